Context: an optimization exercise on an open-source flow, tuned for small area and a short achievable clock period. The choices shown serve that exercise and are no tape-out recipe.
Where RTL was checked, it was by simulation tests only, not by an equivalence proof against the original.
Order is by start time. A run may have started before the one above it ended, and the first run may already hold edits.
Not every run is shown, and edits may drop behaviour that the tests do not exercise.
No functional check of the RTL was part of runs 2 to 7, 9 to 11 and 16.
No activity file was given, so power comes from the tool's default toggle rates.

==> flow/design.v <==
`timescale 1ns / 1ps
module Decoder #(parameter SLAVE_NUM=4)(
	input [$clog2(SLAVE_NUM)-1:0]SEL,
	output reg HSEL_1,
	output reg HSEL_2,
	output reg HSEL_3,
	output reg HSEL_4,
	output [$clog2(SLAVE_NUM)-1:0] Multiplexor_SEL
	);
always@ (*)begin
	if(SEL==0) begin
            HSEL_1=1;
            HSEL_2=0;
            HSEL_3=0;
            HSEL_4=0;
    end
    else if(SEL==1) begin
            HSEL_1=0;
            HSEL_2=1;
            HSEL_3=0;
            HSEL_4=0;
    end
    else if(SEL==2) begin
            HSEL_1=0;
            HSEL_2=0;
            HSEL_3=1;
            HSEL_4=0;
    end
    else if(SEL==3)  begin
            HSEL_1=0;
            HSEL_2=0;
            HSEL_3=0;
            HSEL_4=1;
    end
    else begin
        HSEL_1=0;
        HSEL_2=0;
        HSEL_3=0;
        HSEL_4=0;
    end
end
 assign Multiplexor_SEL=SEL;
endmodule
`timescale 1ns / 1ps
module Multiplexor(
	input [31:0]HRDATA1,
	input [31:0]HRDATA2,
	input [31:0]HRDATA3,
	input [31:0]HRDATA4,
	input HRESP1,
	input HRESP2,
	input HRESP3,
	input HRESP4,
	input HREADYOUT1,
	input HREADYOUT2,
	input HREADYOUT3,
	input HREADYOUT4,
	input [1:0]SEL,
	output reg [31:0]HRDATA,
	output reg HREADYOUT,
	output reg HRESP);
   always@(*)begin
         if (SEL==0)begin
            HRDATA=HRDATA1;
            HREADYOUT=HREADYOUT1;
            HRESP=HRESP1;
         end
         else if(SEL==1)begin
            HRDATA=HRDATA2;
            HREADYOUT=HREADYOUT2;
            HRESP=HRESP2;
         end
         else if(SEL==2)begin
            HRDATA=HRDATA3;
            HREADYOUT=HREADYOUT3;
            HRESP=HRESP3;
        end
        else begin
            HRDATA=HRDATA4;
            HREADYOUT=HREADYOUT4;
            HRESP=HRESP4;
        end
   end
endmodule
`timescale 1ns / 1ps
module master
   (
    input enable,
    input [31:0] addr,
    input [31:0] w_data,
    input [1:0] htrans,
    input [2:0] hsize,
    input hwrite,
    input [1:0] hselx,
    input [2:0]hburst,
    input HCLK,
    input HRESETn,
    input HREADY,
    input HRESP,
    input [31:0] HRDATA,
    output [1:0] HSELx,
    output   HWRITE,
    output reg [31:0] HADDR,
    output reg [31:0] HWDATA,
    output reg [2:0]  HSIZE,
    output reg [2:0]  HBURST,
    output reg [1:0] HTRANS,
    output reg [31:0] data_out
    );
    parameter IDLE=0 , WRITE = 1 , READ = 2  ; 
      parameter SINGLE     = 3'b000;
      parameter INCR       = 3'b001;
      parameter WRAP4      = 3'b010;
      parameter INCR4      = 3'b011;
      parameter WRAP8      = 3'b100;
      parameter INCR8      = 3'b101;
      parameter WRAP16     = 3'b110;
      parameter INCR16     = 3'b111;
    parameter ERROR=1;  
    reg [1:0] current_state , next_state;
    reg [10:0] burst_counter , wrap_counter;
    reg half_of_wrap;
    reg burst_counter_busy_flag,wrap_counter_busy_flag, HREADY_flag;
    reg [31:0] HWDATA_reg_c,HWDATA_reg_d;
    reg [31:0] temp_addr;   
    reg [31:0] data_out_q;
    reg [31:0] wrap , address;
    assign HSELx = hselx;
    assign HWRITE = hwrite;
    always @ (*) begin
        case (hburst) 
            WRAP4: begin
                wrap= ((temp_addr >> 4) <<4);
                address = wrap + 16;
            end
            WRAP8: begin
                wrap= ((temp_addr >> 5) <<5);
                address = wrap + 32;
            end
            WRAP16: begin
                wrap= ((temp_addr >> 6) <<6);
                address = wrap + 64;
            end
            default : begin
                wrap =0;
                address =0;
            end
        endcase
    end
    always @(posedge HCLK or negedge HRESETn ) begin
        if(!HRESETn) begin
            current_state <= IDLE;
        end
        else begin
            current_state <= next_state;
        end
    end
     always @(*) begin
        case(current_state) 
            IDLE: begin
                if(enable) begin
                    if(HRESP == ERROR) begin
                       next_state = IDLE; 
                    end    
                    else if(hwrite) begin
                        next_state = WRITE;
                    end
                    else begin
                        next_state = READ;
                    end
                end
                else begin
                    next_state = IDLE;
                end
            end
            WRITE: begin 
                if(enable) begin
                    if(HREADY) begin
                        if(HRESP == ERROR) begin
                           next_state = IDLE; 
                        end    
                        else if(hwrite) begin
                            next_state = WRITE;
                        end
                        else begin
                            next_state = READ;
                        end
                    end
                    else begin
                        next_state = current_state ;
                    end
                end
                else begin
                    next_state =IDLE ;
                end
            end
            READ: begin
                if(enable) begin
                    if(HREADY) begin
                        if(HRESP == ERROR) begin
                           next_state = IDLE; 
                        end    
                        else if(hwrite) begin
                            next_state = WRITE;
                        end
                        else begin
                            next_state = READ;
                        end
                    end
                    else begin
                        next_state = current_state ;
                    end
                end
                else begin
                    next_state =IDLE ;
                end
            end
            default: begin
                next_state = IDLE;
            end
        endcase
    end
    always @(*) begin
        case(current_state)
            IDLE: begin
                HADDR=0;
                HWDATA=0;
                HSIZE=0;
                HBURST=0;
                HTRANS=0;
                data_out=0;
            end
            WRITE: begin
              if(~HREADY) begin
                HWDATA=HWDATA_reg_c;
              end
              else begin
                HWDATA=HWDATA_reg_d;
              end
                HSIZE=hsize;
                HBURST=hburst;
                HTRANS=htrans;
                data_out=data_out_q;
                case (HBURST)
                    INCR, INCR4, INCR8, INCR16: HADDR=burst_counter;
                    WRAP4, WRAP8, WRAP16 :  HADDR=wrap_counter;
                    SINGLE : HADDR= addr;
                endcase
            end
            READ: begin
               if(~HREADY) begin
                HWDATA=HWDATA_reg_c;
              end
              else begin
                HWDATA=HWDATA_reg_d;
              end
                HSIZE=hsize;
                HBURST=hburst;
                HTRANS=htrans;
                data_out = HRDATA;
                case (HBURST)
                    INCR, INCR4, INCR8, INCR16: HADDR=burst_counter;
                    WRAP4, WRAP8, WRAP16 :  HADDR=wrap_counter ;
                    SINGLE : HADDR= addr;
                endcase
            end
            default: begin
                data_out=0;
                HADDR=0;
                HWDATA=0;
                HSIZE=0;
                HBURST=0;
                HTRANS=0;
            end
        endcase 
    end
     always @(posedge HCLK or negedge HRESETn ) begin
         if(!HRESETn) begin
            burst_counter <=0;
            burst_counter_busy_flag <=0;
            temp_addr <=0;
        end
        else begin
            if(HREADY) begin
                if ( htrans == 2 )  begin
                    burst_counter <= addr;
                    temp_addr <= addr;
                end
                else if (htrans == 3) begin
                    case (hburst) 
                        INCR: begin
                            if(~burst_counter_busy_flag ) begin
                                burst_counter <= burst_counter+4;
                            end
                            else begin
                                burst_counter_busy_flag  <=0;
                            end
                        end
                        INCR4: begin
                            if(~burst_counter_busy_flag ) begin
                                if(burst_counter < temp_addr +12 ) begin
                                    burst_counter <= burst_counter+4;
                                end
                            end    
                            else begin
                                burst_counter_busy_flag  <=0;
                            end
                        end
                        INCR8: begin
                            if(~burst_counter_busy_flag ) begin
                                if(burst_counter < temp_addr +28 ) begin
                                    burst_counter <= burst_counter+4;
                                end
                            end    
                            else begin
                                burst_counter_busy_flag  <=0;
                            end
                        end
                        INCR16: begin
                            if(~burst_counter_busy_flag ) begin
                                if(burst_counter < temp_addr +60 ) begin
                                    burst_counter <= burst_counter+4;
                                end
                            end    
                            else begin
                                burst_counter_busy_flag  <=0;
                            end
                        end
                        default : begin
                            burst_counter <=burst_counter;
                        end
                    endcase
                end
                else if (htrans == 1 ) begin
                    if(burst_counter_busy_flag) begin
                         burst_counter <=burst_counter;
                    end     
                     else begin 
                         burst_counter <=burst_counter +4 ;
                         burst_counter_busy_flag <=1;
                     end    
                end
                else begin
                    burst_counter <=burst_counter;
                end
            end
            else if (htrans == 1 )begin
                if(~burst_counter_busy_flag) begin
                    burst_counter <=burst_counter + 4;
                    burst_counter_busy_flag <=1;
                end
                else begin 
                    burst_counter <=burst_counter  ;                    
                end 
            end
        end
     end
    always @(posedge HCLK or negedge HRESETn ) begin
        if(!HRESETn) begin
            data_out_q <= 0;
        end
        else begin
            data_out_q <= data_out;
        end
    end
    always @(posedge HCLK or negedge HRESETn ) begin
         if(!HRESETn) begin
            HWDATA_reg_c <= 0;
            HWDATA_reg_d <=0;
        end
        else begin
            if(HREADY ) begin
                HWDATA_reg_c <= w_data;
                HWDATA_reg_d <=HWDATA_reg_c;
            end
        end
     end
      always @(posedge HCLK or negedge HRESETn ) begin
         if(!HRESETn) begin
            wrap_counter <= 0;
            wrap_counter_busy_flag <=0;
        end
        else begin
            if(HREADY) begin
                if(htrans == 2) begin
                    wrap_counter <= addr;
                end
                else if (htrans == 3) begin
                    if(~wrap_counter_busy_flag) begin
                        if(wrap_counter >= address - 4) begin
                            wrap_counter <= wrap;
                        end
                        else begin
                            wrap_counter <= wrap_counter+4;
                        end
                    end
                    else begin
                       wrap_counter_busy_flag <=0;                
                    end
                end
                else if (htrans == 1 ) begin
                    if(wrap_counter_busy_flag) begin
                         wrap_counter <=wrap_counter;
                    end     
                    else begin 
                         wrap_counter <=wrap_counter +4 ;
                         wrap_counter_busy_flag <=1;
                    end    
                end
            end
            else begin
                if(~wrap_counter_busy_flag) begin
                    wrap_counter <=wrap_counter + 4;
                    wrap_counter_busy_flag <=1;
                end
                else begin 
                    wrap_counter <=wrap_counter  ;
                end 
            end
         end 
      end
endmodule
`timescale 1ns / 1ps
module slave
#(parameter ADDR_DEPTH = 1024 , hsel = 1 , mem_rst = 0)
    (
    input HCLK,
    input HRESETn,
    input HREADY,
    input HWRITE,
    input HMASTLOCK,
    input [1:0] HTRANS,
    input [2:0] HBURST,
    input [2:0] HSIZE,
    input  HSELx,
    input [3:0] HPROT,
    input [31:0] HWDATA,
    input [31:0] HADDR,
    output reg HREADYout,
    output reg HRESP,
    output reg [31:0] HRDATA
    );
    parameter OKAY =0 , error = 1 ;
    parameter IDLE=0 , WRITE = 1 , READ = 2 , BUSY = 3 ,ERROR = 4; 
    reg [2:0] current_state , next_state;
    reg [32*ADDR_DEPTH-1 : 0] mem;
    reg [31:0]  ADDR_buf;
    reg [31:0] HRDATA_buf1,HRDATA_buf2;
    reg sel_buf1 ;
    reg  Busy_flag;
    reg HREADYout_q, HRESP_q;
    reg [31:0] HRDATA_q;
    wire        mem_we = (current_state == WRITE) && (ADDR_buf < ADDR_DEPTH);
    reg  [31:0] mem_wdata;
    wire [31:0] rd_index = HADDR >> 2;
    reg  [31:0] mem_rdata;
    integer i;
    always @(*) begin
        case(HSIZE)
        0: begin mem_wdata = {{24{1'b0}},HWDATA[7:0]};      end
        1: begin mem_wdata = {{16{1'b0}},HWDATA[15:0]};     end
        2: begin mem_wdata = HWDATA;                        end
        default: begin mem_wdata = HWDATA;                  end
        endcase
    end
    always @(*) begin
        mem_rdata = 0;
        for(i = 0 ; i < ADDR_DEPTH ; i=i+1) begin
            if(rd_index == i) begin
                if(mem_we && ADDR_buf == i)
                    mem_rdata = mem_wdata;
                else
                    mem_rdata = mem[32*i +: 32];
            end
        end
    end
    genvar g;
    generate
        for(g = 0 ; g < ADDR_DEPTH ; g=g+1) begin : word
            always @(posedge HCLK or negedge HRESETn ) begin
                if(!HRESETn) begin
                    mem[32*g +: 32] <= g + mem_rst;
                end
                else if(mem_we && ADDR_buf == g) begin
                    mem[32*g +: 32] <= mem_wdata;
                end
            end
        end
    endgenerate
    always @(posedge HCLK or negedge HRESETn ) begin
        if(!HRESETn) begin
            current_state <= IDLE;
        end
        else begin
            current_state <= next_state;
        end
    end
    always @(posedge HCLK or negedge HRESETn ) begin
        if(!HRESETn) begin
            HREADYout_q <= 0;
            HRESP_q <= OKAY;
            HRDATA_q <= 0;
        end
        else begin
            HREADYout_q <= HREADYout;
            HRESP_q <= HRESP;
            HRDATA_q <= HRDATA;
        end
    end
    always @(posedge HCLK or negedge HRESETn ) begin
        if(!HRESETn) begin
            HRDATA_buf1 <=0;
            HRDATA_buf2 <=0;
            ADDR_buf <=0;
            sel_buf1 <=0;
        end
        else begin
            if(HREADY) begin
                HRDATA_buf1 <= mem_rdata;
                HRDATA_buf2 <= HRDATA_buf1 ;
                ADDR_buf <= HADDR >>2;
                sel_buf1 <= HSELx;
            end
        end
    end
    always @(posedge HCLK or negedge HRESETn ) begin
        if(!HRESETn) begin
            Busy_flag <=0;
        end
        else begin
            if(current_state == BUSY) begin
                Busy_flag <=1;
            end
            else begin
                Busy_flag <=0;
            end
        end
    end
    always @(*) begin
        case(current_state)
            IDLE: begin
                if(HWRITE && HREADY  ) begin
                    next_state = WRITE;
                end
                else if (~HWRITE && HREADY  ) begin
                    next_state = READ;
                end
                else begin
                    next_state = IDLE;
                end
            end
            WRITE: begin
                if(HREADY) begin
                    if(ADDR_buf > ADDR_DEPTH) begin
                        next_state = ERROR;
                    end
                    else if(HTRANS == 1 ) begin
                        next_state = BUSY;
                    end
                    else if ( HTRANS == 2 || HTRANS == 3) begin
                         if(HWRITE && HREADY && HSELx == hsel) begin
                             next_state = WRITE;
                         end
                         else if (~HWRITE && HREADY && HSELx == hsel) begin
                              next_state = READ;
                          end
                          else begin
                             next_state =IDLE;
                         end 
                    end
                    else begin
                        next_state = IDLE;
                    end
                end
                else begin
                    if(HTRANS == 0) begin 
                        next_state = IDLE;
                    end
                    else begin
                        next_state = current_state;
                    end
                end
            end
            READ: begin
                 if(HREADY) begin
                    if(ADDR_buf > ADDR_DEPTH) begin
                        next_state = ERROR;
                    end
                    else if(HTRANS == 1 ) begin
                        next_state = BUSY;
                    end
                    else if ( HTRANS == 2 || HTRANS == 3) begin
                         if(HWRITE && HREADY && HSELx == hsel) begin
                             next_state = WRITE;
                         end
                         else if (~HWRITE && HREADY && HSELx == hsel) begin
                              next_state = READ;
                         end 
                         else begin
                             next_state =IDLE;
                         end
                    end
                    else begin
                        next_state = IDLE;
                    end
                end
                else begin
                    if(HTRANS == 0) begin 
                        next_state = IDLE;
                    end
                    else begin
                        next_state = current_state;
                    end
                end
            end
            BUSY: begin
                if(HTRANS == 1 ) begin
                        next_state = BUSY;
                end
                else if ( HTRANS == 2 || HTRANS == 3) begin
                         if(HWRITE && HREADY && HSELx == hsel) begin
                             next_state = WRITE;
                         end
                         else if (~HWRITE && HREADY && HSELx == hsel) begin
                              next_state = READ;
                         end 
                         else begin
                              next_state = BUSY;
                         end
                end
                else begin
                        next_state = IDLE;
                end
            end
            ERROR: begin
                    next_state = IDLE;
            end
            default : begin
                    next_state = IDLE;
            end
        endcase
    end
    always @(*) begin
        case(current_state)
            IDLE: begin
                HREADYout =0;
                HRESP = OKAY;
                HRDATA =0;
            end
            WRITE: begin
                HRDATA =HRDATA_q;
               if(ADDR_buf > ADDR_DEPTH) begin
                    HRESP = error;
                    HREADYout =0;
               end
               else begin
                    HRESP = OKAY;
                    HREADYout =1;
               end
            end
            READ: begin
               if(ADDR_buf > ADDR_DEPTH) begin
                    HRESP = error;
                    HREADYout =0;
                    HRDATA =HRDATA_q;
               end
               else begin
                    if(Busy_flag ) begin
                        HRDATA =HRDATA_q ;
                        HRESP = HRESP_q;
                        HREADYout = HREADYout_q;
                    end
                    else begin
                        if(HREADY) begin
                            HRDATA = HRDATA_buf1;
                            HREADYout =1;
                            HRESP = OKAY;
                        end
                        else begin
                            HRDATA =HRDATA_buf2 ;
                            HRESP = HRESP_q;
                            HREADYout = HREADYout_q;
                        end
                    end
               end
            end
            BUSY: begin
                if(Busy_flag == 0) begin
                    HRDATA =HRDATA_buf2 ;
                end
                else begin
                    HRDATA = HRDATA_q ;
                end
                HRESP = HRESP_q;
                HREADYout = HREADYout_q;
            end
            ERROR: begin
                HRDATA = HRDATA_q;
                HRESP = error;
                HREADYout =1;
            end
            default : begin
                HREADYout =0;
                HRESP = OKAY;
                HRDATA =0;
            end
        endcase
    end
endmodule
`timescale 1ns / 1ps
module Top
    #(parameter DATA_WIDTH = 32, parameter ADDR_DEPTH = 16)
    (
    input enable,
    input [31:0] addr,
    input [31:0] w_data,
    input [1:0] htrans,
    input [2:0] hsize,
    input hwrite,
    input [2:0]hburst,
    input Master_ready , Slave_ready,  
    input HCLK,
    input HRESETn,
    input [1:0] hselx,  
    output  [31:0] data_out
    );
    wire HREADY;
    wire HRESP;
    wire HRESP1;
    wire HRESP2;
    wire HRESP3;
    wire HRESP4;
    wire HREADYOUT1;
    wire HREADYOUT2;
    wire HREADYOUT3;
    wire HREADYOUT4;
    wire [DATA_WIDTH-1:0]HRDATA1;
    wire [DATA_WIDTH-1:0]HRDATA2;
    wire [DATA_WIDTH-1:0]HRDATA3;
    wire [DATA_WIDTH-1:0]HRDATA4;
    wire HSEL_1;
    wire HSEL_2;
    wire HSEL_3;
    wire HSEL_4;
    wire [1:0]HSEL , Multiplexor_SEL;
        wire [31:0] HWDATA;
        wire [31:0] HRDATA;
        wire [31:0] HADDR;
        wire [2:0]  HBURST;
        wire [2:0]  HSIZE;
        wire [1:0] HTRANS;
        wire HWRITE;
        wire HREADYout;
    master Master
   (
     .enable(enable),
     .addr(addr),
     .w_data(w_data),
     .htrans(htrans),
     .hsize(hsize),
     .hwrite(hwrite),
     .hselx(hselx),
     .hburst(hburst),
     .HCLK(HCLK),
     .HRESETn(HRESETn),
     .HREADY(Master_ready),
     .HRESP(HRESP),
     .HRDATA(HRDATA),
     .HSELx(HSEL),
     .HWRITE(HWRITE),
    . HADDR(HADDR),
     .HWDATA(HWDATA),
     .HSIZE(HSIZE),
    . HBURST(HBURST),
    . HTRANS(HTRANS),
    . data_out(data_out)
    );
    slave #(ADDR_DEPTH , 1 ,  0) Slave1
    (
    .HCLK(HCLK),
    .HRESETn(HRESETn),
    .HREADY(Slave_ready),
    .HWRITE(HWRITE),
    .HTRANS(HTRANS),
    .HBURST(HBURST),
    .HSIZE(HSIZE),
    .HSELx(HSEL_1),
    .HWDATA(HWDATA),
    .HADDR(HADDR),
    .HREADYout(HREADYOUT1),
    .HRESP(HRESP1),
    .HRDATA(HRDATA1)
    );
    slave
     #(ADDR_DEPTH , 1 ,  1024) 
     Slave2
    (
    .HCLK(HCLK),
    .HRESETn(HRESETn),
    .HREADY(Slave_ready),
    .HWRITE(HWRITE),
    .HTRANS(HTRANS),
    .HBURST(HBURST),
    .HSIZE(HSIZE),
    .HSELx(HSEL_2),
    .HWDATA(HWDATA),
    .HADDR(HADDR),
    .HREADYout(HREADYOUT2),
    .HRESP(HRESP2),
    .HRDATA(HRDATA2)
    );
    slave 
    #(ADDR_DEPTH , 1 ,  2048) 
    Slave3
    (
    .HCLK(HCLK),
    .HRESETn(HRESETn),
    .HREADY(Slave_ready),
    .HWRITE(HWRITE),
    .HTRANS(HTRANS),
    .HBURST(HBURST),
    .HSIZE(HSIZE),
    .HSELx(HSEL_3),
    .HWDATA(HWDATA),
    .HADDR(HADDR),
    .HREADYout(HREADYOUT3),
    .HRESP(HRESP3),
    .HRDATA(HRDATA3)
    );
    slave 
    #(ADDR_DEPTH , 1 ,  3072) 
    Slave4
    (
    .HCLK(HCLK),
    .HRESETn(HRESETn),
    .HREADY(Slave_ready),
    .HWRITE(HWRITE),
    .HTRANS(HTRANS),
    .HBURST(HBURST),
    .HSIZE(HSIZE),
    .HSELx(HSEL_4),
    .HWDATA(HWDATA),
    .HADDR(HADDR),
    .HREADYout(HREADYOUT4),
    .HRESP(HRESP4),
    .HRDATA(HRDATA4)
    );
    Decoder Decode
    (.SEL(HSEL),
	.HSEL_1(HSEL_1),
	.HSEL_2(HSEL_2),
	.HSEL_3(HSEL_3),
	.HSEL_4(HSEL_4),
    .Multiplexor_SEL(Multiplexor_SEL)
    );
    Multiplexor Mux(
    .HRDATA1(HRDATA1),
	.HRDATA2(HRDATA2),
	.HRDATA3(HRDATA3),
	.HRDATA4(HRDATA4),
    .HRESP1(HRESP1),
	.HRESP2(HRESP2),
	.HRESP3(HRESP3),
	.HRESP4(HRESP4),
	.HREADYOUT1(HREADYOUT1),
	.HREADYOUT2(HREADYOUT2),
	.HREADYOUT3(HREADYOUT3),
	.HREADYOUT4(HREADYOUT4),
	.SEL(Multiplexor_SEL),
	.HRDATA(HRDATA),
	.HREADYOUT(HREADYout),
	.HRESP(HRESP)
 	);
endmodule
==> flow/run.sh <==
#!/bin/bash
# synth_recipe.tcl (not shown) runs the flow's synth.tcl, then flattens the netlist and writes it again
# the make line also repeats each setting of config.mk as NAME=value (left out here)
make -C /OpenROAD-flow-scripts/flow DESIGN_CONFIG=/design/flow/config.mk WORK_HOME=/design/flow/orfs CLKGATE_MAP_FILE= SYNTH_SCRIPT=/design/flow/synth_recipe.tcl finish
==> flow/config.mk <==
export PLATFORM = sky130hd
export DESIGN_NAME = Top
export DESIGN_NICKNAME = Top
export VERILOG_FILES = /design/flow/design.v
export SDC_FILE = /design/flow/constraint.sdc
export NUM_CORES = 4
export LEC_CHECK = 0
export CAP_MARGIN = 20
export CORE_MARGIN = 2
export CORE_UTILIZATION = 45
export PLACE_DENSITY = 0.6
export SLEW_MARGIN = 20
==> flow/constraint.sdc <==
create_clock -name core_clock -period 8.0 [get_ports {HCLK}]
set_input_delay 1.6000 -clock core_clock [delete_from_list [all_inputs] [get_ports {HCLK}]]
set_output_delay 1.6000 -clock core_clock [all_outputs]
set_load 0.01 [all_outputs]
==> results of run 1 <==
[synth_stat cells (all sizes together), types with 82 or more instances]
library cell and count:
a211oi 89, a21oi 402, a221o 122, a221oi 160
a222oi 137, a22o 96, a22oi 202, and3 82
buf 203, clkbuf 905, dfrtp 2442, dfstp 192
inv 210, mux2 182, mux2i 113, nand2 2581
nand3 143, nand4 82, nor2 370, nor3 134
o21ai 2319, o22ai 119
[metrics by stage]
step / instances / utilization (%) / total power, uW / hold WS [ns]
finish: 15535 / 51.25 / 49050 / 0.4651
global route: 15516 / 51.24 / 50770 / 0.4924
detailed placement: 14981 / 47.40 / 34800 / 0.4548
floorplan: 12157 / - / 26690 / 0.4371
global placement: 14981 / 47.39 / 34330 / 0.4517
CTS: 15512 / 51.21 / 48590 / 0.4676
[cell families after synthesis]
family	count (synthesis)	synth area share, %
adder cells (fa/ha/maj)	43	0.4611
XOR/XNOR	63	0.4729
flip-flops	2634	56.69
multiplexers	297	2.774
AO/OA/AOI/OAI	4109	21.63
buffers and inverters	1318	4.455
AND/OR/NAND/NOR	3693	13.51
[flip-flops by register name (all words and copies together) (netlist names), 9 cells and up]
| name | flops |
|---|---|
| Slave2.HRDATA_q | 32 |
| Slave4.ADDR_buf | 30 |
| Slave4.HRDATA_buf2 | 32 |
| Slave4.HRDATA_buf1 | 32 |
| Slave3.mem | 512 |
| Slave2.HRDATA_buf2 | 32 |
| Master.wrap_counter | 9 |
| Slave3.HRDATA_q | 32 |
| Slave2.mem | 512 |
| Slave1.mem | 512 |
| Master.data_out_q | 32 |
| Slave1.HRDATA_q | 32 |
| Slave3.HRDATA_buf1 | 32 |
| Master.HWDATA_reg_c | 32 |
| Slave3.HRDATA_buf2 | 32 |
| Slave4.HRDATA_q | 32 |
| Master.HWDATA_reg_d | 32 |
| Slave2.HRDATA_buf1 | 32 |
| Slave1.HRDATA_buf2 | 32 |
| Slave1.HRDATA_buf1 | 32 |
| Master.temp_addr | 32 |
| Master.burst_counter | 11 |
| Slave4.mem | 512 |
[worst paths after layout]
kind                                                          start                                   to  slack, ns  cells past startpoint
worst max register to register  Master.current_state[0]$_DFFE_PN0P_   Slave2.HRDATA_buf1[16]$_DFFE_PN0P_       2.15                     14
max in group asynchronous                                   HRESETn    Slave4.HRDATA_buf1[8]$_DFFE_PN0P_       5.27                      3
worst max-delay path                Slave4.ADDR_buf[16]$_DFFE_PN0P_                         data_out[24]       0.33                     14
min in group asynchronous                                   HRESETn   Master.HWDATA_reg_c[2]$_DFFE_PN0P_       0.64                      1
worst min register to register  Master.burst_counter[0]$_DFFE_PN0P_  Master.burst_counter[0]$_DFFE_PN0P_       0.47                      2
worst min-delay path            Master.burst_counter[0]$_DFFE_PN0P_  Master.burst_counter[0]$_DFFE_PN0P_       0.47                      2
[area by class of cell]
type / count / share of cell area, %
sequential: 2634 / 50.15
multi-input combinational: 8205 / 34.77
clock buffer: 485 / 7.019
timing repair buffer: 550 / 3.792
tap: 3384 / 3.209
inverter: 210 / 0.5994
clock inverter: 46 / 0.4211
antenna: 21 / 0.03983
[power by group through the flow]
stage / Sequential, uW / Clock, uW / Combinational (uW)
2_1_floorplan: 18300 / 0 / 8440
3_5_place_dp: 19200 / 0 / 15600
5_1_grt: 19300 / 14500 / 16900
6_report: 19000 / 13900 / 16100
4_1_cts: 19000 / 14000 / 15600
3_3_place_gp: 19100 / 0 / 15300
[layer usage]
| layer | global-route usage (%) | vias up | wire length (um) |
|---|---|---|---|
| met4 | 24.92 | 12 | 39840 |
| met2 | 53.75 | 5908 | 210200 |
| met1 | 48.70 | 49784 | 189000 |
| met3 | 8.717 | 1376 | 52310 |
| li1 | - | 42633 | - |
| met5 | 0 | - | 83 |
[tightest hold or removal path, stage by stage (launching register included)]
cell and delay (ns):
dfrtp_1 0.33, nand2_1 0.05, nand2_1 0.06
==> flow_summary.html, run 1 <==
<table>
<tr><th>Metric</th><th>Value</th></tr>
<tr><th colspan="2">Yosys</th></tr>
<tr><td>Synthesized netlist net count</td><td>12.28k</td></tr>
<tr><td>Leading area contributor after synthesis</td><td>dfrtp_1</td></tr>
<tr><td>Cell types with the largest area share after synthesis</td><td>dfrtp_1 52%, o21ai_0 9.9%, nand2_1 8.3%</td></tr>
<tr><td>Number of synthesized flops with an enable pin</td><td>0</td></tr>
<tr><td>Avg Cell Area, Syn</td><td>9.599 um^2</td></tr>
<tr><td>Primary FF master, synth</td><td>dfrtp_1</td></tr>
<tr><td>Summed instance area of the synthesized netlist</td><td>116700 um^2</td></tr>
<tr><td>Async S/R FF share, synth</td><td>100.0%</td></tr>
<tr><td>Portion of the post-synthesis area used by sequential elements</td><td>56.69%</td></tr>
<tr><td>Post-synthesis register bit count</td><td>2634</td></tr>
<tr><td>Warning count from the yosys run</td><td>7</td></tr>
<tr><td>Yosys top cell area share</td><td>52.37%</td></tr>
<tr><td>Number of standard cells after synthesis</td><td>12.16k</td></tr>
<tr><td>Unique masters post-synth</td><td>112</td></tr>
<tr><th colspan="2">Pwr</th></tr>
<tr><td>Share of power burned in the clock network</td><td>28.3%</td></tr>
<tr><td>Internal Pwr Total</td><td>29850 uW</td></tr>
<tr><td>Peak supply drop</td><td>0.2913 mV</td></tr>
<tr><td>Cell leakage power</td><td>0.06154 uW</td></tr>
<tr><td>Total power per unit cell area</td><td>371.8 nW/um^2</td></tr>
<tr><td>Share of total power in sequential cells</td><td>38.8%</td></tr>
<tr><td>Switching fraction of total power</td><td>39.15%</td></tr>
<tr><td>Comb pwr share</td><td>32.9%</td></tr>
<tr><td>Switch Pwr</td><td>19200 uW</td></tr>
<tr><th colspan="2">Run status</th></tr>
<tr><td>Result of the run</td><td>timing/DRC/antenna clean</td></tr>
<tr><th colspan="2">Critical path</th></tr>
<tr><td>Worst EP required</td><td>6.40 ns</td></tr>
<tr><td>Critical-path cell with the highest stage delay</td><td>a222oi_1</td></tr>
<tr><td>Critical path class</td><td>flip-flop to output port</td></tr>
<tr><td>Startpoint types</td><td>flip-flop</td></tr>
<tr><td>Arrival time reported for the critical path endpoint</td><td>6.07 ns</td></tr>
<tr><td>Kind of end point of the critical path</td><td>output port</td></tr>
<tr><td>Crit path cell chain</td><td>nor4_1 -&gt; and4_1 -&gt; buf_4 -&gt; and3_1 -&gt; nor2_1 -&gt; o21ai_0 -&gt; a21o_1 -&gt; nand2_1 -&gt; buf_4 -&gt; a222oi_1 -&gt; a21oi_1 -&gt; a21oi_1 -&gt; o21ai_0 -&gt; clkdlybuf4s50_1</td></tr>
<tr><td>Buf+Inv Stages, Crit Path</td><td>3</td></tr>
<tr><td>CP Max Fanout</td><td>37</td></tr>
<tr><td>Category of cells accounting for the largest share of critical-path delay</td><td>compound AO/OA/AOI/OAI gates</td></tr>
<tr><td>Largest incremental delay on the critical path</td><td>1.09 ns</td></tr>
<tr><th colspan="2">Timing</th></tr>
<tr><td>Minimum period implied by the final worst setup slack</td><td>7.671 ns</td></tr>
<tr><td>Final worst setup slack</td><td>0.3288 ns</td></tr>
<tr><td>Peak clock frequency supported by timing</td><td>0.1304 GHz</td></tr>
<tr><td>Final Cycle Share</td><td>95.89%</td></tr>
<tr><td>Setup violators final</td><td>0</td></tr>
<tr><td>Max Clock Skew</td><td>0.08304 ns</td></tr>
<tr><td>Setup TNS after final layout</td><td>0 ns</td></tr>
<tr><td>Transition time at the pin with the least slew margin</td><td>1.290 ns</td></tr>
<tr><td>Fin. Hold Viols</td><td>0</td></tr>
<tr><td>Unrepaired setup endpoints after global routing</td><td>no</td></tr>
<tr><td>Max-slew headroom</td><td>13.99%</td></tr>
<tr><td>Number of pins exceeding their max-slew limit in the final report</td><td>0</td></tr>
<tr><th colspan="2">Clock network</th></tr>
<tr><td>Number of levels in the clock H-tree</td><td>5</td></tr>
<tr><td>Clock tree from TritonCTS</td><td>built</td></tr>
<tr><td>Worst-case clock buffer depth</td><td>4</td></tr>
<tr><td>Clock slew seen by the registers of the worst setup and hold paths</td><td>0.05 ns</td></tr>
<tr><td>Number of CTS-inserted buffers</td><td>304</td></tr>
<tr><td>Post-CTS Repair Setup Buffers</td><td>0</td></tr>
<tr><td>CTS Root Cell</td><td>clkbuf_16</td></tr>
<tr><td>Hold buffer count at cts</td><td>0</td></tr>
<tr><td>Num Clock Sinks</td><td>2634</td></tr>
<tr><td>Gates resized, CTS repair</td><td>0</td></tr>
<tr><td>Clock insertion delay at the later pin of the skew report</td><td>0.98 ns</td></tr>
<tr><th colspan="2">Drt</th></tr>
<tr><td>Number of design rule violations left after detail routing</td><td>0</td></tr>
<tr><td>Total via count after detailed routing</td><td>99.71k</td></tr>
<tr><td>Ratio of routed vias to standard cells</td><td>6.419</td></tr>
<tr><td>Number of detailed-route iterations in the first pass</td><td>7</td></tr>
<tr><td>Post-route ant nets</td><td>0</td></tr>
<tr><td>Number of design-rule violations left by the first detailed-router iteration</td><td>13.42k</td></tr>
<tr><td>Average routed wire per standard cell</td><td>31.63 um</td></tr>
<tr><td>Sum of routed wire length over all layers</td><td>491400 um</td></tr>
<tr><th colspan="2">Job</th></tr>
<tr><td>Count of maximum capacitance violations</td><td>0</td></tr>
<tr><th colspan="2">Floorplanning</th></tr>
<tr><td>Area of the die</td><td>263400 um^2</td></tr>
<tr><td>Die Y-Extent</td><td>513.2 um</td></tr>
<tr><td>Row count</td><td>186</td></tr>
<tr><td>Placeable Area</td><td>257400 um^2</td></tr>
<tr><td>Die Wd</td><td>513.2 um</td></tr>
<tr><td>Starting utilization of the core area</td><td>45.34%</td></tr>
<tr><td>Ports</td><td>112</td></tr>
<tr><th colspan="2">Final layout</th></tr>
<tr><td>Commonest non-fill, non-tap cells in the layout</td><td>2534 x nand2_1, 2442 x dfrtp_1, 2296 x o21ai_0, 396 x a21oi_1, 395 x buf_4</td></tr>
<tr><td>Most common cell after layout, fill and taps aside</td><td>nand2_1</td></tr>
<tr><td>Ratio of cells with drive above 1 in the final layout</td><td>12.14%</td></tr>
<tr><td>Reg area</td><td>66150 um^2</td></tr>
<tr><td>Layout filler cell count</td><td>23.61k</td></tr>
<tr><td>Fin nets</td><td>12.03k</td></tr>
<tr><td>Area taken by multi-input logic gates</td><td>45880 um^2</td></tr>
<tr><td>Area grow syn2layout</td><td>13.06%</td></tr>
<tr><td>Final design area excluding fillers</td><td>131900 um^2</td></tr>
<tr><th colspan="2">GRT</th></tr>
<tr><td>Overflow left after global routing</td><td>0</td></tr>
<tr><td>Initial antenna violation count</td><td>40</td></tr>
<tr><td>Global-route wire length before repair</td><td>704100 um</td></tr>
<tr><td>Largest net degree at the start of global routing</td><td>183</td></tr>
<tr><td>Global Route Usage Sum</td><td>36.82%</td></tr>
<tr><td>Vias in the first global route</td><td>95.87k</td></tr>
<tr><th colspan="2">Place</th></tr>
<tr><td>Post-place setup slack</td><td>0.6980 ns</td></tr>
<tr><td>IO buf count</td><td>111</td></tr>
<tr><td>Final weighted congestion of routability-driven global placement</td><td>0.9700</td></tr>
<tr><td>Placed Area</td><td>122000 um^2</td></tr>
<tr><td>Post-detailed-placement half-perimeter wirelength</td><td>325900 um</td></tr>
<tr><th colspan="2">Hold path</th></tr>
<tr><td>Hold/Removal Path Class</td><td>flip-flop to flip-flop</td></tr>
</table>
==> inputs of run 2 (changes only) <==
==> flow/design.v (replaced) <==
module Decoder (
    input  [1:0] SEL,
    output [3:0] HSEL
    );
    assign HSEL = 4'b0001 << SEL;
endmodule
module Multiplexor (
    input      [1:0]   SEL,
    input      [127:0] HRDATA_ALL,
    input      [3:0]   HRESP_ALL,
    output     [31:0]  HRDATA,
    output             HRESP
    );
    assign HRDATA = HRDATA_ALL[32*SEL +: 32];
    assign HRESP  = HRESP_ALL[SEL];
endmodule
module master (
    input             HCLK,
    input             HRESETn,
    input             enable,
    input      [31:0] addr,
    input      [31:0] w_data,
    input      [1:0]  htrans,
    input      [2:0]  hsize,
    input             hwrite,
    input      [2:0]  hburst,
    input             HREADY,
    input             HRESP,
    output            m_idle,
    output            m_write,
    output            m_read,
    output     [31:0] HADDR,
    output     [1:0]  HTRANS,
    output     [31:0] WDATA,      
    input      [31:0] data_out,
    output reg [31:0] data_out_q
    );
    localparam IDLE = 2'd0, WRITE = 2'd1, READ = 2'd2;
    reg [1:0]  state;
    reg [10:0] bc, wc;
    reg        bflag, wflag;
    reg [10:0] temp_lo;
    reg        t_hz, t_ho;
    reg [31:0] wd_c, wd_d;
    assign m_idle  = (state == IDLE) || (state == 2'd3);
    assign m_write = (state == WRITE);
    assign m_read  = (state == READ);
    wire [31:0] cnt_addr = {21'b0, hburst[0] ? bc : wc};
    assign HADDR  = m_idle ? 32'd0 : (hburst == 3'd0) ? addr : cnt_addr;
    assign HTRANS = m_idle ? 2'd0 : htrans;
    wire [2:0]  HSIZE  = m_idle ? 3'd0 : hsize;
    wire [31:0] HWDATA = m_idle ? 32'd0 : (HREADY ? wd_d : wd_c);
    assign WDATA = (HSIZE == 3'd0) ? {24'b0, HWDATA[7:0]} :
                   (HSIZE == 3'd1) ? {16'b0, HWDATA[15:0]} : HWDATA;
    reg [1:0] next_state;
    always @(*) begin
        case (state)
            IDLE:
                next_state = !enable ? IDLE : HRESP ? IDLE : hwrite ? WRITE : READ;
            WRITE, READ:
                next_state = !enable ? IDLE : !HREADY ? state :
                             HRESP ? IDLE : hwrite ? WRITE : READ;
            default:
                next_state = IDLE;
        endcase
    end
    always @(posedge HCLK or negedge HRESETn) begin
        if (!HRESETn) state <= IDLE;
        else          state <= next_state;
    end
    always @(posedge HCLK or negedge HRESETn) begin
        if (!HRESETn) data_out_q <= 32'd0;
        else          data_out_q <= data_out;
    end
    always @(posedge HCLK or negedge HRESETn) begin
        if (!HRESETn) begin
            wd_c <= 32'd0;
            wd_d <= 32'd0;
        end else if (HREADY) begin
            wd_c <= w_data;
            wd_d <= wd_c;
        end
    end
    reg [5:0] lim_k;
    always @(*) begin
        case (hburst)
            3'd3:    lim_k = 6'd12;
            3'd5:    lim_k = 6'd28;
            default: lim_k = 6'd60;
        endcase
    end
    wire [11:0] lim_sum = {1'b0, temp_lo} + {6'b0, lim_k};
    wire        lim_hz  = (t_hz & ~lim_sum[11]) | (t_ho & lim_sum[11]);
    wire        bc_lt   = ~lim_hz | (bc < lim_sum[10:0]);
    wire [10:0] bc_inc = bc + 11'd4;
    always @(posedge HCLK or negedge HRESETn) begin
        if (!HRESETn) begin
            bc      <= 11'd0;
            bflag   <= 1'b0;
            temp_lo <= 11'd0;
            t_hz    <= 1'b1;
            t_ho    <= 1'b0;
        end else if (HREADY) begin
            if (htrans == 2'd2) begin
                bc      <= addr[10:0];
                temp_lo <= addr[10:0];
                t_hz    <= (addr[31:11] == 21'd0);
                t_ho    <= (&addr[31:11]);
            end else if (htrans == 2'd3) begin
                if (hburst[0]) begin
                    if (bflag)
                        bflag <= 1'b0;
                    else if (hburst == 3'd1 || bc_lt)
                        bc <= bc_inc;
                end
            end else if (htrans == 2'd1) begin
                if (!bflag) begin
                    bc    <= bc_inc;
                    bflag <= 1'b1;
                end
            end
        end else if (htrans == 2'd1) begin
            if (!bflag) begin
                bc    <= bc_inc;
                bflag <= 1'b1;
            end
        end
    end
    reg [10:0] wmask;
    reg        wvalid;
    always @(*) begin
        case (hburst)
            3'd2:    begin wmask = 11'h7F0; wvalid = 1'b1; end
            3'd4:    begin wmask = 11'h7E0; wvalid = 1'b1; end
            3'd6:    begin wmask = 11'h7C0; wvalid = 1'b1; end
            default: begin wmask = 11'h000; wvalid = 1'b0; end
        endcase
    end
    wire [10:0] wrapv  = temp_lo & wmask;
    wire [10:0] wlimit = wrapv + (~wmask - 11'd3);
    wire        wcond  = wvalid & t_hz & (wc >= wlimit);
    wire [10:0] wc_inc = wc + 11'd4;
    always @(posedge HCLK or negedge HRESETn) begin
        if (!HRESETn) begin
            wc    <= 11'd0;
            wflag <= 1'b0;
        end else if (HREADY) begin
            if (htrans == 2'd2) begin
                wc <= addr[10:0];
            end else if (htrans == 2'd3) begin
                if (wflag)
                    wflag <= 1'b0;
                else
                    wc <= wcond ? wrapv : wc_inc;
            end else if (htrans == 2'd1) begin
                if (!wflag) begin
                    wc    <= wc_inc;
                    wflag <= 1'b1;
                end
            end
        end else if (!wflag) begin
            wc    <= wc_inc;
            wflag <= 1'b1;
        end
    end
endmodule
module slave #(parameter [1:0] SLAVE = 2'd0) (
    input             HCLK,
    input             HRESETn,
    input             HREADY,
    input             HWRITE,
    input      [1:0]  HTRANS,
    input             HSELx,
    input      [31:0] WDATA,
    input      [3:0]  idx,         
    input             lt16,        
    input             gt16,        
    input      [15:0] wsel,        
    input      [15:0] sel_next,    
    input      [3:0]  idx_next,    
    output reg        HRESP,
    output reg [31:0] HRDATA
    );
    localparam IDLE = 3'd0, WRITE = 3'd1, READ = 3'd2, BUSY = 3'd3, ERROR = 3'd4;
    reg [2:0]  state, next_state;
    reg        busy_flag;
    reg        resp_q;
    reg [31:0] rdata_q;
    reg [31:0] buf2;
    reg [15:0] written;
    reg [511:0] mem;
    wire we = (state == WRITE) & lt16;
    genvar g;
    generate
        for (g = 0; g < 16; g = g + 1) begin : word
            always @(posedge HCLK) begin
                if (we & wsel[g])
                    mem[32*g +: 32] <= WDATA;
            end
        end
    endgenerate
    wire [15:0] written_next = written | ({16{we}} & wsel);
    always @(posedge HCLK or negedge HRESETn) begin
        if (!HRESETn) written <= 16'd0;
        else          written <= written_next;
    end
    wire [15:0] rsel   = sel_next & written;
    wire        rconst = |(sel_next & ~written);
    wire        bypass = we & |(sel_next & wsel);
    reg  [31:0] mem_rd;
    integer i;
    always @(*) begin
        mem_rd = rconst ? {20'b0, SLAVE, 6'b0, idx_next} : 32'd0;
        for (i = 0; i < 16; i = i + 1)
            mem_rd = mem_rd | ({32{rsel[i]}} & mem[32*i +: 32]);
        if (bypass)
            mem_rd = WDATA;
    end
    reg [31:0] buf1;
    always @(posedge HCLK or negedge HRESETn) begin
        if (!HRESETn) begin
            buf1 <= 32'd0;
            buf2 <= 32'd0;
        end else if (HREADY) begin
            buf1 <= mem_rd;
            buf2 <= buf1;
        end
    end
    always @(*) begin
        case (state)
            IDLE:
                next_state = !HREADY ? IDLE : HWRITE ? WRITE : READ;
            WRITE, READ:
                if (HREADY) begin
                    if (gt16)
                        next_state = ERROR;
                    else if (HTRANS == 2'd1)
                        next_state = BUSY;
                    else if (HTRANS[1])
                        next_state = !HSELx ? IDLE : HWRITE ? WRITE : READ;
                    else
                        next_state = IDLE;
                end else begin
                    next_state = (HTRANS == 2'd0) ? IDLE : state;
                end
            BUSY:
                if (HTRANS == 2'd1)
                    next_state = BUSY;
                else if (HTRANS[1])
                    next_state = !(HREADY & HSELx) ? BUSY : HWRITE ? WRITE : READ;
                else
                    next_state = IDLE;
            default:
                next_state = IDLE;
        endcase
    end
    always @(posedge HCLK or negedge HRESETn) begin
        if (!HRESETn) begin
            state     <= IDLE;
            busy_flag <= 1'b0;
            resp_q    <= 1'b0;
            rdata_q   <= 32'd0;
        end else begin
            state     <= next_state;
            busy_flag <= (state == BUSY);
            resp_q    <= HRESP;
            rdata_q   <= HRDATA;
        end
    end
    always @(*) begin
        case (state)
            IDLE: begin
                HRESP  = 1'b0;
                HRDATA = 32'd0;
            end
            WRITE: begin
                HRESP  = gt16;
                HRDATA = rdata_q;
            end
            READ: begin
                if (gt16) begin
                    HRESP  = 1'b1;
                    HRDATA = rdata_q;
                end else if (busy_flag) begin
                    HRESP  = resp_q;
                    HRDATA = rdata_q;
                end else if (HREADY) begin
                    HRESP  = 1'b0;
                    HRDATA = buf1;
                end else begin
                    HRESP  = resp_q;
                    HRDATA = buf2;
                end
            end
            BUSY: begin
                HRESP  = resp_q;
                HRDATA = busy_flag ? rdata_q : buf2;
            end
            ERROR: begin
                HRESP  = 1'b1;
                HRDATA = rdata_q;
            end
            default: begin
                HRESP  = 1'b0;
                HRDATA = 32'd0;
            end
        endcase
    end
endmodule
module Top (
    input         enable,
    input  [31:0] addr,
    input  [31:0] w_data,
    input  [1:0]  htrans,
    input  [2:0]  hsize,
    input         hwrite,
    input  [2:0]  hburst,
    input         Master_ready,
    input         Slave_ready,
    input         HCLK,
    input         HRESETn,
    input  [1:0]  hselx,
    output [31:0] data_out
    );
    wire        m_idle, m_write, m_read;
    wire [31:0] HADDR;
    wire [1:0]  HTRANS;
    wire [31:0] WDATA;
    wire [31:0] data_out_q;
    wire [31:0] HRDATA;
    wire        HRESP;
    wire [3:0]  HSEL;
    wire [127:0] hrdata_all;
    wire [3:0]  hresp_all;
    master Master (
        .HCLK(HCLK), .HRESETn(HRESETn),
        .enable(enable), .addr(addr), .w_data(w_data), .htrans(htrans),
        .hsize(hsize), .hwrite(hwrite), .hburst(hburst),
        .HREADY(Master_ready), .HRESP(HRESP),
        .m_idle(m_idle), .m_write(m_write), .m_read(m_read),
        .HADDR(HADDR), .HTRANS(HTRANS), .WDATA(WDATA),
        .data_out(data_out), .data_out_q(data_out_q)
    );
    reg  [3:0] idx;
    reg        lt16, gt16;
    wire       lt16_n = (HADDR[31:6] == 26'd0);
    wire       eq16_n = (HADDR[31:2] == 30'd16);
    wire [15:0] sel_next = lt16_n ? (16'd1 << HADDR[5:2]) : 16'd0;
    wire [15:0] wsel     = lt16   ? (16'd1 << idx) : 16'd0;
    always @(posedge HCLK or negedge HRESETn) begin
        if (!HRESETn) begin
            idx  <= 4'd0;
            lt16 <= 1'b1;
            gt16 <= 1'b0;
        end else begin
            if (Slave_ready) begin
                idx  <= HADDR[5:2];
                lt16 <= lt16_n;
                gt16 <= ~lt16_n & ~eq16_n;
            end
        end
    end
    Decoder Decode (.SEL(hselx), .HSEL(HSEL));
    genvar s;
    generate
        for (s = 0; s < 4; s = s + 1) begin : sl
            slave #(.SLAVE(s)) Slave (
                .HCLK(HCLK), .HRESETn(HRESETn),
                .HREADY(Slave_ready), .HWRITE(hwrite), .HTRANS(HTRANS),
                .HSELx(HSEL[s]), .WDATA(WDATA),
                .idx(idx), .lt16(lt16), .gt16(gt16), .wsel(wsel),
                .sel_next(sel_next), .idx_next(HADDR[5:2]),
                .HRESP(hresp_all[s]), .HRDATA(hrdata_all[32*s +: 32])
            );
        end
    endgenerate
    Multiplexor Mux (
        .SEL(hselx), .HRDATA_ALL(hrdata_all), .HRESP_ALL(hresp_all),
        .HRDATA(HRDATA), .HRESP(HRESP)
    );
    assign data_out = m_read ? HRDATA : m_write ? data_out_q : 32'd0;
endmodule
==> flow_summary.html, run 2 <==
<table>
<tr><th>Metric</th><th>Value</th></tr>
<tr><th colspan="2">Run status</th></tr>
<tr><td>Result of the run</td><td>timing/DRC/antenna clean</td></tr>
<tr><th colspan="2">Pwr</th></tr>
<tr><td>Comb pwr share</td><td>16.3%</td></tr>
<tr><td>Total power per unit cell area</td><td>310.6 nW/um^2</td></tr>
<tr><td>Peak supply drop</td><td>0.2259 mV</td></tr>
<tr><td>Share of power burned in the clock network</td><td>35.4%</td></tr>
<tr><td>Share of total power in sequential cells</td><td>48.3%</td></tr>
<tr><td>Switch Pwr</td><td>10540 uW</td></tr>
<tr><td>Switching fraction of total power</td><td>29.02%</td></tr>
<tr><td>Cell leakage power</td><td>0.04213 uW</td></tr>
<tr><td>Internal Pwr Total</td><td>25790 uW</td></tr>
<tr><th colspan="2">Hold path</th></tr>
<tr><td>Worst Hold Endpoint</td><td>Master.bc[0]$_DFFE_PN0P_</td></tr>
<tr><td>Hold Path Origin</td><td>Master.bc[0]$_DFFE_PN0P_</td></tr>
<tr><td>Hold/Removal Path Class</td><td>flip-flop to flip-flop</td></tr>
<tr><td>Number of cells on the worst hold path</td><td>2</td></tr>
<tr><th colspan="2">Yosys</th></tr>
<tr><td>Primary FF master, synth</td><td>edfxtp_1</td></tr>
<tr><td>Cell types with the largest area share after synthesis</td><td>edfxtp_1 60%, dfrtp_1 15%, a22oi_1 4.0%</td></tr>
<tr><td>Number of standard cells after synthesis</td><td>6367</td></tr>
<tr><td>Summed instance area of the synthesized netlist</td><td>101800 um^2</td></tr>
<tr><td>Top-count cell post-synth</td><td>edfxtp_1</td></tr>
<tr><td>Synthesized netlist net count</td><td>6473</td></tr>
<tr><td>Async S/R FF share, synth</td><td>22.92%</td></tr>
<tr><td>Post-synthesis register bit count</td><td>2657</td></tr>
<tr><td>Warning count from the yosys run</td><td>6</td></tr>
<tr><td>Unique masters post-synth</td><td>98</td></tr>
<tr><td>Ranking of synthesized cells by instance count</td><td>2048 x edfxtp_1, 607 x dfrtp_1, 541 x a22oi_1, 404 x nand2_1, 281 x clkbuf_1</td></tr>
<tr><td>Yosys top cell area share</td><td>60.39%</td></tr>
<tr><td>Portion of the post-synthesis area used by sequential elements</td><td>75.36%</td></tr>
<tr><td>Leading area contributor after synthesis</td><td>edfxtp_1</td></tr>
<tr><td>Avg Cell Area, Syn</td><td>15.99 um^2</td></tr>
<tr><td>Number of synthesized flops with an enable pin</td><td>2048</td></tr>
<tr><th colspan="2">Timing</th></tr>
<tr><td>Max Clock Skew</td><td>0.05858 ns</td></tr>
<tr><td>Number of pins exceeding their max-slew limit in the final report</td><td>0</td></tr>
<tr><td>Peak clock frequency supported by timing</td><td>0.1522 GHz</td></tr>
<tr><td>Setup TNS after final layout</td><td>0 ns</td></tr>
<tr><td>Setup violators final</td><td>0</td></tr>
<tr><td>Unrepaired setup endpoints after global routing</td><td>no</td></tr>
<tr><td>Transition time at the pin with the least slew margin</td><td>1.155 ns</td></tr>
<tr><td>Max-slew headroom</td><td>23.00%</td></tr>
<tr><td>Minimum period implied by the final worst setup slack</td><td>6.570 ns</td></tr>
<tr><td>Fin. Hold Viols</td><td>0</td></tr>
<tr><td>Final Cycle Share</td><td>82.13%</td></tr>
<tr><th colspan="2">Job</th></tr>
<tr><td>Count of maximum capacitance violations</td><td>0</td></tr>
<tr><th colspan="2">Clock network</th></tr>
<tr><td>Clock slew seen by the registers of the worst setup and hold paths</td><td>0.06 ns</td></tr>
<tr><td>Clock insertion delay at the later pin of the skew report</td><td>0.94 ns</td></tr>
<tr><td>Hold buffer count at cts</td><td>0</td></tr>
<tr><td>Number of levels in the clock H-tree</td><td>5</td></tr>
<tr><td>Number of CTS-inserted buffers</td><td>292</td></tr>
<tr><td>Gates resized, CTS repair</td><td>0</td></tr>
<tr><td>Worst-case clock buffer depth</td><td>4</td></tr>
<tr><td>CTS Root Cell</td><td>clkbuf_16</td></tr>
<tr><td>Num Clock Sinks</td><td>2657</td></tr>
<tr><td>Clock tree from TritonCTS</td><td>built</td></tr>
<tr><td>Post-CTS Repair Setup Buffers</td><td>0</td></tr>
<tr><th colspan="2">Final layout</th></tr>
<tr><td>Most common cell after layout, fill and taps aside</td><td>edfxtp_1</td></tr>
<tr><td>Post-route insts no fill</td><td>9798</td></tr>
<tr><td>Area grow syn2layout</td><td>14.89%</td></tr>
<tr><td>Reg area</td><td>76740 um^2</td></tr>
<tr><td>Layout filler cell count</td><td>18.02k</td></tr>
<tr><td>Area taken by multi-input logic gates</td><td>23980 um^2</td></tr>
<tr><td>Ratio of cells with drive above 1 in the final layout</td><td>16.21%</td></tr>
<tr><td>Commonest non-fill, non-tap cells in the layout</td><td>2048 x edfxtp_1, 607 x dfrtp_1, 541 x a22oi_1, 401 x nand2_1, 301 x clkbuf_16</td></tr>
<tr><td>Max reg flops</td><td>2048</td></tr>
<tr><td>Register name with the most flops</td><td>sl.Slave.mem</td></tr>
<tr><td>Fin nets</td><td>6697</td></tr>
<tr><th colspan="2">Floorplanning</th></tr>
<tr><td>Placeable Area</td><td>224900 um^2</td></tr>
<tr><td>Ports</td><td>112</td></tr>
<tr><td>Die Y-Extent</td><td>479.7 um</td></tr>
<tr><td>Area of the die</td><td>230100 um^2</td></tr>
<tr><td>Starting utilization of the core area</td><td>45.28%</td></tr>
<tr><td>Die Wd</td><td>479.7 um</td></tr>
<tr><td>Row count</td><td>174</td></tr>
<tr><th colspan="2">Drt</th></tr>
<tr><td>Average routed wire per standard cell</td><td>33.85 um</td></tr>
<tr><td>Sum of routed wire length over all layers</td><td>331600 um</td></tr>
<tr><td>Total via count after detailed routing</td><td>64.28k</td></tr>
<tr><td>Number of design-rule violations left by the first detailed-router iteration</td><td>9716</td></tr>
<tr><td>Number of detailed-route iterations in the first pass</td><td>7</td></tr>
<tr><td>Post-route ant nets</td><td>0</td></tr>
<tr><td>Ratio of routed vias to standard cells</td><td>6.561</td></tr>
<tr><td>Number of design rule violations left after detail routing</td><td>0</td></tr>
<tr><th colspan="2">Place</th></tr>
<tr><td>Post-detailed-placement half-perimeter wirelength</td><td>189300 um</td></tr>
<tr><td>IO buf count</td><td>111</td></tr>
<tr><td>Post-placement cell count</td><td>9285</td></tr>
<tr><td>Final weighted congestion of routability-driven global placement</td><td>0.9572</td></tr>
<tr><th colspan="2">Critical path</th></tr>
<tr><td>Depth of the worst register-to-register path</td><td>12</td></tr>
<tr><td>CP Max Fanout</td><td>43</td></tr>
<tr><td>Worst setup startpoint</td><td>Slave_ready</td></tr>
<tr><td>Setup slack of the most critical reg-to-reg path</td><td>2.86 ns</td></tr>
<tr><td>Reg-to-reg endpoint</td><td>sl[1].Slave.buf1[12]$_DFFE_PN0P_</td></tr>
<tr><td>Startpoint types</td><td>primary input</td></tr>
<tr><td>Worst EP required</td><td>6.40 ns</td></tr>
<tr><td>Critical path class</td><td>primary input to output port</td></tr>
<tr><td>Arrival time reported for the critical path endpoint</td><td>4.97 ns</td></tr>
<tr><td>Kind of end point of the critical path</td><td>output port</td></tr>
<tr><td>Reg-to-reg startpoint</td><td>Master.state[0]$_DFFE_PN0P_</td></tr>
<tr><th colspan="2">GRT</th></tr>
<tr><td>Global Route Usage Sum</td><td>28.30%</td></tr>
<tr><td>Initial antenna violation count</td><td>31</td></tr>
<tr><td>Largest net degree at the start of global routing</td><td>177</td></tr>
<tr><td>Global-route wire length before repair</td><td>467500 um</td></tr>
<tr><td>Overflow left after global routing</td><td>0</td></tr>
<tr><td>Vias in the first global route</td><td>61.49k</td></tr>
</table>
run 2: final cells by class:
class                   count  share of cell area, %
multi-input cells        3211                  20.49
diodes                     15                0.03208
flip-flops and latches   2657                  65.59
repair buffers            373                  2.813
clock buffers             391                  6.949
clock inverters           103                 0.7379
inverters                  56                 0.1818
well taps                2992                  3.200
run 2: cell families after synthesis:
logic type | synth area share (%)
other cells | 0.003683
fa+ha+maj | 0.3293
buf+inv | 2.065
flops | 75.36
simple gates | 6.655
xor+xnor | 0.1806
mux | 2.804
compound gates | 12.60
run 2: worst max-delay path by stage:
stage / end / depth (start not counted)
floorplan: data_out[23] / 8
global placement: sl[3].Slave.buf1[21]$_DFFE_PN0P_ / 14
detailed placement: sl[3].Slave.buf1[15]$_DFFE_PN0P_ / 14
CTS: data_out[29] / 7
global route: data_out[29] / 7
finish: data_out[29] / 7
run 2: power by group through the flow:
stage               logic (uW)  clock network, uW  registers (uW)
floorplan                 3220                  0           17200
CTS                       5810              13000           17500
global route              6200              13600           17600
detailed placement        5780                  0           17700
global placement          5690                  0           17700
finish                    5930              12900           17500
run 2: metrics by stage:
| stage | cell area [um^2] | worst slack (ns) | power (uW) | utilization (%) | hold slack (ns) |
|---|---|---|---|---|---|
| floorplan | 101800 | 2.420 | 20410 | - | 0.4374 |
| global placement | 107800 | 1.155 | 23420 | 47.95 | 0.4521 |
| detailed placement | 107900 | 1.079 | 23530 | 47.97 | 0.4550 |
| CTS | 116900 | 1.520 | 36300 | 51.97 | 0.4696 |
| global route | 117000 | 1.394 | 37360 | 52.01 | 0.4934 |
| finish | 117000 | 1.430 | 36330 | 52.02 | 0.4689 |
run 2: critical path: stages:
cell	delay (ns)
buf_8	0.37
buf_4	0.58
mux2_2	0.42
a221o_1	0.48
mux4_2	0.50
a22o_1	0.38
clkdlybuf4s50_1	0.53
run 2: layer usage:
metal,share of wire [%],GRT usage (%)
met5,0.032,0
met2,46,43.78
met3,10,5.416
met4,4.3,11.23
met1,40,39.62
==> inputs of run 3 (changes only) <==
--- a/flow/design.v
+++ b/flow/design.v
@@ -6,13 +6,17 @@
 endmodule
 module Multiplexor (
     input      [1:0]   SEL,
-    input      [127:0] HRDATA_ALL,
+    input              READY,
     input      [3:0]   HRESP_ALL,
-    output     [31:0]  HRDATA,
-    output             HRESP
+    input      [127:0] G1_ALL,
+    input      [127:0] G0_ALL,
+    output             HRESP,
+    output     [31:0]  data_out
     );
-    assign HRDATA = HRDATA_ALL[32*SEL +: 32];
-    assign HRESP  = HRESP_ALL[SEL];
+    assign HRESP = HRESP_ALL[SEL];
+    wire [31:0] d1 = G1_ALL[32*SEL +: 32];
+    wire [31:0] d0 = G0_ALL[32*SEL +: 32];
+    assign data_out = READY ? d1 : d0;
 endmodule
 module master (
     input             HCLK,
@@ -29,6 +33,7 @@
     output            m_idle,
     output            m_write,
     output            m_read,
+    output            mr_next,
     output     [31:0] HADDR,
     output     [1:0]  HTRANS,
     output     [31:0] WDATA,      
@@ -53,6 +58,7 @@
     assign WDATA = (HSIZE == 3'd0) ? {24'b0, HWDATA[7:0]} :
                    (HSIZE == 3'd1) ? {16'b0, HWDATA[15:0]} : HWDATA;
     reg [1:0] next_state;
+    assign mr_next = (next_state == READ);
     always @(*) begin
         case (state)
             IDLE:
@@ -178,8 +184,14 @@
     input      [15:0] wsel,        
     input      [15:0] sel_next,    
     input      [3:0]  idx_next,    
+    input             gt16_next,   
+    input             mr_next,     
+    input             mw,          
+    input      [31:0] doq,         
     output reg        HRESP,
-    output reg [31:0] HRDATA
+    output reg [31:0] HRDATA,
+    output     [31:0] G1,
+    output     [31:0] G0
     );
     localparam IDLE = 3'd0, WRITE = 3'd1, READ = 3'd2, BUSY = 3'd3, ERROR = 3'd4;
     reg [2:0]  state, next_state;
@@ -267,6 +279,25 @@
             rdata_q   <= HRDATA;
         end
     end
+    wire n_idle = (next_state == IDLE) || (next_state > ERROR);
+    wire n_b1   = (next_state == READ) & ~gt16_next & (state != BUSY);
+    wire n_b2   = (next_state == BUSY) & (state != BUSY);
+    reg  e_b1, e_b2, e_q;
+    always @(posedge HCLK or negedge HRESETn) begin
+        if (!HRESETn) begin
+            e_b1 <= 1'b0;
+            e_b2 <= 1'b0;
+            e_q  <= 1'b0;
+        end else begin
+            e_b1 <= mr_next & n_b1;
+            e_b2 <= mr_next & n_b2;
+            e_q  <= mr_next & ~n_idle & ~n_b1 & ~n_b2;
+        end
+    end
+    assign G1 = ({32{e_b1}} & buf1) | ({32{e_b2}} & buf2) |
+                ({32{e_q}} & rdata_q) | ({32{mw}} & doq);
+    assign G0 = ({32{e_b1 | e_b2}} & buf2) |
+                ({32{e_q}} & rdata_q) | ({32{mw}} & doq);
     always @(*) begin
         case (state)
             IDLE: begin
@@ -322,22 +353,21 @@
     input  [1:0]  hselx,
     output [31:0] data_out
     );
-    wire        m_idle, m_write, m_read;
+    wire        m_idle, m_write, m_read, mr_next;
     wire [31:0] HADDR;
     wire [1:0]  HTRANS;
     wire [31:0] WDATA;
     wire [31:0] data_out_q;
-    wire [31:0] HRDATA;
     wire        HRESP;
     wire [3:0]  HSEL;
-    wire [127:0] hrdata_all;
+    wire [127:0] hrdata_all, g1_all, g0_all;
     wire [3:0]  hresp_all;
     master Master (
         .HCLK(HCLK), .HRESETn(HRESETn),
         .enable(enable), .addr(addr), .w_data(w_data), .htrans(htrans),
         .hsize(hsize), .hwrite(hwrite), .hburst(hburst),
         .HREADY(Master_ready), .HRESP(HRESP),
-        .m_idle(m_idle), .m_write(m_write), .m_read(m_read),
+        .m_idle(m_idle), .m_write(m_write), .m_read(m_read), .mr_next(mr_next),
         .HADDR(HADDR), .HTRANS(HTRANS), .WDATA(WDATA),
         .data_out(data_out), .data_out_q(data_out_q)
     );
@@ -370,13 +400,16 @@
                 .HSELx(HSEL[s]), .WDATA(WDATA),
                 .idx(idx), .lt16(lt16), .gt16(gt16), .wsel(wsel),
                 .sel_next(sel_next), .idx_next(HADDR[5:2]),
+                .gt16_next(Slave_ready ? (~lt16_n & ~eq16_n) : gt16),
+                .mr_next(mr_next), .mw(m_write), .doq(data_out_q),
+                .G1(g1_all[32*s +: 32]), .G0(g0_all[32*s +: 32]),
                 .HRESP(hresp_all[s]), .HRDATA(hrdata_all[32*s +: 32])
             );
         end
     endgenerate
     Multiplexor Mux (
-        .SEL(hselx), .HRDATA_ALL(hrdata_all), .HRESP_ALL(hresp_all),
-        .HRDATA(HRDATA), .HRESP(HRESP)
+        .SEL(hselx), .READY(Slave_ready), .HRESP_ALL(hresp_all),
+        .G1_ALL(g1_all), .G0_ALL(g0_all),
+        .HRESP(HRESP), .data_out(data_out)
     );
-    assign data_out = m_read ? HRDATA : m_write ? data_out_q : 32'd0;
 endmodule
--- a/flow/config.mk
+++ b/flow/config.mk
@@ -8,5 +8,8 @@
 export CAP_MARGIN = 20
 export CORE_MARGIN = 2
 export CORE_UTILIZATION = 45
+export CTS_CLUSTER_DIAMETER = 60
+export CTS_CLUSTER_SIZE = 24
 export PLACE_DENSITY = 0.6
+export SETUP_SLACK_MARGIN = 3.5
 export SLEW_MARGIN = 20
==> flow_summary.html, run 3 <==
<table>
<tr><th>Metric</th><th>Value</th></tr>
<tr><th colspan="2">Run status</th></tr>
<tr><td>Result of the run</td><td>timing/DRC/antenna clean</td></tr>
<tr><th colspan="2">Clock network</th></tr>
<tr><td>Worst-case clock buffer depth</td><td>3</td></tr>
<tr><td>CTS Root Cell</td><td>clkbuf_16</td></tr>
<tr><td>Number of CTS-inserted buffers</td><td>167</td></tr>
<tr><td>Hold buffer count at cts</td><td>0</td></tr>
<tr><td>Num Clock Sinks</td><td>2669</td></tr>
<tr><td>Clock slew seen by the registers of the worst setup and hold paths</td><td>0.08 ns</td></tr>
<tr><td>Clock tree from TritonCTS</td><td>built</td></tr>
<tr><td>Number of levels in the clock H-tree</td><td>4</td></tr>
<tr><td>Clock insertion delay at the later pin of the skew report</td><td>0.89 ns</td></tr>
<tr><th colspan="2">Timing</th></tr>
<tr><td>Transition time at the pin with the least slew margin</td><td>1.237 ns</td></tr>
<tr><td>Unrepaired setup endpoints after global routing</td><td>yes</td></tr>
<tr><td>Final Cycle Share</td><td>67.48%</td></tr>
<tr><td>Fin. Hold Viols</td><td>0</td></tr>
<tr><td>Post-Route Hold Slack</td><td>0.4819 ns</td></tr>
<tr><td>Max-slew headroom</td><td>17.30%</td></tr>
<tr><td>Setup violators final</td><td>0</td></tr>
<tr><td>Minimum period implied by the final worst setup slack</td><td>5.398 ns</td></tr>
<tr><td>Max Clock Skew</td><td>0.06712 ns</td></tr>
<tr><td>Number of pins exceeding their max-slew limit in the final report</td><td>0</td></tr>
<tr><td>Setup TNS after final layout</td><td>0 ns</td></tr>
<tr><td>Peak clock frequency supported by timing</td><td>0.1852 GHz</td></tr>
<tr><th colspan="2">Critical path</th></tr>
<tr><td>Largest incremental delay on the critical path</td><td>0.85 ns</td></tr>
<tr><td>Reg-to-reg startpoint</td><td>Master.state[0]$_DFF_PN0_</td></tr>
<tr><td>Setup slack of the most critical reg-to-reg path</td><td>3.68 ns</td></tr>
<tr><td>Startpoint types</td><td>primary input</td></tr>
<tr><td>CP Max Fanout</td><td>6</td></tr>
<tr><td>Arrival time reported for the critical path endpoint</td><td>3.80 ns</td></tr>
<tr><td>Kind of end point of the critical path</td><td>output port</td></tr>
<tr><td>Most frequent CP cell</td><td>buf_6</td></tr>
<tr><td>Critical path class</td><td>primary input to output port</td></tr>
<tr><td>Buf+Inv Stages, Crit Path</td><td>7</td></tr>
<tr><td>Crit path cell chain</td><td>buf_16 -&gt; inv_16 -&gt; buf_12 -&gt; buf_8 -&gt; a21o_4 -&gt; buf_6 -&gt; buf_6 -&gt; a222oi_1 -&gt; o221ai_2 -&gt; buf_2</td></tr>
<tr><td>Category of cells accounting for the largest share of critical-path delay</td><td>compound AO/OA/AOI/OAI gates</td></tr>
<tr><td>Critical-path cell with the highest stage delay</td><td>a222oi_1</td></tr>
<tr><td>Worst EP required</td><td>6.40 ns</td></tr>
<tr><td>Depth of the worst register-to-register path</td><td>15</td></tr>
<tr><td>Reg-to-reg endpoint</td><td>sl[2].Slave.buf1[19]$_DFFE_PN0P_</td></tr>
<tr><th colspan="2">Floorplanning</th></tr>
<tr><td>Die Y-Extent</td><td>484.3 um</td></tr>
<tr><td>Row count</td><td>176</td></tr>
<tr><td>Placeable Area</td><td>229700 um^2</td></tr>
<tr><td>Die Wd</td><td>484.3 um</td></tr>
<tr><td>Starting utilization of the core area</td><td>45.20%</td></tr>
<tr><td>Ports</td><td>112</td></tr>
<tr><td>Area of the die</td><td>234600 um^2</td></tr>
<tr><th colspan="2">Yosys</th></tr>
<tr><td>Async S/R FF share, synth</td><td>23.27%</td></tr>
<tr><td>Leading area contributor after synthesis</td><td>edfxtp_1</td></tr>
<tr><td>Yosys top cell area share</td><td>59.23%</td></tr>
<tr><td>Warning count from the yosys run</td><td>6</td></tr>
<tr><td>Portion of the post-synthesis area used by sequential elements</td><td>74.20%</td></tr>
<tr><td>Cell types with the largest area share after synthesis</td><td>edfxtp_1 59%, dfrtp_1 15%, a22oi_1 4.3%</td></tr>
<tr><td>Summed instance area of the synthesized netlist</td><td>103800 um^2</td></tr>
<tr><td>Number of standard cells after synthesis</td><td>6797</td></tr>
<tr><td>Unique masters post-synth</td><td>91</td></tr>
<tr><td>Avg Cell Area, Syn</td><td>15.28 um^2</td></tr>
<tr><td>Ranking of synthesized cells by instance count</td><td>2048 x edfxtp_1, 619 x dfrtp_1, 598 x a22oi_1, 434 x nand2_1, 347 x nor2_1</td></tr>
<tr><td>Number of synthesized flops with an enable pin</td><td>2048</td></tr>
<tr><td>Post-synthesis register bit count</td><td>2669</td></tr>
<tr><td>Primary FF master, synth</td><td>edfxtp_1</td></tr>
<tr><td>Synthesized netlist net count</td><td>6903</td></tr>
<tr><td>Top-count cell post-synth</td><td>edfxtp_1</td></tr>
<tr><th colspan="2">Pwr</th></tr>
<tr><td>Peak supply drop</td><td>0.2648 mV</td></tr>
<tr><td>Pwr Total</td><td>35850 uW</td></tr>
<tr><td>Internal Pwr Total</td><td>23840 uW</td></tr>
<tr><td>Share of power burned in the clock network</td><td>27.0%</td></tr>
<tr><td>Cell leakage power</td><td>0.04177 uW</td></tr>
<tr><td>Share of total power in sequential cells</td><td>49.9%</td></tr>
<tr><td>Switch Pwr</td><td>12010 uW</td></tr>
<tr><td>Comb pwr share</td><td>23.1%</td></tr>
<tr><td>Total power per unit cell area</td><td>300.7 nW/um^2</td></tr>
<tr><td>Switching fraction of total power</td><td>33.49%</td></tr>
<tr><th colspan="2">Drt</th></tr>
<tr><td>Ratio of routed vias to standard cells</td><td>6.687</td></tr>
<tr><td>Number of design rule violations left after detail routing</td><td>0</td></tr>
<tr><td>Post-route ant nets</td><td>0</td></tr>
<tr><td>Total via count after detailed routing</td><td>68.61k</td></tr>
<tr><td>Number of detailed-route iterations in the first pass</td><td>10</td></tr>
<tr><td>Sum of routed wire length over all layers</td><td>361100 um</td></tr>
<tr><td>Average routed wire per standard cell</td><td>35.20 um</td></tr>
<tr><td>Number of design-rule violations left by the first detailed-router iteration</td><td>12.60k</td></tr>
<tr><th colspan="2">Hold path</th></tr>
<tr><td>Worst Hold Endpoint</td><td>Master.bc[0]$_DFFE_PN0P_</td></tr>
<tr><td>Hold Path Origin</td><td>Master.bc[0]$_DFFE_PN0P_</td></tr>
<tr><td>Hold/Removal Path Class</td><td>flip-flop to flip-flop</td></tr>
<tr><td>Number of cells on the worst hold path</td><td>2</td></tr>
<tr><th colspan="2">GRT</th></tr>
<tr><td>Vias in the first global route</td><td>64.12k</td></tr>
<tr><td>Global Route Usage Sum</td><td>29.81%</td></tr>
<tr><td>Global-route wire length before repair</td><td>500600 um</td></tr>
<tr><td>Initial antenna violation count</td><td>37</td></tr>
<tr><td>Largest net degree at the start of global routing</td><td>144</td></tr>
<tr><td>Overflow left after global routing</td><td>0</td></tr>
<tr><th colspan="2">Final layout</th></tr>
<tr><td>Register name with the most flops</td><td>sl.Slave.mem</td></tr>
<tr><td>Ratio of cells with drive above 1 in the final layout</td><td>19.67%</td></tr>
<tr><td>Fin nets</td><td>7185</td></tr>
<tr><td>Commonest non-fill, non-tap cells in the layout</td><td>2048 x edfxtp_1, 618 x dfrtp_1, 596 x a22oi_1, 426 x nand2_1, 401 x buf_4</td></tr>
<tr><td>Layout filler cell count</td><td>18.65k</td></tr>
<tr><td>Most common cell after layout, fill and taps aside</td><td>edfxtp_1</td></tr>
<tr><td>Max reg flops</td><td>2048</td></tr>
<tr><td>Area grow syn2layout</td><td>14.83%</td></tr>
<tr><th colspan="2">Place</th></tr>
<tr><td>Final weighted congestion of routability-driven global placement</td><td>0.9625</td></tr>
<tr><td>Post-detailed-placement half-perimeter wirelength</td><td>216500 um</td></tr>
<tr><td>IO buf count</td><td>111</td></tr>
<tr><th colspan="2">Job</th></tr>
<tr><td>Count of maximum capacitance violations</td><td>0</td></tr>
</table>
==> run 3: per-layer routing <==
layer  GRT usage, %  share of wire [%]
met5              0              0.048
met1          42.87                 39
met2          43.72                 44
met3          6.842                 12
met4          12.37                4.5
==> run 3: area by class of cell <==
type	instances	area [um^2]	share of cell area, %
diodes	16	40.04	0.03358
inverters	29	125.1	0.1049
multi-input cells	3586	26380	22.12
repair inverters	2	17.52	0.01469
flip-flops and latches	2669	77040	64.62
repair buffers	624	5992	5.026
clock inverters	113	1381	1.159
well taps	3026	3786	3.176
clock buffers	195	4463	3.743
==> run 3: stage by stage <==
step	instance area (um^2)	cells	util [%]	worst slack, ns
after CTS	118000	10168	51.40	2.598
after global routing	119200	10246	51.89	2.666
after floorplan	104300	6797	-	3.266
final	119200	10260	51.91	2.602
after global placement	110000	9737	47.88	1.019
after detailed placement	110000	9738	47.89	0.9399
==> run 3: worst max path at each step <==
stage,end,depth (start not counted),slack [ns],from
2_1_floorplan,Master.bc[10]$_DFFE_PN0P_,19,3.27,hburst[0]
3_3_place_gp,sl[2].Slave.buf1[29]$_DFFE_PN0P_,11,1.02,hburst[1]
3_5_place_dp,sl[2].Slave.buf1[29]$_DFFE_PN0P_,11,0.94,hburst[1]
4_1_cts,data_out[12],7,2.60,Slave_ready
5_1_grt,data_out[25],10,2.67,Slave_ready
6_report,data_out[21],10,2.60,Slave_ready
==> run 3: tightest hold or removal path, cell delays in order (launching register included) <==
cell and delay [ns]:
dfrtp_1 0.34, nand2_1 0.05, nand2_1 0.06
==> run 3: power by group through the flow <==
stage / registers (uW) / clock network (uW) / logic (uW)
3_3_place_gp: 18000 / 0 / 7230
4_1_cts: 17800 / 9750 / 7820
5_1_grt: 18000 / 10200 / 8640
3_5_place_dp: 18100 / 0 / 7390
2_1_floorplan: 17500 / 0 / 4140
6_report: 17900 / 9660 / 8290
==> run 3: what timing repair did <==
action / 4_1_cts / 5_1_grt
endpoints found under the setup margin: 178 / 95
buffers inserted: 110 / 68
cloned: 12 / 7
gates resized for setup: 427 / 136
pin swaps: 77 / 75
==> run 3: kinds of logic after synthesis <==
logic type | synth area share [%]
xor+xnor | 0.1772
other cells | 0.003612
compound gates | 13.99
buf+inv | 2.458
mux | 2.284
fa+ha+maj | 0.3133
simple gates | 6.575
flops | 74.20
==> inputs of run 4 (changes only) <==
--- a/flow/config.mk
+++ b/flow/config.mk
@@ -8,8 +8,6 @@
 export CAP_MARGIN = 20
 export CORE_MARGIN = 2
 export CORE_UTILIZATION = 45
-export CTS_CLUSTER_DIAMETER = 60
-export CTS_CLUSTER_SIZE = 24
 export PLACE_DENSITY = 0.6
 export SETUP_SLACK_MARGIN = 3.5
 export SLEW_MARGIN = 20
==> flow_summary.html, run 4 <==
<table>
<tr><th>Metric</th><th>Value</th></tr>
<tr><th colspan="2">Run status</th></tr>
<tr><td>Result of the run</td><td>timing/DRC/antenna clean</td></tr>
<tr><th colspan="2">Drt</th></tr>
<tr><td>Number of design-rule violations left by the first detailed-router iteration</td><td>12.21k</td></tr>
<tr><td>Sum of routed wire length over all layers</td><td>361700 um</td></tr>
<tr><td>Average routed wire per standard cell</td><td>34.66 um</td></tr>
<tr><td>Ratio of routed vias to standard cells</td><td>6.606</td></tr>
<tr><td>Post-route ant nets</td><td>0</td></tr>
<tr><td>Total via count after detailed routing</td><td>68.93k</td></tr>
<tr><td>Number of design rule violations left after detail routing</td><td>0</td></tr>
<tr><td>Number of detailed-route iterations in the first pass</td><td>11</td></tr>
<tr><th colspan="2">Place</th></tr>
<tr><td>IO buf count</td><td>111</td></tr>
<tr><td>Post-detailed-placement half-perimeter wirelength</td><td>216500 um</td></tr>
<tr><td>Final weighted congestion of routability-driven global placement</td><td>0.9625</td></tr>
<tr><td>Post-placement cell count</td><td>9738</td></tr>
<tr><th colspan="2">Final layout</th></tr>
<tr><td>Final core area utilization</td><td>53.20%</td></tr>
<tr><td>Area grow syn2layout</td><td>17.69%</td></tr>
<tr><td>Max reg flops</td><td>2048</td></tr>
<tr><td>Post-route insts no fill</td><td>10.44k</td></tr>
<tr><td>Most common cell after layout, fill and taps aside</td><td>edfxtp_1</td></tr>
<tr><td>Ratio of cells with drive above 1 in the final layout</td><td>20.50%</td></tr>
<tr><td>Register name with the most flops</td><td>sl.Slave.mem</td></tr>
<tr><td>Commonest non-fill, non-tap cells in the layout</td><td>2048 x edfxtp_1, 617 x dfrtp_1, 595 x a22oi_1, 425 x nand2_1, 387 x buf_4</td></tr>
<tr><td>Fin nets</td><td>7281</td></tr>
<tr><th colspan="2">Critical path</th></tr>
<tr><td>Arrival time reported for the critical path endpoint</td><td>3.81 ns</td></tr>
<tr><td>Worst EP required</td><td>6.40 ns</td></tr>
<tr><td>Worst setup path endpoint</td><td>data_out[12]</td></tr>
<tr><td>Critical path class</td><td>primary input to output port</td></tr>
<tr><td>CP Max Fanout</td><td>6</td></tr>
<tr><td>Startpoint types</td><td>primary input</td></tr>
<tr><td>Reg-to-reg startpoint</td><td>Master.state[0]$_DFF_PN0_</td></tr>
<tr><td>Setup slack of the most critical reg-to-reg path</td><td>3.62 ns</td></tr>
<tr><td>Critical-path cell with the highest stage delay</td><td>a222oi_1</td></tr>
<tr><td>Reg-to-reg endpoint</td><td>sl[1].Slave.buf1[2]$_DFFE_PN0P_</td></tr>
<tr><td>Worst setup startpoint</td><td>Slave_ready</td></tr>
<tr><td>Depth of the worst register-to-register path</td><td>15</td></tr>
<tr><td>Largest incremental delay on the critical path</td><td>1.01 ns</td></tr>
<tr><td>Crit path cell chain</td><td>buf_16 -&gt; inv_16 -&gt; a21o_4 -&gt; a222oi_1 -&gt; mux4_2 -&gt; nand2_2 -&gt; buf_6</td></tr>
<tr><td>Kind of end point of the critical path</td><td>output port</td></tr>
<tr><th colspan="2">GRT</th></tr>
<tr><td>Largest net degree at the start of global routing</td><td>144</td></tr>
<tr><td>Overflow left after global routing</td><td>0</td></tr>
<tr><td>Initial antenna violation count</td><td>37</td></tr>
<tr><td>Global Route Usage Sum</td><td>30.15%</td></tr>
<tr><td>Vias in the first global route</td><td>65.46k</td></tr>
<tr><td>Global-route wire length before repair</td><td>506200 um</td></tr>
<tr><th colspan="2">Timing</th></tr>
<tr><td>Transition time at the pin with the least slew margin</td><td>1.201 ns</td></tr>
<tr><td>Max Clock Skew</td><td>0.06694 ns</td></tr>
<tr><td>Post-Route Hold Slack</td><td>0.4772 ns</td></tr>
<tr><td>Final Cycle Share</td><td>67.56%</td></tr>
<tr><td>Minimum period implied by the final worst setup slack</td><td>5.405 ns</td></tr>
<tr><td>Max-slew headroom</td><td>19.77%</td></tr>
<tr><td>Setup violators final</td><td>0</td></tr>
<tr><td>Fin. Hold Viols</td><td>0</td></tr>
<tr><td>Unrepaired setup endpoints after global routing</td><td>yes</td></tr>
<tr><td>Number of pins exceeding their max-slew limit in the final report</td><td>0</td></tr>
<tr><td>Setup TNS after final layout</td><td>0 ns</td></tr>
<tr><td>Peak clock frequency supported by timing</td><td>0.1850 GHz</td></tr>
<tr><th colspan="2">Yosys</th></tr>
<tr><td>Top-count cell post-synth</td><td>edfxtp_1</td></tr>
<tr><td>Ranking of synthesized cells by instance count</td><td>2048 x edfxtp_1, 619 x dfrtp_1, 598 x a22oi_1, 434 x nand2_1, 347 x nor2_1</td></tr>
<tr><td>Leading area contributor after synthesis</td><td>edfxtp_1</td></tr>
<tr><td>Warning count from the yosys run</td><td>6</td></tr>
<tr><td>Cell types with the largest area share after synthesis</td><td>edfxtp_1 59%, dfrtp_1 15%, a22oi_1 4.3%</td></tr>
<tr><td>Yosys top cell area share</td><td>59.23%</td></tr>
<tr><td>Unique masters post-synth</td><td>91</td></tr>
<tr><td>Summed instance area of the synthesized netlist</td><td>103800 um^2</td></tr>
<tr><td>Synthesized netlist net count</td><td>6903</td></tr>
<tr><td>Avg Cell Area, Syn</td><td>15.28 um^2</td></tr>
<tr><td>Number of synthesized flops with an enable pin</td><td>2048</td></tr>
<tr><td>Primary FF master, synth</td><td>edfxtp_1</td></tr>
<tr><td>Number of standard cells after synthesis</td><td>6797</td></tr>
<tr><td>Async S/R FF share, synth</td><td>23.27%</td></tr>
<tr><td>Portion of the post-synthesis area used by sequential elements</td><td>74.20%</td></tr>
<tr><td>Post-synthesis register bit count</td><td>2669</td></tr>
<tr><th colspan="2">Clock network</th></tr>
<tr><td>Number of CTS-inserted buffers</td><td>292</td></tr>
<tr><td>CTS Root Cell</td><td>clkbuf_16</td></tr>
<tr><td>Worst-case clock buffer depth</td><td>4</td></tr>
<tr><td>Num Clock Sinks</td><td>2669</td></tr>
<tr><td>Clock insertion delay at the later pin of the skew report</td><td>0.97 ns</td></tr>
<tr><td>Number of levels in the clock H-tree</td><td>5</td></tr>
<tr><td>Clock slew seen by the registers of the worst setup and hold paths</td><td>0.06 ns</td></tr>
<tr><td>Clock tree from TritonCTS</td><td>built</td></tr>
<tr><td>Hold buffer count at cts</td><td>0</td></tr>
<tr><th colspan="2">Floorplanning</th></tr>
<tr><td>Starting utilization of the core area</td><td>45.20%</td></tr>
<tr><td>Ports</td><td>112</td></tr>
<tr><td>Area of the die</td><td>234600 um^2</td></tr>
<tr><td>Placeable Area</td><td>229700 um^2</td></tr>
<tr><td>Die Y-Extent</td><td>484.3 um</td></tr>
<tr><td>Row count</td><td>176</td></tr>
<tr><td>Die Wd</td><td>484.3 um</td></tr>
<tr><th colspan="2">Pwr</th></tr>
<tr><td>Share of power burned in the clock network</td><td>33.2%</td></tr>
<tr><td>Share of total power in sequential cells</td><td>45.7%</td></tr>
<tr><td>Switch Pwr</td><td>12260 uW</td></tr>
<tr><td>Total power per unit cell area</td><td>320.9 nW/um^2</td></tr>
<tr><td>Cell leakage power</td><td>0.04324 uW</td></tr>
<tr><td>Comb pwr share</td><td>21.1%</td></tr>
<tr><td>Peak supply drop</td><td>0.2950 mV</td></tr>
<tr><td>Switching fraction of total power</td><td>31.26%</td></tr>
<tr><td>Internal Pwr Total</td><td>26960 uW</td></tr>
<tr><th colspan="2">Job</th></tr>
<tr><td>Count of maximum capacitance violations</td><td>0</td></tr>
<tr><th colspan="2">Hold path</th></tr>
<tr><td>Hold/Removal Path Class</td><td>flip-flop to flip-flop</td></tr>
</table>
==> run 4: cell count changes in the layout (fill, tap and decap cells not counted), sizes merged, moves of 4 or more <==
cell and delta:
bufinv +10, clkinv +55, clkinvlp -4, clkbuf +184, buf -25, and3 -4, inv -46
==> run 4: worst min path at each step <==
stage | from | depth (start not counted) | to
floorplan | Master.bc[0]$_DFFE_PN0P_ | 2 | Master.bc[0]$_DFFE_PN0P_
global placement | Master.bc[0]$_DFFE_PN0P_ | 2 | Master.bc[0]$_DFFE_PN0P_
detailed placement | Master.bc[0]$_DFFE_PN0P_ | 2 | Master.bc[0]$_DFFE_PN0P_
CTS | Master.bc[0]$_DFFE_PN0P_ | 2 | Master.bc[0]$_DFFE_PN0P_
global route | Master.data_out_q[24]$_DFF_PN0_ | 2 | Master.data_out_q[24]$_DFF_PN0_
finish | Master.bc[0]$_DFFE_PN0P_ | 2 | Master.bc[0]$_DFFE_PN0P_
==> run 4: critical path: cells and delay by family <==
family	cells	cell delay, ns
compound gates	2	1.22
simple gates	1	0.09
buf+inv	3	0.32
mux	1	0.55
==> run 4: per-stage QoR <==
stage / cell area (um^2) / setup WS [ns] / total power (uW)
floorplan: 104300 / 3.266 / 21680
global placement: 110000 / 1.019 / 25250
detailed placement: 110000 / 0.9399 / 25470
CTS: 121200 / 2.613 / 38870
global route: 122100 / 2.659 / 40320
finish: 122200 / 2.595 / 39210
==> run 4: cells by family (layout without fill, tap and decap cells) <==
| kind of cell | Yosys count | count (layout) | share of synthesized area, % |
|---|---|---|---|
| adders and majority gates | 26 | 26 | 0.3133 |
| muxes | 206 | 206 | 2.284 |
| other | 1 | 20 | 0.003612 |
| and+or+nand+nor | 1425 | 1428 | 6.575 |
| AOI/OAI and AO/OA | 1900 | 1901 | 13.99 |
| xor gates and xnor gates | 21 | 21 | 0.1772 |
| buffers and inverters | 549 | 1138 | 2.458 |
| DFF | 2669 | 2669 | 74.20 |
==> run 4: power by group through the flow <==
stage / clock, uW / sequential, uW / combinational, uW
floorplan: 0 / 17500 / 4140
global placement: 0 / 18000 / 7230
detailed placement: 0 / 18100 / 7390
CTS: 13100 / 17800 / 7920
global route: 13700 / 18000 / 8630
finish: 13000 / 17900 / 8280
==> run 4: per-layer routing <==
| layer | track usage [%] | routed length, um | part of all wire, % | vias up |
|---|---|---|---|---|
| met5 | 0 | 448 | 0.12 | - |
| met4 | 13.41 | 17780 | 4.9 | 38 |
| met3 | 8.026 | 42920 | 12 | 697 |
| met2 | 43.79 | 157200 | 43 | 4363 |
| met1 | 42.62 | 143300 | 40 | 35603 |
| li1 | - | - | - | 28231 |
==> run 4: timing repair <==
| item | in CTS | in global routing |
|---|---|---|
| setup endpoints to repair | 178 | 139 |
| pin swaps | 73 | 68 |
| gates resized for setup | 407 | 127 |
| endpoints found under the hold margin | 0 | 0 |
| buffers inserted | 92 | 61 |
| cloned | 15 | 1 |
==> run 4: cell type report <==
cell class	count	area (um^2)
antenna	19	47.55
fill	18401	107500
timing repair inverter	2	17.52
tap	3026	3786
multi-input combinational	3583	26330
clock buffer	381	7951
clock inverter	128	1141
inverter	29	125.1
sequential	2669	77040
timing repair buffer	598	5752
==> inputs of run 5 (changes only) <==
--- a/flow/config.mk
+++ b/flow/config.mk
@@ -8,6 +8,9 @@
 export CAP_MARGIN = 20
 export CORE_MARGIN = 2
 export CORE_UTILIZATION = 45
+export CTS_CLUSTER_DIAMETER = 60
+export CTS_CLUSTER_SIZE = 24
 export PLACE_DENSITY = 0.6
 export SETUP_SLACK_MARGIN = 3.5
 export SLEW_MARGIN = 20
+export SYNTH_HIERARCHICAL = 1
==> flow_summary.html, run 5 <==
<table>
<tr><th>Metric</th><th>Value</th></tr>
<tr><th colspan="2">Floorplanning</th></tr>
<tr><td>Starting utilization of the core area</td><td>45.36%</td></tr>
<tr><td>Area of the die</td><td>249600 um^2</td></tr>
<tr><td>Die Y-Extent</td><td>499.6 um</td></tr>
<tr><td>Row count</td><td>181</td></tr>
<tr><td>Die Wd</td><td>499.6 um</td></tr>
<tr><td>Placeable Area</td><td>243700 um^2</td></tr>
<tr><td>Ports</td><td>112</td></tr>
<tr><th colspan="2">Drt</th></tr>
<tr><td>DR top layer</td><td>met5</td></tr>
<tr><td>Wire length on met3</td><td>52370 um</td></tr>
<tr><td>Average routed wire per standard cell</td><td>38.75 um</td></tr>
<tr><td>Ratio of routed vias to standard cells</td><td>6.986</td></tr>
<tr><td>M1 WL</td><td>157500 um</td></tr>
<tr><td>Sum of routed wire length over all layers</td><td>432400 um</td></tr>
<tr><td>Number of detailed-route iterations in the first pass</td><td>8</td></tr>
<tr><td>Number of design-rule violations left by the first detailed-router iteration</td><td>12.66k</td></tr>
<tr><td>Post-route ant nets</td><td>0</td></tr>
<tr><td>Total via count after detailed routing</td><td>77.95k</td></tr>
<tr><td>Met2 Routed Length</td><td>192400 um</td></tr>
<tr><td>Number of design rule violations left after detail routing</td><td>0</td></tr>
<tr><th colspan="2">GRT</th></tr>
<tr><td>Overflow left after global routing</td><td>0</td></tr>
<tr><td>Global Route Usage Sum</td><td>33.36%</td></tr>
<tr><td>Initial antenna violation count</td><td>33</td></tr>
<tr><td>Vias in the first global route</td><td>73.04k</td></tr>
<tr><td>Global-route wire length before repair</td><td>588500 um</td></tr>
<tr><td>Largest net degree at the start of global routing</td><td>166</td></tr>
<tr><th colspan="2">Timing</th></tr>
<tr><td>Transition time at the pin with the least slew margin</td><td>1.387 ns</td></tr>
<tr><td>Setup violators final</td><td>0</td></tr>
<tr><td>Final worst setup slack</td><td>2.900 ns</td></tr>
<tr><td>Post-Route Hold Slack</td><td>0.4906 ns</td></tr>
<tr><td>Number of pins exceeding their max-slew limit in the final report</td><td>0</td></tr>
<tr><td>Setup TNS after final layout</td><td>0 ns</td></tr>
<tr><td>Minimum period implied by the final worst setup slack</td><td>5.100 ns</td></tr>
<tr><td>Unrepaired setup endpoints after global routing</td><td>yes</td></tr>
<tr><td>Peak clock frequency supported by timing</td><td>0.1961 GHz</td></tr>
<tr><td>Max Clock Skew</td><td>0.04564 ns</td></tr>
<tr><td>Max-slew headroom</td><td>7.163%</td></tr>
<tr><td>Fin. Hold Viols</td><td>0</td></tr>
<tr><td>Final Cycle Share</td><td>63.75%</td></tr>
<tr><th colspan="2">Critical path</th></tr>
<tr><td>Reg-to-reg startpoint</td><td>Master.state[0]$_DFF_PN0_</td></tr>
<tr><td>Largest incremental delay on the critical path</td><td>0.55 ns</td></tr>
<tr><td>Crit path cell chain</td><td>ha_4 -&gt; buf_12 -&gt; buf_12 -&gt; buf_16 -&gt; a22o_1 -&gt; a221o_1 -&gt; mux4_2 -&gt; mux2_4 -&gt; buf_6</td></tr>
<tr><td>Critical path class</td><td>flip-flop to output port</td></tr>
<tr><td>Startpoint types</td><td>flip-flop</td></tr>
<tr><td>CP Max Fanout</td><td>6</td></tr>
<tr><td>Worst EP required</td><td>6.40 ns</td></tr>
<tr><td>Most frequent CP cell</td><td>buf_12</td></tr>
<tr><td>Depth of the worst register-to-register path</td><td>24</td></tr>
<tr><td>Arrival time reported for the critical path endpoint</td><td>3.50 ns</td></tr>
<tr><td>Critical-path cell with the highest stage delay</td><td>mux4_2</td></tr>
<tr><td>Worst setup startpoint</td><td>Master.state[0]$_DFF_PN0_</td></tr>
<tr><td>Kind of end point of the critical path</td><td>output port</td></tr>
<tr><td>Setup slack of the most critical reg-to-reg path</td><td>3.43 ns</td></tr>
<tr><td>Reg-to-reg endpoint</td><td>sl[0].Slave.buf1[13]$_DFFE_PN0P_</td></tr>
<tr><th colspan="2">Yosys</th></tr>
<tr><td>Number of standard cells after synthesis</td><td>7449</td></tr>
<tr><td>Avg Cell Area, Syn</td><td>14.84 um^2</td></tr>
<tr><td>Synthesized netlist net count</td><td>7555</td></tr>
<tr><td>Summed instance area of the synthesized netlist</td><td>110500 um^2</td></tr>
<tr><td>Warning count from the yosys run</td><td>12</td></tr>
<tr><th colspan="2">Final layout</th></tr>
<tr><td>Fin nets</td><td>7884</td></tr>
<tr><td>Register name with the most flops</td><td>sl.Slave.mem</td></tr>
<tr><td>Ratio of cells with drive above 1 in the final layout</td><td>23.41%</td></tr>
<tr><td>Commonest non-fill, non-tap cells in the layout</td><td>2048 x edfxtp_1, 646 x and3_1, 630 x a22oi_1, 613 x dfrtp_1, 398 x buf_4</td></tr>
<tr><td>Layout filler cell count</td><td>19.58k</td></tr>
<tr><td>Max reg flops</td><td>2048</td></tr>
<tr><td>Most common cell after layout, fill and taps aside</td><td>edfxtp_1</td></tr>
<tr><td>Area grow syn2layout</td><td>16.98%</td></tr>
<tr><th colspan="2">Pwr</th></tr>
<tr><td>Switch Pwr</td><td>13560 uW</td></tr>
<tr><td>Share of power burned in the clock network</td><td>26.8%</td></tr>
<tr><td>Internal Pwr Total</td><td>24230 uW</td></tr>
<tr><td>Switching fraction of total power</td><td>35.87%</td></tr>
<tr><td>Share of total power in sequential cells</td><td>48.3%</td></tr>
<tr><td>Cell leakage power</td><td>0.04923 uW</td></tr>
<tr><td>Peak supply drop</td><td>0.2182 mV</td></tr>
<tr><td>Comb pwr share</td><td>24.9%</td></tr>
<tr><td>Total power per unit cell area</td><td>292.3 nW/um^2</td></tr>
<tr><th colspan="2">Clock network</th></tr>
<tr><td>Clock tree from TritonCTS</td><td>built</td></tr>
<tr><td>CTS Root Cell</td><td>clkbuf_16</td></tr>
<tr><td>Clock slew seen by the registers of the worst setup and hold paths</td><td>0.08 ns</td></tr>
<tr><td>Worst-case clock buffer depth</td><td>3</td></tr>
<tr><td>Hold buffer count at cts</td><td>0</td></tr>
<tr><td>Clock insertion delay at the later pin of the skew report</td><td>0.91 ns</td></tr>
<tr><td>Number of levels in the clock H-tree</td><td>4</td></tr>
<tr><td>Number of CTS-inserted buffers</td><td>178</td></tr>
<tr><td>Num Clock Sinks</td><td>2669</td></tr>
<tr><th colspan="2">Place</th></tr>
<tr><td>Final weighted congestion of routability-driven global placement</td><td>0.9103</td></tr>
<tr><td>IO buf count</td><td>111</td></tr>
<tr><td>Post-detailed-placement half-perimeter wirelength</td><td>241500 um</td></tr>
<tr><td>Post-place setup slack</td><td>0.7652 ns</td></tr>
<tr><th colspan="2">Run status</th></tr>
<tr><td>Result of the run</td><td>timing/DRC/antenna clean</td></tr>
<tr><th colspan="2">Hold path</th></tr>
<tr><td>Worst Hold Endpoint</td><td>Master.temp_lo[0]$_DFFE_PN0P_</td></tr>
<tr><td>Hold/Removal Path Class</td><td>flip-flop to flip-flop</td></tr>
<tr><td>Number of cells on the worst hold path</td><td>2</td></tr>
<tr><td>Hold Path Origin</td><td>Master.temp_lo[0]$_DFFE_PN0P_</td></tr>
<tr><th colspan="2">Job</th></tr>
<tr><td>Count of maximum capacitance violations</td><td>0</td></tr>
</table>
==> run 5: area by class of cell <==
class                   instances  area (um^2)  share of cell area, %
well taps                    3202         4006                  3.099
clock inverters               133         1526                  1.181
multi-input cells            4070        33610                  26.00
flip-flops and latches       2669        77060                  59.60
clock buffers                 202         4701                  3.636
repair buffers                698         7719                  5.970
inverters                     161        611.8                 0.4732
diodes                         23        57.56                0.04452
==> run 5: worst max-delay path, delay by kind of cell (launching register included) <==
family,cells,cell delay [ns]
AO/OA/AOI/OAI,2,0.47
adder cells (fa/ha/maj),1,0.19
buffers and inverters,4,0.60
flip-flops,1,0.42
multiplexers,2,0.90
==> run 5: how the worst max path moves through the flow <==
stage	end	slack, ns
2_1_floorplan	sl[3].Slave.buf1[0]$_DFFE_PN0P_	3.15
3_3_place_gp	sl[0].Slave.buf1[17]$_DFFE_PN0P_	0.82
3_5_place_dp	sl[0].Slave.buf1[2]$_DFFE_PN0P_	0.77
4_1_cts	data_out[11]	2.87
5_1_grt	data_out[29]	2.86
6_report	data_out[29]	2.90
==> run 5: per-layer routing <==
metal / track usage [%] / vias up
met4: 19.77 / 16
met2: 50.33 / 5900
li1: - / 30741
met3: 7.386 / 1109
met1: 44.40 / 40183
met5: 0 / -
==> run 5: power groups by stage <==
| stage | Combinational (uW) | Sequential [uW] | Clock (uW) |
|---|---|---|---|
| global placement | 7260 | 18400 | 0 |
| global route | 9620 | 18300 | 10600 |
| finish | 9410 | 18300 | 10100 |
| floorplan | 4170 | 17400 | 0 |
| detailed placement | 7380 | 18400 | 0 |
| CTS | 8260 | 18100 | 10200 |
==> run 5: repair_timing <==
action                                  4_1_cts  5_1_grt
buffers inserted                             88      121
endpoints found under the setup margin      177      168
resized for setup                           531      418
pin swaps                                    37       72
cloned                                       25       18
==> run 5: per-stage QoR <==
stage	instances	util [%]	total power [uW]	instance area [um^2]
finish	11158	53.06	37790	129300
global placement	10547	48.20	25630	117500
CTS	10996	51.76	36530	126100
global route	11136	53.04	38520	129200
floorplan	7449	-	21540	112100
detailed placement	10548	48.23	25800	117500
==> inputs of run 6 (changes only) <==
--- a/flow/design.v
+++ b/flow/design.v
@@ -34,22 +34,22 @@
     output            m_write,
     output            m_read,
     output            mr_next,
+    output            mw_next,
     output     [31:0] HADDR,
     output     [1:0]  HTRANS,
     output     [31:0] WDATA,      
     input      [31:0] data_out,
     output reg [31:0] data_out_q
     );
-    localparam IDLE = 2'd0, WRITE = 2'd1, READ = 2'd2;
-    reg [1:0]  state;
+    reg        st_w, st_r;    
     reg [10:0] bc, wc;
     reg        bflag, wflag;
     reg [10:0] temp_lo;
     reg        t_hz, t_ho;
     reg [31:0] wd_c, wd_d;
-    assign m_idle  = (state == IDLE) || (state == 2'd3);
-    assign m_write = (state == WRITE);
-    assign m_read  = (state == READ);
+    assign m_idle  = ~st_w & ~st_r;
+    assign m_write = st_w;
+    assign m_read  = st_r;
     wire [31:0] cnt_addr = {21'b0, hburst[0] ? bc : wc};
     assign HADDR  = m_idle ? 32'd0 : (hburst == 3'd0) ? addr : cnt_addr;
     assign HTRANS = m_idle ? 2'd0 : htrans;
@@ -57,22 +57,19 @@
     wire [31:0] HWDATA = m_idle ? 32'd0 : (HREADY ? wd_d : wd_c);
     assign WDATA = (HSIZE == 3'd0) ? {24'b0, HWDATA[7:0]} :
                    (HSIZE == 3'd1) ? {16'b0, HWDATA[15:0]} : HWDATA;
-    reg [1:0] next_state;
-    assign mr_next = (next_state == READ);
-    always @(*) begin
-        case (state)
-            IDLE:
-                next_state = !enable ? IDLE : HRESP ? IDLE : hwrite ? WRITE : READ;
-            WRITE, READ:
-                next_state = !enable ? IDLE : !HREADY ? state :
-                             HRESP ? IDLE : hwrite ? WRITE : READ;
-            default:
-                next_state = IDLE;
-        endcase
-    end
+    wire hold_st = ~m_idle & ~HREADY;
+    wire nw = enable & (hold_st ? st_w : (~HRESP & hwrite));
+    wire nr = enable & (hold_st ? st_r : (~HRESP & ~hwrite));
+    assign mr_next = nr;
+    assign mw_next = nw;
     always @(posedge HCLK or negedge HRESETn) begin
-        if (!HRESETn) state <= IDLE;
-        else          state <= next_state;
+        if (!HRESETn) begin
+            st_w <= 1'b0;
+            st_r <= 1'b0;
+        end else begin
+            st_w <= nw;
+            st_r <= nr;
+        end
     end
     always @(posedge HCLK or negedge HRESETn) begin
         if (!HRESETn) data_out_q <= 32'd0;
@@ -186,7 +183,7 @@
     input      [3:0]  idx_next,    
     input             gt16_next,   
     input             mr_next,     
-    input             mw,          
+    input             mw_next,     
     input      [31:0] doq,         
     output reg        HRESP,
     output reg [31:0] HRDATA,
@@ -282,22 +279,24 @@
     wire n_idle = (next_state == IDLE) || (next_state > ERROR);
     wire n_b1   = (next_state == READ) & ~gt16_next & (state != BUSY);
     wire n_b2   = (next_state == BUSY) & (state != BUSY);
-    reg  e_b1, e_b2, e_q;
+    reg  e_b1, e_b2, e_q, e_w;
     always @(posedge HCLK or negedge HRESETn) begin
         if (!HRESETn) begin
             e_b1 <= 1'b0;
             e_b2 <= 1'b0;
             e_q  <= 1'b0;
+            e_w  <= 1'b0;
         end else begin
+            e_w  <= mw_next;
             e_b1 <= mr_next & n_b1;
             e_b2 <= mr_next & n_b2;
             e_q  <= mr_next & ~n_idle & ~n_b1 & ~n_b2;
         end
     end
     assign G1 = ({32{e_b1}} & buf1) | ({32{e_b2}} & buf2) |
-                ({32{e_q}} & rdata_q) | ({32{mw}} & doq);
+                ({32{e_q}} & rdata_q) | ({32{e_w}} & doq);
     assign G0 = ({32{e_b1 | e_b2}} & buf2) |
-                ({32{e_q}} & rdata_q) | ({32{mw}} & doq);
+                ({32{e_q}} & rdata_q) | ({32{e_w}} & doq);
     always @(*) begin
         case (state)
             IDLE: begin
@@ -353,7 +352,7 @@
     input  [1:0]  hselx,
     output [31:0] data_out
     );
-    wire        m_idle, m_write, m_read, mr_next;
+    wire        m_idle, m_write, m_read, mr_next, mw_next;
     wire [31:0] HADDR;
     wire [1:0]  HTRANS;
     wire [31:0] WDATA;
@@ -367,7 +366,7 @@
         .enable(enable), .addr(addr), .w_data(w_data), .htrans(htrans),
         .hsize(hsize), .hwrite(hwrite), .hburst(hburst),
         .HREADY(Master_ready), .HRESP(HRESP),
-        .m_idle(m_idle), .m_write(m_write), .m_read(m_read), .mr_next(mr_next),
+        .m_idle(m_idle), .m_write(m_write), .m_read(m_read), .mr_next(mr_next), .mw_next(mw_next),
         .HADDR(HADDR), .HTRANS(HTRANS), .WDATA(WDATA),
         .data_out(data_out), .data_out_q(data_out_q)
     );
@@ -401,7 +400,7 @@
                 .idx(idx), .lt16(lt16), .gt16(gt16), .wsel(wsel),
                 .sel_next(sel_next), .idx_next(HADDR[5:2]),
                 .gt16_next(Slave_ready ? (~lt16_n & ~eq16_n) : gt16),
-                .mr_next(mr_next), .mw(m_write), .doq(data_out_q),
+                .mr_next(mr_next), .mw_next(mw_next), .doq(data_out_q),
                 .G1(g1_all[32*s +: 32]), .G0(g0_all[32*s +: 32]),
                 .HRESP(hresp_all[s]), .HRDATA(hrdata_all[32*s +: 32])
             );
==> flow/flow/run.sh (new file) <==
#!/bin/bash
set -euo pipefail
export SYNTH_KEEP_MODULES="Multiplexor"
export BUFFER_PORTS_ARGS="-buffer_cell sky130_fd_sc_hd__buf_4"
bash standard.sh > standard.log 2>&1
==> flow/standard.sh (new file) <==
#!/bin/bash
# synth_recipe.tcl (not shown) runs the flow's synth.tcl, then flattens the netlist and writes it again
# the make line also repeats each setting of config.mk as NAME=value (left out here)
make -C /OpenROAD-flow-scripts/flow DESIGN_CONFIG=/design/flow/config.mk WORK_HOME=/design/flow/orfs CLKGATE_MAP_FILE= SYNTH_SCRIPT=/design/flow/synth_recipe.tcl "${@:-finish}"
--- a/flow/config.mk
+++ b/flow/config.mk
@@ -13,4 +13,3 @@
 export PLACE_DENSITY = 0.6
 export SETUP_SLACK_MARGIN = 3.5
 export SLEW_MARGIN = 20
-export SYNTH_HIERARCHICAL = 1
removed: flow/run.sh
==> flow_summary.html, run 6 <==
<table>
<tr><th>Metric</th><th>Value</th></tr>
<tr><th colspan="2">Timing</th></tr>
<tr><td>Transition time at the pin with the least slew margin</td><td>1.244 ns</td></tr>
<tr><td>Max Clock Skew</td><td>0.06302 ns</td></tr>
<tr><td>Setup TNS after final layout</td><td>0 ns</td></tr>
<tr><td>Unrepaired setup endpoints after global routing</td><td>yes</td></tr>
<tr><td>Final Cycle Share</td><td>58.42%</td></tr>
<tr><td>Peak clock frequency supported by timing</td><td>0.2140 GHz</td></tr>
<tr><td>Number of pins exceeding their max-slew limit in the final report</td><td>0</td></tr>
<tr><td>Minimum period implied by the final worst setup slack</td><td>4.674 ns</td></tr>
<tr><td>Setup violators final</td><td>0</td></tr>
<tr><td>Max-slew headroom</td><td>17.05%</td></tr>
<tr><td>Fin. Hold Viols</td><td>0</td></tr>
<tr><th colspan="2">Critical path</th></tr>
<tr><td>Most frequent CP cell</td><td>buf_6</td></tr>
<tr><td>Critical path class</td><td>flip-flop to output port</td></tr>
<tr><td>Kind of end point of the critical path</td><td>output port</td></tr>
<tr><td>Largest incremental delay on the critical path</td><td>0.57 ns</td></tr>
<tr><td>Worst EP required</td><td>6.40 ns</td></tr>
<tr><td>Depth of the worst register-to-register path</td><td>14</td></tr>
<tr><td>Setup slack of the most critical reg-to-reg path</td><td>3.43 ns</td></tr>
<tr><td>Reg-to-reg endpoint</td><td>sl[3].Slave.buf1[2]$_DFFE_PN0P_</td></tr>
<tr><td>Startpoint types</td><td>flip-flop</td></tr>
<tr><td>CP Max Fanout</td><td>36</td></tr>
<tr><td>Critical-path cell with the highest stage delay</td><td>mux4_2</td></tr>
<tr><td>Reg-to-reg startpoint</td><td>sl[3].Slave.e_w$_DFF_PN0_</td></tr>
<tr><td>Crit path cell chain</td><td>buf_6 -&gt; nand2_2 -&gt; nand3_1 -&gt; mux4_2 -&gt; mux2_4 -&gt; buf_6</td></tr>
<tr><td>Arrival time reported for the critical path endpoint</td><td>3.07 ns</td></tr>
<tr><th colspan="2">Floorplanning</th></tr>
<tr><td>Starting utilization of the core area</td><td>45.35%</td></tr>
<tr><td>Die Wd</td><td>494.3 um</td></tr>
<tr><td>Row count</td><td>179</td></tr>
<tr><td>Area of the die</td><td>244300 um^2</td></tr>
<tr><td>Placeable Area</td><td>238500 um^2</td></tr>
<tr><td>Die Y-Extent</td><td>494.3 um</td></tr>
<tr><td>Ports</td><td>112</td></tr>
<tr><th colspan="2">Yosys</th></tr>
<tr><td>Post-synthesis register bit count</td><td>2669</td></tr>
<tr><td>Cell types with the largest area share after synthesis</td><td>edfxtp_1 57%, dfrtp_1 14%, a22oi_1 4.6%</td></tr>
<tr><td>Number of standard cells after synthesis</td><td>7480</td></tr>
<tr><td>Warning count from the yosys run</td><td>6</td></tr>
<tr><td>Ranking of synthesized cells by instance count</td><td>2048 x edfxtp_1, 664 x a22oi_1, 640 x nand2_1, 619 x dfrtp_1, 462 x nand3_1</td></tr>
<tr><td>Top-count cell post-synth</td><td>edfxtp_1</td></tr>
<tr><td>Synthesized netlist net count</td><td>7583</td></tr>
<tr><td>Summed instance area of the synthesized netlist</td><td>108200 um^2</td></tr>
<tr><td>Primary FF master, synth</td><td>edfxtp_1</td></tr>
<tr><td>Portion of the post-synthesis area used by sequential elements</td><td>71.22%</td></tr>
<tr><td>Yosys top cell area share</td><td>56.85%</td></tr>
<tr><td>Leading area contributor after synthesis</td><td>edfxtp_1</td></tr>
<tr><td>Unique masters post-synth</td><td>97</td></tr>
<tr><td>Avg Cell Area, Syn</td><td>14.46 um^2</td></tr>
<tr><td>Number of synthesized flops with an enable pin</td><td>2048</td></tr>
<tr><td>Async S/R FF share, synth</td><td>23.27%</td></tr>
<tr><th colspan="2">GRT</th></tr>
<tr><td>Global-route wire length before repair</td><td>574600 um</td></tr>
<tr><td>Largest net degree at the start of global routing</td><td>167</td></tr>
<tr><td>Global Route Usage Sum</td><td>33.64%</td></tr>
<tr><td>Initial antenna violation count</td><td>46</td></tr>
<tr><td>Vias in the first global route</td><td>71.19k</td></tr>
<tr><td>Overflow left after global routing</td><td>0</td></tr>
<tr><th colspan="2">Hold path</th></tr>
<tr><td>Hold Path Origin</td><td>Master.temp_lo[0]$_DFFE_PN0P_</td></tr>
<tr><td>Hold/Removal Path Class</td><td>flip-flop to flip-flop</td></tr>
<tr><td>Worst Hold Endpoint</td><td>Master.temp_lo[0]$_DFFE_PN0P_</td></tr>
<tr><td>Number of cells on the worst hold path</td><td>2</td></tr>
<tr><th colspan="2">Final layout</th></tr>
<tr><td>Area grow syn2layout</td><td>13.87%</td></tr>
<tr><td>Fin nets</td><td>7768</td></tr>
<tr><td>Post-route insts no fill</td><td>11.01k</td></tr>
<tr><td>Area taken by multi-input logic gates</td><td>30400 um^2</td></tr>
<tr><td>Final design area excluding fillers</td><td>123200 um^2</td></tr>
<tr><td>Commonest non-fill, non-tap cells in the layout</td><td>2048 x edfxtp_1, 650 x a22oi_1, 606 x dfrtp_1, 594 x nand2_1, 454 x nand3_1</td></tr>
<tr><td>Most common cell after layout, fill and taps aside</td><td>edfxtp_1</td></tr>
<tr><td>Ratio of cells with drive above 1 in the final layout</td><td>19.21%</td></tr>
<tr><td>Layout filler cell count</td><td>19.77k</td></tr>
<tr><td>Final core area utilization</td><td>51.64%</td></tr>
<tr><td>Reg area</td><td>77070 um^2</td></tr>
<tr><td>Register name with the most flops</td><td>sl.Slave.mem</td></tr>
<tr><td>Max reg flops</td><td>2048</td></tr>
<tr><th colspan="2">Place</th></tr>
<tr><td>Final weighted congestion of routability-driven global placement</td><td>0.9874</td></tr>
<tr><td>Post-detailed-placement half-perimeter wirelength</td><td>247400 um</td></tr>
<tr><td>Placed Area</td><td>114500 um^2</td></tr>
<tr><td>Post-placement cell count</td><td>10.54k</td></tr>
<tr><td>IO buf count</td><td>111</td></tr>
<tr><th colspan="2">Run status</th></tr>
<tr><td>Result of the run</td><td>timing/DRC/antenna clean</td></tr>
<tr><th colspan="2">Clock network</th></tr>
<tr><td>Hold buffer count at cts</td><td>0</td></tr>
<tr><td>Clock insertion delay at the later pin of the skew report</td><td>0.90 ns</td></tr>
<tr><td>Worst-case clock buffer depth</td><td>3</td></tr>
<tr><td>Number of CTS-inserted buffers</td><td>176</td></tr>
<tr><td>Clock tree from TritonCTS</td><td>built</td></tr>
<tr><td>CTS Root Cell</td><td>clkbuf_16</td></tr>
<tr><td>Num Clock Sinks</td><td>2669</td></tr>
<tr><td>Number of levels in the clock H-tree</td><td>4</td></tr>
<tr><td>Clock slew seen by the registers of the worst setup and hold paths</td><td>0.08 ns</td></tr>
<tr><th colspan="2">Drt</th></tr>
<tr><td>Sum of routed wire length over all layers</td><td>418400 um</td></tr>
<tr><td>Average routed wire per standard cell</td><td>38.01 um</td></tr>
<tr><td>Number of detailed-route iterations in the first pass</td><td>10</td></tr>
<tr><td>Number of design rule violations left after detail routing</td><td>0</td></tr>
<tr><td>Total via count after detailed routing</td><td>75.90k</td></tr>
<tr><td>Post-route ant nets</td><td>0</td></tr>
<tr><td>Ratio of routed vias to standard cells</td><td>6.896</td></tr>
<tr><td>Number of design-rule violations left by the first detailed-router iteration</td><td>13.76k</td></tr>
<tr><th colspan="2">Job</th></tr>
<tr><td>Count of maximum capacitance violations</td><td>0</td></tr>
<tr><th colspan="2">Pwr</th></tr>
<tr><td>Pwr Total</td><td>36070 uW</td></tr>
<tr><td>Peak supply drop</td><td>0.2424 mV</td></tr>
<tr><td>Total power per unit cell area</td><td>292.8 nW/um^2</td></tr>
<tr><td>Cell leakage power</td><td>0.04428 uW</td></tr>
</table>
-- run 6: cell types whose count changed in the layout (fill, tap and decap cells not counted), sizes merged, moves of 104 or more --
| cell | before | now |
|---|---|---|
| a2111oi | 188 | 46 |
| a211oi | 136 | 9 |
| a21oi | 92 | 212 |
| a221o | 257 | 30 |
| a222oi | 1 | 226 |
| and3 | 646 | 109 |
| inv | 237 | 130 |
| nand2 | 246 | 640 |
| nand3 | 190 | 462 |
| nor2 | 112 | 300 |
| o31ai | 114 | 10 |
-- run 6: report_power, final --
group	leakage (uW)	switching, uW	internal (uW)
registers	0.0270	1730	16500
clock network	0.00309	5430	4870
logic	0.0142	5290	2220
total	0.0443	12500	23600
-- run 6: worst max path at each step --
stage	from	endpoint
3_5_place_dp	hburst[0]	sl[0].Slave.buf1[8]$_DFFE_PN0P_
3_3_place_gp	hburst[0]	sl[0].Slave.buf1[24]$_DFFE_PN0P_
5_1_grt	sl[1].Slave.e_b2$_DFF_PN0_	data_out[22]
6_report	sl[3].Slave.e_w$_DFF_PN0_	data_out[27]
2_1_floorplan	hburst[0]	Master.wc[9]$_DFFE_PN0P_
4_1_cts	sl[3].Slave.e_w$_DFF_PN0_	data_out[22]
-- run 6: logic make-up (layout without fill, tap and decap cells) --
group,Yosys count,in the layout,share of synthesized area (%)
AND/OR/NAND/NOR,2119,2131,9.682
buffers and inverters,607,930,2.335
AO/OA/AOI/OAI,1753,1755,12.48
flip-flops,2669,2669,71.22
adder cells (fa/ha/maj),23,23,0.2660
multiplexers,284,284,3.822
other,1,24,0.003467
XOR/XNOR,24,24,0.1943
-- run 6: per-layer routing --
metal / global-route usage, % / part of all wire, %
met5: 0 / 0.058
met2: 49.39 / 44
met1: 45.83 / 37
met4: 15.65 / 5.4
met3: 10.32 / 14
-- run 6: worst max-delay path: cells and delay by family (launching register included) --
| kind | cells | cell delay, ns |
|---|---|---|
| multiplexers | 2 | 0.90 |
| AND/OR/NAND/NOR | 2 | 0.44 |
| buffers and inverters | 2 | 0.39 |
| flip-flops | 1 | 0.38 |
-- run 6: per-module statistics from Yosys, one instance, submodules excluded --
module | cell area, um^2 | flip-flops and latches | times used | cells inside
Top | 106000 | 2669 | 1 | 7365
Multiplexor | 2157 | 0 | 1 | 115
-- run 6: what timing repair did --
| item | CTS | global route |
|---|---|---|
| gates cloned | 33 | 0 |
| hold endpoints to repair | 0 | 0 |
| gates resized for setup | 262 | 68 |
| pin swaps | 60 | 22 |
| setup endpoints to repair | 164 | 151 |
| buffers inserted | 69 | 12 |
-- run 6: stage by stage --
step           setup slack (ns)  hold WS [ns]
6_report                  3.326        0.4898
5_1_grt                   3.308        0.5091
4_1_cts                   3.314        0.4881
3_5_place_dp              1.545        0.4684
3_3_place_gp              1.531        0.4514
2_1_floorplan             3.542        0.4373
-- run 6: layout make-up --
type | instances | area share, %
flip-flops and latches | 2669 | 62.56
diodes | 23 | 0.04672
multi-input cells | 4218 | 24.68
clock buffers | 197 | 3.732
clock inverters | 133 | 1.504
well taps | 3167 | 3.217
inverters | 70 | 0.2153
repair buffers | 530 | 4.043
==> inputs of run 7 (changes only) <==
==> flow/run.sh (new file) <==
#!/bin/bash
# synth_recipe.tcl (not shown) runs the flow's synth.tcl, then flattens the netlist and writes it again
# the make line also repeats each setting of config.mk as NAME=value (left out here)
make -C /OpenROAD-flow-scripts/flow DESIGN_CONFIG=/design/flow/config.mk WORK_HOME=/design/flow/orfs CLKGATE_MAP_FILE= SYNTH_SCRIPT=/design/flow/synth_recipe.tcl finish
removed: flow/flow/run.sh
removed: flow/standard.sh
==> flow_summary.html, run 7 <==
<table>
<tr><th>Metric</th><th>Value</th></tr>
<tr><th colspan="2">Yosys</th></tr>
<tr><td>Synthesized netlist net count</td><td>7135</td></tr>
<tr><td>Unique masters post-synth</td><td>98</td></tr>
<tr><td>Number of synthesized flops with an enable pin</td><td>2048</td></tr>
<tr><td>Leading area contributor after synthesis</td><td>edfxtp_1</td></tr>
<tr><td>Portion of the post-synthesis area used by sequential elements</td><td>73.29%</td></tr>
<tr><td>Summed instance area of the synthesized netlist</td><td>105100 um^2</td></tr>
<tr><td>Warning count from the yosys run</td><td>6</td></tr>
<tr><td>Post-synthesis register bit count</td><td>2669</td></tr>
<tr><td>Number of standard cells after synthesis</td><td>7032</td></tr>
<tr><td>Top-count cell post-synth</td><td>edfxtp_1</td></tr>
<tr><td>Primary FF master, synth</td><td>edfxtp_1</td></tr>
<tr><td>Yosys top cell area share</td><td>58.50%</td></tr>
<tr><td>Ranking of synthesized cells by instance count</td><td>2048 x edfxtp_1, 619 x dfrtp_1, 555 x a22oi_1, 429 x nand2_1, 361 x nor2_1</td></tr>
<tr><td>Cell types with the largest area share after synthesis</td><td>edfxtp_1 59%, dfrtp_1 15%, a22oi_1 4.0%</td></tr>
<tr><td>Async S/R FF share, synth</td><td>23.27%</td></tr>
<tr><td>Avg Cell Area, Syn</td><td>14.95 um^2</td></tr>
<tr><th colspan="2">Floorplanning</th></tr>
<tr><td>Row count</td><td>177</td></tr>
<tr><td>Placeable Area</td><td>232500 um^2</td></tr>
<tr><td>Die Wd</td><td>487.3 um</td></tr>
<tr><td>Die Y-Extent</td><td>487.3 um</td></tr>
<tr><td>Ports</td><td>112</td></tr>
<tr><td>Starting utilization of the core area</td><td>45.21%</td></tr>
<tr><td>Area of the die</td><td>237500 um^2</td></tr>
<tr><th colspan="2">Place</th></tr>
<tr><td>Post-place setup slack</td><td>1.194 ns</td></tr>
<tr><td>IO buf count</td><td>111</td></tr>
<tr><td>Post-detailed-placement half-perimeter wirelength</td><td>228700 um</td></tr>
<tr><td>Final weighted congestion of routability-driven global placement</td><td>0.9786</td></tr>
<tr><th colspan="2">Pwr</th></tr>
<tr><td>Cell leakage power</td><td>0.04268 uW</td></tr>
<tr><td>Peak supply drop</td><td>0.2606 mV</td></tr>
<tr><td>Total power per unit cell area</td><td>271.3 nW/um^2</td></tr>
<tr><th colspan="2">Clock network</th></tr>
<tr><td>Num Clock Sinks</td><td>2669</td></tr>
<tr><td>Worst-case clock buffer depth</td><td>3</td></tr>
<tr><td>Clock insertion delay at the later pin of the skew report</td><td>0.92 ns</td></tr>
<tr><td>Clock slew seen by the registers of the worst setup and hold paths</td><td>0.09 ns</td></tr>
<tr><td>Number of CTS-inserted buffers</td><td>166</td></tr>
<tr><td>Hold buffer count at cts</td><td>0</td></tr>
<tr><td>Number of levels in the clock H-tree</td><td>4</td></tr>
<tr><td>Clock tree from TritonCTS</td><td>built</td></tr>
<tr><td>CTS Root Cell</td><td>clkbuf_16</td></tr>
<tr><th colspan="2">Final layout</th></tr>
<tr><td>Area grow syn2layout</td><td>15.38%</td></tr>
<tr><td>Fin nets</td><td>7433</td></tr>
<tr><td>Max reg flops</td><td>2048</td></tr>
<tr><td>Register name with the most flops</td><td>sl.Slave.mem</td></tr>
<tr><td>Most common cell after layout, fill and taps aside</td><td>edfxtp_1</td></tr>
<tr><td>Final core area utilization</td><td>52.16%</td></tr>
<tr><td>Commonest non-fill, non-tap cells in the layout</td><td>2048 x edfxtp_1, 617 x dfrtp_1, 551 x a22oi_1, 430 x buf_4, 421 x nand2_1</td></tr>
<tr><td>Ratio of cells with drive above 1 in the final layout</td><td>19.99%</td></tr>
<tr><th colspan="2">Drt</th></tr>
<tr><td>Ratio of routed vias to standard cells</td><td>6.802</td></tr>
<tr><td>Average routed wire per standard cell</td><td>35.86 um</td></tr>
<tr><td>Number of design rule violations left after detail routing</td><td>0</td></tr>
<tr><td>Number of detailed-route iterations in the first pass</td><td>10</td></tr>
<tr><td>Number of design-rule violations left by the first detailed-router iteration</td><td>13.55k</td></tr>
<tr><td>Total via count after detailed routing</td><td>71.64k</td></tr>
<tr><td>Sum of routed wire length over all layers</td><td>377700 um</td></tr>
<tr><td>Post-route ant nets</td><td>0</td></tr>
<tr><th colspan="2">GRT</th></tr>
<tr><td>Vias in the first global route</td><td>66.90k</td></tr>
<tr><td>Largest net degree at the start of global routing</td><td>142</td></tr>
<tr><td>Overflow left after global routing</td><td>0</td></tr>
<tr><td>Initial antenna violation count</td><td>42</td></tr>
<tr><td>Global Route Usage Sum</td><td>31.06%</td></tr>
<tr><td>Global-route wire length before repair</td><td>523300 um</td></tr>
<tr><th colspan="2">Hold path</th></tr>
<tr><td>Hold/Removal Path Class</td><td>flip-flop to flip-flop</td></tr>
<tr><th colspan="2">Critical path</th></tr>
<tr><td>Critical-path cell with the highest stage delay</td><td>a222oi_1</td></tr>
<tr><td>Crit path cell chain</td><td>buf_16 -&gt; inv_16 -&gt; buf_4 -&gt; buf_6 -&gt; a21o_4 -&gt; a222oi_1 -&gt; mux2_4 -&gt; o221ai_2 -&gt; buf_2</td></tr>
<tr><td>Arrival time reported for the critical path endpoint</td><td>3.85 ns</td></tr>
<tr><td>Worst EP required</td><td>6.40 ns</td></tr>
<tr><td>CP Max Fanout</td><td>6</td></tr>
<tr><td>Critical path class</td><td>primary input to output port</td></tr>
<tr><td>Largest incremental delay on the critical path</td><td>0.93 ns</td></tr>
<tr><td>Startpoint types</td><td>primary input</td></tr>
<tr><td>Kind of end point of the critical path</td><td>output port</td></tr>
<tr><td>Setup slack of the most critical reg-to-reg path</td><td>3.54 ns</td></tr>
<tr><th colspan="2">Job</th></tr>
<tr><td>Count of maximum capacitance violations</td><td>0</td></tr>
<tr><th colspan="2">Timing</th></tr>
<tr><td>Post-Route Hold Slack</td><td>0.4836 ns</td></tr>
<tr><td>Peak clock frequency supported by timing</td><td>0.1834 GHz</td></tr>
<tr><td>Minimum period implied by the final worst setup slack</td><td>5.452 ns</td></tr>
<tr><td>Setup violators final</td><td>0</td></tr>
<tr><td>Final worst setup slack</td><td>2.548 ns</td></tr>
<tr><td>Transition time at the pin with the least slew margin</td><td>1.287 ns</td></tr>
<tr><td>Max Clock Skew</td><td>0.05931 ns</td></tr>
<tr><td>Final Cycle Share</td><td>68.15%</td></tr>
<tr><td>Setup TNS after final layout</td><td>0 ns</td></tr>
<tr><td>Fin. Hold Viols</td><td>0</td></tr>
<tr><td>Unrepaired setup endpoints after global routing</td><td>yes</td></tr>
<tr><td>Max-slew headroom</td><td>14.21%</td></tr>
<tr><td>Number of pins exceeding their max-slew limit in the final report</td><td>0</td></tr>
<tr><th colspan="2">Run status</th></tr>
<tr><td>Result of the run</td><td>timing/DRC/antenna clean</td></tr>
</table>
run 7: layer usage:
metal  track usage, %  vias to the layer above  routed length, um
met4            13.53                       20              19140
met1            43.96                    36718             144700
met2            45.46                     5158             164800
met3            7.830                      790              48970
li1                 -                    28951                  -
met5                0                        -                130
run 7: repair_timing:
action,CTS,global route
setup endpoints to repair,177,165
pin swaps,110,86
gates resized for setup,419,155
gates cloned,18,5
setup buffers,107,61
run 7: kinds of logic (layout without fill, tap and decap cells):
| logic type | count (synthesis) | count (layout) | share of synthesized area (%) |
|---|---|---|---|
| multiplexers | 214 | 214 | 2.286 |
| XOR/XNOR | 17 | 17 | 0.1416 |
| adder cells (fa/ha/maj) | 23 | 23 | 0.2738 |
| other | 1 | 14 | 0.003567 |
| flip-flops | 2669 | 2669 | 73.29 |
| buffers and inverters | 559 | 996 | 2.275 |
| AND/OR/NAND/NOR | 1661 | 1661 | 7.904 |
| AO/OA/AOI/OAI | 1888 | 1894 | 13.83 |
run 7: worst max-delay path, delay by kind of cell:
kind / cells / cell delay, ns
muxes: 1 / 0.30
AOI/OAI and AO/OA: 3 / 1.28
buffers and inverters: 5 / 0.65
run 7: final timing paths:
kind	startpoint	cells after the start	to
hold reg to reg	Master.temp_lo[0]$_DFFE_PN0P_	2	Master.temp_lo[0]$_DFFE_PN0P_
hold / removal	Master.temp_lo[0]$_DFFE_PN0P_	2	Master.temp_lo[0]$_DFFE_PN0P_
setup reg to reg	sl[3].Slave.e_w$_DFF_PN0_	14	sl[2].Slave.buf1[24]$_DFFE_PN0P_
min in group asynchronous	HRESETn	1	sl[2].Slave.buf2[24]$_DFF_PN0_
setup / recovery	Slave_ready	9	data_out[10]
max in group asynchronous	HRESETn	2	sl[2].Slave.written[8]$_DFF_PN0_
run 7: through the flow:
step                      instance area (um^2)  power (uW)  cells
after floorplan                         105400       20080   7032
after global placement                  111700       22640  10004
after detailed placement                111800       22820  10010
after CTS                               120100       32560  10448
after global routing                    121300       33770  10520
final                                   121300       32910  10531
run 7: report_power, final:
group          switching [uW]  total [uW]  internal, uW
clock                    5200        9690          4490
sequential               1340       17600         16300
combinational            3760        5590          1830
total                   10300       32900         22600
run 7: layout make-up:
type                       count  area, um^2
clock buffer                 200        4449
timing repair buffer         631        5848
tap                         3043        3807
inverter                      50       209.0
clock inverter               113        1431
sequential                  2669       77040
antenna                       13       32.53
fill                       18978      111200
multi-input combinational   3810       28450
timing repair inverter         2       17.52
==> inputs of run 8 (changes only) <==
--- a/flow/design.v
+++ b/flow/design.v
@@ -1,22 +1,23 @@
 module Decoder (
     input  [1:0] SEL,
-    output [3:0] HSEL
+    input        READY,
+    output [3:0] HSEL,
+    output [7:0] DSEL     
     );
     assign HSEL = 4'b0001 << SEL;
+    assign DSEL = 8'b00000001 << {SEL, READY};
 endmodule
 module Multiplexor (
-    input      [1:0]   SEL,
-    input              READY,
-    input      [3:0]   HRESP_ALL,
-    input      [127:0] G1_ALL,
-    input      [127:0] G0_ALL,
-    output             HRESP,
-    output     [31:0]  data_out
+    input      [7:0]   DSEL,
+    input      [255:0] G_ALL,      
+    output reg [31:0]  data_out
     );
-    assign HRESP = HRESP_ALL[SEL];
-    wire [31:0] d1 = G1_ALL[32*SEL +: 32];
-    wire [31:0] d0 = G0_ALL[32*SEL +: 32];
-    assign data_out = READY ? d1 : d0;
+    integer i;
+    always @(*) begin
+        data_out = 32'd0;
+        for (i = 0; i < 8; i = i + 1)
+            data_out = data_out | ({32{DSEL[i]}} & G_ALL[32*i +: 32]);
+    end
 endmodule
 module master (
     input             HCLK,
@@ -359,7 +360,8 @@
     wire [31:0] data_out_q;
     wire        HRESP;
     wire [3:0]  HSEL;
-    wire [127:0] hrdata_all, g1_all, g0_all;
+    wire [127:0] hrdata_all;
+    wire [255:0] g_all;
     wire [3:0]  hresp_all;
     master Master (
         .HCLK(HCLK), .HRESETn(HRESETn),
@@ -389,7 +391,8 @@
             end
         end
     end
-    Decoder Decode (.SEL(hselx), .HSEL(HSEL));
+    wire [7:0] DSEL;
+    Decoder Decode (.SEL(hselx), .READY(Slave_ready), .HSEL(HSEL), .DSEL(DSEL));
     genvar s;
     generate
         for (s = 0; s < 4; s = s + 1) begin : sl
@@ -401,14 +404,11 @@
                 .sel_next(sel_next), .idx_next(HADDR[5:2]),
                 .gt16_next(Slave_ready ? (~lt16_n & ~eq16_n) : gt16),
                 .mr_next(mr_next), .mw_next(mw_next), .doq(data_out_q),
-                .G1(g1_all[32*s +: 32]), .G0(g0_all[32*s +: 32]),
+                .G1(g_all[64*s + 32 +: 32]), .G0(g_all[64*s +: 32]),
                 .HRESP(hresp_all[s]), .HRDATA(hrdata_all[32*s +: 32])
             );
         end
     endgenerate
-    Multiplexor Mux (
-        .SEL(hselx), .READY(Slave_ready), .HRESP_ALL(hresp_all),
-        .G1_ALL(g1_all), .G0_ALL(g0_all),
-        .HRESP(HRESP), .data_out(data_out)
-    );
+    assign HRESP = hresp_all[hselx];
+    Multiplexor Mux (.DSEL(DSEL), .G_ALL(g_all), .data_out(data_out));
 endmodule
==> flow/flow/run.sh (new file) <==
#!/bin/bash
set -euo pipefail
export SYNTH_KEEP_MODULES="Multiplexor"
export BUFFER_PORTS_ARGS="-buffer_cell sky130_fd_sc_hd__buf_4"
bash standard.sh > standard.log 2>&1
==> flow/standard.sh (new file) <==
#!/bin/bash
# synth_recipe.tcl (not shown) runs the flow's synth.tcl, then flattens the netlist and writes it again
# the make line also repeats each setting of config.mk as NAME=value (left out here)
make -C /OpenROAD-flow-scripts/flow DESIGN_CONFIG=/design/flow/config.mk WORK_HOME=/design/flow/orfs CLKGATE_MAP_FILE= SYNTH_SCRIPT=/design/flow/synth_recipe.tcl "${@:-finish}"
removed: flow/run.sh
==> flow_summary.html, run 8 <==
<table>
<tr><th>Metric</th><th>Value</th></tr>
<tr><th colspan="2">Run status</th></tr>
<tr><td>Result of the run</td><td>timing/DRC/antenna clean</td></tr>
<tr><th colspan="2">Pwr</th></tr>
<tr><td>Cell leakage power</td><td>0.04345 uW</td></tr>
<tr><td>Peak supply drop</td><td>0.5729 mV</td></tr>
<tr><td>Pwr Total</td><td>33960 uW</td></tr>
<tr><td>Total power per unit cell area</td><td>280.6 nW/um^2</td></tr>
<tr><th colspan="2">Yosys</th></tr>
<tr><td>Async S/R FF share, synth</td><td>23.27%</td></tr>
<tr><td>Avg Cell Area, Syn</td><td>14.53 um^2</td></tr>
<tr><td>Cell types with the largest area share after synthesis</td><td>edfxtp_1 57%, dfrtp_1 14%, a22oi_1 4.1%</td></tr>
<tr><td>Summed instance area of the synthesized netlist</td><td>107400 um^2</td></tr>
<tr><td>Number of standard cells after synthesis</td><td>7393</td></tr>
<tr><td>Synthesized netlist net count</td><td>7496</td></tr>
<tr><td>Number of synthesized flops with an enable pin</td><td>2048</td></tr>
<tr><td>Portion of the post-synthesis area used by sequential elements</td><td>71.73%</td></tr>
<tr><td>Primary FF master, synth</td><td>edfxtp_1</td></tr>
<tr><td>Leading area contributor after synthesis</td><td>edfxtp_1</td></tr>
<tr><td>Post-synthesis register bit count</td><td>2669</td></tr>
<tr><td>Top-count cell post-synth</td><td>edfxtp_1</td></tr>
<tr><td>Unique masters post-synth</td><td>99</td></tr>
<tr><td>Ranking of synthesized cells by instance count</td><td>2048 x edfxtp_1, 635 x nand2_1, 619 x dfrtp_1, 589 x a22oi_1, 416 x a22o_1</td></tr>
<tr><td>Yosys top cell area share</td><td>57.26%</td></tr>
<tr><td>Warning count from the yosys run</td><td>7</td></tr>
<tr><th colspan="2">Final layout</th></tr>
<tr><td>Reg area</td><td>77050 um^2</td></tr>
<tr><td>Commonest non-fill, non-tap cells in the layout</td><td>2048 x edfxtp_1, 618 x nand2_1, 611 x dfrtp_1, 505 x a22oi_1, 416 x a22o_1</td></tr>
<tr><td>Area grow syn2layout</td><td>12.67%</td></tr>
<tr><td>Max reg flops</td><td>2048</td></tr>
<tr><td>Fin nets</td><td>7607</td></tr>
<tr><td>Final design area excluding fillers</td><td>121000 um^2</td></tr>
<tr><td>Layout filler cell count</td><td>19.65k</td></tr>
<tr><td>Area taken by multi-input logic gates</td><td>29250 um^2</td></tr>
<tr><td>Post-route insts no fill</td><td>10.84k</td></tr>
<tr><td>Most common cell after layout, fill and taps aside</td><td>edfxtp_1</td></tr>
<tr><td>Ratio of cells with drive above 1 in the final layout</td><td>17.90%</td></tr>
<tr><td>Register name with the most flops</td><td>sl.Slave.mem</td></tr>
<tr><th colspan="2">Drt</th></tr>
<tr><td>Sum of routed wire length over all layers</td><td>391900 um</td></tr>
<tr><td>Ratio of routed vias to standard cells</td><td>6.800</td></tr>
<tr><td>Number of detailed-route iterations in the first pass</td><td>9</td></tr>
<tr><td>Post-route ant nets</td><td>0</td></tr>
<tr><td>Average routed wire per standard cell</td><td>36.15 um</td></tr>
<tr><td>Number of design-rule violations left by the first detailed-router iteration</td><td>12.15k</td></tr>
<tr><td>Number of design rule violations left after detail routing</td><td>0</td></tr>
<tr><td>Total via count after detailed routing</td><td>73.71k</td></tr>
<tr><th colspan="2">Timing</th></tr>
<tr><td>Number of pins exceeding their max-slew limit in the final report</td><td>0</td></tr>
<tr><td>Max Clock Skew</td><td>0.05793 ns</td></tr>
<tr><td>Transition time at the pin with the least slew margin</td><td>1.154 ns</td></tr>
<tr><td>Unrepaired setup endpoints after global routing</td><td>yes</td></tr>
<tr><td>Final Cycle Share</td><td>58.53%</td></tr>
<tr><td>Fin. Hold Viols</td><td>0</td></tr>
<tr><td>Setup TNS after final layout</td><td>0 ns</td></tr>
<tr><td>Setup violators final</td><td>0</td></tr>
<tr><td>Max-slew headroom</td><td>22.80%</td></tr>
<tr><td>Peak clock frequency supported by timing</td><td>0.2136 GHz</td></tr>
<tr><td>Post-Route Hold Slack</td><td>0.4815 ns</td></tr>
<tr><td>Minimum period implied by the final worst setup slack</td><td>4.682 ns</td></tr>
<tr><th colspan="2">Clock network</th></tr>
<tr><td>Clock insertion delay at the later pin of the skew report</td><td>0.88 ns</td></tr>
<tr><td>Clock tree from TritonCTS</td><td>built</td></tr>
<tr><td>CTS Root Cell</td><td>clkbuf_16</td></tr>
<tr><td>Clock slew seen by the registers of the worst setup and hold paths</td><td>0.08 ns</td></tr>
<tr><td>Worst-case clock buffer depth</td><td>3</td></tr>
<tr><td>Number of levels in the clock H-tree</td><td>4</td></tr>
<tr><td>Num Clock Sinks</td><td>2669</td></tr>
<tr><td>Number of CTS-inserted buffers</td><td>174</td></tr>
<tr><th colspan="2">Critical path</th></tr>
<tr><td>Setup slack of the most critical reg-to-reg path</td><td>3.50 ns</td></tr>
<tr><td>Reg-to-reg startpoint</td><td>sl[3].Slave.e_w$_DFF_PN0_</td></tr>
<tr><td>CP Max Fanout</td><td>8</td></tr>
<tr><td>Startpoint types</td><td>primary input</td></tr>
<tr><td>Arrival time reported for the critical path endpoint</td><td>3.08 ns</td></tr>
<tr><td>Critical path class</td><td>primary input to output port</td></tr>
<tr><td>Depth of the worst register-to-register path</td><td>12</td></tr>
<tr><td>Kind of end point of the critical path</td><td>output port</td></tr>
<tr><td>Reg-to-reg endpoint</td><td>sl[2].Slave.e_q$_DFF_PN0_</td></tr>
<tr><td>Worst EP required</td><td>6.40 ns</td></tr>
<tr><th colspan="2">Floorplanning</th></tr>
<tr><td>Row count</td><td>179</td></tr>
<tr><td>Die Y-Extent</td><td>492.5 um</td></tr>
<tr><td>Ports</td><td>112</td></tr>
<tr><td>Placeable Area</td><td>237600 um^2</td></tr>
<tr><td>Die Wd</td><td>492.5 um</td></tr>
<tr><td>Starting utilization of the core area</td><td>45.20%</td></tr>
<tr><td>Area of the die</td><td>242600 um^2</td></tr>
<tr><th colspan="2">Hold path</th></tr>
<tr><td>Hold Path Origin</td><td>Master.temp_lo[0]$_DFFE_PN0P_</td></tr>
<tr><td>Number of cells on the worst hold path</td><td>2</td></tr>
<tr><td>Hold/Removal Path Class</td><td>flip-flop to flip-flop</td></tr>
<tr><td>Worst Hold Endpoint</td><td>Master.temp_lo[0]$_DFFE_PN0P_</td></tr>
<tr><th colspan="2">GRT</th></tr>
<tr><td>Global Route Usage Sum</td><td>31.42%</td></tr>
<tr><td>Vias in the first global route</td><td>69.42k</td></tr>
<tr><td>Overflow left after global routing</td><td>0</td></tr>
<tr><td>Initial antenna violation count</td><td>40</td></tr>
<tr><td>Global-route wire length before repair</td><td>541600 um</td></tr>
<tr><td>Largest net degree at the start of global routing</td><td>158</td></tr>
<tr><th colspan="2">Place</th></tr>
<tr><td>Post-detailed-placement half-perimeter wirelength</td><td>216600 um</td></tr>
<tr><td>Post-placement cell count</td><td>10.38k</td></tr>
<tr><td>Placed Area</td><td>112600 um^2</td></tr>
<tr><td>Final weighted congestion of routability-driven global placement</td><td>0.9919</td></tr>
<tr><td>IO buf count</td><td>111</td></tr>
<tr><th colspan="2">Job</th></tr>
<tr><td>Count of maximum capacitance violations</td><td>0</td></tr>
</table>
## run 8: cell types whose count changed in the layout (fill, tap and decap cells not counted), moves of 46 or more
cell             delta
a22oi_2            +84
o21ai_0            -81
a22oi_1            -46
a221oi_1          +322
o21ai_1            +48
a22o_1            +325
a222oi_1          -278
o2bb2ai_1          -94
nor3_1             -69
nand3_1           +186
clkdlybuf4s50_1    -65
nand2_1           +197
and3_1             -50
buf_4              -54
## run 8: cells by family after synthesis
kind of cell             Yosys count  share of synthesized area, %
other                              1                      0.003492
AND/OR/NAND/NOR                 1862                         8.290
buffers and inverters            599                         2.890
multiplexers                     206                         2.126
XOR/XNOR                          24                        0.1957
flip-flops                      2669                         71.73
AO/OA/AOI/OAI                   2009                         14.49
adder cells (fa/ha/maj)           23                        0.2679
## run 8: worst max-delay path by stage
stage,depth (start not counted),startpoint,slack [ns],to
detailed placement,12,addr[23],1.96,sl[3].Slave.buf1[2]$_DFFE_PN0P_
global route,8,Slave_ready,3.37,data_out[11]
global placement,12,hburst[0],1.98,sl[3].Slave.buf1[25]$_DFFE_PN0P_
floorplan,20,hburst[2],3.31,Master.bc[6]$_DFFE_PN0P_
finish,7,hselx[1],3.32,data_out[19]
CTS,9,Slave_ready,3.42,data_out[10]
## run 8: worst max-delay path, stage by stage
cell      delay (ns)
buf_12          0.12
nand2b_4        0.26
nor2_4          0.07
buf_12          0.15
a22oi_2         0.26
nand4_1         0.33
buf_4           0.26
## run 8: per-module statistics from Yosys, one instance, submodules excluded
| module | times used | flops+latches | cells |
|---|---|---|---|
| Top | 1 | 2669 | 7209 |
| Multiplexor | 1 | 0 | 184 |
## run 8: where the power goes
group,switching (uW),internal (uW),total (uW)
Clock,5320,4680,10000
Sequential,1240,16400,17700
Combinational,4430,1880,6300
Total,11000,23000,34000
## run 8: through the flow
| step | utilization [%] | worst slack, ns |
|---|---|---|
| finish | 50.92 | 3.318 |
| CTS | 50.71 | 3.416 |
| global route | 50.90 | 3.369 |
| detailed placement | 47.38 | 1.960 |
| floorplan | - | 3.314 |
| global placement | 47.37 | 1.985 |
## run 8: what timing repair did
action | CTS | global route
hold buffers | 0 | 0
gates resized for setup | 189 | 54
setup endpoints to repair | 166 | 104
cloned | 22 | 4
pin swaps | 67 | 42
buffers inserted | 71 | 17
## run 8: layout make-up
type                            count  share of cell area (%)
Tap cell                         3167                   3.275
Sequential cell                  2669                   63.68
Multi-Input combinational cell   4140                   24.17
Inverter                           55                  0.1923
Clock buffer                      196                   3.753
Timing Repair Buffer              462                   3.538
Antenna cell                       27                 0.05584
Clock inverter                    122                   1.324
Timing Repair inverter              2                 0.01448
## run 8: per-layer routing
layer / vias to the layer above / global-route usage (%) / share of wire (%)
met5: - / 0 / 0.018
met4: 10 / 13.28 / 4.8
met3: 908 / 8.585 / 13
met1: 37841 / 43.78 / 38
met2: 5337 / 46.51 / 44
li1: 29618 / - / -
==> inputs of run 9 (changes only) <==
--- a/flow/design.v
+++ b/flow/design.v
@@ -37,6 +37,7 @@
     output            mr_next,
     output            mw_next,
     output     [31:0] HADDR,
+    output     [15:0] SEL_NEXT,   
     output     [1:0]  HTRANS,
     output     [31:0] WDATA,      
     input      [31:0] data_out,
@@ -54,6 +55,11 @@
     wire [31:0] cnt_addr = {21'b0, hburst[0] ? bc : wc};
     assign HADDR  = m_idle ? 32'd0 : (hburst == 3'd0) ? addr : cnt_addr;
     assign HTRANS = m_idle ? 2'd0 : htrans;
+    wire [15:0] oh_addr = (addr[31:6] == 26'd0) ? (16'd1 << addr[5:2]) : 16'd0;
+    wire [15:0] oh_bc   = (bc[10:6] == 5'd0)    ? (16'd1 << bc[5:2])   : 16'd0;
+    wire [15:0] oh_wc   = (wc[10:6] == 5'd0)    ? (16'd1 << wc[5:2])   : 16'd0;
+    assign SEL_NEXT = m_idle ? 16'd1 : (hburst == 3'd0) ? oh_addr :
+                      hburst[0] ? oh_bc : oh_wc;
     wire [2:0]  HSIZE  = m_idle ? 3'd0 : hsize;
     wire [31:0] HWDATA = m_idle ? 32'd0 : (HREADY ? wd_d : wd_c);
     assign WDATA = (HSIZE == 3'd0) ? {24'b0, HWDATA[7:0]} :
@@ -216,7 +222,8 @@
     end
     wire [15:0] rsel   = sel_next & written;
     wire        rconst = |(sel_next & ~written);
-    wire        bypass = we & |(sel_next & wsel);
+    wire [15:0] wsel_we = {16{we}} & wsel;
+    wire        bypass  = |(sel_next & wsel_we);
     reg  [31:0] mem_rd;
     integer i;
     always @(*) begin
@@ -369,14 +376,14 @@
         .hsize(hsize), .hwrite(hwrite), .hburst(hburst),
         .HREADY(Master_ready), .HRESP(HRESP),
         .m_idle(m_idle), .m_write(m_write), .m_read(m_read), .mr_next(mr_next), .mw_next(mw_next),
-        .HADDR(HADDR), .HTRANS(HTRANS), .WDATA(WDATA),
+        .HADDR(HADDR), .SEL_NEXT(sel_next), .HTRANS(HTRANS), .WDATA(WDATA),
         .data_out(data_out), .data_out_q(data_out_q)
     );
     reg  [3:0] idx;
     reg        lt16, gt16;
     wire       lt16_n = (HADDR[31:6] == 26'd0);
     wire       eq16_n = (HADDR[31:2] == 30'd16);
-    wire [15:0] sel_next = lt16_n ? (16'd1 << HADDR[5:2]) : 16'd0;
+    wire [15:0] sel_next;
     wire [15:0] wsel     = lt16   ? (16'd1 << idx) : 16'd0;
     always @(posedge HCLK or negedge HRESETn) begin
         if (!HRESETn) begin
--- a/flow/config.mk
+++ b/flow/config.mk
@@ -7,9 +7,9 @@
 export LEC_CHECK = 0
 export CAP_MARGIN = 20
 export CORE_MARGIN = 2
-export CORE_UTILIZATION = 45
-export CTS_CLUSTER_DIAMETER = 60
-export CTS_CLUSTER_SIZE = 24
-export PLACE_DENSITY = 0.6
+export CORE_UTILIZATION = 58
+export CTS_CLUSTER_DIAMETER = 70
+export CTS_CLUSTER_SIZE = 30
+export PLACE_DENSITY = 0.72
 export SETUP_SLACK_MARGIN = 3.5
 export SLEW_MARGIN = 20
==> flow_summary.html, run 9 <==
<table>
<tr><th>Metric</th><th>Value</th></tr>
<tr><th colspan="2">Run status</th></tr>
<tr><td>Result of the run</td><td>timing/DRC/antenna clean</td></tr>
<tr><th colspan="2">Yosys</th></tr>
<tr><td>Ranking of synthesized cells by instance count</td><td>2048 x edfxtp_1, 777 x a22oi_1, 769 x nand2_1, 619 x dfrtp_1, 513 x nand3_1</td></tr>
<tr><td>Synthesized netlist net count</td><td>7955</td></tr>
<tr><td>Number of synthesized flops with an enable pin</td><td>2048</td></tr>
<tr><td>Async S/R FF share, synth</td><td>23.27%</td></tr>
<tr><td>Number of standard cells after synthesis</td><td>7842</td></tr>
<tr><td>Unique masters post-synth</td><td>101</td></tr>
<tr><td>Post-synthesis register bit count</td><td>2669</td></tr>
<tr><td>Avg Cell Area, Syn</td><td>13.87 um^2</td></tr>
<tr><td>Yosys top cell area share</td><td>56.56%</td></tr>
<tr><td>Cell types with the largest area share after synthesis</td><td>edfxtp_1 57%, dfrtp_1 14%, a22oi_1 5.4%</td></tr>
<tr><td>Primary FF master, synth</td><td>edfxtp_1</td></tr>
<tr><td>Summed instance area of the synthesized netlist</td><td>108700 um^2</td></tr>
<tr><td>Leading area contributor after synthesis</td><td>edfxtp_1</td></tr>
<tr><td>Warning count from the yosys run</td><td>7</td></tr>
<tr><td>Portion of the post-synthesis area used by sequential elements</td><td>70.86%</td></tr>
<tr><td>Top-count cell post-synth</td><td>edfxtp_1</td></tr>
<tr><th colspan="2">Critical path</th></tr>
<tr><td>Critical-path cell with the highest stage delay</td><td>a22oi_2</td></tr>
<tr><td>Arrival time reported for the critical path endpoint</td><td>3.13 ns</td></tr>
<tr><td>Crit path cell chain</td><td>buf_12 -&gt; buf_6 -&gt; nor3_4 -&gt; buf_12 -&gt; buf_12 -&gt; buf_16 -&gt; a22oi_2 -&gt; nand4_1 -&gt; buf_4</td></tr>
<tr><td>Largest incremental delay on the critical path</td><td>0.38 ns</td></tr>
<tr><td>Worst EP required</td><td>6.40 ns</td></tr>
<tr><td>CP Max Fanout</td><td>8</td></tr>
<tr><td>Buf+Inv Stages, Crit Path</td><td>6</td></tr>
<tr><td>Kind of end point of the critical path</td><td>output port</td></tr>
<tr><td>Setup slack of the most critical reg-to-reg path</td><td>3.37 ns</td></tr>
<tr><td>Reg-to-reg endpoint</td><td>sl[2].Slave.buf1[11]$_DFFE_PN0P_</td></tr>
<tr><td>Category of cells accounting for the largest share of critical-path delay</td><td>buffers and inverters</td></tr>
<tr><td>Startpoint types</td><td>primary input</td></tr>
<tr><td>Depth of the worst register-to-register path</td><td>11</td></tr>
<tr><td>Reg-to-reg startpoint</td><td>sl[3].Slave.e_w$_DFF_PN0_</td></tr>
<tr><td>Most frequent CP cell</td><td>buf_12</td></tr>
<tr><td>Critical path class</td><td>primary input to output port</td></tr>
<tr><th colspan="2">Timing</th></tr>
<tr><td>Fin. Hold Viols</td><td>0</td></tr>
<tr><td>Unrepaired setup endpoints after global routing</td><td>yes</td></tr>
<tr><td>Peak clock frequency supported by timing</td><td>0.2112 GHz</td></tr>
<tr><td>Max-slew headroom</td><td>20.50%</td></tr>
<tr><td>Transition time at the pin with the least slew margin</td><td>1.190 ns</td></tr>
<tr><td>Minimum period implied by the final worst setup slack</td><td>4.734 ns</td></tr>
<tr><td>Setup violators final</td><td>0</td></tr>
<tr><td>Max Clock Skew</td><td>0.04853 ns</td></tr>
<tr><td>Setup TNS after final layout</td><td>0 ns</td></tr>
<tr><td>Number of pins exceeding their max-slew limit in the final report</td><td>0</td></tr>
<tr><td>Final Cycle Share</td><td>59.17%</td></tr>
<tr><th colspan="2">Floorplanning</th></tr>
<tr><td>Starting utilization of the core area</td><td>58.51%</td></tr>
<tr><td>Die Y-Extent</td><td>437.0 um</td></tr>
<tr><td>Placeable Area</td><td>185800 um^2</td></tr>
<tr><td>Area of the die</td><td>190900 um^2</td></tr>
<tr><td>Row count</td><td>158</td></tr>
<tr><td>Ports</td><td>112</td></tr>
<tr><td>Die Wd</td><td>437.0 um</td></tr>
<tr><th colspan="2">Clock network</th></tr>
<tr><td>Hold buffer count at cts</td><td>0</td></tr>
<tr><td>Clock slew seen by the registers of the worst setup and hold paths</td><td>0.08 ns</td></tr>
<tr><td>Num Clock Sinks</td><td>2669</td></tr>
<tr><td>Number of levels in the clock H-tree</td><td>4</td></tr>
<tr><td>CTS Root Cell</td><td>clkbuf_16</td></tr>
<tr><td>Clock insertion delay at the later pin of the skew report</td><td>0.88 ns</td></tr>
<tr><td>Clock tree from TritonCTS</td><td>built</td></tr>
<tr><td>Number of CTS-inserted buffers</td><td>138</td></tr>
<tr><td>Worst-case clock buffer depth</td><td>3</td></tr>
<tr><th colspan="2">Final layout</th></tr>
<tr><td>Layout filler cell count</td><td>13.15k</td></tr>
<tr><td>Max reg flops</td><td>2048</td></tr>
<tr><td>Fin nets</td><td>8186</td></tr>
<tr><td>Most common cell after layout, fill and taps aside</td><td>edfxtp_1</td></tr>
<tr><td>Ratio of cells with drive above 1 in the final layout</td><td>17.26%</td></tr>
<tr><td>Register name with the most flops</td><td>sl.Slave.mem</td></tr>
<tr><td>Area grow syn2layout</td><td>12.58%</td></tr>
<tr><td>Commonest non-fill, non-tap cells in the layout</td><td>2048 x edfxtp_1, 736 x nand2_1, 701 x a22oi_1, 616 x dfrtp_1, 512 x nand3_1</td></tr>
<tr><td>Post-route insts no fill</td><td>10.69k</td></tr>
<tr><th colspan="2">Drt</th></tr>
<tr><td>Number of detailed-route iterations in the first pass</td><td>10</td></tr>
<tr><td>Number of design-rule violations left by the first detailed-router iteration</td><td>14.23k</td></tr>
<tr><td>Post-route ant nets</td><td>0</td></tr>
<tr><td>Average routed wire per standard cell</td><td>37.70 um</td></tr>
<tr><td>Number of design rule violations left after detail routing</td><td>0</td></tr>
<tr><td>Ratio of routed vias to standard cells</td><td>7.345</td></tr>
<tr><td>Sum of routed wire length over all layers</td><td>403000 um</td></tr>
<tr><td>Total via count after detailed routing</td><td>78.51k</td></tr>
<tr><th colspan="2">Hold path</th></tr>
<tr><td>Number of cells on the worst hold path</td><td>2</td></tr>
<tr><td>Hold Path Origin</td><td>Master.bc[0]$_DFFE_PN0P_</td></tr>
<tr><td>Worst Hold Endpoint</td><td>Master.bc[0]$_DFFE_PN0P_</td></tr>
<tr><td>Hold/Removal Path Class</td><td>flip-flop to flip-flop</td></tr>
<tr><th colspan="2">Pwr</th></tr>
<tr><td>Share of power burned in the clock network</td><td>27.2%</td></tr>
<tr><td>Total power per unit cell area</td><td>261.8 nW/um^2</td></tr>
<tr><td>Internal Pwr Total</td><td>21920 uW</td></tr>
<tr><td>Switching fraction of total power</td><td>31.59%</td></tr>
<tr><td>Cell leakage power</td><td>0.04408 uW</td></tr>
<tr><td>Comb pwr share</td><td>17.7%</td></tr>
<tr><td>Switch Pwr</td><td>10120 uW</td></tr>
<tr><td>Share of total power in sequential cells</td><td>55.1%</td></tr>
<tr><td>Peak supply drop</td><td>0.2650 mV</td></tr>
<tr><th colspan="2">GRT</th></tr>
<tr><td>Initial antenna violation count</td><td>40</td></tr>
<tr><td>Vias in the first global route</td><td>73.29k</td></tr>
<tr><td>Largest net degree at the start of global routing</td><td>156</td></tr>
<tr><td>Global-route wire length before repair</td><td>558400 um</td></tr>
<tr><td>Global Route Usage Sum</td><td>41.56%</td></tr>
<tr><td>Overflow left after global routing</td><td>0</td></tr>
<tr><th colspan="2">Place</th></tr>
<tr><td>Final weighted congestion of routability-driven global placement</td><td>1.063</td></tr>
<tr><td>Post-detailed-placement half-perimeter wirelength</td><td>242200 um</td></tr>
<tr><td>IO buf count</td><td>111</td></tr>
<tr><td>Post-placement cell count</td><td>10.26k</td></tr>
<tr><th colspan="2">Job</th></tr>
<tr><td>Count of maximum capacitance violations</td><td>0</td></tr>
</table>
==> run 9: changes by cell type in the layout (fill, tap and decap cells not counted), moves of 71 or more <==
cell,change
a222oi_1,+151
a221oi_1,-302
o2bb2ai_1,+71
nand3_1,+110
buf_4,+126
a22o_1,-238
nand2_1,+118
o21ai_0,+90
a22oi_1,+196
==> run 9: how the worst max path moves through the flow <==
stage	from	end	slack [ns]	cells past startpoint
2_1_floorplan	Slave_ready	data_out[1]	3.43	9
3_3_place_gp	addr[6]	sl[0].Slave.buf1[31]$_DFFE_PN0P_	1.68	11
3_5_place_dp	addr[6]	sl[1].Slave.buf1[30]$_DFFE_PN0P_	1.82	11
4_1_cts	hselx[1]	data_out[16]	3.35	7
5_1_grt	hselx[1]	data_out[13]	3.30	8
6_report	hselx[1]	data_out[30]	3.27	9
==> run 9: layer usage <==
layer  part of all wire, %  wire [um]  vias up  track usage (%)
met5                  0.14        554        -           0.9577
met4                   6.5      26260       44            22.46
met3                    15      58700     1156            13.51
met2                    44     176400     6245            61.07
met1                    35     141100    39474            55.14
li1                      -          -    31587                -
==> run 9: worst register-to-register path: stages, from the launching register on <==
cell      delay [ns]
dfrtp_4         0.55
buf_4           0.19
or2_1           0.21
buf_4           0.30
and2_0          0.36
a32o_1          0.55
nor2_2          0.60
o22ai_1         0.28
a211o_1         0.34
or4_4           0.50
nor4_2          0.44
o221ai_1        0.16
==> run 9: area by class of cell <==
type	instances	area (um^2)	share of cell area, %
clock buffer	168	3724	3.042
timing repair buffer	591	5321	4.347
timing repair inverter	1	8.758	0.007155
sequential	2669	77050	62.94
antenna	24	60.06	0.04906
multi-input combinational	4606	31650	25.85
clock inverter	84	1230	1.005
tap	2480	3103	2.535
inverter	66	266.5	0.2177
==> run 9: cells by family after synthesis <==
family	share of synthesized area [%]
adders and majority gates	0.3797
xor gates and xnor gates	0.1853
buffers and inverters	2.196
muxes	1.922
AOI/OAI and AO/OA	14.84
DFF	70.86
other	0.003449
and+or+nand+nor	9.619
==> run 9: what timing repair did <==
action                                  in CTS  in global routing
gates cloned                                24                  2
endpoints found under the setup margin     160                139
pin swaps                                   54                 42
gates resized for setup                    172                 63
buffers inserted                            82                 48
==> run 9: per-stage QoR <==
step           power (uW)  setup WS, ns  hold WS, ns  instance area [um^2]  utilization [%]
2_1_floorplan       20290         3.431       0.4261                109200                -
3_3_place_gp        22890         1.679       0.4487                114700            61.72
3_5_place_dp        23090         1.816       0.4610                114700            61.74
4_1_cts             31650         3.353       0.4807                121600            65.43
5_1_grt             32850         3.304       0.5211                122400            65.84
6_report            32040         3.266       0.4776                122400            65.87
==> run 9: per-module statistics from Yosys (local to each module, per instance) <==
| module | flops+latches | copies in the design | cells |
|---|---|---|---|
| Multiplexor | 0 | 1 | 184 |
| Top | 2669 | 1 | 7658 |
==> run 9: power by group through the flow <==
stage | registers, uW | logic [uW] | clock network (uW)
global route | 17700 | 5970 | 9200
floorplan | 17100 | 3140 | 0
global placement | 17800 | 5120 | 0
detailed placement | 17800 | 5270 | 0
CTS | 17500 | 5410 | 8710
finish | 17600 | 5680 | 8720
==> inputs of run 10 (changes only) <==
--- a/flow/design.v
+++ b/flow/design.v
@@ -1,20 +1,23 @@
 module Decoder (
     input  [1:0] SEL,
     input        READY,
+    input        EN,
     output [3:0] HSEL,
     output [7:0] DSEL     
     );
     assign HSEL = 4'b0001 << SEL;
-    assign DSEL = 8'b00000001 << {SEL, READY};
+    assign DSEL = EN ? (8'b00000001 << {SEL, READY}) : 8'd0;
 endmodule
 module Multiplexor (
     input      [7:0]   DSEL,
     input      [255:0] G_ALL,      
+    input              HOLD,       
+    input      [31:0]  DOQ,
     output reg [31:0]  data_out
     );
     integer i;
     always @(*) begin
-        data_out = 32'd0;
+        data_out = {32{HOLD}} & DOQ;
         for (i = 0; i < 8; i = i + 1)
             data_out = data_out | ({32{DSEL[i]}} & G_ALL[32*i +: 32]);
     end
@@ -34,8 +37,6 @@
     output            m_idle,
     output            m_write,
     output            m_read,
-    output            mr_next,
-    output            mw_next,
     output     [31:0] HADDR,
     output     [15:0] SEL_NEXT,   
     output     [1:0]  HTRANS,
@@ -67,8 +68,6 @@
     wire hold_st = ~m_idle & ~HREADY;
     wire nw = enable & (hold_st ? st_w : (~HRESP & hwrite));
     wire nr = enable & (hold_st ? st_r : (~HRESP & ~hwrite));
-    assign mr_next = nr;
-    assign mw_next = nw;
     always @(posedge HCLK or negedge HRESETn) begin
         if (!HRESETn) begin
             st_w <= 1'b0;
@@ -189,9 +188,6 @@
     input      [15:0] sel_next,    
     input      [3:0]  idx_next,    
     input             gt16_next,   
-    input             mr_next,     
-    input             mw_next,     
-    input      [31:0] doq,         
     output reg        HRESP,
     output reg [31:0] HRDATA,
     output     [31:0] G1,
@@ -287,61 +283,29 @@
     wire n_idle = (next_state == IDLE) || (next_state > ERROR);
     wire n_b1   = (next_state == READ) & ~gt16_next & (state != BUSY);
     wire n_b2   = (next_state == BUSY) & (state != BUSY);
-    reg  e_b1, e_b2, e_q, e_w;
+    reg  e_b1, e_b2, e_q;
     always @(posedge HCLK or negedge HRESETn) begin
         if (!HRESETn) begin
             e_b1 <= 1'b0;
             e_b2 <= 1'b0;
             e_q  <= 1'b0;
-            e_w  <= 1'b0;
         end else begin
-            e_w  <= mw_next;
-            e_b1 <= mr_next & n_b1;
-            e_b2 <= mr_next & n_b2;
-            e_q  <= mr_next & ~n_idle & ~n_b1 & ~n_b2;
+            e_b1 <= n_b1;
+            e_b2 <= n_b2;
+            e_q  <= ~n_idle & ~n_b1 & ~n_b2;
         end
     end
-    assign G1 = ({32{e_b1}} & buf1) | ({32{e_b2}} & buf2) |
-                ({32{e_q}} & rdata_q) | ({32{e_w}} & doq);
-    assign G0 = ({32{e_b1 | e_b2}} & buf2) |
-                ({32{e_q}} & rdata_q) | ({32{e_w}} & doq);
+    assign G1 = ({32{e_b1}} & buf1) | ({32{e_b2}} & buf2) | ({32{e_q}} & rdata_q);
+    assign G0 = ({32{e_b1 | e_b2}} & buf2) | ({32{e_q}} & rdata_q);
     always @(*) begin
+        HRDATA = HREADY ? G1 : G0;
         case (state)
-            IDLE: begin
-                HRESP  = 1'b0;
-                HRDATA = 32'd0;
-            end
-            WRITE: begin
-                HRESP  = gt16;
-                HRDATA = rdata_q;
-            end
-            READ: begin
-                if (gt16) begin
-                    HRESP  = 1'b1;
-                    HRDATA = rdata_q;
-                end else if (busy_flag) begin
-                    HRESP  = resp_q;
-                    HRDATA = rdata_q;
-                end else if (HREADY) begin
-                    HRESP  = 1'b0;
-                    HRDATA = buf1;
-                end else begin
-                    HRESP  = resp_q;
-                    HRDATA = buf2;
-                end
-            end
-            BUSY: begin
-                HRESP  = resp_q;
-                HRDATA = busy_flag ? rdata_q : buf2;
-            end
-            ERROR: begin
-                HRESP  = 1'b1;
-                HRDATA = rdata_q;
-            end
-            default: begin
-                HRESP  = 1'b0;
-                HRDATA = 32'd0;
-            end
+            IDLE:    HRESP = 1'b0;
+            WRITE:   HRESP = gt16;
+            READ:    HRESP = gt16 | ((busy_flag | ~HREADY) & resp_q);
+            BUSY:    HRESP = resp_q;
+            ERROR:   HRESP = 1'b1;
+            default: HRESP = 1'b0;
         endcase
     end
 endmodule
@@ -360,7 +324,7 @@
     input  [1:0]  hselx,
     output [31:0] data_out
     );
-    wire        m_idle, m_write, m_read, mr_next, mw_next;
+    wire        m_idle, m_write, m_read;
     wire [31:0] HADDR;
     wire [1:0]  HTRANS;
     wire [31:0] WDATA;
@@ -375,7 +339,7 @@
         .enable(enable), .addr(addr), .w_data(w_data), .htrans(htrans),
         .hsize(hsize), .hwrite(hwrite), .hburst(hburst),
         .HREADY(Master_ready), .HRESP(HRESP),
-        .m_idle(m_idle), .m_write(m_write), .m_read(m_read), .mr_next(mr_next), .mw_next(mw_next),
+        .m_idle(m_idle), .m_write(m_write), .m_read(m_read),
         .HADDR(HADDR), .SEL_NEXT(sel_next), .HTRANS(HTRANS), .WDATA(WDATA),
         .data_out(data_out), .data_out_q(data_out_q)
     );
@@ -399,7 +363,7 @@
         end
     end
     wire [7:0] DSEL;
-    Decoder Decode (.SEL(hselx), .READY(Slave_ready), .HSEL(HSEL), .DSEL(DSEL));
+    Decoder Decode (.SEL(hselx), .READY(Slave_ready), .EN(m_read), .HSEL(HSEL), .DSEL(DSEL));
     genvar s;
     generate
         for (s = 0; s < 4; s = s + 1) begin : sl
@@ -410,12 +374,12 @@
                 .idx(idx), .lt16(lt16), .gt16(gt16), .wsel(wsel),
                 .sel_next(sel_next), .idx_next(HADDR[5:2]),
                 .gt16_next(Slave_ready ? (~lt16_n & ~eq16_n) : gt16),
-                .mr_next(mr_next), .mw_next(mw_next), .doq(data_out_q),
                 .G1(g_all[64*s + 32 +: 32]), .G0(g_all[64*s +: 32]),
                 .HRESP(hresp_all[s]), .HRDATA(hrdata_all[32*s +: 32])
             );
         end
     endgenerate
     assign HRESP = hresp_all[hselx];
-    Multiplexor Mux (.DSEL(DSEL), .G_ALL(g_all), .data_out(data_out));
+    Multiplexor Mux (.DSEL(DSEL), .G_ALL(g_all), .HOLD(m_write), .DOQ(data_out_q),
+                     .data_out(data_out));
 endmodule
==> flow_summary.html, run 10 <==
<table>
<tr><th>Metric</th><th>Value</th></tr>
<tr><th colspan="2">Place</th></tr>
<tr><td>IO buf count</td><td>111</td></tr>
<tr><td>Post-placement cell count</td><td>9536</td></tr>
<tr><td>Final weighted congestion of routability-driven global placement</td><td>1.020</td></tr>
<tr><td>Post-detailed-placement half-perimeter wirelength</td><td>208900 um</td></tr>
<tr><td>Placed Area</td><td>111900 um^2</td></tr>
<tr><th colspan="2">Final layout</th></tr>
<tr><td>Reg area</td><td>77060 um^2</td></tr>
<tr><td>Max reg flops</td><td>2048</td></tr>
<tr><td>Post-route insts no fill</td><td>9997</td></tr>
<tr><td>Area taken by multi-input logic gates</td><td>29150 um^2</td></tr>
<tr><td>Area grow syn2layout</td><td>12.49%</td></tr>
<tr><td>Ratio of cells with drive above 1 in the final layout</td><td>17.98%</td></tr>
<tr><td>Register name with the most flops</td><td>sl.Slave.mem</td></tr>
<tr><td>Most common cell after layout, fill and taps aside</td><td>edfxtp_1</td></tr>
<tr><td>Commonest non-fill, non-tap cells in the layout</td><td>2048 x edfxtp_1, 607 x dfrtp_1, 492 x a22oi_1, 443 x a22o_1, 427 x buf_4</td></tr>
<tr><td>Layout filler cell count</td><td>12.58k</td></tr>
<tr><td>Final design area excluding fillers</td><td>120000 um^2</td></tr>
<tr><td>Fin nets</td><td>7523</td></tr>
<tr><th colspan="2">Yosys</th></tr>
<tr><td>Multiplexer area fraction after synthesis</td><td>1.857%</td></tr>
<tr><td>Share of the synthesized area in compound gates (AO/OA/AOI/OAI)</td><td>15.86%</td></tr>
<tr><td>Leading area contributor after synthesis</td><td>edfxtp_1</td></tr>
<tr><td>Cell types with the largest area share after synthesis</td><td>edfxtp_1 58%, dfrtp_1 15%, a22o_1 3.7%</td></tr>
<tr><td>Summed instance area of the synthesized netlist</td><td>106700 um^2</td></tr>
<tr><td>Post-Synth XOR/XNOR Area</td><td>0.1232%</td></tr>
<tr><td>Dominant combinational cell family by area after synthesis</td><td>compound AO/OA/AOI/OAI gates</td></tr>
<tr><td>Number of synthesized flops with an enable pin</td><td>2048</td></tr>
<tr><td>Ranking of synthesized cells by instance count</td><td>2048 x edfxtp_1, 619 x dfrtp_1, 492 x a22oi_1, 446 x a22o_1, 373 x nand2_1</td></tr>
<tr><td>Top-count cell post-synth</td><td>edfxtp_1</td></tr>
<tr><td>Fraction of the mapped netlist area in simple logic gates</td><td>6.958%</td></tr>
<tr><td>Unique masters post-synth</td><td>93</td></tr>
<tr><td>Adder-cell area share of the yosys netlist</td><td>0.3871%</td></tr>
<tr><td>Yosys top cell area share</td><td>57.66%</td></tr>
<tr><td>Primary FF master, synth</td><td>edfxtp_1</td></tr>
<tr><td>Portion of the post-synthesis area used by sequential elements</td><td>72.24%</td></tr>
<tr><td>Synthesized netlist net count</td><td>7301</td></tr>
<tr><td>Async S/R FF share, synth</td><td>23.27%</td></tr>
<tr><td>Post-synthesis register bit count</td><td>2669</td></tr>
<tr><td>Avg Cell Area, Syn</td><td>14.84 um^2</td></tr>
<tr><td>Warning count from the yosys run</td><td>7</td></tr>
<tr><td>Number of standard cells after synthesis</td><td>7188</td></tr>
<tr><th colspan="2">Floorplanning</th></tr>
<tr><td>Starting utilization of the core area</td><td>58.32%</td></tr>
<tr><td>Placeable Area</td><td>182900 um^2</td></tr>
<tr><td>Die Y-Extent</td><td>432.8 um</td></tr>
<tr><td>Ports</td><td>112</td></tr>
<tr><td>Area of the die</td><td>187300 um^2</td></tr>
<tr><td>Die Wd</td><td>432.8 um</td></tr>
<tr><td>Row count</td><td>157</td></tr>
<tr><th colspan="2">Timing</th></tr>
<tr><td>Fin. Hold Viols</td><td>0</td></tr>
<tr><td>Unrepaired setup endpoints after global routing</td><td>yes</td></tr>
<tr><td>Number of pins exceeding their max-slew limit in the final report</td><td>0</td></tr>
<tr><td>Final Cycle Share</td><td>59.64%</td></tr>
<tr><td>Minimum period implied by the final worst setup slack</td><td>4.772 ns</td></tr>
<tr><td>Max Clock Skew</td><td>0.07284 ns</td></tr>
<tr><td>Transition time at the pin with the least slew margin</td><td>1.152 ns</td></tr>
<tr><td>Peak clock frequency supported by timing</td><td>0.2096 GHz</td></tr>
<tr><td>Post-Route Hold Slack</td><td>0.4776 ns</td></tr>
<tr><td>Max-slew headroom</td><td>22.63%</td></tr>
<tr><td>Setup TNS after final layout</td><td>0 ns</td></tr>
<tr><td>Setup violators final</td><td>0</td></tr>
<tr><th colspan="2">Pwr</th></tr>
<tr><td>Pwr Total</td><td>31780 uW</td></tr>
<tr><td>Share of total power in sequential cells</td><td>55.4%</td></tr>
<tr><td>Share of power burned in the clock network</td><td>26.7%</td></tr>
<tr><td>Switching fraction of total power</td><td>31.56%</td></tr>
<tr><td>Comb pwr share</td><td>17.9%</td></tr>
<tr><td>Total power per unit cell area</td><td>264.9 nW/um^2</td></tr>
<tr><td>Internal Pwr Total</td><td>21750 uW</td></tr>
<tr><td>Peak supply drop</td><td>0.3100 mV</td></tr>
<tr><td>Switch Pwr</td><td>10030 uW</td></tr>
<tr><td>Cell leakage power</td><td>0.04332 uW</td></tr>
<tr><th colspan="2">Job</th></tr>
<tr><td>Count of maximum capacitance violations</td><td>0</td></tr>
<tr><th colspan="2">Drt</th></tr>
<tr><td>Number of design rule violations left after detail routing</td><td>0</td></tr>
<tr><td>Number of detailed-route iterations in the first pass</td><td>14</td></tr>
<tr><td>Average routed wire per standard cell</td><td>37.70 um</td></tr>
<tr><td>Number of design-rule violations left by the first detailed-router iteration</td><td>14.37k</td></tr>
<tr><td>Sum of routed wire length over all layers</td><td>376900 um</td></tr>
<tr><td>Ratio of routed vias to standard cells</td><td>7.444</td></tr>
<tr><td>Total via count after detailed routing</td><td>74.42k</td></tr>
<tr><td>Post-route ant nets</td><td>0</td></tr>
<tr><th colspan="2">Clock network</th></tr>
<tr><td>Number of CTS-inserted buffers</td><td>136</td></tr>
<tr><td>Number of levels in the clock H-tree</td><td>4</td></tr>
<tr><td>Clock tree from TritonCTS</td><td>built</td></tr>
<tr><td>CTS Root Cell</td><td>clkbuf_16</td></tr>
<tr><td>Num Clock Sinks</td><td>2669</td></tr>
<tr><td>Clock insertion delay at the later pin of the skew report</td><td>0.87 ns</td></tr>
<tr><td>Clock slew seen by the registers of the worst setup and hold paths</td><td>0.10 ns</td></tr>
<tr><td>Hold buffer count at cts</td><td>0</td></tr>
<tr><td>Worst-case clock buffer depth</td><td>3</td></tr>
<tr><th colspan="2">Critical path</th></tr>
<tr><td>Reg-to-reg endpoint</td><td>Master.data_out_q[16]$_DFF_PN0_</td></tr>
<tr><td>Reg-to-reg startpoint</td><td>sl[2].Slave.e_b1$_DFF_PN0_</td></tr>
<tr><td>Worst EP required</td><td>8.76 ns</td></tr>
<tr><td>CP Max Fanout</td><td>5</td></tr>
<tr><td>Kind of end point of the critical path</td><td>flip-flop</td></tr>
<tr><td>Largest incremental delay on the critical path</td><td>0.56 ns</td></tr>
<tr><td>Startpoint types</td><td>flip-flop</td></tr>
<tr><td>Most frequent CP cell</td><td>buf_4</td></tr>
<tr><td>Critical path class</td><td>flip-flop to flip-flop</td></tr>
<tr><td>Setup slack of the most critical reg-to-reg path</td><td>3.23 ns</td></tr>
<tr><td>Arrival time reported for the critical path endpoint</td><td>5.53 ns</td></tr>
<tr><td>Depth of the worst register-to-register path</td><td>29</td></tr>
<tr><td>Worst setup startpoint</td><td>sl[2].Slave.e_b1$_DFF_PN0_</td></tr>
<tr><td>Critical-path cell with the highest stage delay</td><td>a222oi_1</td></tr>
<tr><th colspan="2">Run status</th></tr>
<tr><td>Result of the run</td><td>timing/DRC/antenna clean</td></tr>
<tr><th colspan="2">Hold path</th></tr>
<tr><td>Worst Hold Endpoint</td><td>Master.bc[0]$_DFFE_PN0P_</td></tr>
<tr><td>Hold Path Origin</td><td>Master.bc[0]$_DFFE_PN0P_</td></tr>
<tr><td>Hold/Removal Path Class</td><td>flip-flop to flip-flop</td></tr>
<tr><td>Number of cells on the worst hold path</td><td>2</td></tr>
<tr><th colspan="2">GRT</th></tr>
<tr><td>Largest net degree at the start of global routing</td><td>178</td></tr>
<tr><td>Global Route Usage Sum</td><td>39.68%</td></tr>
<tr><td>Overflow left after global routing</td><td>0</td></tr>
<tr><td>Initial antenna violation count</td><td>32</td></tr>
<tr><td>Global-route wire length before repair</td><td>523600 um</td></tr>
<tr><td>Vias in the first global route</td><td>69.76k</td></tr>
</table>
-- run 10: cell count changes after synthesis, moves of 28 or more --
cell | before | now
nand2_1 | 769 | 373
nand3_1 | 513 | 218
a22oi_1 | 777 | 492
a22o_1 | 178 | 446
a221oi_1 | 106 | 246
inv_1 | 65 | 171
clkbuf_1 | 384 | 300
a21oi_1 | 266 | 221
nor2_1 | 328 | 290
buf_2 | 87 | 123
nand4_1 | 105 | 137
a221oi_2 | 0 | 29
a221o_1 | 37 | 9
-- run 10: power by group through the flow --
| stage | sequential (uW) | clock (uW) | combinational [uW] |
|---|---|---|---|
| 3_5_place_dp | 17800 | 0 | 4930 |
| 6_report | 17600 | 8490 | 5670 |
| 4_1_cts | 17500 | 8480 | 5300 |
| 2_1_floorplan | 17000 | 0 | 2990 |
| 5_1_grt | 17600 | 8950 | 5910 |
| 3_3_place_gp | 17700 | 0 | 4820 |
-- run 10: cell families (layout without fill, tap and decap cells) --
family                   after synthesis  in the layout
flip-flops                          2669           2669
AO/OA/AOI/OAI                       2156           2162
AND/OR/NAND/NOR                     1482           1495
buffers and inverters                655            968
multiplexers                         177            177
adder cells (fa/ha/maj)               33             33
XOR/XNOR                              15             15
other                                  1             14
-- run 10: how the worst max path moves through the flow --
stage / endpoint / cells after the start
5_1_grt: data_out[4] / 11
4_1_cts: data_out[21] / 9
3_3_place_gp: sl[1].Slave.buf1[19]$_DFFE_PN0P_ / 11
3_5_place_dp: sl[1].Slave.buf1[2]$_DFFE_PN0P_ / 11
6_report: Master.data_out_q[16]$_DFF_PN0_ / 29
2_1_floorplan: sl[0].Slave.buf1[29]$_DFFE_PN0P_ / 6
-- run 10: area by class of cell --
| type | instances | share of cell area (%) |
|---|---|---|
| diodes | 13 | 0.02712 |
| inverters | 171 | 0.5506 |
| repair inverters | 2 | 0.01460 |
| repair buffers | 547 | 4.332 |
| clock buffers | 175 | 3.135 |
| multi-input cells | 3883 | 24.30 |
| well taps | 2464 | 2.570 |
| flip-flops and latches | 2669 | 64.23 |
| clock inverters | 73 | 0.8447 |
-- run 10: repair_timing --
action	CTS	global route
setup endpoints to repair	160	163
buffers inserted	123	41
pin swaps	81	77
resized for setup	183	75
cloned	28	7
-- run 10: metal layers --
metal | vias up | global-route usage [%] | share of wire, %
met5 | - | 0 | 0.030
met4 | 16 | 21.87 | 6.6
met3 | 1216 | 13.85 | 16
met2 | 6277 | 57.01 | 43
met1 | 37535 | 53.08 | 35
li1 | 29371 | - | -
-- run 10: worst max-delay path, delay by kind of cell (launching register included) --
kind | cells | cell delay (ns)
DFF | 1 | 0.45
buffers and inverters | 26 | 3.20
and+or+nand+nor | 1 | 0.16
AOI/OAI and AO/OA | 2 | 0.84
-- run 10: metrics by stage --
stage | util [%] | setup WS (ns)
6_report | 65.60 | 3.228
3_5_place_dp | 61.19 | 1.850
3_3_place_gp | 61.17 | 1.900
2_1_floorplan | - | 3.387
4_1_cts | 65.12 | 3.358
5_1_grt | 65.59 | 3.233
-- run 10: Yosys stat by module (local to each module, per instance) --
module,cells inside,area (um^2)
Multiplexor,187,1598
Top,7001,105100
==> inputs of run 11 (changes only) <==
--- a/flow/design.v
+++ b/flow/design.v
@@ -77,10 +77,8 @@
             st_r <= nr;
         end
     end
-    always @(posedge HCLK or negedge HRESETn) begin
-        if (!HRESETn) data_out_q <= 32'd0;
-        else          data_out_q <= data_out;
-    end
+    always @(posedge HCLK)
+        data_out_q <= data_out;
     always @(posedge HCLK or negedge HRESETn) begin
         if (!HRESETn) begin
             wd_c <= 32'd0;
@@ -230,15 +228,23 @@
             mem_rd = WDATA;
     end
     reg [31:0] buf1;
+    always @(posedge HCLK) begin
+        if (HREADY) begin
+            buf1 <= mem_rd;
+            buf2 <= buf1;
+        end
+    end
+    reg b1v, b2v;
     always @(posedge HCLK or negedge HRESETn) begin
         if (!HRESETn) begin
-            buf1 <= 32'd0;
-            buf2 <= 32'd0;
+            b1v <= 1'b0;
+            b2v <= 1'b0;
         end else if (HREADY) begin
-            buf1 <= mem_rd;
-            buf2 <= buf1;
+            b1v <= 1'b1;
+            b2v <= b1v;
         end
     end
+    wire b2v_next = HREADY ? b1v : b2v;
     always @(*) begin
         case (state)
             IDLE:
@@ -272,31 +278,33 @@
             state     <= IDLE;
             busy_flag <= 1'b0;
             resp_q    <= 1'b0;
-            rdata_q   <= 32'd0;
         end else begin
             state     <= next_state;
             busy_flag <= (state == BUSY);
             resp_q    <= HRESP;
-            rdata_q   <= HRDATA;
         end
     end
     wire n_idle = (next_state == IDLE) || (next_state > ERROR);
     wire n_b1   = (next_state == READ) & ~gt16_next & (state != BUSY);
     wire n_b2   = (next_state == BUSY) & (state != BUSY);
-    reg  e_b1, e_b2, e_q;
+    reg  e_b1, e_b2, e_b12, e_q;
     always @(posedge HCLK or negedge HRESETn) begin
         if (!HRESETn) begin
-            e_b1 <= 1'b0;
-            e_b2 <= 1'b0;
-            e_q  <= 1'b0;
+            e_b1  <= 1'b0;
+            e_b2  <= 1'b0;
+            e_b12 <= 1'b0;
+            e_q   <= 1'b0;
         end else begin
-            e_b1 <= n_b1;
-            e_b2 <= n_b2;
-            e_q  <= ~n_idle & ~n_b1 & ~n_b2;
+            e_b1  <= n_b1;
+            e_b2  <= n_b2 & b2v_next;
+            e_b12 <= (n_b1 | n_b2) & b2v_next;
+            e_q   <= ~n_idle & ~n_b1 & ~n_b2;
         end
     end
     assign G1 = ({32{e_b1}} & buf1) | ({32{e_b2}} & buf2) | ({32{e_q}} & rdata_q);
-    assign G0 = ({32{e_b1 | e_b2}} & buf2) | ({32{e_q}} & rdata_q);
+    assign G0 = ({32{e_b12}} & buf2) | ({32{e_q}} & rdata_q);
+    always @(posedge HCLK)
+        rdata_q <= HRDATA;
     always @(*) begin
         HRDATA = HREADY ? G1 : G0;
         case (state)
==> flow_summary.html, run 11 <==
<table>
<tr><th>Metric</th><th>Value</th></tr>
<tr><th colspan="2">Critical path</th></tr>
<tr><td>Reg-to-reg startpoint</td><td>Master.st_w$_DFF_PN0_</td></tr>
<tr><td>Setup slack of the most critical reg-to-reg path</td><td>3.38 ns</td></tr>
<tr><td>Arrival time reported for the critical path endpoint</td><td>3.13 ns</td></tr>
<tr><td>Critical path class</td><td>primary input to output port</td></tr>
<tr><td>Reg-to-reg endpoint</td><td>sl[2].Slave.buf1[0]$_DFFE_PP_</td></tr>
<tr><td>Worst EP required</td><td>6.40 ns</td></tr>
<tr><td>CP Max Fanout</td><td>8</td></tr>
<tr><td>Kind of end point of the critical path</td><td>output port</td></tr>
<tr><td>Depth of the worst register-to-register path</td><td>10</td></tr>
<tr><td>Startpoint types</td><td>primary input</td></tr>
<tr><th colspan="2">Timing</th></tr>
<tr><td>Minimum period implied by the final worst setup slack</td><td>4.728 ns</td></tr>
<tr><td>Final Cycle Share</td><td>59.10%</td></tr>
<tr><td>Post-Route Hold Slack</td><td>0.4485 ns</td></tr>
<tr><td>Transition time at the pin with the least slew margin</td><td>1.119 ns</td></tr>
<tr><td>Setup TNS after final layout</td><td>0 ns</td></tr>
<tr><td>Final worst setup slack</td><td>3.272 ns</td></tr>
<tr><td>Number of pins exceeding their max-slew limit in the final report</td><td>0</td></tr>
<tr><td>Setup violators final</td><td>0</td></tr>
<tr><td>Max-slew headroom</td><td>25.33%</td></tr>
<tr><td>Peak clock frequency supported by timing</td><td>0.2115 GHz</td></tr>
<tr><td>Fin. Hold Viols</td><td>0</td></tr>
<tr><td>Unrepaired setup endpoints after global routing</td><td>yes</td></tr>
<tr><td>Max Clock Skew</td><td>0.05489 ns</td></tr>
<tr><th colspan="2">Yosys</th></tr>
<tr><td>Primary FF master, synth</td><td>edfxtp_1</td></tr>
<tr><td>Number of synthesized flops with an enable pin</td><td>2304</td></tr>
<tr><td>Top-count cell post-synth</td><td>edfxtp_1</td></tr>
<tr><td>Warning count from the yosys run</td><td>7</td></tr>
<tr><td>Avg Cell Area, Syn</td><td>14.90 um^2</td></tr>
<tr><td>Cell types with the largest area share after synthesis</td><td>edfxtp_1 65%, dfrtp_1 5.0%, a22oi_1 3.8%</td></tr>
<tr><td>Leading area contributor after synthesis</td><td>edfxtp_1</td></tr>
<tr><td>Ranking of synthesized cells by instance count</td><td>2304 x edfxtp_1, 534 x a22oi_1, 457 x nand2_1, 315 x a22o_1, 305 x a21oi_1</td></tr>
<tr><td>Number of standard cells after synthesis</td><td>7131</td></tr>
<tr><td>Portion of the post-synthesis area used by sequential elements</td><td>73.20%</td></tr>
<tr><td>Yosys top cell area share</td><td>65.14%</td></tr>
<tr><td>Synthesized netlist net count</td><td>7244</td></tr>
<tr><td>Unique masters post-synth</td><td>106</td></tr>
<tr><td>Async S/R FF share, synth</td><td>7.991%</td></tr>
<tr><td>Post-synthesis register bit count</td><td>2678</td></tr>
<tr><td>Summed instance area of the synthesized netlist</td><td>106200 um^2</td></tr>
<tr><th colspan="2">Final layout</th></tr>
<tr><td>Max reg flops</td><td>2048</td></tr>
<tr><td>Ratio of cells with drive above 1 in the final layout</td><td>16.54%</td></tr>
<tr><td>Final design area excluding fillers</td><td>118800 um^2</td></tr>
<tr><td>Area grow syn2layout</td><td>11.87%</td></tr>
<tr><td>Commonest non-fill, non-tap cells in the layout</td><td>2304 x edfxtp_1, 533 x a22oi_1, 463 x buf_4, 451 x nand2_1, 315 x a22o_1</td></tr>
<tr><td>Most common cell after layout, fill and taps aside</td><td>edfxtp_1</td></tr>
<tr><td>Layout filler cell count</td><td>12.67k</td></tr>
<tr><td>Post-route insts no fill</td><td>9886</td></tr>
<tr><td>Fin nets</td><td>7500</td></tr>
<tr><td>Register name with the most flops</td><td>sl.Slave.mem</td></tr>
<tr><th colspan="2">Drt</th></tr>
<tr><td>Post-route ant nets</td><td>0</td></tr>
<tr><td>Ratio of routed vias to standard cells</td><td>7.465</td></tr>
<tr><td>Number of detailed-route iterations in the first pass</td><td>11</td></tr>
<tr><td>Average routed wire per standard cell</td><td>39.96 um</td></tr>
<tr><td>Number of design rule violations left after detail routing</td><td>0</td></tr>
<tr><td>Sum of routed wire length over all layers</td><td>395000 um</td></tr>
<tr><td>Number of design-rule violations left by the first detailed-router iteration</td><td>15.41k</td></tr>
<tr><td>Total via count after detailed routing</td><td>73.80k</td></tr>
<tr><th colspan="2">Place</th></tr>
<tr><td>IO buf count</td><td>111</td></tr>
<tr><td>Post-detailed-placement half-perimeter wirelength</td><td>243500 um</td></tr>
<tr><td>Post-placement cell count</td><td>9501</td></tr>
<tr><td>Post-place setup slack</td><td>1.785 ns</td></tr>
<tr><td>Placed Area</td><td>111500 um^2</td></tr>
<tr><td>Final weighted congestion of routability-driven global placement</td><td>1.063</td></tr>
<tr><th colspan="2">Floorplanning</th></tr>
<tr><td>Starting utilization of the core area</td><td>58.20%</td></tr>
<tr><td>Row count</td><td>157</td></tr>
<tr><td>Ports</td><td>112</td></tr>
<tr><td>Die Wd</td><td>431.9 um</td></tr>
<tr><td>Area of the die</td><td>186600 um^2</td></tr>
<tr><td>Placeable Area</td><td>182500 um^2</td></tr>
<tr><td>Die Y-Extent</td><td>431.9 um</td></tr>
<tr><th colspan="2">Clock network</th></tr>
<tr><td>Clock tree from TritonCTS</td><td>built</td></tr>
<tr><td>Clock slew seen by the registers of the worst setup and hold paths</td><td>0.10 ns</td></tr>
<tr><td>Number of CTS-inserted buffers</td><td>133</td></tr>
<tr><td>Worst-case clock buffer depth</td><td>3</td></tr>
<tr><td>CTS Root Cell</td><td>clkbuf_16</td></tr>
<tr><td>Number of levels in the clock H-tree</td><td>4</td></tr>
<tr><td>Clock insertion delay at the later pin of the skew report</td><td>0.85 ns</td></tr>
<tr><td>Hold buffer count at cts</td><td>0</td></tr>
<tr><td>Num Clock Sinks</td><td>2678</td></tr>
<tr><th colspan="2">GRT</th></tr>
<tr><td>Global-route wire length before repair</td><td>538900 um</td></tr>
<tr><td>Global Route Usage Sum</td><td>41.70%</td></tr>
<tr><td>Vias in the first global route</td><td>67.90k</td></tr>
<tr><td>Overflow left after global routing</td><td>0</td></tr>
<tr><td>Largest net degree at the start of global routing</td><td>183</td></tr>
<tr><td>Initial antenna violation count</td><td>38</td></tr>
<tr><th colspan="2">Run status</th></tr>
<tr><td>Result of the run</td><td>timing/DRC/antenna clean</td></tr>
<tr><th colspan="2">Pwr</th></tr>
<tr><td>Total power per unit cell area</td><td>269.0 nW/um^2</td></tr>
<tr><td>Peak supply drop</td><td>0.2861 mV</td></tr>
<tr><td>Cell leakage power</td><td>0.04151 uW</td></tr>
<tr><th colspan="2">Job</th></tr>
<tr><td>Count of maximum capacitance violations</td><td>0</td></tr>
<tr><th colspan="2">Hold path</th></tr>
<tr><td>Number of cells on the worst hold path</td><td>0</td></tr>
<tr><td>Hold/Removal Path Class</td><td>flip-flop to flip-flop</td></tr>
<tr><td>Hold Path Origin</td><td>sl[1].Slave.buf1[19]$_DFFE_PP_</td></tr>
<tr><td>Worst Hold Endpoint</td><td>sl[1].Slave.buf2[19]$_DFFE_PP_</td></tr>
</table>
## run 11: worst max-delay path by stage
stage | end | cells after the start | startpoint
final | data_out[16] | 10 | Slave_ready
after global routing | data_out[16] | 10 | Slave_ready
after CTS | data_out[7] | 9 | Slave_ready
after detailed placement | sl[0].Slave.buf1[30]$_DFFE_PP_ | 10 | hburst[0]
after global placement | sl[3].Slave.buf1[21]$_DFFE_PP_ | 10 | addr[21]
after floorplan | data_out[12] | 8 | Slave_ready
## run 11: cells by family (layout without fill, tap and decap cells)
kind of cell	count (synthesis)	count (layout)	synth area share [%]
flip-flops	2678	2678	73.20
XOR/XNOR	24	24	0.1979
AND/OR/NAND/NOR	1582	1587	7.447
other	1	17	0.003530
multiplexers	110	110	1.104
adder cells (fa/ha/maj)	33	33	0.3887
AO/OA/AOI/OAI	2021	2022	14.93
buffers and inverters	682	1030	2.736
## run 11: per-layer routing
layer	share of wire, %	vias up	track usage [%]
met5	0.074	-	0
met4	7.0	38	23.43
met3	16	1174	14.59
met2	42	6476	58.88
met1	35	36897	56.55
li1	-	29216	-
## run 11: per-stage QoR
step / power [uW] / utilization (%)
CTS: 31470 / 64.76
global placement: 23080 / 61.08
floorplan: 20300 / -
detailed placement: 23230 / 61.12
global route: 32580 / 65.09
finish: 31960 / 65.11
## run 11: timing repair
item                                    4_1_cts  5_1_grt
setup buffers                                87       34
resized for setup                           198       52
endpoints found under the setup margin      163      165
cloned                                       11        3
pin swaps                                    77       54
## run 11: final cells by class
class                           count  area, um^2  share of cell area (%)
Clock buffer                      156        3487                   2.935
Timing Repair Buffer              565        5111                   4.301
Antenna cell                       16       40.04                 0.03370
Sequential cell                  2678       77780                   65.46
Inverter                          232       895.9                  0.7539
Clock inverter                     77        1089                  0.9161
Multi-Input combinational cell   3777       27440                   23.09
Tap cell                         2385        2984                   2.511
## run 11: power by group
part	leakage, uW	internal [uW]	switching [uW]
sequential	0.0254	16600	1110
combinational	0.0139	1730	4220
clock	0.00221	3560	4770
total	0.0415	21900	10100
## run 11: modules after synthesis (local to each module, per instance)
module	flops+latches	cells	cell area, um^2	times used
Multiplexor	0	187	1598	1
Top	2678	6944	104600	1
## run 11: critical path, cell delays in order
cell and delay, ns:
buf_16 0.13, clkinv_8 0.05, nand2_8 0.06, buf_12 0.16, nor2_4 0.30, clkbuf_16 0.27
a22o_1 0.15, a221oi_2 0.04, nand3_1 0.19, buf_6 0.16
==> inputs of run 12 (changes only) <==
--- a/flow/design.v
+++ b/flow/design.v
@@ -1,23 +1,20 @@
 module Decoder (
     input  [1:0] SEL,
     input        READY,
-    input        EN,
     output [3:0] HSEL,
     output [7:0] DSEL     
     );
     assign HSEL = 4'b0001 << SEL;
-    assign DSEL = EN ? (8'b00000001 << {SEL, READY}) : 8'd0;
+    assign DSEL = 8'b00000001 << {SEL, READY};
 endmodule
 module Multiplexor (
     input      [7:0]   DSEL,
     input      [255:0] G_ALL,      
-    input              HOLD,       
-    input      [31:0]  DOQ,
     output reg [31:0]  data_out
     );
     integer i;
     always @(*) begin
-        data_out = {32{HOLD}} & DOQ;
+        data_out = 32'd0;
         for (i = 0; i < 8; i = i + 1)
             data_out = data_out | ({32{DSEL[i]}} & G_ALL[32*i +: 32]);
     end
@@ -37,8 +34,9 @@
     output            m_idle,
     output            m_write,
     output            m_read,
+    output            mr_next,
+    output            mw_next,
     output     [31:0] HADDR,
-    output     [15:0] SEL_NEXT,   
     output     [1:0]  HTRANS,
     output     [31:0] WDATA,      
     input      [31:0] data_out,
@@ -56,11 +54,6 @@
     wire [31:0] cnt_addr = {21'b0, hburst[0] ? bc : wc};
     assign HADDR  = m_idle ? 32'd0 : (hburst == 3'd0) ? addr : cnt_addr;
     assign HTRANS = m_idle ? 2'd0 : htrans;
-    wire [15:0] oh_addr = (addr[31:6] == 26'd0) ? (16'd1 << addr[5:2]) : 16'd0;
-    wire [15:0] oh_bc   = (bc[10:6] == 5'd0)    ? (16'd1 << bc[5:2])   : 16'd0;
-    wire [15:0] oh_wc   = (wc[10:6] == 5'd0)    ? (16'd1 << wc[5:2])   : 16'd0;
-    assign SEL_NEXT = m_idle ? 16'd1 : (hburst == 3'd0) ? oh_addr :
-                      hburst[0] ? oh_bc : oh_wc;
     wire [2:0]  HSIZE  = m_idle ? 3'd0 : hsize;
     wire [31:0] HWDATA = m_idle ? 32'd0 : (HREADY ? wd_d : wd_c);
     assign WDATA = (HSIZE == 3'd0) ? {24'b0, HWDATA[7:0]} :
@@ -68,6 +61,8 @@
     wire hold_st = ~m_idle & ~HREADY;
     wire nw = enable & (hold_st ? st_w : (~HRESP & hwrite));
     wire nr = enable & (hold_st ? st_r : (~HRESP & ~hwrite));
+    assign mr_next = nr;
+    assign mw_next = nw;
     always @(posedge HCLK or negedge HRESETn) begin
         if (!HRESETn) begin
             st_w <= 1'b0;
@@ -186,6 +181,9 @@
     input      [15:0] sel_next,    
     input      [3:0]  idx_next,    
     input             gt16_next,   
+    input             mr_next,     
+    input             mw_next,     
+    input      [31:0] doq,         
     output reg        HRESP,
     output reg [31:0] HRDATA,
     output     [31:0] G1,
@@ -216,8 +214,7 @@
     end
     wire [15:0] rsel   = sel_next & written;
     wire        rconst = |(sel_next & ~written);
-    wire [15:0] wsel_we = {16{we}} & wsel;
-    wire        bypass  = |(sel_next & wsel_we);
+    wire        bypass = we & |(sel_next & wsel);
     reg  [31:0] mem_rd;
     integer i;
     always @(*) begin
@@ -228,23 +225,20 @@
             mem_rd = WDATA;
     end
     reg [31:0] buf1;
+    reg        b1v;
     always @(posedge HCLK) begin
-        if (HREADY) begin
+        if (HREADY)
             buf1 <= mem_rd;
-            buf2 <= buf1;
-        end
     end
-    reg b1v, b2v;
     always @(posedge HCLK or negedge HRESETn) begin
         if (!HRESETn) begin
-            b1v <= 1'b0;
-            b2v <= 1'b0;
+            b1v  <= 1'b0;
+            buf2 <= 32'd0;
         end else if (HREADY) begin
-            b1v <= 1'b1;
-            b2v <= b1v;
+            b1v  <= 1'b1;
+            buf2 <= {32{b1v}} & buf1;
         end
     end
-    wire b2v_next = HREADY ? b1v : b2v;
     always @(*) begin
         case (state)
             IDLE:
@@ -284,36 +278,66 @@
             resp_q    <= HRESP;
         end
     end
+    always @(posedge HCLK)
+        rdata_q <= HRDATA;
     wire n_idle = (next_state == IDLE) || (next_state > ERROR);
     wire n_b1   = (next_state == READ) & ~gt16_next & (state != BUSY);
     wire n_b2   = (next_state == BUSY) & (state != BUSY);
-    reg  e_b1, e_b2, e_b12, e_q;
+    reg  e_b1, e_b2, e_q, e_w;
     always @(posedge HCLK or negedge HRESETn) begin
         if (!HRESETn) begin
-            e_b1  <= 1'b0;
-            e_b2  <= 1'b0;
-            e_b12 <= 1'b0;
-            e_q   <= 1'b0;
+            e_b1 <= 1'b0;
+            e_b2 <= 1'b0;
+            e_q  <= 1'b0;
+            e_w  <= 1'b0;
         end else begin
-            e_b1  <= n_b1;
-            e_b2  <= n_b2 & b2v_next;
-            e_b12 <= (n_b1 | n_b2) & b2v_next;
-            e_q   <= ~n_idle & ~n_b1 & ~n_b2;
+            e_w  <= mw_next;
+            e_b1 <= mr_next & n_b1;
+            e_b2 <= mr_next & n_b2;
+            e_q  <= mr_next & ~n_idle & ~n_b1 & ~n_b2;
         end
     end
-    assign G1 = ({32{e_b1}} & buf1) | ({32{e_b2}} & buf2) | ({32{e_q}} & rdata_q);
-    assign G0 = ({32{e_b12}} & buf2) | ({32{e_q}} & rdata_q);
-    always @(posedge HCLK)
-        rdata_q <= HRDATA;
+    assign G1 = ({32{e_b1}} & buf1) | ({32{e_b2}} & buf2) |
+                ({32{e_q}} & rdata_q) | ({32{e_w}} & doq);
+    assign G0 = ({32{e_b1 | e_b2}} & buf2) |
+                ({32{e_q}} & rdata_q) | ({32{e_w}} & doq);
     always @(*) begin
-        HRDATA = HREADY ? G1 : G0;
         case (state)
-            IDLE:    HRESP = 1'b0;
-            WRITE:   HRESP = gt16;
-            READ:    HRESP = gt16 | ((busy_flag | ~HREADY) & resp_q);
-            BUSY:    HRESP = resp_q;
-            ERROR:   HRESP = 1'b1;
-            default: HRESP = 1'b0;
+            IDLE: begin
+                HRESP  = 1'b0;
+                HRDATA = 32'd0;
+            end
+            WRITE: begin
+                HRESP  = gt16;
+                HRDATA = rdata_q;
+            end
+            READ: begin
+                if (gt16) begin
+                    HRESP  = 1'b1;
+                    HRDATA = rdata_q;
+                end else if (busy_flag) begin
+                    HRESP  = resp_q;
+                    HRDATA = rdata_q;
+                end else if (HREADY) begin
+                    HRESP  = 1'b0;
+                    HRDATA = buf1;
+                end else begin
+                    HRESP  = resp_q;
+                    HRDATA = buf2;
+                end
+            end
+            BUSY: begin
+                HRESP  = resp_q;
+                HRDATA = busy_flag ? rdata_q : buf2;
+            end
+            ERROR: begin
+                HRESP  = 1'b1;
+                HRDATA = rdata_q;
+            end
+            default: begin
+                HRESP  = 1'b0;
+                HRDATA = 32'd0;
+            end
         endcase
     end
 endmodule
@@ -332,7 +356,7 @@
     input  [1:0]  hselx,
     output [31:0] data_out
     );
-    wire        m_idle, m_write, m_read;
+    wire        m_idle, m_write, m_read, mr_next, mw_next;
     wire [31:0] HADDR;
     wire [1:0]  HTRANS;
     wire [31:0] WDATA;
@@ -347,15 +371,15 @@
         .enable(enable), .addr(addr), .w_data(w_data), .htrans(htrans),
         .hsize(hsize), .hwrite(hwrite), .hburst(hburst),
         .HREADY(Master_ready), .HRESP(HRESP),
-        .m_idle(m_idle), .m_write(m_write), .m_read(m_read),
-        .HADDR(HADDR), .SEL_NEXT(sel_next), .HTRANS(HTRANS), .WDATA(WDATA),
+        .m_idle(m_idle), .m_write(m_write), .m_read(m_read), .mr_next(mr_next), .mw_next(mw_next),
+        .HADDR(HADDR), .HTRANS(HTRANS), .WDATA(WDATA),
         .data_out(data_out), .data_out_q(data_out_q)
     );
     reg  [3:0] idx;
     reg        lt16, gt16;
     wire       lt16_n = (HADDR[31:6] == 26'd0);
     wire       eq16_n = (HADDR[31:2] == 30'd16);
-    wire [15:0] sel_next;
+    wire [15:0] sel_next = lt16_n ? (16'd1 << HADDR[5:2]) : 16'd0;
     wire [15:0] wsel     = lt16   ? (16'd1 << idx) : 16'd0;
     always @(posedge HCLK or negedge HRESETn) begin
         if (!HRESETn) begin
@@ -371,7 +395,7 @@
         end
     end
     wire [7:0] DSEL;
-    Decoder Decode (.SEL(hselx), .READY(Slave_ready), .EN(m_read), .HSEL(HSEL), .DSEL(DSEL));
+    Decoder Decode (.SEL(hselx), .READY(Slave_ready), .HSEL(HSEL), .DSEL(DSEL));
     genvar s;
     generate
         for (s = 0; s < 4; s = s + 1) begin : sl
@@ -382,12 +406,12 @@
                 .idx(idx), .lt16(lt16), .gt16(gt16), .wsel(wsel),
                 .sel_next(sel_next), .idx_next(HADDR[5:2]),
                 .gt16_next(Slave_ready ? (~lt16_n & ~eq16_n) : gt16),
+                .mr_next(mr_next), .mw_next(mw_next), .doq(data_out_q),
                 .G1(g_all[64*s + 32 +: 32]), .G0(g_all[64*s +: 32]),
                 .HRESP(hresp_all[s]), .HRDATA(hrdata_all[32*s +: 32])
             );
         end
     endgenerate
     assign HRESP = hresp_all[hselx];
-    Multiplexor Mux (.DSEL(DSEL), .G_ALL(g_all), .HOLD(m_write), .DOQ(data_out_q),
-                     .data_out(data_out));
+    Multiplexor Mux (.DSEL(DSEL), .G_ALL(g_all), .data_out(data_out));
 endmodule
--- a/flow/config.mk
+++ b/flow/config.mk
@@ -7,9 +7,9 @@
 export LEC_CHECK = 0
 export CAP_MARGIN = 20
 export CORE_MARGIN = 2
-export CORE_UTILIZATION = 58
-export CTS_CLUSTER_DIAMETER = 70
-export CTS_CLUSTER_SIZE = 30
-export PLACE_DENSITY = 0.72
+export CORE_UTILIZATION = 45
+export CTS_CLUSTER_DIAMETER = 60
+export CTS_CLUSTER_SIZE = 24
+export PLACE_DENSITY = 0.6
 export SETUP_SLACK_MARGIN = 3.5
 export SLEW_MARGIN = 20
==> flow_summary.html, run 12 <==
<table>
<tr><th>Metric</th><th>Value</th></tr>
<tr><th colspan="2">Yosys</th></tr>
<tr><td>Synthesized netlist net count</td><td>7388</td></tr>
<tr><td>Yosys top cell area share</td><td>65.35%</td></tr>
<tr><td>Primary FF master, synth</td><td>edfxtp_1</td></tr>
<tr><td>Number of synthesized flops with an enable pin</td><td>2304</td></tr>
<tr><td>Avg Cell Area, Syn</td><td>14.53 um^2</td></tr>
<tr><td>Async S/R FF share, synth</td><td>12.51%</td></tr>
<tr><td>Portion of the post-synthesis area used by sequential elements</td><td>73.85%</td></tr>
<tr><td>Cell types with the largest area share after synthesis</td><td>edfxtp_1 65%, dfrtp_1 7.8%, a22oi_1 5.3%</td></tr>
<tr><td>Ranking of synthesized cells by instance count</td><td>2304 x edfxtp_1, 810 x nand2_1, 754 x a22oi_1, 401 x nand3_1, 332 x dfrtp_1</td></tr>
<tr><td>Warning count from the yosys run</td><td>7</td></tr>
<tr><td>Leading area contributor after synthesis</td><td>edfxtp_1</td></tr>
<tr><td>Top-count cell post-synth</td><td>edfxtp_1</td></tr>
<tr><td>Post-synthesis register bit count</td><td>2670</td></tr>
<tr><td>Unique masters post-synth</td><td>97</td></tr>
<tr><td>Number of standard cells after synthesis</td><td>7285</td></tr>
<tr><td>Summed instance area of the synthesized netlist</td><td>105900 um^2</td></tr>
<tr><th colspan="2">Pwr</th></tr>
<tr><td>Cell leakage power</td><td>0.04161 uW</td></tr>
<tr><td>Total power per unit cell area</td><td>276.6 nW/um^2</td></tr>
<tr><td>Peak supply drop</td><td>0.2633 mV</td></tr>
<tr><th colspan="2">GRT</th></tr>
<tr><td>Global-route wire length before repair</td><td>512800 um</td></tr>
<tr><td>Global Route Usage Sum</td><td>30.21%</td></tr>
<tr><td>Initial antenna violation count</td><td>18</td></tr>
<tr><td>Vias in the first global route</td><td>66.56k</td></tr>
<tr><td>Largest net degree at the start of global routing</td><td>199</td></tr>
<tr><td>Overflow left after global routing</td><td>0</td></tr>
<tr><th colspan="2">Clock network</th></tr>
<tr><td>Worst-case clock buffer depth</td><td>3</td></tr>
<tr><td>Number of levels in the clock H-tree</td><td>4</td></tr>
<tr><td>Clock insertion delay at the later pin of the skew report</td><td>0.89 ns</td></tr>
<tr><td>Clock tree from TritonCTS</td><td>built</td></tr>
<tr><td>CTS Root Cell</td><td>clkbuf_16</td></tr>
<tr><td>Clock slew seen by the registers of the worst setup and hold paths</td><td>0.08 ns</td></tr>
<tr><td>Num Clock Sinks</td><td>2670</td></tr>
<tr><td>Number of CTS-inserted buffers</td><td>169</td></tr>
<tr><th colspan="2">Drt</th></tr>
<tr><td>Post-route ant nets</td><td>0</td></tr>
<tr><td>Average routed wire per standard cell</td><td>34.38 um</td></tr>
<tr><td>Sum of routed wire length over all layers</td><td>370000 um</td></tr>
<tr><td>Total via count after detailed routing</td><td>71.53k</td></tr>
<tr><td>Number of design rule violations left after detail routing</td><td>0</td></tr>
<tr><td>Ratio of routed vias to standard cells</td><td>6.648</td></tr>
<tr><td>Number of detailed-route iterations in the first pass</td><td>10</td></tr>
<tr><td>Number of design-rule violations left by the first detailed-router iteration</td><td>12.52k</td></tr>
<tr><th colspan="2">Final layout</th></tr>
<tr><td>Max reg flops</td><td>2048</td></tr>
<tr><td>Final design area excluding fillers</td><td>120300 um^2</td></tr>
<tr><td>Ratio of cells with drive above 1 in the final layout</td><td>16.97%</td></tr>
<tr><td>Register name with the most flops</td><td>sl.Slave.mem</td></tr>
<tr><td>Fin nets</td><td>7570</td></tr>
<tr><td>Post-route insts no fill</td><td>10.76k</td></tr>
<tr><td>Most common cell after layout, fill and taps aside</td><td>edfxtp_1</td></tr>
<tr><td>Commonest non-fill, non-tap cells in the layout</td><td>2304 x edfxtp_1, 787 x nand2_1, 674 x a22oi_1, 414 x buf_4, 400 x nand3_1</td></tr>
<tr><td>Layout filler cell count</td><td>19.36k</td></tr>
<tr><td>Area grow syn2layout</td><td>13.65%</td></tr>
<tr><th colspan="2">Hold path</th></tr>
<tr><td>Hold Path Origin</td><td>Master.temp_lo[0]$_DFFE_PN0P_</td></tr>
<tr><td>Worst Hold Endpoint</td><td>Master.temp_lo[0]$_DFFE_PN0P_</td></tr>
<tr><td>Number of cells on the worst hold path</td><td>2</td></tr>
<tr><td>Hold/Removal Path Class</td><td>flip-flop to flip-flop</td></tr>
<tr><th colspan="2">Critical path</th></tr>
<tr><td>Depth of the worst register-to-register path</td><td>14</td></tr>
<tr><td>Reg-to-reg startpoint</td><td>Master.st_r$_DFF_PN0_</td></tr>
<tr><td>Worst EP required</td><td>6.40 ns</td></tr>
<tr><td>Kind of end point of the critical path</td><td>output port</td></tr>
<tr><td>Arrival time reported for the critical path endpoint</td><td>3.10 ns</td></tr>
<tr><td>Critical path class</td><td>primary input to output port</td></tr>
<tr><td>Setup slack of the most critical reg-to-reg path</td><td>3.60 ns</td></tr>
<tr><td>Startpoint types</td><td>primary input</td></tr>
<tr><td>CP Max Fanout</td><td>8</td></tr>
<tr><td>Reg-to-reg endpoint</td><td>sl[3].Slave.buf1[2]$_DFFE_PP_</td></tr>
<tr><th colspan="2">Floorplanning</th></tr>
<tr><td>Die Y-Extent</td><td>489.0 um</td></tr>
<tr><td>Area of the die</td><td>239200 um^2</td></tr>
<tr><td>Placeable Area</td><td>234500 um^2</td></tr>
<tr><td>Row count</td><td>178</td></tr>
<tr><td>Starting utilization of the core area</td><td>45.14%</td></tr>
<tr><td>Die Wd</td><td>489.0 um</td></tr>
<tr><td>Ports</td><td>112</td></tr>
<tr><th colspan="2">Timing</th></tr>
<tr><td>Setup TNS after final layout</td><td>0 ns</td></tr>
<tr><td>Fin. Hold Viols</td><td>0</td></tr>
<tr><td>Max-slew headroom</td><td>18.92%</td></tr>
<tr><td>Transition time at the pin with the least slew margin</td><td>1.216 ns</td></tr>
<tr><td>Unrepaired setup endpoints after global routing</td><td>yes</td></tr>
<tr><td>Peak clock frequency supported by timing</td><td>0.2126 GHz</td></tr>
<tr><td>Number of pins exceeding their max-slew limit in the final report</td><td>0</td></tr>
<tr><td>Minimum period implied by the final worst setup slack</td><td>4.704 ns</td></tr>
<tr><td>Post-Route Hold Slack</td><td>0.4899 ns</td></tr>
<tr><td>Max Clock Skew</td><td>0.04894 ns</td></tr>
<tr><td>Final Cycle Share</td><td>58.80%</td></tr>
<tr><td>Setup violators final</td><td>0</td></tr>
<tr><th colspan="2">Place</th></tr>
<tr><td>Post-placement cell count</td><td>10.29k</td></tr>
<tr><td>IO buf count</td><td>111</td></tr>
<tr><td>Final weighted congestion of routability-driven global placement</td><td>0.9980</td></tr>
<tr><td>Placed Area</td><td>111600 um^2</td></tr>
<tr><td>Post-detailed-placement half-perimeter wirelength</td><td>210900 um</td></tr>
<tr><th colspan="2">Job</th></tr>
<tr><td>Count of maximum capacitance violations</td><td>0</td></tr>
<tr><th colspan="2">Run status</th></tr>
<tr><td>Result of the run</td><td>timing/DRC/antenna clean</td></tr>
</table>
==> run 12: cell types whose count changed after synthesis, moves of 36 or more <==
| cell | before | now |
|---|---|---|
| dfrtp_1 | 212 | 332 |
| nand3_1 | 247 | 401 |
| a2111oi_0 | 43 | 7 |
| inv_1 | 231 | 100 |
| mux2i_1 | 53 | 13 |
| a22o_1 | 315 | 161 |
| clkbuf_1 | 248 | 318 |
| nor2_1 | 288 | 208 |
| a21oi_1 | 305 | 241 |
| nand2_1 | 457 | 810 |
| nand4_1 | 97 | 177 |
| dfxtp_1 | 160 | 32 |
| a22oi_1 | 534 | 754 |
==> run 12: per-stage QoR <==
stage	setup slack, ns	utilization (%)	power [uW]
2_1_floorplan	3.492	-	20530
3_3_place_gp	1.384	47.55	23180
3_5_place_dp	1.214	47.57	23300
4_1_cts	3.354	51.02	33020
5_1_grt	3.313	51.30	34170
6_report	3.296	51.31	33290
==> run 12: final cells by class <==
cell class | instances | area, um^2 | share of cell area (%)
Antenna cell | 7 | 17.52 | 0.01456
Clock buffer | 193 | 4434 | 3.685
Clock inverter | 114 | 1421 | 1.181
Inverter | 101 | 399.1 | 0.3317
Multi-Input combinational cell | 4001 | 26900 | 22.36
Sequential cell | 2670 | 78190 | 64.99
Tap cell | 3150 | 3941 | 3.276
Timing Repair Buffer | 523 | 5007 | 4.162
Timing Repair inverter | 1 | 8.758 | 0.007279
==> run 12: power breakdown <==
group | switching (uW) | internal (uW) | total [uW] | leakage [uW]
combinational | 4040 | 1670 | 5700 | 0.0126
sequential | 1160 | 16800 | 18000 | 0.0262
clock | 5140 | 4470 | 9610 | 0.00283
==> run 12: per-module statistics from Yosys (local to each module, per instance) <==
module       copies in the design  cell area (um^2)
Top                             1            104500
Multiplexor                     1              1343
==> run 12: cells by family after synthesis <==
group           count (synthesis)  share of synthesized area [%]
compound gates               1787                          12.81
xor+xnor                       19                         0.1572
fa+ha+maj                      24                         0.2813
buf+inv                       628                          2.592
flops                        2670                          73.85
mux                            90                         0.9667
other cells                     1                       0.003542
simple gates                 2066                          9.335
==> run 12: worst max path at each step <==
stage | startpoint | depth (start not counted) | slack (ns) | end
after floorplan | addr[17] | 12 | 3.49 | sl[1].Slave.buf1[13]$_DFFE_PP_
after global placement | hburst[2] | 12 | 1.38 | sl[2].Slave.buf1[15]$_DFFE_PP_
after detailed placement | hburst[2] | 12 | 1.21 | sl[2].Slave.buf1[16]$_DFFE_PP_
after CTS | Slave_ready | 9 | 3.35 | data_out[0]
after global routing | Slave_ready | 9 | 3.31 | data_out[14]
final | Slave_ready | 9 | 3.30 | data_out[15]
==> run 12: timing repair <==
item	4_1_cts	5_1_grt
hold buffers	0	0
endpoints found under the hold margin	0	0
setup buffers	95	29
pin swaps	69	46
cloned	25	2
resized for setup	220	83
setup endpoints to repair	168	169
==> run 12: critical path: stages <==
cell and delay, ns:
buf_16 0.13, buf_12 0.13, nor3_4 0.04, buf_12 0.13
buf_12 0.15, a22oi_2 0.38, nand4_1 0.16, buf_4 0.19
buf_4 0.15
==> run 12: layer usage <==
| layer | global-route usage (%) | vias to the layer above | routed length, um | share of wire, % |
|---|---|---|---|---|
| met2 | 44.77 | 4676 | 162200 | 44 |
| met3 | 7.416 | 694 | 45880 | 12 |
| met5 | 0 | - | 16 | 0.0043 |
| met1 | 42.50 | 36826 | 144000 | 39 |
| li1 | - | 29334 | - | - |
| met4 | 12.97 | 4 | 17870 | 4.8 |
==> inputs of run 13 (changes only) <==
--- a/flow/config.mk
+++ b/flow/config.mk
@@ -8,8 +8,8 @@
 export CAP_MARGIN = 20
 export CORE_MARGIN = 2
 export CORE_UTILIZATION = 45
-export CTS_CLUSTER_DIAMETER = 60
-export CTS_CLUSTER_SIZE = 24
+export CTS_CLUSTER_DIAMETER = 70
+export CTS_CLUSTER_SIZE = 30
 export PLACE_DENSITY = 0.6
 export SETUP_SLACK_MARGIN = 3.5
 export SLEW_MARGIN = 20
==> flow_summary.html, run 13 <==
<table>
<tr><th>Metric</th><th>Value</th></tr>
<tr><th colspan="2">Run status</th></tr>
<tr><td>Result of the run</td><td>timing/DRC/antenna clean</td></tr>
<tr><th colspan="2">Final layout</th></tr>
<tr><td>Fin nets</td><td>7568</td></tr>
<tr><td>Register name with the most flops</td><td>sl.Slave.mem</td></tr>
<tr><td>Most common cell after layout, fill and taps aside</td><td>edfxtp_1</td></tr>
<tr><td>Final design area excluding fillers</td><td>120000 um^2</td></tr>
<tr><td>Layout filler cell count</td><td>19.40k</td></tr>
<tr><td>Area grow syn2layout</td><td>13.32%</td></tr>
<tr><td>Max reg flops</td><td>2048</td></tr>
<tr><td>Ratio of cells with drive above 1 in the final layout</td><td>16.81%</td></tr>
<tr><td>Commonest non-fill, non-tap cells in the layout</td><td>2304 x edfxtp_1, 783 x nand2_1, 668 x a22oi_1, 410 x buf_4, 400 x nand3_1</td></tr>
<tr><td>Final core area utilization</td><td>51.16%</td></tr>
<tr><td>Post-route insts no fill</td><td>10.74k</td></tr>
<tr><th colspan="2">GRT</th></tr>
<tr><td>Vias in the first global route</td><td>66.35k</td></tr>
<tr><td>Initial antenna violation count</td><td>18</td></tr>
<tr><td>Largest net degree at the start of global routing</td><td>199</td></tr>
<tr><td>Global Route Usage Sum</td><td>30.07%</td></tr>
<tr><td>Global-route wire length before repair</td><td>510600 um</td></tr>
<tr><td>Overflow left after global routing</td><td>0</td></tr>
<tr><th colspan="2">Floorplanning</th></tr>
<tr><td>Row count</td><td>178</td></tr>
<tr><td>Placeable Area</td><td>234500 um^2</td></tr>
<tr><td>Die Y-Extent</td><td>489.0 um</td></tr>
<tr><td>Die Wd</td><td>489.0 um</td></tr>
<tr><td>Ports</td><td>112</td></tr>
<tr><td>Area of the die</td><td>239200 um^2</td></tr>
<tr><td>Starting utilization of the core area</td><td>45.14%</td></tr>
<tr><th colspan="2">Clock network</th></tr>
<tr><td>Num Clock Sinks</td><td>2670</td></tr>
<tr><td>Clock insertion delay at the later pin of the skew report</td><td>0.89 ns</td></tr>
<tr><td>Worst-case clock buffer depth</td><td>3</td></tr>
<tr><td>Number of levels in the clock H-tree</td><td>4</td></tr>
<tr><td>Number of CTS-inserted buffers</td><td>142</td></tr>
<tr><td>Clock tree from TritonCTS</td><td>built</td></tr>
<tr><td>CTS Root Cell</td><td>clkbuf_16</td></tr>
<tr><td>Clock slew seen by the registers of the worst setup and hold paths</td><td>0.09 ns</td></tr>
<tr><th colspan="2">Drt</th></tr>
<tr><td>Total via count after detailed routing</td><td>71.66k</td></tr>
<tr><td>Sum of routed wire length over all layers</td><td>370800 um</td></tr>
<tr><td>Number of detailed-route iterations in the first pass</td><td>10</td></tr>
<tr><td>Number of design-rule violations left by the first detailed-router iteration</td><td>12.52k</td></tr>
<tr><td>Average routed wire per standard cell</td><td>34.54 um</td></tr>
<tr><td>Post-route ant nets</td><td>0</td></tr>
<tr><td>Ratio of routed vias to standard cells</td><td>6.674</td></tr>
<tr><td>Number of design rule violations left after detail routing</td><td>0</td></tr>
<tr><th colspan="2">Timing</th></tr>
<tr><td>Unrepaired setup endpoints after global routing</td><td>yes</td></tr>
<tr><td>Transition time at the pin with the least slew margin</td><td>1.223 ns</td></tr>
<tr><td>Number of pins exceeding their max-slew limit in the final report</td><td>0</td></tr>
<tr><td>Fin. Hold Viols</td><td>0</td></tr>
<tr><td>Max-slew headroom</td><td>18.49%</td></tr>
<tr><td>Minimum period implied by the final worst setup slack</td><td>4.683 ns</td></tr>
<tr><td>Peak clock frequency supported by timing</td><td>0.2135 GHz</td></tr>
<tr><td>Setup violators final</td><td>0</td></tr>
<tr><td>Setup TNS after final layout</td><td>0 ns</td></tr>
<tr><td>Max Clock Skew</td><td>0.04669 ns</td></tr>
<tr><td>Final Cycle Share</td><td>58.54%</td></tr>
<tr><th colspan="2">Job</th></tr>
<tr><td>Count of maximum capacitance violations</td><td>0</td></tr>
<tr><th colspan="2">Yosys</th></tr>
<tr><td>Portion of the post-synthesis area used by sequential elements</td><td>73.85%</td></tr>
<tr><td>Primary FF master, synth</td><td>edfxtp_1</td></tr>
<tr><td>Yosys top cell area share</td><td>65.35%</td></tr>
<tr><td>Share of the synthesized area in compound gates (AO/OA/AOI/OAI)</td><td>12.81%</td></tr>
<tr><td>Synthesized netlist net count</td><td>7388</td></tr>
<tr><td>Async S/R FF share, synth</td><td>12.51%</td></tr>
<tr><td>Dominant combinational cell family by area after synthesis</td><td>compound AO/OA/AOI/OAI gates</td></tr>
<tr><td>Leading area contributor after synthesis</td><td>edfxtp_1</td></tr>
<tr><td>Post-Synth XOR/XNOR Area</td><td>0.1572%</td></tr>
<tr><td>Number of standard cells after synthesis</td><td>7285</td></tr>
<tr><td>Multiplexer area fraction after synthesis</td><td>0.9667%</td></tr>
<tr><td>Adder-cell area share of the yosys netlist</td><td>0.2813%</td></tr>
<tr><td>Post-synthesis register bit count</td><td>2670</td></tr>
<tr><td>Cell types with the largest area share after synthesis</td><td>edfxtp_1 65%, dfrtp_1 7.8%, a22oi_1 5.3%</td></tr>
<tr><td>Top-count cell post-synth</td><td>edfxtp_1</td></tr>
<tr><td>Ranking of synthesized cells by instance count</td><td>2304 x edfxtp_1, 810 x nand2_1, 754 x a22oi_1, 401 x nand3_1, 332 x dfrtp_1</td></tr>
<tr><td>Unique masters post-synth</td><td>97</td></tr>
<tr><td>Number of synthesized flops with an enable pin</td><td>2304</td></tr>
<tr><td>Warning count from the yosys run</td><td>7</td></tr>
<tr><td>Avg Cell Area, Syn</td><td>14.53 um^2</td></tr>
<tr><td>Fraction of the mapped netlist area in simple logic gates</td><td>9.335%</td></tr>
<tr><td>Summed instance area of the synthesized netlist</td><td>105900 um^2</td></tr>
<tr><th colspan="2">Critical path</th></tr>
<tr><td>Worst EP required</td><td>6.40 ns</td></tr>
<tr><td>Arrival time reported for the critical path endpoint</td><td>3.08 ns</td></tr>
<tr><td>Startpoint types</td><td>primary input</td></tr>
<tr><td>CP Max Fanout</td><td>11</td></tr>
<tr><td>Kind of end point of the critical path</td><td>output port</td></tr>
<tr><td>Critical path class</td><td>primary input to output port</td></tr>
<tr><th colspan="2">Pwr</th></tr>
<tr><td>Cell leakage power</td><td>0.04139 uW</td></tr>
<tr><td>Share of total power in sequential cells</td><td>55.2%</td></tr>
<tr><td>Internal Pwr Total</td><td>22390 uW</td></tr>
<tr><td>Switching fraction of total power</td><td>31.27%</td></tr>
<tr><td>Total power per unit cell area</td><td>271.6 nW/um^2</td></tr>
<tr><td>Peak supply drop</td><td>0.2759 mV</td></tr>
<tr><td>Switch Pwr</td><td>10190 uW</td></tr>
<tr><td>Share of power burned in the clock network</td><td>27.2%</td></tr>
<tr><td>Comb pwr share</td><td>17.7%</td></tr>
<tr><th colspan="2">Place</th></tr>
<tr><td>Final weighted congestion of routability-driven global placement</td><td>0.9980</td></tr>
<tr><td>Post-placement cell count</td><td>10.29k</td></tr>
<tr><td>Post-detailed-placement half-perimeter wirelength</td><td>210900 um</td></tr>
<tr><td>IO buf count</td><td>111</td></tr>
<tr><td>Placed Area</td><td>111600 um^2</td></tr>
<tr><th colspan="2">Hold path</th></tr>
<tr><td>Hold/Removal Path Class</td><td>flip-flop to flip-flop</td></tr>
</table>
run 13: cell types whose count changed in the layout (fill, tap and decap cells not counted), moves of 5 or more:
cell	previous run	this run
a22oi_2	81	87
inv_6	24	18
a22oi_1	674	668
inv_12	3	10
clkinv_8	26	13
nor3_2	10	5
clkbuf_16	174	152
diode_2	7	13
clkbuf_1	17	10
clkinv_2	11	6
buf_6	50	65
run 13: cell type report:
type / instances / area (um^2) / share of cell area, %
diodes: 13 / 32.53 / 0.02712
clock buffers: 156 / 3691 / 3.077
clock inverters: 98 / 1358 / 1.132
inverters: 101 / 399.1 / 0.3327
multi-input cells: 4002 / 26950 / 22.46
flip-flops and latches: 2670 / 78190 / 65.17
well taps: 3150 / 3941 / 3.285
repair buffers: 547 / 5403 / 4.503
repair inverters: 1 / 8.758 / 0.007300
run 13: metal layers:
metal / wire length (um) / global-route usage [%]
met1: 143100 / 42.50
met5: 42 / 0
met3: 47350 / 7.214
met2: 162300 / 44.42
met4: 18030 / 12.99
run 13: power by group through the flow:
stage,Combinational [uW],Sequential (uW),Clock (uW)
2_1_floorplan,2970,17600,0
3_3_place_gp,5020,18200,0
3_5_place_dp,5120,18200,0
4_1_cts,5430,17900,8930
5_1_grt,6010,18000,9390
6_report,5750,18000,8850
run 13: what timing repair did:
| item | 4_1_cts | 5_1_grt |
|---|---|---|
| setup endpoints to repair | 168 | 172 |
| pin swaps | 70 | 52 |
| buffers inserted | 88 | 54 |
| gates resized for setup | 251 | 96 |
| hold buffers | 0 | 0 |
| gates cloned | 25 | 8 |
run 13: stage by stage:
step                      total power, uW  hold slack (ns)  setup slack (ns)
after floorplan                     20530           0.4373             3.492
after global placement              23180           0.4498             1.384
after detailed placement            23300           0.4694             1.214
after CTS                           32240           0.4919             3.343
after global routing                33410           0.5262             3.305
final                               32580           0.4896             3.317
run 13: cell families (layout without fill, tap and decap cells):
| kind of cell | Yosys count | in the layout |
|---|---|---|
| mux | 90 | 90 |
| simple gates | 2066 | 2080 |
| flops | 2670 | 2670 |
| buf+inv | 628 | 903 |
| other cells | 1 | 14 |
| compound gates | 1787 | 1788 |
| fa+ha+maj | 24 | 24 |
| xor+xnor | 19 | 19 |
run 13: modules after synthesis (local to each module, per instance):
module	cells	cell area, um^2	copies in the design
Multiplexor	184	1343	1
Top	7101	104500	1
run 13: final timing paths:
| kind | startpoint | end | slack [ns] | cells past startpoint |
|---|---|---|---|---|
| max in group asynchronous | HRESETn | sl[2].Slave.e_q$_DFF_PN0_ | 5.79 | 2 |
| min in group asynchronous | HRESETn | Master.wc[2]$_DFFE_PN0P_ | 0.70 | 1 |
| worst max register to register | Master.st_r$_DFF_PN0_ | sl[2].Slave.buf1[15]$_DFFE_PP_ | 3.71 | 13 |
| worst max-delay path | hselx[1] | data_out[16] | 3.32 | 9 |
| worst min-delay path | Master.temp_lo[0]$_DFFE_PN0P_ | Master.temp_lo[0]$_DFFE_PN0P_ | 0.49 | 2 |
| worst min register to register | Master.temp_lo[0]$_DFFE_PN0P_ | Master.temp_lo[0]$_DFFE_PN0P_ | 0.49 | 2 |
run 13: critical path, cell delays in order:
cell and delay, ns:
buf_12 0.12, nand2b_4 0.17, nor2_4 0.05, buf_12 0.15, buf_12 0.14, a22oi_1 0.29
nand4_1 0.23, buf_12 0.20, buf_6 0.11
==> inputs of run 14 (changes only) <==
--- a/flow/config.mk
+++ b/flow/config.mk
@@ -5,11 +5,11 @@
 export SDC_FILE = /design/flow/constraint.sdc
 export NUM_CORES = 4
 export LEC_CHECK = 0
-export CAP_MARGIN = 20
+export CAP_MARGIN = 10
 export CORE_MARGIN = 2
 export CORE_UTILIZATION = 45
 export CTS_CLUSTER_DIAMETER = 70
 export CTS_CLUSTER_SIZE = 30
 export PLACE_DENSITY = 0.6
 export SETUP_SLACK_MARGIN = 3.5
-export SLEW_MARGIN = 20
+export SLEW_MARGIN = 10
==> flow_summary.html, run 14 <==
<table>
<tr><th>Metric</th><th>Value</th></tr>
<tr><th colspan="2">Place</th></tr>
<tr><td>Placed Area</td><td>111500 um^2</td></tr>
<tr><td>IO buf count</td><td>111</td></tr>
<tr><td>Final weighted congestion of routability-driven global placement</td><td>0.9980</td></tr>
<tr><td>Post-detailed-placement half-perimeter wirelength</td><td>210600 um</td></tr>
<tr><th colspan="2">Clock network</th></tr>
<tr><td>Number of levels in the clock H-tree</td><td>4</td></tr>
<tr><td>Clock tree from TritonCTS</td><td>built</td></tr>
<tr><td>Clock slew seen by the registers of the worst setup and hold paths</td><td>0.08 ns</td></tr>
<tr><td>Number of CTS-inserted buffers</td><td>143</td></tr>
<tr><td>Clock insertion delay at the later pin of the skew report</td><td>0.90 ns</td></tr>
<tr><td>Worst-case clock buffer depth</td><td>3</td></tr>
<tr><td>CTS Root Cell</td><td>clkbuf_16</td></tr>
<tr><td>Num Clock Sinks</td><td>2670</td></tr>
<tr><th colspan="2">Final layout</th></tr>
<tr><td>Most common cell after layout, fill and taps aside</td><td>edfxtp_1</td></tr>
<tr><td>Commonest non-fill, non-tap cells in the layout</td><td>2304 x edfxtp_1, 791 x nand2_1, 686 x a22oi_1, 418 x buf_4, 400 x nand3_1</td></tr>
<tr><td>Ratio of cells with drive above 1 in the final layout</td><td>16.28%</td></tr>
<tr><td>Area grow syn2layout</td><td>13.09%</td></tr>
<tr><td>Max reg flops</td><td>2048</td></tr>
<tr><td>Final design area excluding fillers</td><td>119700 um^2</td></tr>
<tr><td>Layout filler cell count</td><td>19.38k</td></tr>
<tr><td>Fin nets</td><td>7551</td></tr>
<tr><td>Register name with the most flops</td><td>sl.Slave.mem</td></tr>
<tr><th colspan="2">GRT</th></tr>
<tr><td>Largest net degree at the start of global routing</td><td>199</td></tr>
<tr><td>Initial antenna violation count</td><td>21</td></tr>
<tr><td>Overflow left after global routing</td><td>0</td></tr>
<tr><td>Vias in the first global route</td><td>65.62k</td></tr>
<tr><td>Global Route Usage Sum</td><td>29.83%</td></tr>
<tr><td>Global-route wire length before repair</td><td>506100 um</td></tr>
<tr><th colspan="2">Yosys</th></tr>
<tr><td>Number of standard cells after synthesis</td><td>7285</td></tr>
<tr><td>Warning count from the yosys run</td><td>7</td></tr>
<tr><td>Yosys top cell area share</td><td>65.35%</td></tr>
<tr><td>Unique masters post-synth</td><td>97</td></tr>
<tr><td>Share of the synthesized area in compound gates (AO/OA/AOI/OAI)</td><td>12.81%</td></tr>
<tr><td>Synthesized netlist net count</td><td>7388</td></tr>
<tr><td>Cell types with the largest area share after synthesis</td><td>edfxtp_1 65%, dfrtp_1 7.8%, a22oi_1 5.3%</td></tr>
<tr><td>Portion of the post-synthesis area used by sequential elements</td><td>73.85%</td></tr>
<tr><td>Async S/R FF share, synth</td><td>12.51%</td></tr>
<tr><td>Ranking of synthesized cells by instance count</td><td>2304 x edfxtp_1, 810 x nand2_1, 754 x a22oi_1, 401 x nand3_1, 332 x dfrtp_1</td></tr>
<tr><td>Adder-cell area share of the yosys netlist</td><td>0.2813%</td></tr>
<tr><td>Number of synthesized flops with an enable pin</td><td>2304</td></tr>
<tr><td>Top-count cell post-synth</td><td>edfxtp_1</td></tr>
<tr><td>Summed instance area of the synthesized netlist</td><td>105900 um^2</td></tr>
<tr><td>Fraction of the mapped netlist area in simple logic gates</td><td>9.335%</td></tr>
<tr><td>Dominant combinational cell family by area after synthesis</td><td>compound AO/OA/AOI/OAI gates</td></tr>
<tr><td>Avg Cell Area, Syn</td><td>14.53 um^2</td></tr>
<tr><td>Post-Synth XOR/XNOR Area</td><td>0.1572%</td></tr>
<tr><td>Leading area contributor after synthesis</td><td>edfxtp_1</td></tr>
<tr><td>Multiplexer area fraction after synthesis</td><td>0.9667%</td></tr>
<tr><td>Post-synthesis register bit count</td><td>2670</td></tr>
<tr><td>Primary FF master, synth</td><td>edfxtp_1</td></tr>
<tr><th colspan="2">Timing</th></tr>
<tr><td>Number of pins exceeding their max-slew limit in the final report</td><td>0</td></tr>
<tr><td>Fin. Hold Viols</td><td>0</td></tr>
<tr><td>Minimum period implied by the final worst setup slack</td><td>4.702 ns</td></tr>
<tr><td>Peak clock frequency supported by timing</td><td>0.2127 GHz</td></tr>
<tr><td>Post-Route Hold Slack</td><td>0.4886 ns</td></tr>
<tr><td>Transition time at the pin with the least slew margin</td><td>1.296 ns</td></tr>
<tr><td>Max Clock Skew</td><td>0.05072 ns</td></tr>
<tr><td>Setup TNS after final layout</td><td>0 ns</td></tr>
<tr><td>Setup violators final</td><td>0</td></tr>
<tr><td>Max-slew headroom</td><td>13.60%</td></tr>
<tr><td>Unrepaired setup endpoints after global routing</td><td>yes</td></tr>
<tr><td>Final Cycle Share</td><td>58.77%</td></tr>
<tr><th colspan="2">Floorplanning</th></tr>
<tr><td>Die Y-Extent</td><td>489.0 um</td></tr>
<tr><td>Area of the die</td><td>239200 um^2</td></tr>
<tr><td>Die Wd</td><td>489.0 um</td></tr>
<tr><td>Placeable Area</td><td>234500 um^2</td></tr>
<tr><td>Ports</td><td>112</td></tr>
<tr><td>Starting utilization of the core area</td><td>45.14%</td></tr>
<tr><td>Row count</td><td>178</td></tr>
<tr><th colspan="2">Hold path</th></tr>
<tr><td>Hold/Removal Path Class</td><td>flip-flop to flip-flop</td></tr>
<tr><th colspan="2">Run status</th></tr>
<tr><td>Result of the run</td><td>timing/DRC/antenna clean</td></tr>
<tr><th colspan="2">Drt</th></tr>
<tr><td>Average routed wire per standard cell</td><td>34.47 um</td></tr>
<tr><td>Total via count after detailed routing</td><td>71.43k</td></tr>
<tr><td>Sum of routed wire length over all layers</td><td>369400 um</td></tr>
<tr><td>Number of design rule violations left after detail routing</td><td>0</td></tr>
<tr><td>Ratio of routed vias to standard cells</td><td>6.664</td></tr>
<tr><td>Number of detailed-route iterations in the first pass</td><td>10</td></tr>
<tr><td>Post-route ant nets</td><td>0</td></tr>
<tr><td>Number of design-rule violations left by the first detailed-router iteration</td><td>13.08k</td></tr>
<tr><th colspan="2">Pwr</th></tr>
<tr><td>Peak supply drop</td><td>0.2442 mV</td></tr>
<tr><td>Total power per unit cell area</td><td>274.2 nW/um^2</td></tr>
<tr><td>Cell leakage power</td><td>0.04128 uW</td></tr>
<tr><th colspan="2">Critical path</th></tr>
<tr><td>Startpoint types</td><td>primary input</td></tr>
<tr><td>CP Max Fanout</td><td>8</td></tr>
<tr><td>Crit path cell chain</td><td>buf_16 -&gt; nand2b_4 -&gt; nor2_4 -&gt; buf_4 -&gt; buf_8 -&gt; a22oi_1 -&gt; nand4_1 -&gt; buf_4 -&gt; buf_4</td></tr>
<tr><td>Arrival time reported for the critical path endpoint</td><td>3.10 ns</td></tr>
<tr><td>Critical-path cell with the highest stage delay</td><td>nor2_4</td></tr>
<tr><td>Worst EP required</td><td>6.40 ns</td></tr>
<tr><td>Critical path class</td><td>primary input to output port</td></tr>
<tr><td>Most frequent CP cell</td><td>buf_4</td></tr>
<tr><td>Kind of end point of the critical path</td><td>output port</td></tr>
<tr><td>Largest incremental delay on the critical path</td><td>0.30 ns</td></tr>
<tr><th colspan="2">Job</th></tr>
<tr><td>Count of maximum capacitance violations</td><td>0</td></tr>
</table>
run 14: per-layer routing:
metal / share of wire [%] / track usage (%) / vias up
met2: 44 / 44.42 / 4955
met4: 4.6 / 12.56 / 2
li1: - / - / 29260
met1: 38 / 41.98 / 36535
met3: 13 / 7.165 / 673
met5: 0.015 / 0 / -
run 14: path summary, 6_finish.rpt:
| kind | from | end | slack [ns] | depth (start not counted) |
|---|---|---|---|---|
| hold / removal | Master.temp_lo[0]$_DFFE_PN0P_ | Master.temp_lo[0]$_DFFE_PN0P_ | 0.49 | 2 |
| setup / recovery | hselx[0] | data_out[2] | 3.30 | 9 |
| hold reg to reg | Master.temp_lo[0]$_DFFE_PN0P_ | Master.temp_lo[0]$_DFFE_PN0P_ | 0.49 | 2 |
| min in group asynchronous | HRESETn | Master.wc[5]$_DFFE_PN0P_ | 0.69 | 1 |
| max in group asynchronous | HRESETn | sl[2].Slave.e_q$_DFF_PN0_ | 5.80 | 2 |
| setup reg to reg | sl[3].Slave.e_w$_DFF_PN0_ | sl[3].Slave.buf1[2]$_DFFE_PP_ | 3.67 | 12 |
run 14: power breakdown:
part / internal (uW) / switching [uW]
Sequential: 16800 / 1160
Combinational: 1670 / 4030
Clock: 4120 / 5040
Total: 22600 / 10200
run 14: timing repair:
item / CTS / global route
buffers inserted: 86 / 43
endpoints found under the setup margin: 172 / 158
pin swaps: 64 / 44
resized for setup: 188 / 107
hold endpoints to repair: 0 / 0
hold buffers: 0 / 0
cloned: 20 / 11
run 14: worst max-delay path: cells and delay by family:
family	cells	cell delay (ns)
AOI/OAI and AO/OA	1	0.11
buffers and inverters	5	0.80
and+or+nand+nor	3	0.58
run 14: stage by stage:
stage | cells | util (%) | power (uW) | worst slack, ns
2_1_floorplan | 7285 | - | 20530 | 3.492
3_3_place_gp | 10292 | 47.55 | 23180 | 1.384
3_5_place_dp | 10292 | 47.55 | 23300 | 1.227
4_1_cts | 10655 | 50.57 | 32420 | 3.369
5_1_grt | 10711 | 51.05 | 33670 | 3.316
6_report | 10718 | 51.05 | 32830 | 3.298
run 14: layout make-up:
class	instances	area (um^2)	area share [%]
Antenna cell	8	20.02	0.01672
Clock buffer	153	3711	3.100
Clock inverter	104	1603	1.339
Inverter	101	395.4	0.3302
Multi-Input combinational cell	4001	26820	22.40
Sequential cell	2670	78190	65.31
Tap cell	3150	3941	3.292
Timing Repair Buffer	530	5041	4.210
Timing Repair inverter	1	8.758	0.007315
run 14: cells by family (layout without fill, tap and decap cells):
kind of cell | Yosys count | after routing
AO/OA/AOI/OAI | 1787 | 1788
other | 1 | 9
multiplexers | 90 | 90
adder cells (fa/ha/maj) | 24 | 24
XOR/XNOR | 19 | 19
buffers and inverters | 628 | 889
AND/OR/NAND/NOR | 2066 | 2079
flip-flops | 2670 | 2670
run 14: per-module statistics from Yosys (local to each module, per instance):
| module | copies in the design | cell area, um^2 | cells | flops+latches |
|---|---|---|---|---|
| Multiplexor | 1 | 1343 | 184 | 0 |
| Top | 1 | 104500 | 7101 | 2670 |
==> inputs of run 15 (changes only) <==
==> flow/config.mk (replaced) <==
export PLATFORM = sky130hd
export DESIGN_NAME = Top
export DESIGN_NICKNAME = Top
export VERILOG_FILES = /design/flow/design.v
export SDC_FILE = /design/flow/constraint.sdc
export NUM_CORES = 4
export LEC_CHECK = 0
export CAP_MARGIN = 20
export CORE_MARGIN = 2
export CORE_UTILIZATION = 45
export CTS_CLUSTER_DIAMETER = 70
export CTS_CLUSTER_SIZE = 30
export PLACE_DENSITY = 0.6
export SETUP_SLACK_MARGIN = 4.2
export SLEW_MARGIN = 20
==> flow_summary.html, run 15 <==
<table>
<tr><th>Metric</th><th>Value</th></tr>
<tr><th colspan="2">Yosys</th></tr>
<tr><td>Avg Cell Area, Syn</td><td>14.53 um^2</td></tr>
<tr><td>Leading area contributor after synthesis</td><td>edfxtp_1</td></tr>
<tr><td>Portion of the post-synthesis area used by sequential elements</td><td>73.85%</td></tr>
<tr><td>Top-count cell post-synth</td><td>edfxtp_1</td></tr>
<tr><td>Synthesized netlist net count</td><td>7388</td></tr>
<tr><td>Ranking of synthesized cells by instance count</td><td>2304 x edfxtp_1, 810 x nand2_1, 754 x a22oi_1, 401 x nand3_1, 332 x dfrtp_1</td></tr>
<tr><td>Fraction of the mapped netlist area in simple logic gates</td><td>9.335%</td></tr>
<tr><td>Warning count from the yosys run</td><td>7</td></tr>
<tr><td>Cell types with the largest area share after synthesis</td><td>edfxtp_1 65%, dfrtp_1 7.8%, a22oi_1 5.3%</td></tr>
<tr><td>Number of synthesized flops with an enable pin</td><td>2304</td></tr>
<tr><td>Primary FF master, synth</td><td>edfxtp_1</td></tr>
<tr><td>Yosys top cell area share</td><td>65.35%</td></tr>
<tr><td>Unique masters post-synth</td><td>97</td></tr>
<tr><td>Summed instance area of the synthesized netlist</td><td>105900 um^2</td></tr>
<tr><td>Share of the synthesized area in compound gates (AO/OA/AOI/OAI)</td><td>12.81%</td></tr>
<tr><td>Post-Synth XOR/XNOR Area</td><td>0.1572%</td></tr>
<tr><td>Adder-cell area share of the yosys netlist</td><td>0.2813%</td></tr>
<tr><td>Multiplexer area fraction after synthesis</td><td>0.9667%</td></tr>
<tr><td>Async S/R FF share, synth</td><td>12.51%</td></tr>
<tr><td>Number of standard cells after synthesis</td><td>7285</td></tr>
<tr><td>Post-synthesis register bit count</td><td>2670</td></tr>
<tr><td>Dominant combinational cell family by area after synthesis</td><td>compound AO/OA/AOI/OAI gates</td></tr>
<tr><th colspan="2">Timing</th></tr>
<tr><td>Setup violators final</td><td>0</td></tr>
<tr><td>Post-Route Hold Slack</td><td>0.4897 ns</td></tr>
<tr><td>Setup TNS after final layout</td><td>0 ns</td></tr>
<tr><td>Peak clock frequency supported by timing</td><td>0.2135 GHz</td></tr>
<tr><td>Max-slew headroom</td><td>16.51%</td></tr>
<tr><td>Number of pins exceeding their max-slew limit in the final report</td><td>0</td></tr>
<tr><td>Transition time at the pin with the least slew margin</td><td>1.252 ns</td></tr>
<tr><td>Unrepaired setup endpoints after global routing</td><td>yes</td></tr>
<tr><td>Max Clock Skew</td><td>0.04907 ns</td></tr>
<tr><td>Minimum period implied by the final worst setup slack</td><td>4.684 ns</td></tr>
<tr><td>Fin. Hold Viols</td><td>0</td></tr>
<tr><td>Final Cycle Share</td><td>58.55%</td></tr>
<tr><th colspan="2">Clock network</th></tr>
<tr><td>Clock slew seen by the registers of the worst setup and hold paths</td><td>0.09 ns</td></tr>
<tr><td>Num Clock Sinks</td><td>2670</td></tr>
<tr><td>Clock insertion delay at the later pin of the skew report</td><td>0.88 ns</td></tr>
<tr><td>CTS Root Cell</td><td>clkbuf_16</td></tr>
<tr><td>Clock tree from TritonCTS</td><td>built</td></tr>
<tr><td>Number of CTS-inserted buffers</td><td>140</td></tr>
<tr><td>Number of levels in the clock H-tree</td><td>4</td></tr>
<tr><td>Worst-case clock buffer depth</td><td>3</td></tr>
<tr><th colspan="2">Critical path</th></tr>
<tr><td>Startpoint types</td><td>primary input</td></tr>
<tr><td>Depth of the worst register-to-register path</td><td>16</td></tr>
<tr><td>CP Max Fanout</td><td>7</td></tr>
<tr><td>Arrival time reported for the critical path endpoint</td><td>3.08 ns</td></tr>
<tr><td>Reg-to-reg endpoint</td><td>sl[3].Slave.buf1[13]$_DFFE_PP_</td></tr>
<tr><td>Worst EP required</td><td>6.40 ns</td></tr>
<tr><td>Critical path class</td><td>primary input to output port</td></tr>
<tr><td>Setup slack of the most critical reg-to-reg path</td><td>3.74 ns</td></tr>
<tr><td>Kind of end point of the critical path</td><td>output port</td></tr>
<tr><td>Worst setup startpoint</td><td>hselx[1]</td></tr>
<tr><td>Worst setup path endpoint</td><td>data_out[21]</td></tr>
<tr><td>Reg-to-reg startpoint</td><td>sl[3].Slave.e_w$_DFF_PN0_</td></tr>
<tr><th colspan="2">Floorplanning</th></tr>
<tr><td>Area of the die</td><td>239200 um^2</td></tr>
<tr><td>Starting utilization of the core area</td><td>45.14%</td></tr>
<tr><td>Ports</td><td>112</td></tr>
<tr><td>Row count</td><td>178</td></tr>
<tr><td>Die Wd</td><td>489.0 um</td></tr>
<tr><td>Die Y-Extent</td><td>489.0 um</td></tr>
<tr><td>Placeable Area</td><td>234500 um^2</td></tr>
<tr><th colspan="2">GRT</th></tr>
<tr><td>Global Route Usage Sum</td><td>31.83%</td></tr>
<tr><td>Vias in the first global route</td><td>67.54k</td></tr>
<tr><td>Largest net degree at the start of global routing</td><td>129</td></tr>
<tr><td>Global-route wire length before repair</td><td>537000 um</td></tr>
<tr><td>Overflow left after global routing</td><td>0</td></tr>
<tr><td>Initial antenna violation count</td><td>17</td></tr>
<tr><th colspan="2">Pwr</th></tr>
<tr><td>Total power per unit cell area</td><td>271.7 nW/um^2</td></tr>
<tr><td>Peak supply drop</td><td>0.2591 mV</td></tr>
<tr><td>Cell leakage power</td><td>0.04246 uW</td></tr>
<tr><th colspan="2">Drt</th></tr>
<tr><td>Number of design-rule violations left by the first detailed-router iteration</td><td>13.36k</td></tr>
<tr><td>Post-route ant nets</td><td>0</td></tr>
<tr><td>Number of design rule violations left after detail routing</td><td>0</td></tr>
<tr><td>Total via count after detailed routing</td><td>72.94k</td></tr>
<tr><td>Sum of routed wire length over all layers</td><td>388100 um</td></tr>
<tr><td>Number of detailed-route iterations in the first pass</td><td>12</td></tr>
<tr><td>Average routed wire per standard cell</td><td>35.89 um</td></tr>
<tr><td>Ratio of routed vias to standard cells</td><td>6.744</td></tr>
<tr><th colspan="2">Place</th></tr>
<tr><td>IO buf count</td><td>111</td></tr>
<tr><td>Post-detailed-placement half-perimeter wirelength</td><td>207900 um</td></tr>
<tr><td>Placed Area</td><td>111900 um^2</td></tr>
<tr><td>Final weighted congestion of routability-driven global placement</td><td>0.9825</td></tr>
<tr><th colspan="2">Final layout</th></tr>
<tr><td>Area grow syn2layout</td><td>16.69%</td></tr>
<tr><td>Max reg flops</td><td>2048</td></tr>
<tr><td>Most common cell after layout, fill and taps aside</td><td>edfxtp_1</td></tr>
<tr><td>Final design area excluding fillers</td><td>123500 um^2</td></tr>
<tr><td>Ratio of cells with drive above 1 in the final layout</td><td>20.77%</td></tr>
<tr><td>Register name with the most flops</td><td>sl.Slave.mem</td></tr>
<tr><td>Commonest non-fill, non-tap cells in the layout</td><td>2304 x edfxtp_1, 791 x nand2_1, 678 x a22oi_1, 398 x nand3_1, 392 x buf_4</td></tr>
<tr><td>Fin nets</td><td>7647</td></tr>
<tr><th colspan="2">Hold path</th></tr>
<tr><td>Hold/Removal Path Class</td><td>flip-flop to flip-flop</td></tr>
<tr><td>Number of cells on the worst hold path</td><td>2</td></tr>
<tr><th colspan="2">Job</th></tr>
<tr><td>Count of maximum capacitance violations</td><td>0</td></tr>
<tr><th colspan="2">Run status</th></tr>
<tr><td>Result of the run</td><td>timing/DRC/antenna clean</td></tr>
</table>
run 15: cell counts after synthesis:
Identical to the previous run, type by type.
run 15: layout make-up:
class                      instances  area [um^2]
antenna                           12        30.03
clock buffer                     156         3711
clock inverter                    96         1296
fill                           18945       111000
inverter                         101        395.4
multi-input combinational       4011        28900
sequential                      2670        78190
tap                             3150         3941
timing repair buffer             619         7077
timing repair inverter             1        8.758
run 15: worst min-delay path by stage:
stage                                             start                       endpoint  slack, ns
after floorplan                Master.bc[0]$_DFFE_PN0P_       Master.bc[0]$_DFFE_PN0P_       0.44
after global placement         Master.bc[0]$_DFFE_PN0P_       Master.bc[0]$_DFFE_PN0P_       0.45
after detailed placement  Master.temp_lo[0]$_DFFE_PN0P_  Master.temp_lo[0]$_DFFE_PN0P_       0.46
after CTS                      Master.bc[0]$_DFFE_PN0P_       Master.bc[0]$_DFFE_PN0P_       0.49
after global routing           Master.bc[0]$_DFFE_PN0P_       Master.bc[0]$_DFFE_PN0P_       0.52
final                     Master.temp_lo[0]$_DFFE_PN0P_  Master.temp_lo[0]$_DFFE_PN0P_       0.49
run 15: report_power, final:
part           switching [uW]  leakage (uW)  total [uW]  internal, uW
clock                    4950       0.00243        8880          3930
combinational            4500        0.0139        6640          2130
sequential               1230        0.0262       18000         16800
total                   10700        0.0425       33600         22900
run 15: routing by layer:
| layer | vias up | track usage [%] | wire [um] |
|---|---|---|---|
| met1 | 37350 | 44.18 | 146500 |
| met5 | - | 0 | 103 |
| met4 | 16 | 13.48 | 19800 |
| met3 | 854 | 8.244 | 51480 |
| met2 | 5236 | 47.60 | 170200 |
| li1 | 29486 | - | - |
run 15: cell families (layout without fill, tap and decap cells):
logic type,count (synthesis),in the layout
AO/OA/AOI/OAI,1787,1790
multiplexers,90,90
XOR/XNOR,19,19
flip-flops,2670,2670
other,1,13
adder cells (fa/ha/maj),24,24
buffers and inverters,628,973
AND/OR/NAND/NOR,2066,2087
run 15: repair_timing:
item | CTS | global route
gates cloned | 66 | 3
pin swaps | 151 | 68
setup buffers | 196 | 21
resized for setup | 593 | 109
endpoints found under the setup margin | 261 | 345
hold buffers | 0 | 0
run 15: modules after synthesis, one instance, submodules excluded:
module       area (um^2)  flops+latches  cells inside
Top               104500           2670          7101
Multiplexor         1343              0           184
run 15: metrics by stage:
| stage | total power (uW) | util, % | worst slack (ns) | instances |
|---|---|---|---|---|
| global route | 34390 | 52.67 | 3.359 | 10805 |
| finish | 33570 | 52.68 | 3.316 | 10816 |
| detailed placement | 23460 | 47.72 | 1.461 | 10263 |
| CTS | 33160 | 52.30 | 3.380 | 10777 |
| floorplan | 20750 | - | 3.349 | 7285 |
| global placement | 23350 | 47.72 | 1.577 | 10263 |
run 15: worst max-delay path: stages:
cell,delay (ns)
buf_16,0.13
buf_8,0.12
nand2b_4,0.09
nor2_4,0.08
buf_12,0.13
buf_12,0.14
a22oi_2,0.23
nand4_1,0.29
buf_4,0.25
==> inputs of run 16 (changes only) <==
--- a/flow/design.v
+++ b/flow/design.v
@@ -8,15 +8,15 @@
     assign DSEL = 8'b00000001 << {SEL, READY};
 endmodule
 module Multiplexor (
-    input      [7:0]   DSEL,
-    input      [255:0] G_ALL,      
-    output reg [31:0]  data_out
+    input      [7:0]  DSEL,
+    input      [63:0] G_SLICE,    
+    output reg [7:0]  data_out
     );
     integer i;
     always @(*) begin
-        data_out = 32'd0;
+        data_out = 8'd0;
         for (i = 0; i < 8; i = i + 1)
-            data_out = data_out | ({32{DSEL[i]}} & G_ALL[32*i +: 32]);
+            data_out = data_out | ({8{DSEL[i]}} & G_SLICE[8*i +: 8]);
     end
 endmodule
 module master (
@@ -394,8 +394,8 @@
             end
         end
     end
-    wire [7:0] DSEL;
-    Decoder Decode (.SEL(hselx), .READY(Slave_ready), .HSEL(HSEL), .DSEL(DSEL));
+    wire [7:0] dsel_unused;
+    Decoder Decode (.SEL(hselx), .READY(Slave_ready), .HSEL(HSEL), .DSEL(dsel_unused));
     genvar s;
     generate
         for (s = 0; s < 4; s = s + 1) begin : sl
@@ -413,5 +413,17 @@
         end
     endgenerate
     assign HRESP = hresp_all[hselx];
-    Multiplexor Mux (.DSEL(DSEL), .G_ALL(g_all), .data_out(data_out));
+    genvar b, c;
+    generate
+        for (b = 0; b < 4; b = b + 1) begin : mx
+            wire [63:0] g_slice;
+            for (c = 0; c < 8; c = c + 1) begin : cand
+                assign g_slice[8*c +: 8] = g_all[32*c + 8*b +: 8];
+            end
+            wire [3:0] hsel_unused;
+            wire [7:0] dsel;
+            Decoder Decode (.SEL(hselx), .READY(Slave_ready), .HSEL(hsel_unused), .DSEL(dsel));
+            Multiplexor Mux (.DSEL(dsel), .G_SLICE(g_slice), .data_out(data_out[8*b +: 8]));
+        end
+    endgenerate
 endmodule
==> flow/flow/run.sh (replaced) <==
#!/bin/bash
set -euo pipefail
export SYNTH_KEEP_MODULES="Multiplexor Decoder"
export BUFFER_PORTS_ARGS="-buffer_cell sky130_fd_sc_hd__buf_4"
bash standard.sh > standard.log 2>&1
--- a/flow/config.mk
+++ b/flow/config.mk
@@ -11,5 +11,5 @@
 export CTS_CLUSTER_DIAMETER = 70
 export CTS_CLUSTER_SIZE = 30
 export PLACE_DENSITY = 0.6
-export SETUP_SLACK_MARGIN = 4.2
+export SETUP_SLACK_MARGIN = 3.5
 export SLEW_MARGIN = 20
==> flow_summary.html, run 16 <==
<table>
<tr><th>Metric</th><th>Value</th></tr>
<tr><th colspan="2">Timing</th></tr>
<tr><td>Unrepaired setup endpoints after global routing</td><td>yes</td></tr>
<tr><td>Number of pins exceeding their max-slew limit in the final report</td><td>0</td></tr>
<tr><td>Max-slew headroom</td><td>19.57%</td></tr>
<tr><td>Setup violators final</td><td>0</td></tr>
<tr><td>Max Clock Skew</td><td>0.04186 ns</td></tr>
<tr><td>Final Cycle Share</td><td>58.65%</td></tr>
<tr><td>Peak clock frequency supported by timing</td><td>0.2131 GHz</td></tr>
<tr><td>Transition time at the pin with the least slew margin</td><td>1.206 ns</td></tr>
<tr><td>Fin. Hold Viols</td><td>0</td></tr>
<tr><td>Setup TNS after final layout</td><td>0 ns</td></tr>
<tr><td>Minimum period implied by the final worst setup slack</td><td>4.692 ns</td></tr>
<tr><th colspan="2">Floorplanning</th></tr>
<tr><td>Ports</td><td>112</td></tr>
<tr><td>Placeable Area</td><td>235400 um^2</td></tr>
<tr><td>Row count</td><td>178</td></tr>
<tr><td>Starting utilization of the core area</td><td>45.29%</td></tr>
<tr><td>Die Y-Extent</td><td>490.7 um</td></tr>
<tr><td>Die Wd</td><td>490.7 um</td></tr>
<tr><td>Area of the die</td><td>240800 um^2</td></tr>
<tr><th colspan="2">GRT</th></tr>
<tr><td>Vias in the first global route</td><td>66.01k</td></tr>
<tr><td>Overflow left after global routing</td><td>0</td></tr>
<tr><td>Largest net degree at the start of global routing</td><td>152</td></tr>
<tr><td>Global-route wire length before repair</td><td>515500 um</td></tr>
<tr><td>Initial antenna violation count</td><td>14</td></tr>
<tr><td>Global Route Usage Sum</td><td>29.87%</td></tr>
<tr><th colspan="2">Pwr</th></tr>
<tr><td>Switching fraction of total power</td><td>30.60%</td></tr>
<tr><td>Peak supply drop</td><td>0.2762 mV</td></tr>
<tr><td>Cell leakage power</td><td>0.04195 uW</td></tr>
<tr><td>Share of total power in sequential cells</td><td>55.5%</td></tr>
<tr><td>Share of power burned in the clock network</td><td>27.9%</td></tr>
<tr><td>Comb pwr share</td><td>16.6%</td></tr>
<tr><td>Total power per unit cell area</td><td>263.0 nW/um^2</td></tr>
<tr><td>Internal Pwr Total</td><td>21920 uW</td></tr>
<tr><td>Switch Pwr</td><td>9664 uW</td></tr>
<tr><th colspan="2">Critical path</th></tr>
<tr><td>Crit path cell chain</td><td>buf_16 -&gt; buf_12 -&gt; buf_6 -&gt; nor3b_4 -&gt; buf_6 -&gt; a22oi_2 -&gt; nand4_1 -&gt; buf_4</td></tr>
<tr><td>Critical-path cell with the highest stage delay</td><td>a22oi_2</td></tr>
<tr><td>Setup slack of the most critical reg-to-reg path</td><td>3.48 ns</td></tr>
<tr><td>Critical path class</td><td>primary input to output port</td></tr>
<tr><td>Startpoint types</td><td>primary input</td></tr>
<tr><td>Arrival time reported for the critical path endpoint</td><td>3.09 ns</td></tr>
<tr><td>Category of cells accounting for the largest share of critical-path delay</td><td>buffers and inverters</td></tr>
<tr><td>Depth of the worst register-to-register path</td><td>13</td></tr>
<tr><td>Worst EP required</td><td>6.40 ns</td></tr>
<tr><td>Kind of end point of the critical path</td><td>output port</td></tr>
<tr><td>Reg-to-reg startpoint</td><td>sl[3].Slave.e_w$_DFF_PN0_</td></tr>
<tr><td>Reg-to-reg endpoint</td><td>sl[0].Slave.buf1[13]$_DFFE_PP_</td></tr>
<tr><td>CP Max Fanout</td><td>6</td></tr>
<tr><td>Buf+Inv Stages, Crit Path</td><td>5</td></tr>
<tr><td>Largest incremental delay on the critical path</td><td>0.33 ns</td></tr>
<tr><td>Most frequent CP cell</td><td>buf_6</td></tr>
<tr><th colspan="2">Place</th></tr>
<tr><td>Post-detailed-placement half-perimeter wirelength</td><td>218600 um</td></tr>
<tr><td>Post-placement cell count</td><td>10.37k</td></tr>
<tr><td>IO buf count</td><td>111</td></tr>
<tr><td>Final weighted congestion of routability-driven global placement</td><td>0.9713</td></tr>
<tr><th colspan="2">Job</th></tr>
<tr><td>Count of maximum capacitance violations</td><td>0</td></tr>
<tr><th colspan="2">Clock network</th></tr>
<tr><td>Worst-case clock buffer depth</td><td>3</td></tr>
<tr><td>Num Clock Sinks</td><td>2670</td></tr>
<tr><td>Clock insertion delay at the later pin of the skew report</td><td>0.87 ns</td></tr>
<tr><td>Clock slew seen by the registers of the worst setup and hold paths</td><td>0.09 ns</td></tr>
<tr><td>Clock tree from TritonCTS</td><td>built</td></tr>
<tr><td>CTS Root Cell</td><td>clkbuf_16</td></tr>
<tr><td>Number of CTS-inserted buffers</td><td>141</td></tr>
<tr><td>Number of levels in the clock H-tree</td><td>4</td></tr>
<tr><th colspan="2">Yosys</th></tr>
<tr><td>Number of standard cells after synthesis</td><td>7373</td></tr>
<tr><td>Warning count from the yosys run</td><td>7</td></tr>
<tr><td>Synthesized netlist net count</td><td>7476</td></tr>
<tr><td>Summed instance area of the synthesized netlist</td><td>106600 um^2</td></tr>
<tr><td>Avg Cell Area, Syn</td><td>14.46 um^2</td></tr>
<tr><th colspan="2">Final layout</th></tr>
<tr><td>Ratio of cells with drive above 1 in the final layout</td><td>16.89%</td></tr>
<tr><td>Post-route insts no fill</td><td>10.77k</td></tr>
<tr><td>Reg area</td><td>78190 um^2</td></tr>
<tr><td>Commonest non-fill, non-tap cells in the layout</td><td>2304 x edfxtp_1, 852 x nand2_1, 626 x a22oi_1, 399 x nand3_1, 388 x buf_4</td></tr>
<tr><td>Final core area utilization</td><td>51.00%</td></tr>
<tr><td>Max reg flops</td><td>2048</td></tr>
<tr><td>Area grow syn2layout</td><td>12.62%</td></tr>
<tr><td>Fin nets</td><td>7609</td></tr>
<tr><td>Register name with the most flops</td><td>sl.Slave.mem</td></tr>
<tr><td>Layout filler cell count</td><td>19.51k</td></tr>
<tr><td>Most common cell after layout, fill and taps aside</td><td>edfxtp_1</td></tr>
<tr><td>Area taken by multi-input logic gates</td><td>27700 um^2</td></tr>
<tr><th colspan="2">Drt</th></tr>
<tr><td>Average routed wire per standard cell</td><td>34.35 um</td></tr>
<tr><td>Number of design-rule violations left by the first detailed-router iteration</td><td>12.75k</td></tr>
<tr><td>Number of detailed-route iterations in the first pass</td><td>7</td></tr>
<tr><td>Ratio of routed vias to standard cells</td><td>6.620</td></tr>
<tr><td>Total via count after detailed routing</td><td>71.30k</td></tr>
<tr><td>Sum of routed wire length over all layers</td><td>370000 um</td></tr>
<tr><td>Number of design rule violations left after detail routing</td><td>0</td></tr>
<tr><td>Post-route ant nets</td><td>0</td></tr>
<tr><th colspan="2">Hold path</th></tr>
<tr><td>Hold/Removal Path Class</td><td>flip-flop to flip-flop</td></tr>
<tr><td>Hold Path Origin</td><td>Master.bc[0]$_DFFE_PN0P_</td></tr>
<tr><td>Number of cells on the worst hold path</td><td>2</td></tr>
<tr><td>Worst Hold Endpoint</td><td>Master.bc[0]$_DFFE_PN0P_</td></tr>
<tr><th colspan="2">Run status</th></tr>
<tr><td>Result of the run</td><td>timing/DRC/antenna clean</td></tr>
</table>
[run 16: cell types whose count changed in the layout (fill, tap and decap cells not counted), moves of 46 or more]
| cell | delta |
|---|---|
| a41oi_1 | +53 |
| a31oi_1 | +47 |
| nand4_1 | -92 |
| nor2_1 | +122 |
| nand2_1 | +61 |
| a22o_1 | +69 |
| a22oi_1 | -52 |
| buf_12 | -46 |
[run 16: worst reg2reg max path, delay by kind of cell (launching register included)]
family,cells,cell delay [ns]
compound gates,4,1.30
flops,1,0.37
buf+inv,4,1.29
simple gates,5,1.34
[run 16: final cells by class]
type | instances | share of cell area (%)
inverter | 87 | 0.2730
antenna | 11 | 0.02293
timing repair buffer | 507 | 4.066
clock inverter | 88 | 1.055
sequential | 2670 | 65.12
clock buffer | 159 | 3.109
tap | 3150 | 3.283
multi-input combinational | 4099 | 23.07
[run 16: power groups by stage]
| stage | clock network, uW | logic (uW) | registers [uW] |
|---|---|---|---|
| after detailed placement | 0 | 4710 | 17800 |
| final | 8820 | 5230 | 17500 |
| after CTS | 8880 | 4970 | 17500 |
| after floorplan | 0 | 2690 | 17300 |
| after global placement | 0 | 4620 | 17700 |
| after global routing | 9350 | 5450 | 17600 |
[run 16: stage by stage]
stage	instance area, um^2	hold slack (ns)	total power (uW)	worst slack, ns
final	120100	0.4833	31580	3.308
after global routing	120000	0.5115	32390	3.337
after CTS	119200	0.4850	31310	3.345
after detailed placement	111800	0.4617	22480	1.567
after global placement	111800	0.4486	22360	1.674
after floorplan	106700	0.4371	19980	3.520
[run 16: how the worst max path moves through the flow]
stage / slack, ns / end / startpoint / depth (start not counted)
after floorplan: 3.52 / Master.bc[10]$_DFFE_PN0P_ / hburst[0] / 16
after global placement: 1.67 / sl[0].Slave.buf1[19]$_DFFE_PP_ / hburst[0] / 12
after detailed placement: 1.57 / sl[0].Slave.buf1[19]$_DFFE_PP_ / hburst[0] / 12
after CTS: 3.35 / data_out[7] / sl[3].Slave.e_b2$_DFF_PN0_ / 9
after global routing: 3.34 / data_out[9] / hselx[1] / 8
final: 3.31 / data_out[20] / hselx[1] / 8
[run 16: per-layer routing]
| layer | vias to the layer above | track usage [%] | part of all wire (%) |
|---|---|---|---|
| met5 | - | 0 | 0.0073 |
| met2 | 4699 | 43.89 | 44 |
| met4 | 4 | 12.52 | 4.5 |
| met3 | 638 | 7.480 | 12 |
| met1 | 36627 | 42.35 | 39 |
| li1 | 29335 | - | - |
[run 16: timing repair]
action,CTS,global route
pin swaps,85,69
setup buffers,82,37
cloned,25,1
setup endpoints to repair,168,137
hold buffers,0,0
resized for setup,299,122
==> inputs of run 17 (changes only) <==
--- a/flow/design.v
+++ b/flow/design.v
@@ -182,7 +182,8 @@
     input      [3:0]  idx_next,    
     input             gt16_next,   
     input             mr_next,     
-    input             mw_next,     
+    input             mw,          
+    input             b1v,         
     input      [31:0] doq,         
     output reg        HRESP,
     output reg [31:0] HRDATA,
@@ -225,19 +226,15 @@
             mem_rd = WDATA;
     end
     reg [31:0] buf1;
-    reg        b1v;
     always @(posedge HCLK) begin
         if (HREADY)
             buf1 <= mem_rd;
     end
     always @(posedge HCLK or negedge HRESETn) begin
-        if (!HRESETn) begin
-            b1v  <= 1'b0;
+        if (!HRESETn)
             buf2 <= 32'd0;
-        end else if (HREADY) begin
-            b1v  <= 1'b1;
+        else if (HREADY)
             buf2 <= {32{b1v}} & buf1;
-        end
     end
     always @(*) begin
         case (state)
@@ -283,24 +280,24 @@
     wire n_idle = (next_state == IDLE) || (next_state > ERROR);
     wire n_b1   = (next_state == READ) & ~gt16_next & (state != BUSY);
     wire n_b2   = (next_state == BUSY) & (state != BUSY);
-    reg  e_b1, e_b2, e_q, e_w;
+    reg  e_b1, e_b2, e_b12, e_q;
     always @(posedge HCLK or negedge HRESETn) begin
         if (!HRESETn) begin
             e_b1 <= 1'b0;
             e_b2 <= 1'b0;
+            e_b12 <= 1'b0;
             e_q  <= 1'b0;
-            e_w  <= 1'b0;
         end else begin
-            e_w  <= mw_next;
             e_b1 <= mr_next & n_b1;
             e_b2 <= mr_next & n_b2;
+            e_b12 <= mr_next & (n_b1 | n_b2);
             e_q  <= mr_next & ~n_idle & ~n_b1 & ~n_b2;
         end
     end
     assign G1 = ({32{e_b1}} & buf1) | ({32{e_b2}} & buf2) |
-                ({32{e_q}} & rdata_q) | ({32{e_w}} & doq);
-    assign G0 = ({32{e_b1 | e_b2}} & buf2) |
-                ({32{e_q}} & rdata_q) | ({32{e_w}} & doq);
+                ({32{e_q}} & rdata_q) | ({32{mw}} & doq);
+    assign G0 = ({32{e_b12}} & buf2) |
+                ({32{e_q}} & rdata_q) | ({32{mw}} & doq);
     always @(*) begin
         case (state)
             IDLE: begin
@@ -377,6 +374,7 @@
     );
     reg  [3:0] idx;
     reg        lt16, gt16;
+    reg        b1v;      
     wire       lt16_n = (HADDR[31:6] == 26'd0);
     wire       eq16_n = (HADDR[31:2] == 30'd16);
     wire [15:0] sel_next = lt16_n ? (16'd1 << HADDR[5:2]) : 16'd0;
@@ -386,8 +384,10 @@
             idx  <= 4'd0;
             lt16 <= 1'b1;
             gt16 <= 1'b0;
+            b1v  <= 1'b0;
         end else begin
             if (Slave_ready) begin
+                b1v  <= 1'b1;
                 idx  <= HADDR[5:2];
                 lt16 <= lt16_n;
                 gt16 <= ~lt16_n & ~eq16_n;
@@ -406,7 +406,7 @@
                 .idx(idx), .lt16(lt16), .gt16(gt16), .wsel(wsel),
                 .sel_next(sel_next), .idx_next(HADDR[5:2]),
                 .gt16_next(Slave_ready ? (~lt16_n & ~eq16_n) : gt16),
-                .mr_next(mr_next), .mw_next(mw_next), .doq(data_out_q),
+                .mr_next(mr_next), .mw(m_write), .b1v(b1v), .doq(data_out_q),
                 .G1(g_all[64*s + 32 +: 32]), .G0(g_all[64*s +: 32]),
                 .HRESP(hresp_all[s]), .HRDATA(hrdata_all[32*s +: 32])
             );
--- a/flow/config.mk
+++ b/flow/config.mk
@@ -7,9 +7,9 @@
 export LEC_CHECK = 0
 export CAP_MARGIN = 20
 export CORE_MARGIN = 2
-export CORE_UTILIZATION = 45
+export CORE_UTILIZATION = 55
 export CTS_CLUSTER_DIAMETER = 70
 export CTS_CLUSTER_SIZE = 30
-export PLACE_DENSITY = 0.6
+export PLACE_DENSITY = 0.7
 export SETUP_SLACK_MARGIN = 3.5
 export SLEW_MARGIN = 20
==> flow_summary.html, run 17 <==
<table>
<tr><th>Metric</th><th>Value</th></tr>
<tr><th colspan="2">Place</th></tr>
<tr><td>Post-placement cell count</td><td>9679</td></tr>
<tr><td>IO buf count</td><td>111</td></tr>
<tr><td>Final weighted congestion of routability-driven global placement</td><td>0.9896</td></tr>
<tr><td>Post-detailed-placement half-perimeter wirelength</td><td>197400 um</td></tr>
<tr><th colspan="2">Drt</th></tr>
<tr><td>Number of detailed-route iterations in the first pass</td><td>9</td></tr>
<tr><td>Average routed wire per standard cell</td><td>34.76 um</td></tr>
<tr><td>Post-route ant nets</td><td>0</td></tr>
<tr><td>Number of design rule violations left after detail routing</td><td>0</td></tr>
<tr><td>Number of design-rule violations left by the first detailed-router iteration</td><td>13.27k</td></tr>
<tr><td>Sum of routed wire length over all layers</td><td>349500 um</td></tr>
<tr><td>Total via count after detailed routing</td><td>70.90k</td></tr>
<tr><td>Ratio of routed vias to standard cells</td><td>7.052</td></tr>
<tr><th colspan="2">Timing</th></tr>
<tr><td>Max-slew headroom</td><td>20.36%</td></tr>
<tr><td>Fin. Hold Viols</td><td>0</td></tr>
<tr><td>Unrepaired setup endpoints after global routing</td><td>yes</td></tr>
<tr><td>Setup violators final</td><td>0</td></tr>
<tr><td>Max Clock Skew</td><td>0.03807 ns</td></tr>
<tr><td>Peak clock frequency supported by timing</td><td>0.2155 GHz</td></tr>
<tr><td>Number of pins exceeding their max-slew limit in the final report</td><td>0</td></tr>
<tr><td>Transition time at the pin with the least slew margin</td><td>1.185 ns</td></tr>
<tr><td>Final Cycle Share</td><td>58.00%</td></tr>
<tr><td>Setup TNS after final layout</td><td>0 ns</td></tr>
<tr><td>Minimum period implied by the final worst setup slack</td><td>4.640 ns</td></tr>
<tr><th colspan="2">Final layout</th></tr>
<tr><td>Ratio of cells with drive above 1 in the final layout</td><td>15.58%</td></tr>
<tr><td>Fin nets</td><td>7518</td></tr>
<tr><td>Commonest non-fill, non-tap cells in the layout</td><td>2304 x edfxtp_1, 696 x nand2_1, 618 x a22oi_1, 433 x nand3_1, 384 x buf_4</td></tr>
<tr><td>Post-route insts no fill</td><td>10.05k</td></tr>
<tr><td>Register name with the most flops</td><td>sl.Slave.mem</td></tr>
<tr><td>Area grow syn2layout</td><td>11.07%</td></tr>
<tr><td>Most common cell after layout, fill and taps aside</td><td>edfxtp_1</td></tr>
<tr><td>Max reg flops</td><td>2048</td></tr>
<tr><th colspan="2">Yosys</th></tr>
<tr><td>Summed instance area of the synthesized netlist</td><td>106300 um^2</td></tr>
<tr><td>Warning count from the yosys run</td><td>7</td></tr>
<tr><td>Number of standard cells after synthesis</td><td>7319</td></tr>
<tr><td>Synthesized netlist net count</td><td>7422</td></tr>
<tr><td>Avg Cell Area, Syn</td><td>14.52 um^2</td></tr>
<tr><th colspan="2">Critical path</th></tr>
<tr><td>CP Max Fanout</td><td>8</td></tr>
<tr><td>Critical path class</td><td>primary input to output port</td></tr>
<tr><td>Arrival time reported for the critical path endpoint</td><td>3.04 ns</td></tr>
<tr><td>Worst EP required</td><td>6.40 ns</td></tr>
<tr><td>Kind of end point of the critical path</td><td>output port</td></tr>
<tr><td>Depth of the worst register-to-register path</td><td>13</td></tr>
<tr><td>Startpoint types</td><td>primary input</td></tr>
<tr><th colspan="2">GRT</th></tr>
<tr><td>Global-route wire length before repair</td><td>489000 um</td></tr>
<tr><td>Overflow left after global routing</td><td>0</td></tr>
<tr><td>Largest net degree at the start of global routing</td><td>155</td></tr>
<tr><td>Global Route Usage Sum</td><td>34.74%</td></tr>
<tr><td>Vias in the first global route</td><td>66.61k</td></tr>
<tr><td>Initial antenna violation count</td><td>7</td></tr>
<tr><th colspan="2">Pwr</th></tr>
<tr><td>Cell leakage power</td><td>0.04109 uW</td></tr>
<tr><td>Share of power burned in the clock network</td><td>27.4%</td></tr>
<tr><td>Internal Pwr Total</td><td>21630 uW</td></tr>
<tr><td>Share of total power in sequential cells</td><td>56.7%</td></tr>
<tr><td>Total power per unit cell area</td><td>262.7 nW/um^2</td></tr>
<tr><td>Switch Pwr</td><td>9378 uW</td></tr>
<tr><td>Peak supply drop</td><td>0.2421 mV</td></tr>
<tr><td>Comb pwr share</td><td>15.9%</td></tr>
<tr><td>Switching fraction of total power</td><td>30.24%</td></tr>
<tr><th colspan="2">Floorplanning</th></tr>
<tr><td>Row count</td><td>161</td></tr>
<tr><td>Die Wd</td><td>443.6 um</td></tr>
<tr><td>Starting utilization of the core area</td><td>55.26%</td></tr>
<tr><td>Area of the die</td><td>196800 um^2</td></tr>
<tr><td>Die Y-Extent</td><td>443.6 um</td></tr>
<tr><td>Placeable Area</td><td>192400 um^2</td></tr>
<tr><td>Ports</td><td>112</td></tr>
<tr><th colspan="2">Run status</th></tr>
<tr><td>Result of the run</td><td>timing/DRC/antenna clean</td></tr>
<tr><th colspan="2">Clock network</th></tr>
<tr><td>Hold buffer count at cts</td><td>0</td></tr>
<tr><td>Num Clock Sinks</td><td>2674</td></tr>
<tr><td>Clock insertion delay at the later pin of the skew report</td><td>0.86 ns</td></tr>
<tr><td>Clock slew seen by the registers of the worst setup and hold paths</td><td>0.08 ns</td></tr>
<tr><td>Number of levels in the clock H-tree</td><td>4</td></tr>
<tr><td>Number of CTS-inserted buffers</td><td>139</td></tr>
<tr><td>Clock tree from TritonCTS</td><td>built</td></tr>
<tr><td>CTS Root Cell</td><td>clkbuf_16</td></tr>
<tr><td>Worst-case clock buffer depth</td><td>3</td></tr>
<tr><th colspan="2">Hold path</th></tr>
<tr><td>Hold/Removal Path Class</td><td>flip-flop to flip-flop</td></tr>
<tr><td>Number of cells on the worst hold path</td><td>2</td></tr>
<tr><th colspan="2">Job</th></tr>
<tr><td>Count of maximum capacitance violations</td><td>0</td></tr>
</table>
-- run 17: metal layers --
layer	routed length, um	vias to the layer above	track usage, %
li1	-	29034	-
met1	126700	35680	48.16
met2	154000	5309	51.58
met3	48470	868	8.603
met4	20090	4	17.33
met5	184	-	0
-- run 17: path summary, 6_finish.rpt --
kind | start | end | slack [ns]
setup / recovery | Slave_ready | data_out[25] | 3.36
hold / removal | Master.bc[0]$_DFFE_PN0P_ | Master.bc[0]$_DFFE_PN0P_ | 0.49
setup reg to reg | Master.st_w$_DFF_PN0_ | sl[0].Slave.buf1[12]$_DFFE_PP_ | 3.72
hold reg to reg | Master.bc[0]$_DFFE_PN0P_ | Master.bc[0]$_DFFE_PN0P_ | 0.49
max in group asynchronous | HRESETn | sl[2].Slave.written[2]$_DFF_PN0_ | 5.62
min in group asynchronous | HRESETn | sl[0].Slave.resp_q$_DFF_PN0_ | 0.75
-- run 17: metrics by stage --
step           utilization, %  setup WS (ns)  cell area (um^2)  hold WS [ns]  total power (uW)
2_1_floorplan               -          3.536            106400        0.4374             19920
3_3_place_gp            57.55          1.499            110700        0.4494             22150
3_5_place_dp            57.62          1.719            110800        0.4582             22290
4_1_cts                 60.97          3.391            117300        0.4916             30700
5_1_grt                 61.37          3.426            118100        0.5162             31780
6_report                61.37          3.360            118100        0.4893             31010
-- run 17: layout make-up --
class / count / area (um^2)
diodes: 6 / 15.01
clock buffers: 151 / 3523
clock inverters: 96 / 1234
fillers: 14103 / 74310
inverters: 174 / 656.9
multi-input cells: 3962 / 26840
flip-flops and latches: 2674 / 78300
well taps: 2526 / 3161
repair buffers: 464 / 4344
-- run 17: power by group through the flow --
stage          clock network (uW)  logic [uW]  registers (uW)
6_report                     8500        4940           17600
2_1_floorplan                   0        2590           17300
4_1_cts                      8540        4670           17500
5_1_grt                      8980        5170           17600
3_5_place_dp                    0        4490           17800
3_3_place_gp                    0        4360           17800
-- run 17: worst max-delay path, cell delays in order --
cell and delay [ns]:
buf_16 0.13, buf_16 0.13, and3b_2 0.29, a22oi_2 0.31, nand4_1 0.31, buf_4 0.25
-- run 17: timing repair --
item                       4_1_cts  5_1_grt
gates resized for setup        190       80
setup endpoints to repair      160      160
setup buffers                   60       41
pin swaps                       73       52
cloned                          13        4
==> inputs of run 18 (changes only) <==
--- a/flow/config.mk
+++ b/flow/config.mk
@@ -7,9 +7,9 @@
 export LEC_CHECK = 0
 export CAP_MARGIN = 20
 export CORE_MARGIN = 2
-export CORE_UTILIZATION = 55
+export CORE_UTILIZATION = 45
 export CTS_CLUSTER_DIAMETER = 70
 export CTS_CLUSTER_SIZE = 30
-export PLACE_DENSITY = 0.7
+export PLACE_DENSITY = 0.6
 export SETUP_SLACK_MARGIN = 3.5
 export SLEW_MARGIN = 20
==> flow_summary.html, run 18 <==
<table>
<tr><th>Metric</th><th>Value</th></tr>
<tr><th colspan="2">Run status</th></tr>
<tr><td>Result of the run</td><td>timing/DRC/antenna clean</td></tr>
<tr><th colspan="2">Final layout</th></tr>
<tr><td>Most common cell after layout, fill and taps aside</td><td>edfxtp_1</td></tr>
<tr><td>Register name with the most flops</td><td>sl.Slave.mem</td></tr>
<tr><td>Max reg flops</td><td>2048</td></tr>
<tr><td>Layout filler cell count</td><td>19.48k</td></tr>
<tr><td>Ratio of cells with drive above 1 in the final layout</td><td>15.61%</td></tr>
<tr><td>Final design area excluding fillers</td><td>119400 um^2</td></tr>
<tr><td>Commonest non-fill, non-tap cells in the layout</td><td>2304 x edfxtp_1, 696 x nand2_1, 617 x a22oi_1, 434 x nand3_1, 386 x buf_4</td></tr>
<tr><td>Post-route insts no fill</td><td>10.69k</td></tr>
<tr><td>Area grow syn2layout</td><td>12.28%</td></tr>
<tr><td>Fin nets</td><td>7509</td></tr>
<tr><th colspan="2">Yosys</th></tr>
<tr><td>Number of standard cells after synthesis</td><td>7319</td></tr>
<tr><td>Synthesized netlist net count</td><td>7422</td></tr>
<tr><td>Warning count from the yosys run</td><td>7</td></tr>
<tr><td>Avg Cell Area, Syn</td><td>14.52 um^2</td></tr>
<tr><td>Summed instance area of the synthesized netlist</td><td>106300 um^2</td></tr>
<tr><th colspan="2">Place</th></tr>
<tr><td>Post-detailed-placement half-perimeter wirelength</td><td>204500 um</td></tr>
<tr><td>Final weighted congestion of routability-driven global placement</td><td>0.9357</td></tr>
<tr><td>Post-place setup slack</td><td>1.684 ns</td></tr>
<tr><td>Post-placement cell count</td><td>10.32k</td></tr>
<tr><td>Placed Area</td><td>111700 um^2</td></tr>
<tr><td>IO buf count</td><td>111</td></tr>
<tr><th colspan="2">Floorplanning</th></tr>
<tr><td>Starting utilization of the core area</td><td>45.24%</td></tr>
<tr><td>Row count</td><td>178</td></tr>
<tr><td>Ports</td><td>112</td></tr>
<tr><td>Placeable Area</td><td>235000 um^2</td></tr>
<tr><td>Area of the die</td><td>240100 um^2</td></tr>
<tr><td>Die Wd</td><td>490.0 um</td></tr>
<tr><td>Die Y-Extent</td><td>490.0 um</td></tr>
<tr><th colspan="2">Timing</th></tr>
<tr><td>Max Clock Skew</td><td>0.04432 ns</td></tr>
<tr><td>Number of pins exceeding their max-slew limit in the final report</td><td>0</td></tr>
<tr><td>Final Cycle Share</td><td>57.23%</td></tr>
<tr><td>Final worst setup slack</td><td>3.422 ns</td></tr>
<tr><td>Unrepaired setup endpoints after global routing</td><td>yes</td></tr>
<tr><td>Minimum period implied by the final worst setup slack</td><td>4.578 ns</td></tr>
<tr><td>Setup TNS after final layout</td><td>0 ns</td></tr>
<tr><td>Fin. Hold Viols</td><td>0</td></tr>
<tr><td>Transition time at the pin with the least slew margin</td><td>1.230 ns</td></tr>
<tr><td>Setup violators final</td><td>0</td></tr>
<tr><td>Max-slew headroom</td><td>17.99%</td></tr>
<tr><td>Peak clock frequency supported by timing</td><td>0.2184 GHz</td></tr>
<tr><th colspan="2">Clock network</th></tr>
<tr><td>Clock insertion delay at the later pin of the skew report</td><td>0.89 ns</td></tr>
<tr><td>Clock slew seen by the registers of the worst setup and hold paths</td><td>0.07 ns</td></tr>
<tr><td>Number of CTS-inserted buffers</td><td>148</td></tr>
<tr><td>CTS Root Cell</td><td>clkbuf_16</td></tr>
<tr><td>Worst-case clock buffer depth</td><td>3</td></tr>
<tr><td>Clock tree from TritonCTS</td><td>built</td></tr>
<tr><td>Number of levels in the clock H-tree</td><td>4</td></tr>
<tr><td>Num Clock Sinks</td><td>2674</td></tr>
<tr><th colspan="2">Pwr</th></tr>
<tr><td>Internal Pwr Total</td><td>22040 uW</td></tr>
<tr><td>Peak supply drop</td><td>0.2247 mV</td></tr>
<tr><td>Switching fraction of total power</td><td>30.55%</td></tr>
<tr><td>Comb pwr share</td><td>15.4%</td></tr>
<tr><td>Share of power burned in the clock network</td><td>29.2%</td></tr>
<tr><td>Share of total power in sequential cells</td><td>55.5%</td></tr>
<tr><td>Total power per unit cell area</td><td>265.9 nW/um^2</td></tr>
<tr><td>Cell leakage power</td><td>0.04136 uW</td></tr>
<tr><td>Switch Pwr</td><td>9696 uW</td></tr>
<tr><th colspan="2">Drt</th></tr>
<tr><td>Number of design-rule violations left by the first detailed-router iteration</td><td>11.79k</td></tr>
<tr><td>Sum of routed wire length over all layers</td><td>356400 um</td></tr>
<tr><td>Total via count after detailed routing</td><td>70.07k</td></tr>
<tr><td>Post-route ant nets</td><td>0</td></tr>
<tr><td>Number of detailed-route iterations in the first pass</td><td>8</td></tr>
<tr><td>Number of design rule violations left after detail routing</td><td>0</td></tr>
<tr><td>Ratio of routed vias to standard cells</td><td>6.558</td></tr>
<tr><td>Average routed wire per standard cell</td><td>33.35 um</td></tr>
<tr><th colspan="2">Job</th></tr>
<tr><td>Count of maximum capacitance violations</td><td>0</td></tr>
<tr><th colspan="2">Critical path</th></tr>
<tr><td>Worst setup path endpoint</td><td>data_out[2]</td></tr>
<tr><td>Reg-to-reg endpoint</td><td>sl[3].Slave.buf1[8]$_DFFE_PP_</td></tr>
<tr><td>Worst EP required</td><td>6.40 ns</td></tr>
<tr><td>Worst setup startpoint</td><td>Slave_ready</td></tr>
<tr><td>Startpoint types</td><td>primary input</td></tr>
<tr><td>Setup slack of the most critical reg-to-reg path</td><td>3.54 ns</td></tr>
<tr><td>Kind of end point of the critical path</td><td>output port</td></tr>
<tr><td>Critical path class</td><td>primary input to output port</td></tr>
<tr><td>Depth of the worst register-to-register path</td><td>10</td></tr>
<tr><td>CP Max Fanout</td><td>13</td></tr>
<tr><td>Reg-to-reg startpoint</td><td>Master.st_w$_DFF_PN0_</td></tr>
<tr><td>Arrival time reported for the critical path endpoint</td><td>2.98 ns</td></tr>
<tr><th colspan="2">Hold path</th></tr>
<tr><td>Hold/Removal Path Class</td><td>flip-flop to flip-flop</td></tr>
<tr><th colspan="2">GRT</th></tr>
<tr><td>Global Route Usage Sum</td><td>28.72%</td></tr>
<tr><td>Overflow left after global routing</td><td>0</td></tr>
<tr><td>Global-route wire length before repair</td><td>497400 um</td></tr>
<tr><td>Largest net degree at the start of global routing</td><td>141</td></tr>
<tr><td>Vias in the first global route</td><td>65.50k</td></tr>
<tr><td>Initial antenna violation count</td><td>15</td></tr>
</table>
[run 18: per-stage QoR]
step	power [uW]	hold slack, ns	utilization [%]
after floorplan	19920	0.4374	-
after global placement	22220	0.4510	47.48
after detailed placement	22350	0.4707	47.55
after CTS	31540	0.4904	50.56
after global routing	32640	0.5046	50.79
final	31730	0.4866	50.80
[run 18: critical path, cell delays in order]
cell and delay (ns):
buf_16 0.17, buf_16 0.15, and3_4 0.21, a22oi_2 0.28
nand4_1 0.31, buf_4 0.25
[run 18: routing by layer]
layer  up-vias  wire length (um)  global-route usage, %
li1      29046                 -                      -
met1     36074            140000                  40.69
met2      4360            160600                  43.88
met3       582             42810                  6.567
met4         8             12890                  9.531
met5         -                59                      0
[run 18: final cells by class]
class / count / area [um^2] / share of cell area (%)
flip-flops and latches: 2674 / 78290 / 65.59
clock inverters: 107 / 1599 / 1.340
inverters: 174 / 653.1 / 0.5472
clock buffers: 164 / 3891 / 3.260
diodes: 8 / 20.02 / 0.01677
multi-input cells: 3962 / 26770 / 22.43
repair buffers: 446 / 4189 / 3.510
well taps: 3150 / 3941 / 3.302
[run 18: power groups by stage]
stage               registers [uW]  clock network [uW]  logic [uW]
global route                 17700                9830        5140
finish                       17600                9250        4870
global placement             17800                   0        4380
floorplan                    17300                   0        2590
CTS                          17600                9340        4640
detailed placement           17900                   0        4490
[run 18: worst min path at each step]
stage / to / slack [ns] / cells after the start / startpoint
floorplan: Master.bc[0]$_DFFE_PN0P_ / 0.44 / 2 / Master.bc[0]$_DFFE_PN0P_
global placement: Master.bc[0]$_DFFE_PN0P_ / 0.45 / 2 / Master.bc[0]$_DFFE_PN0P_
detailed placement: sl[0].Slave.written[5]$_DFF_PN0_ / 0.47 / 1 / sl[0].Slave.written[5]$_DFF_PN0_
CTS: Master.bc[0]$_DFFE_PN0P_ / 0.49 / 2 / Master.bc[0]$_DFFE_PN0P_
global route: sl[1].Slave.written[1]$_DFF_PN0_ / 0.50 / 1 / sl[1].Slave.written[1]$_DFF_PN0_
finish: Master.bc[0]$_DFFE_PN0P_ / 0.49 / 2 / Master.bc[0]$_DFFE_PN0P_
[run 18: repair_timing]
item                       CTS  global route
setup endpoints to repair  160           147
gates cloned                14             4
hold buffers                 0             0
resized for setup          185            60
pin swaps                   53            22
buffers inserted            47            14

re-timing with driven ports:
The flow's constraints put no driver on any port. The routed layouts listed below were extracted and timed again, unchanged, in two steps.
Step 1: set_driving_cell puts a clkbuf_16 on HCLK and a buf_2 on each other input, an assumption about the parent block.
Step 2, shift: input delay + t, output delay - t, t = (earliest + latest rising clock arrival at the registers) / 2. This alone moves slack from input paths to output paths.
Three values: ideal ports, drivers, drivers and shift; two values: the first two.
| run | shift t [ns] | setup slack, ns | cell pins on the clock port's net |
|---|---|---|---|
| run 1 | 1.046 | 0.329 / 0.217 / 0.425 | 1 |
| run 2 | 1.000 | 1.430 / 1.381 / 0.842 | 1 |
| run 3 | 0.956 | 2.602 / 2.310 / 2.310 | 1 |
| run 4 | 1.025 | 2.595 / 2.315 / 2.315 | 1 |
| run 5 | 0.980 | 2.900 / 2.810 / 2.485 | 1 |
| run 6 | 0.960 | 3.326 / 3.019 / 2.537 | 1 |
| run 7 | 0.980 | 2.548 / 2.029 / 2.029 | 1 |
| run 8 | 0.942 | 3.318 / 3.228 / 2.396 | 1 |
| run 9 | 0.939 | 3.266 / 3.059 / 2.441 | 1 |
| run 10 | 0.919 | 3.228 / 3.084 / 2.281 | 1 |
| run 11 | 0.914 | 3.272 / 3.015 / 2.518 | 1 |
| run 12 | 0.964 | 3.296 / 2.928 / 2.563 | 1 |
| run 13 | 0.958 | 3.317 / 2.977 / 2.565 | 1 |
| run 14 | 0.956 | 3.298 / 3.002 / 2.583 | 1 |
| run 15 | 0.947 | 3.316 / 3.071 / 2.572 | 1 |
| run 16 | 0.944 | 3.308 / 2.932 / 2.464 | 1 |
| run 17 | 0.928 | 3.360 / 2.956 / 2.526 | 1 |
| run 18 | 0.955 | 3.422 / 3.009 / 2.592 | 1 |
After both steps setup and hold are still met in every run listed. For run 10, which loses most, drivers alone change the setup slack by -0.144 ns; drivers and shift together by -0.947 ns.
